Background: an optimization exercise with open tools, aiming at small area and a short achievable clock period. Do not read the settings as production practice.
RTL that was checked went through simulation tests only; none was proved equivalent to the original.
Order is by start time. A run may have started before the one above it ended, and the first run may already hold edits.
The series may have gaps, and a smaller design here may also do less where the tests do not look.
Function not checked in runs 4 and 14: the RTL went through the layout flow alone.
In runs 13 to 17 the design's own scripts or RTL, not TritonCTS, make the clock network.
The clock input has no modelled driver; a real chip could not lean on it and would need a root buffer or a full tree.
No activity file was given, so power comes from the tool's default toggle rates.

## design/flow/run.sh

```bash
#!/bin/bash
# synth_recipe.tcl (not shown) runs the flow's synth.tcl, then flattens the netlist and writes it again
# the make line also repeats each setting of config.mk as NAME=value (left out here)
make -C /OpenROAD-flow-scripts/flow DESIGN_CONFIG=/design/flow/config.mk WORK_HOME=/design/flow/orfs CLKGATE_MAP_FILE= SYNTH_SCRIPT=/design/flow/synth_recipe.tcl finish
```

## design/flow/config.mk

```make
export PLATFORM = sky130hd
export DESIGN_NAME = Apb3UartCtrl
export DESIGN_NICKNAME = Apb3UartCtrl
export VERILOG_FILES = /design/flow/design.v
export SDC_FILE = /design/flow/constraint.sdc
export NUM_CORES = 4
export LEC_CHECK = 0
export CAP_MARGIN = 20
export CORE_MARGIN = 2
export CORE_UTILIZATION = 40
export SLEW_MARGIN = 20
```

## design/flow/constraint.sdc

```tcl
create_clock -name core_clock -period 10.0 [get_ports {io_axiClk}]
set_input_delay 2.0000 -clock core_clock [delete_from_list [all_inputs] [get_ports {io_axiClk}]]
set_output_delay 2.0000 -clock core_clock [all_outputs]
set_load 0.01 [all_outputs]
```

## design/flow/design.v

```verilog
module Apb3UartCtrl (
  input      [4:0]    io_apb_PADDR,
  input      [0:0]    io_apb_PSEL,
  input               io_apb_PENABLE,
  output              io_apb_PREADY,
  input               io_apb_PWRITE,
  input      [31:0]   io_apb_PWDATA,
  output     [31:0]   io_apb_PRDATA,
  output              io_uart_txd,
  input               io_uart_rxd,
  output              io_interrupt,
  input               io_axiClk,
  input               resetCtrl_axiReset
);
  wire clk = io_axiClk;
  wire rst = resetCtrl_axiReset;
  localparam [2:0] S_IDLE = 3'd0, S_START = 3'd1, S_DATA = 3'd2,
                   S_PARITY = 3'd3, S_STOP = 3'd4;
  reg s_w0, s_w4, s_w8, s_wc, s_w10, s_r0, s_r4, s_r10;
  always @(posedge clk) begin
    s_w0  <=  io_apb_PWRITE & (io_apb_PADDR == 5'h00);
    s_w4  <=  io_apb_PWRITE & (io_apb_PADDR == 5'h04);
    s_w8  <=  io_apb_PWRITE & (io_apb_PADDR == 5'h08);
    s_wc  <=  io_apb_PWRITE & (io_apb_PADDR == 5'h0c);
    s_w10 <=  io_apb_PWRITE & (io_apb_PADDR == 5'h10);
    s_r0  <= !io_apb_PWRITE & (io_apb_PADDR == 5'h00);
    s_r4  <= !io_apb_PWRITE & (io_apb_PADDR == 5'h04);
    s_r10 <= !io_apb_PWRITE & (io_apb_PADDR == 5'h10);
  end
  wire acc  = io_apb_PSEL[0] & io_apb_PENABLE;
  wire wr0  = acc & s_w0;
  wire wr4  = acc & s_w4;
  wire wr8  = acc & s_w8;
  wire wrc  = acc & s_wc;
  wire wr10 = acc & s_w10;
  wire rd0  = acc & s_r0;
  reg [19:0] divider;
  reg        tie, rie;
  reg        readError, overflowError, breakDetected, doBreak;
  reg [2:0]  dataLength;
  reg [1:0]  parity;
  reg        stop2;
  reg        brk_prev;
  wire       brk;           
  wire       rx_error;
  wire       rx_overflow;
  always @(posedge clk or posedge rst) begin
    if (rst) begin
      divider       <= 20'h0;
      tie           <= 1'b0;
      rie           <= 1'b0;
      readError     <= 1'b0;
      overflowError <= 1'b0;
      breakDetected <= 1'b0;
      doBreak       <= 1'b0;
    end else begin
      if (wr8) divider <= io_apb_PWDATA[19:0];
      if (wr4) begin
        tie <= io_apb_PWDATA[0];
        rie <= io_apb_PWDATA[1];
      end
      if (rx_error) readError <= 1'b1;
      else if (wr10 & io_apb_PWDATA[0]) readError <= 1'b0;
      if (rx_overflow) overflowError <= 1'b1;
      else if (wr10 & io_apb_PWDATA[1]) overflowError <= 1'b0;
      if (wr10 & io_apb_PWDATA[9]) breakDetected <= 1'b0;
      else if (brk & !brk_prev) breakDetected <= 1'b1;
      if (wr10 & io_apb_PWDATA[11]) doBreak <= 1'b0;
      else if (wr10 & io_apb_PWDATA[10]) doBreak <= 1'b1;
    end
  end
  always @(posedge clk) begin
    brk_prev <= brk;
    if (wrc) begin
      dataLength <= io_apb_PWDATA[2:0];
      parity     <= io_apb_PWDATA[9:8];
      stop2      <= io_apb_PWDATA[16];
    end
  end
  reg [19:0] bcnt;
  reg        tick;
  always @(posedge clk or posedge rst) begin
    if (rst) begin
      bcnt <= 20'h0;
      tick <= 1'b1;
    end else if (tick) begin
      bcnt <= divider;
      tick <= (divider == 20'h0);
    end else begin
      bcnt <= bcnt - 20'h1;
      tick <= (bcnt == 20'h1);
    end
  end
  reg b0, b1;
  reg s1, s2, s3, s4;
  reg sval, stick;
  reg [6:0] bkcnt;
  reg brk_q;
  reg [2:0] rstate;
  reg rvalid;
  reg [2:0] btimer;
  reg [2:0] bcount;
  reg rpar;
  reg [7:0] shifter;
  assign brk = brk_q;
  wire s0 = b1;
  wire maj = (s0 & s1 & (s2 | s3 | s4)) | (s2 & s3 & (s0 | s1 | s4)) |
             (s4 & ((s0 & (s2 | s3)) | (s1 & (s2 | s3))));
  wire btick = stick & (btimer == 3'd0);
  wire rx_go = stick & !sval & !brk_q;
  wire rdlast = (bcount == dataLength);
  assign rx_error = btick & (((rstate == S_PARITY) & (rpar != sval)) |
                             ((rstate == S_STOP) & !sval));
  always @(posedge clk or posedge rst) begin
    if (rst) begin
      b0 <= 1'b0;
      b1 <= 1'b0;
      s1 <= 1'b1;
      s2 <= 1'b1;
      s3 <= 1'b1;
      s4 <= 1'b1;
      sval <= 1'b1;
      stick <= 1'b0;
      bkcnt <= 7'h0;
      brk_q <= 1'b0;
      rstate <= S_IDLE;
      rvalid <= 1'b0;
    end else begin
      b0 <= io_uart_rxd;
      b1 <= b0;
      if (tick) begin
        s1 <= s0;
        s2 <= s1;
        s3 <= s2;
        s4 <= s3;
      end
      sval <= maj;
      stick <= tick;
      if (sval) begin
        bkcnt <= 7'h0;
        brk_q <= 1'b0;
      end else if (tick & !brk_q) begin
        bkcnt <= bkcnt + 7'h1;
        brk_q <= (bkcnt == 7'd103);
      end
      rvalid <= 1'b0;
      case (rstate)
        S_IDLE: if (rx_go) rstate <= S_START;
        S_START: if (btick) rstate <= sval ? S_IDLE : S_DATA;
        S_DATA: if (btick & rdlast) begin
          if (parity == 2'b00) begin
            rstate <= S_STOP;
            rvalid <= 1'b1;
          end else begin
            rstate <= S_PARITY;
          end
        end
        S_PARITY: if (btick) begin
          if (rpar == sval) begin
            rstate <= S_STOP;
            rvalid <= 1'b1;
          end else begin
            rstate <= S_IDLE;
          end
        end
        default: if (btick) begin
          if (!sval) rstate <= S_IDLE;
          else if (bcount == {2'b00, stop2}) rstate <= S_IDLE;
        end
      endcase
    end
  end
  always @(posedge clk) begin
    if (stick) btimer <= btimer - 3'd1;
    if (btick) begin
      bcount <= bcount + 3'd1;
      rpar <= rpar ^ sval;
    end
    case (rstate)
      S_IDLE: if (rx_go) btimer <= 3'd2;
      S_START: if (btick) begin
        bcount <= 3'd0;
        rpar <= (parity == 2'b10);
      end
      S_DATA: if (btick) begin
        shifter[bcount] <= sval;
        if (rdlast) bcount <= 3'd0;
      end
      S_PARITY: if (btick) bcount <= 3'd0;
      default: ;
    endcase
  end
  reg [7:0] rram [0:15];
  reg [3:0] rpush, rpop;
  reg [4:0] rocc;
  reg       rzz, rv;
  reg [7:0] rout;
  wire rfull  = rocc[4];
  wire rempty = (rocc == 5'd0);
  wire rone   = (rocc == 5'd1);
  wire r15    = (rocc == 5'd15);
  wire r_push = rvalid & !rfull;
  wire r_pop  = rv & (rd0 | brk_q);
  assign rx_overflow = rvalid & rfull;
  wire [3:0] rpop1 = rpop + 4'd1;
  wire req0 = (rpush == rpop);
  wire req1 = (rpush == rpop1);
  wire rempty_n0 = rempty & !r_push;
  wire rfull_n0  = rfull | (r15 & r_push);
  wire rzz_n0    = req0;
  wire rv_n0     = !rempty_n0 & !(rzz_n0 & !rfull_n0);
  wire rempty_n1 = rone & !r_push;
  wire rzz_n1    = req1;
  wire rv_n1     = !rempty_n1 & !rzz_n1;    
  always @(posedge clk or posedge rst) begin
    if (rst) begin
      rpush <= 4'd0;
      rpop  <= 4'd0;
      rocc  <= 5'd0;
      rzz   <= 1'b0;
      rv    <= 1'b0;
    end else begin
      if (r_push) rpush <= rpush + 4'd1;
      if (r_pop) rpop <= rpop1;
      if (r_push & !r_pop) rocc <= rocc + 5'd1;
      else if (!r_push & r_pop) rocc <= rocc - 5'd1;
      rzz <= r_pop ? rzz_n1 : rzz_n0;
      rv  <= r_pop ? rv_n1 : rv_n0;
    end
  end
  always @(posedge clk) begin
    if (r_push) rram[rpush] <= shifter;
    if (r_push & (r_pop ? req1 : req0)) rout <= shifter;
    else if (r_pop) rout <= rram[rpop1];
  end
  reg [7:0] tram [0:15];
  reg [3:0] tpush, tpop;
  reg [4:0] tavail;
  reg       tzz, tv;
  reg [7:0] tout;
  wire tempty = tavail[4];
  wire tfull  = (tavail == 5'd0);
  wire tone   = (tavail == 5'd15);
  wire t15    = (tavail == 5'd1);
  wire tx_ready;
  wire t_push = wr0 & !tfull;
  wire t_pop  = tv & (tx_ready | brk_q);
  wire [3:0] tpopn = tpop + {3'd0, t_pop};
  wire tempty_n = t_pop ? (tone & !t_push) : (tempty & !t_push);
  wire tfull_n  = !t_pop & (tfull | (t15 & t_push));
  wire tzz_n    = (tpopn == tpush);
  always @(posedge clk or posedge rst) begin
    if (rst) begin
      tpush  <= 4'd0;
      tpop   <= 4'd0;
      tavail <= 5'd16;
      tzz    <= 1'b0;
      tv     <= 1'b0;
    end else begin
      if (t_push) tpush <= tpush + 4'd1;
      tpop <= tpopn;
      if (t_push & !t_pop) tavail <= tavail - 5'd1;
      else if (!t_push & t_pop) tavail <= tavail + 5'd1;
      tzz <= tzz_n;
      tv  <= !tempty_n & !(tzz_n & !tfull_n);
    end
  end
  always @(posedge clk) begin
    if (t_push) tram[tpush] <= io_apb_PWDATA[7:0];
    tout <= tram[tpopn];
  end
  reg [2:0] tdiv;
  reg [2:0] tstate;
  reg [2:0] tcnt;
  reg       tpar;
  reg       txd_q;
  wire tovf = tick & (tdiv == 3'd7);
  wire tdlast = (tcnt == dataLength);
  wire tx_in_valid = tv & !brk_q;
  reg  stxd;
  always @(*) begin
    case (tstate)
      S_START:  stxd = 1'b0;
      S_DATA:   stxd = tout[tcnt];
      S_PARITY: stxd = tpar;
      default:  stxd = 1'b1;
    endcase
  end
  assign tx_ready = doBreak | ((tstate == S_DATA) & tovf & tdlast);
  always @(posedge clk or posedge rst) begin
    if (rst) begin
      tdiv   <= 3'd0;
      tstate <= S_IDLE;
      txd_q  <= 1'b1;
    end else begin
      tdiv <= tdiv + {2'd0, tick};
      case (tstate)
        S_IDLE: if (tx_in_valid & tovf) tstate <= S_START;
        S_START: if (tovf) tstate <= S_DATA;
        S_DATA: if (tovf & tdlast) tstate <= (parity == 2'b00) ? S_STOP : S_PARITY;
        S_PARITY: if (tovf) tstate <= S_STOP;
        default: if (tovf & (tcnt == {2'b00, stop2}))
          tstate <= tx_in_valid ? S_START : S_IDLE;
      endcase
      txd_q <= stxd & !doBreak;
    end
  end
  always @(posedge clk) begin
    if (tovf) begin
      tcnt <= tcnt + 3'd1;
      tpar <= tpar ^ stxd;
    end
    case (tstate)
      S_START: if (tovf) begin
        tpar <= (parity == 2'b10);
        tcnt <= 3'd0;
      end
      S_DATA: if (tovf & tdlast) tcnt <= 3'd0;
      S_PARITY: if (tovf) tcnt <= 3'd0;
      default: ;
    endcase
  end
  wire rx_avail = rv & !brk_q;
  wire tx_int = tie & !tv;
  wire rx_int = rie & rx_avail;
  assign io_apb_PREADY = 1'b1;
  assign io_uart_txd = txd_q;
  assign io_interrupt = tx_int | rx_int;
  assign io_apb_PRDATA[0]     = (s_r0 & rout[0]) | (s_r4 & tie) | (s_r10 & readError);
  assign io_apb_PRDATA[1]     = (s_r0 & rout[1]) | (s_r4 & rie) | (s_r10 & overflowError);
  assign io_apb_PRDATA[7:2]   = {6{s_r0}} & rout[7:2];
  assign io_apb_PRDATA[8]     = (s_r4 & tx_int) | (s_r10 & brk_q);
  assign io_apb_PRDATA[9]     = (s_r4 & rx_int) | (s_r10 & breakDetected);
  assign io_apb_PRDATA[14:10] = 5'd0;
  assign io_apb_PRDATA[15]    = s_r4 & tv;
  assign io_apb_PRDATA[16]    = (s_r0 & rx_avail) | (s_r4 & tavail[0]);
  assign io_apb_PRDATA[20:17] = {4{s_r4}} & tavail[4:1];
  assign io_apb_PRDATA[23:21] = 3'd0;
  assign io_apb_PRDATA[28:24] = {5{s_r4}} & rocc;
  assign io_apb_PRDATA[31:29] = 3'd0;
endmodule
```

==> key figures, run 1 <==
Yosys
  – Syn avg cell area: 15.3 um2
  – Adder-cell share of the synthesized area: 0.0271
  – Synth warnings: 1
  – Yosys top cell area share: 0.479
  – Most frequent cells after synthesis: 278 x edfxtp_1, 94 x dfrtp_1, 75 x nand2_1, 73 x mux4_2, 71 x nor2_1
  – Count leader, synth: edfxtp_1
  – Sequential area share after synthesis: 0.658
  – Main flop type after synthesis: edfxtp_1
  – Synth unique cells: 70
  – Post-synth EDFFs: 278
  – Cell taking the most area after synthesis: edfxtp_1
  – Xor/xnor share of the synthesized area: 0.0355
  – Post-Syn Area: 17400 um2
  – Simple-gate share of the synthesized area: 0.0822
  – Compound-cell area share of the yosys netlist: 0.0464
  – Largest family of logic cells by synthesized area: multiplexers
  – Mux contribution to synthesized area: 0.127
  – #FFs+latches synth: 408
  – Fraction of registers with async set/reset: 0.250
  – Area contributors post-synth: edfxtp_1 48%, dfrtp_1 13%, mux4_2 9.4%, dfxtp_1 3.2%, ha_1 2.7%
  – Mapped Cells: 1143

Floorplanning
  – Die X: 213 um
  – Total core area: 43100 um2
  – Initial Utilization: 0.405
  – Site Rows: 76
  – Die height: 213 um
  – Full die area: 45300 um2
  – I/O pin count: 78

Critical path
  – Reg2Reg Depth: 10
  – Reg-to-reg startpoint: tcnt[0]
  – Reg2reg end: tout[4]
  – Req. time, crit path: 8.00 ns
  – CP Buf/Inv Count: 1
  – Critical Path Stages: 3
  – Crit-path cells: nor2b_1 -> a32o_1 -> clkdlybuf4s50_1
  – Critical Path Sink Type: output port
  – Worst-path cell with the longest stage delay: clkdlybuf4s50_1
  – Crit Path Class: reg2out
  – Worst Path Max Fanout: 10
  – CP top delay family: buffers and inverters
  – CP Data Arrival Time: 2.28 ns
  – Crit-path max cell delay: 0.59 ns
  – Startpoint type of the worst setup path: flip-flop
  – Reg2reg setup slack: 6.10 ns

Clock network
  – Reg clk slew, reported paths: 0.06 ns
  – Postcts setup bufs: 0
  – CTS tree: yes
  – Htree depth: 2
  – Clock root cell: clkbuf_16
  – CTS max path bufs: 3
  – Clk latency of the worst-skew pair: 0.54 ns
  – Num CTS Buffers: 42
  – CTS Sinks: 408
  – Post-CTS Resized: 0
  – Cts hold-fix bufs: 0

Routing
  – Detail Route Antenna Nets: 0
  – Starting DRT DRC Count: 536
  – DR WL/cell: 19.5 um
  – First-pass DRT Iterations: 4
  – Drt drc: 0
  – Vias per cell: 5.19
  – DR vias: 9448
  – Total Routed Length: 35500 um

Place
  – DP Wirelength: 22700 um
  – RePlAce Congestion: 0.783
  – DP Cell Count: 1745
  – Port buffer count: 53
  – Dpl cell area: 18600 um2

STA
  – Slew Limit Fails: 0
  – Final min period: 4.28 ns
  – Least-Margin Pin Slew: 0.974 ns
  – Setup TNS: 0 ns
  – Max_slew headroom: 0.346
  – RSZ-0062 raised after global routing: false
  – FMAX: 234 MHz
  – Clock Skews: 0.0201 ns
  – Setup violations, final: 0
  – Final Hold Vio Count: 0
  – Tcrit/Tclk final: 0.428

Finish
  – Diode count: 0
  – Ratio of cells with drive above 1 in the final layout: 0.167
  – Fillers: 3755
  – Layout overhead on the synthesized area: 13.9%
  – Final Cell Area: 19900 um2
  – Register area: 11500 um2
  – Non-filler cells, final: 1822
  – Multi-input logic area: 5600 um2
  – Nets: 1284
  – Final Core Density: 0.461

Power
  – Peak VDD IR: 0.153 mV
  – Tot Pwr: 0.00366 W
  – Pwr dens: 184 nW/um2
  – Leakage: 6.84 nW

Min path
  – Worst Min Path Start: b0
  – Hold path cells: 0
  – Worst hold endpoint: b1
  – Worst min-delay path category: reg2reg

Global route
  – First-pass GRT wire length: 54300 um
  – Vias in the first global route: 9475
  – Total Routing Usage GR: 0.158
  – Pin count of the biggest net entering global routing: 64
  – Overflow after GRT: 0
  – Initial antenna violation count: 0

Job
  – Max-cap violations: 0

Run status
  – Outcome: no timing/DRC/antenna violations
==> per-layer routing <==
metal,vias up,share of wire,track usage
li1,4424,-,-
met2,194,0.50,0.271
met3,50,0.039,0.0229
met1,4780,0.44,0.210
met4,0,0.021,0.0444
met5,-,0,0
==> worst max-delay path by stage <==
stage                                  start          endpoint
after floorplan           resetCtrl_axiReset                b0
after global placement        io_apb_PSEL[0]       tram[11][6]
after detailed placement      io_apb_PSEL[0]        tram[7][1]
after CTS                              brk_q  io_apb_PRDATA[9]
after global routing          io_apb_PENABLE        tram[7][4]
final                                  brk_q  io_apb_PRDATA[9]
==> cell usage in the layout (no fill, tap or decap), types with 12 or more instances in the layout <==
cell | netlist | final
clkdlybuf4s50_1 | 0 | 53
nor3_1 | 24 | 24
edfxtp_1 | 278 | 278
clkbuf_16 | 0 | 43
ha_1 | 37 | 35
dfxtp_1 | 28 | 28
nand2_1 | 75 | 75
mux4_2 | 73 | 73
nor2b_1 | 15 | 15
a21oi_1 | 25 | 25
inv_1 | 31 | 30
buf_4 | 13 | 15
conb_1 | 2 | 12
xnor2_1 | 37 | 37
nor2_1 | 71 | 71
xor2_1 | 28 | 27
clkbuf_1 | 35 | 18
mux2i_1 | 14 | 14
o21ai_0 | 40 | 40
dfrtp_1 | 94 | 93
mux2_2 | 38 | 38
and2_1 | 17 | 17
==> kinds of logic after synthesis <==
family / count (synthesis)
DFF: 408
and+or+nand+nor: 285
adders and majority gates: 38
AOI/OAI and AO/OA: 125
other: 2
muxes: 125
xor gates and xnor gates: 67
buffers and inverters: 93
==> where the power goes <==
group	leakage [nW]	switching, W	total, W	internal [W]
sequential	3.92	0.0000332	0.00187	0.00184
clock	0.624	0.000627	0.00147	0.000845
combinational	2.29	0.000156	0.000322	0.000166
total	6.84	0.000816	0.00366	0.00285
==> stage by stage <==
step,setup WS (ns),hold WS (ns)
global placement,5.18,0.339
detailed placement,5.16,0.336
finish,5.72,0.348
floorplan,5.34,0.331
global route,5.48,0.382
CTS,5.68,0.348
==> state kept, by name (all words and copies together) (netlist names), 2 cells and up <==
| name | flops |
|---|---|
| btimer | 3 |
| rocc | 5 |
| rram | 128 |
| parity | 2 |
| bkcnt | 7 |
| rstate | 3 |
| bcnt | 20 |
| tcnt | 3 |
| tout | 8 |
| tstate | 3 |
| rpop | 4 |
| tpush | 4 |
| tavail | 5 |
| tpop | 4 |
| tdiv | 3 |
| divider | 20 |
| bcount | 3 |
| dataLength | 3 |
| rout | 8 |
| tram | 128 |
| rpush | 4 |
| shifter | 8 |
==> final cells by class <==
type | count | share of cell area
Clock buffer | 64 | 0.0597
Tap cell | 585 | 0.0369
Clock inverter | 13 | 0.00510
Multi-Input combinational cell | 652 | 0.282
Sequential cell | 408 | 0.578
Timing Repair Buffer | 68 | 0.0324
Inverter | 32 | 0.00617
==> run 2, diff against run 1 <==
==> design/flow/flow/run.sh (new file) <==
#!/bin/bash
# Standard ORFS layout (standard synthesis unchanged), with the I/O port
# buffers made from plain buffers and repair_timing asked for extra setup
# margin. Each step's full output is in orfs/logs; make's own output in make.log.
set -euo pipefail
bash standard.sh \
  "BUFFER_PORTS_ARGS=-buffer_cell sky130_fd_sc_hd__buf_2" \
  "SETUP_SLACK_MARGIN=7" \
  "TNS_END_PERCENT=100" \
  finish > make.log 2>&1
==> design/flow/standard.sh (new file) <==
#!/bin/bash
# synth_recipe.tcl (not shown) runs the flow's synth.tcl, then flattens the netlist and writes it again
# the make line also repeats each setting of config.mk as NAME=value (left out here)
make -C /OpenROAD-flow-scripts/flow DESIGN_CONFIG=/design/flow/config.mk WORK_HOME=/design/flow/orfs CLKGATE_MAP_FILE= SYNTH_SCRIPT=/design/flow/synth_recipe.tcl "${@:-finish}"
removed: design/flow/run.sh
==> key figures, run 2 <==
Run status
  – Outcome: no timing/DRC/antenna violations

Critical path
  – Startpoint type of the worst setup path: flip-flop
  – Crit Path Class: reg2out
  – Critical Path Sink Type: output port
  – Reg-to-reg startpoint: dataLength[1]
  – CP Data Arrival Time: 1.55 ns (-0.73 ns)
  – CP Launch Point: rie
  – Worst Path Max Fanout: 2 (-8)
  – Req. time, crit path: 8.00 ns (about the same)

Global route
  – Total Routing Usage GR: 0.159 (+0.00109)
  – Overflow after GRT: 0 (unchanged)
  – Initial antenna violation count: 0 (unchanged)
  – First-pass GRT wire length: 54900 um (+0.99%)
  – Vias in the first global route: 9542 (+0.71%)
  – Pin count of the biggest net entering global routing: 55 (-14%)

Finish
  – Commonest non-fill, non-tap cell in the layout: edfxtp_1
  – Final Core Density: 0.477 (+0.0164)
  – Layout overhead on the synthesized area: 17.9%
  – Diode count: 0 (unchanged)
  – Most frequent cells in the layout: 278 x edfxtp_1, 86 x dfrtp_1, 73 x mux4_2
  – Nets: 1312 (+2.2%)
  – Ratio of cells with drive above 1 in the final layout: 0.288 (+0.121)
  – Fillers: 3659 (-2.6%)
  – Largest regs: rram: 128 flops, tram: 128 flops

STA
  – Max_slew headroom: 0.427 (+0.0814)
  – FMAX: 282 MHz (+20%)
  – RSZ-0062 raised after global routing: true
  – Tcrit/Tclk final: 0.355 (-0.0724)
  – Slew Limit Fails: 0 (unchanged)
  – Final Hold Vio Count: 0 (unchanged)
  – Clock Skews: 0.0201 ns (+0.0000103 ns)
  – Setup violations, final: 0 (unchanged)
  – Least-Margin Pin Slew: 0.853 ns (-0.121 ns)
  – Final min period: 3.55 ns (-0.724 ns)
  – Setup TNS: 0 ns (unchanged)

Power
  – Leakage: 7.24 nW (+5.9%)
  – Pwr dens: 184 nW/um2 (about the same)
  – Clock power frac: 0.395 (-0.007)
  – Sw frac: 0.228 (+0.00507)
  – Pint: 0.00293 W (+2.9%)
  – P_sw: 0.000864 W (+5.9%)
  – Peak VDD IR: 0.148 mV (-3.1%)
  – Sequential share of power: 0.493 (-0.017)
  – Combinational power share: 0.112 (+0.024)

Clock network
  – Clock root cell: clkbuf_16
  – Reg clk slew, reported paths: 0.05 ns (about the same)
  – CTS max path bufs: 3 (unchanged)
  – Htree depth: 2 (unchanged)
  – CTS tree: yes
  – Num CTS Buffers: 43 (+2.4%)
  – Clk latency of the worst-skew pair: 0.56 ns (+0.02 ns)
  – CTS Sinks: 408 (unchanged)

Place
  – RePlAce Congestion: 0.834 (+6.6%)
  – DP Wirelength: 22200 um (-2.2%)
  – Port buffer count: 53 (unchanged)

Routing
  – Max layer used: met4
  – DR WL/cell: 19.0 um (-2.3%)
  – DR vias: 9494 (+0.49%)
  – WL met2: 16500 um (-6.7%)
  – Met1 wire length: 16700 um (+7.3%)
  – Total Routed Length: 35100 um (-0.96%)
  – Detail Route Antenna Nets: 0 (unchanged)
  – Starting DRT DRC Count: 703 (+31%)
  – First-pass DRT Iterations: 5 (+1)
  – Vias per cell: 5.14 (-0.87%)
  – Drt drc: 0 (unchanged)
  – Met3 routed WL: 1270 um (-9.4%)

Yosys
  – Cell taking the most area after synthesis: edfxtp_1
  – Mapped Cells: 1143 (unchanged)
  – Main flop type after synthesis: edfxtp_1
  – #FFs+latches synth: 408 (unchanged)
  – Fraction of registers with async set/reset: 0.250 (unchanged)
  – Post-synth EDFFs: 278 (unchanged)
  – Most frequent cells after synthesis: 278 x edfxtp_1, 94 x dfrtp_1, 75 x nand2_1, 73 x mux4_2, 71 x nor2_1
  – Area contributors post-synth: edfxtp_1 48%, dfrtp_1 13%, mux4_2 9.4%, dfxtp_1 3.2%, ha_1 2.7%
  – Sequential area share after synthesis: 0.658 (unchanged)
  – Synth warnings: 1 (unchanged)
  – Post-Syn Area: 17400 um2 (unchanged)
  – Count leader, synth: edfxtp_1
  – Synth unique cells: 70 (unchanged)
  – Yosys top cell area share: 0.479 (unchanged)
  – Syn avg cell area: 15.3 um2 (unchanged)

Floorplanning
  – Total core area: 43100 um2 (unchanged)
  – Full die area: 45300 um2 (unchanged)
  – Die height: 213 um (unchanged)
  – Site Rows: 76 (unchanged)
  – I/O pin count: 78 (unchanged)
  – Initial Utilization: 0.405 (unchanged)
  – Die X: 213 um (unchanged)

Min path
  – Worst Min Path Start: b0
  – Worst min-delay path category: reg2reg

Job
  – Max-cap violations: 0 (unchanged)
-- run 2: cell counts after synthesis --
No cell type changed its count.
-- run 2: path summary, 6_finish.rpt --
path | endpoint | slack (ns) | cells after the start
setup / recovery | io_apb_PRDATA[1] | 6.45 | 3
hold / removal | b1 | 0.35 | 0
setup reg to reg | tout[5] | 7.07 | 11
hold reg to reg | b1 | 0.35 | 0
max in group asynchronous | txd_q | 7.45 | 4
min in group asynchronous | bkcnt[0] | 1.64 | 3
-- run 2: cell families (layout without fill, tap and decap cells) --
| kind of cell | after synthesis | after routing | share of synthesized area |
|---|---|---|---|
| flops | 408 | 408 | 0.658 |
| simple gates | 285 | 285 | 0.0822 |
| compound gates | 125 | 125 | 0.0464 |
| mux | 125 | 125 | 0.127 |
| buf+inv | 93 | 202 | 0.0235 |
| xor+xnor | 67 | 67 | 0.0355 |
| fa+ha+maj | 38 | 38 | 0.0271 |
| other cells | 2 | 12 | 0.000431 |
-- run 2: repair_timing --
action	CTS	global route
cloned	2	2
endpoints found under the setup margin	143	115
hold buffers	0	0
buffers inserted	14	15
hold endpoints to repair	0	0
pin swaps	9	7
gates resized for setup	54	32
-- run 2: per-layer routing --
layer	up-vias	GRT usage
li1	4474	-
met1	4816	0.226
met2	163	0.253
met3	41	0.0257
met4	0	0.0490
met5	-	0
-- run 2: critical path, stage by stage (launching register included) --
cell and delay, ns:
dfrtp_1 0.39, a222oi_1 0.40, inv_1 0.07, buf_2 0.15
-- run 2: layout make-up --
cell class | count | area, um2 | share of cell area
Inverter | 32 | 126 | 0.00615
Sequential cell | 408 | 11500 | 0.559
Clock inverter | 19 | 176 | 0.00858
Multi-Input combinational cell | 652 | 6040 | 0.294
Timing Repair Buffer | 95 | 848 | 0.0413
Tap cell | 585 | 732 | 0.0356
Clock buffer | 56 | 1140 | 0.0557
-- run 2: power groups by stage --
stage / Sequential (W) / Clock [W] / Combinational, W
after floorplan: 0.00189 / 0 / 0.000265
after detailed placement: 0.00190 / 0 / 0.000335
after global routing: 0.00187 / 0.00161 / 0.000461
after CTS: 0.00187 / 0.00154 / 0.000378
after global placement: 0.00190 / 0 / 0.000331
final: 0.00187 / 0.00150 / 0.000425
-- run 2: stage by stage --
stage	power (W)	instances	cell area, um2	setup WS [ns]	hold WS [ns]
2_1_floorplan	0.00215	1153	17800	6.52	0.331
3_3_place_gp	0.00223	1739	18500	6.12	0.333
3_5_place_dp	0.00224	1739	18500	6.13	0.341
4_1_cts	0.00378	1830	20200	6.42	0.354
5_1_grt	0.00394	1847	20600	6.36	0.366
6_report	0.00379	1847	20600	6.45	0.349
==> run 3, diff against run 2 <==
--- a/design/flow/flow/run.sh
+++ b/design/flow/flow/run.sh
@@ -7,3 +7,3 @@
   "BUFFER_PORTS_ARGS=-buffer_cell sky130_fd_sc_hd__buf_2" \
-  "SETUP_SLACK_MARGIN=7" \
+  "SETUP_SLACK_MARGIN=6" \
   "TNS_END_PERCENT=100" \
==> key figures, run 3 <==
Run status
  – Outcome: no timing/DRC/antenna violations

Critical path
  – CP Data Arrival Time: 4.03 ns (+2.48 ns)
  – Crit Path Class: in2reg
  – Reg2Reg Depth: 10 (-1)
  – CP Launch Point: io_apb_PSEL[0]
  – Worst Path Max Fanout: 10 (+8)
  – Critical Path Sink Type: flip-flop
  – Reg-to-reg startpoint: tick
  – Req. time, crit path: 10.16 ns (+2.16 ns)
  – Startpoint type of the worst setup path: primary input

STA
  – FMAX: 258 MHz (-8.4%)
  – Slew Limit Fails: 0 (unchanged)
  – Final Hold Vio Count: 0 (unchanged)
  – Tcrit/Tclk final: 0.388 (+0.0325)
  – Setup TNS: 0 ns (unchanged)
  – Final min period: 3.88 ns (+0.325 ns)
  – Least-Margin Pin Slew: 1.02 ns (+0.167 ns)
  – Max_slew headroom: 0.318 (-0.109)
  – Clock Skews: 0.0167 ns (-0.00342 ns)
  – Setup violations, final: 0 (unchanged)
  – RSZ-0062 raised after global routing: true

Power
  – Tot Pwr: 0.00373 W (-1.5%)
  – Pwr dens: 190 nW/um2 (+2.9%)
  – Peak VDD IR: 0.104 mV (-30%)
  – Leakage: 6.91 nW (-4.6%)

Floorplanning
  – I/O pin count: 78 (unchanged)
  – Full die area: 45300 um2 (unchanged)
  – Die X: 213 um (unchanged)
  – Die height: 213 um (unchanged)
  – Site Rows: 76 (unchanged)
  – Total core area: 43100 um2 (unchanged)
  – Initial Utilization: 0.405 (unchanged)

Routing
  – Drt drc: 0 (unchanged)
  – Starting DRT DRC Count: 588 (-16%)
  – Detail Route Antenna Nets: 0 (unchanged)
  – DR vias: 9454 (-0.42%)
  – First-pass DRT Iterations: 5 (unchanged)
  – Total Routed Length: 34400 um (-2.0%)
  – DR WL/cell: 19.0 um (-0.33%)
  – Vias per cell: 5.21 (+1.3%)

Finish
  – Fillers: 3759 (+2.7%)
  – Layout overhead on the synthesized area: 12.9%
  – Commonest non-fill, non-tap cell in the layout: edfxtp_1
  – Ratio of cells with drive above 1 in the final layout: 0.215 (-0.0724)
  – Final Cell Area: 19700 um2 (-4.3%)
  – Largest regs: rram: 128 flops, tram: 128 flops
  – Nets: 1280 (-2.4%)
  – Register area: 11500 um2 (-0.14%)
  – Multi-input logic area: 5630 um2 (-6.8%)
  – Diode count: 0 (unchanged)
  – Most frequent cells in the layout: 278 x edfxtp_1, 93 x dfrtp_1, 75 x nand2_1
  – Non-filler cells, final: 1816 (-1.7%)
  – Final Core Density: 0.457 (-0.0206)

Clock network
  – CTS max path bufs: 3 (unchanged)
  – Cts hold-fix bufs: 0 (unchanged)
  – Clock root cell: clkbuf_16
  – Num CTS Buffers: 41 (-4.7%)
  – Reg clk slew, reported paths: 0.06 ns (about the same)
  – CTS Sinks: 408 (unchanged)
  – CTS tree: yes
  – Postcts setup bufs: 0 (-14)
  – Clk latency of the worst-skew pair: 0.53 ns (-0.03 ns)
  – Htree depth: 2 (unchanged)

Yosys
  – Cell taking the most area after synthesis: edfxtp_1
  – Post-Syn Area: 17400 um2 (unchanged)
  – Syn avg cell area: 15.3 um2 (unchanged)
  – #FFs+latches synth: 408 (unchanged)
  – Yosys top cell area share: 0.479 (unchanged)
  – Area contributors post-synth: edfxtp_1 48%, dfrtp_1 13%, mux4_2 9.4%, dfxtp_1 3.2%, ha_1 2.7%
  – Post-synth EDFFs: 278 (unchanged)
  – Sequential area share after synthesis: 0.658 (unchanged)
  – Most frequent cells after synthesis: 278 x edfxtp_1, 94 x dfrtp_1, 75 x nand2_1, 73 x mux4_2, 71 x nor2_1
  – Count leader, synth: edfxtp_1
  – Main flop type after synthesis: edfxtp_1
  – Fraction of registers with async set/reset: 0.250 (unchanged)
  – Synth unique cells: 70 (unchanged)
  – Mapped Cells: 1143 (unchanged)
  – Synth warnings: 1 (unchanged)

Place
  – DP Cell Count: 1742 (+0.17%)
  – DP Wirelength: 22100 um (-0.48%)
  – Port buffer count: 53 (unchanged)
  – RePlAce Congestion: 0.775 (-7.1%)
  – Dpl cell area: 18300 um2 (-1.3%)

Global route
  – Initial antenna violation count: 0 (unchanged)
  – Met2 usage: 0.259 (+0.00665)
  – Total Routing Usage GR: 0.156 (-0.00344)
  – Pin count of the biggest net entering global routing: 66 (+20%)
  – First-pass GRT wire length: 53900 um (-1.7%)
  – M1 GR Usage: 0.212 (-0.0144)
  – Vias in the first global route: 9521 (-0.22%)
  – GR Util met3: 0.0244 (-0.00132)
  – Overflow after GRT: 0 (unchanged)
  – GRT busiest layer: met2

Min path
  – Worst Min Path Start: b0
  – Worst min-delay path category: reg2reg
  – Hold path cells: 0 (unchanged)

Job
  – Max-cap violations: 0 (unchanged)
run 3: metal layers:
metal,routed length (um),part of all wire
met1,15500,0.45
met2,16600,0.48
met3,1470,0.043
met4,857,0.025
met5,0,0
run 3: path summary, 6_finish.rpt:
path	to	slack [ns]
hold reg to reg	b1	0.37
setup / recovery	tram[11][4]	6.12
min in group asynchronous	divider[14]	1.63
hold / removal	b1	0.37
setup reg to reg	tout[3]	6.46
max in group asynchronous	rpop[0]	6.98
run 3: per-stage QoR:
stage / worst slack [ns] / hold WS (ns)
after detailed placement: 5.64 / 0.358
after CTS: 6.05 / 0.372
after floorplan: 6.15 / 0.331
after global routing: 5.95 / 0.381
after global placement: 5.63 / 0.363
final: 6.12 / 0.369
run 3: power breakdown:
group	switching [W]	internal [W]	leakage, nW	total (W)
clock	0.000619	0.000933	0.660	0.00155
combinational	0.000156	0.000160	2.32	0.000316
sequential	0.0000327	0.00183	3.93	0.00187
total	0.000807	0.00293	6.91	0.00373
run 3: worst max-delay path, cell delays in order:
cell     delay [ns]
buf_2          0.10
and2_1         0.19
nand2_1        0.09
nor2_1         0.54
nand2_1        0.38
nor2_1         0.74
run 3: kinds of logic (layout without fill, tap and decap cells):
group | Yosys count | after routing | synth area share
XOR/XNOR | 67 | 67 | 0.0355
AO/OA/AOI/OAI | 125 | 125 | 0.0464
buffers and inverters | 93 | 171 | 0.0235
multiplexers | 125 | 125 | 0.127
AND/OR/NAND/NOR | 285 | 285 | 0.0822
flip-flops | 408 | 408 | 0.658
other | 2 | 12 | 0.000431
adder cells (fa/ha/maj) | 38 | 38 | 0.0271
run 3: cell type report:
| type | instances | area share |
|---|---|---|
| Sequential cell | 408 | 0.583 |
| Multi-Input combinational cell | 652 | 0.286 |
| Clock buffer | 55 | 0.0563 |
| Tap cell | 585 | 0.0372 |
| Timing Repair Buffer | 65 | 0.0182 |
| Clock inverter | 19 | 0.0124 |
| Inverter | 32 | 0.00630 |
run 3: what timing repair did:
| item | 4_1_cts | 5_1_grt |
|---|---|---|
| cloned | 0 | 0 |
| hold endpoints to repair | 0 | 0 |
| resized for setup | 1 | 6 |
| setup endpoints to repair | 2 | 49 |
| pin swaps | 0 | 0 |
==> run 4, diff against run 3 <==
--- a/design/flow/design.v
+++ b/design/flow/design.v
@@ -214,2 +214,3 @@
   wire rv_n1     = !rempty_n1 & !rzz_n1;    
+  wire rv_n      = r_pop ? rv_n1 : rv_n0;
   always @(posedge clk or posedge rst) begin
@@ -227,3 +228,3 @@
       rzz <= r_pop ? rzz_n1 : rzz_n0;
-      rv  <= r_pop ? rv_n1 : rv_n0;
+      rv  <= rv_n;
     end
@@ -251,2 +252,3 @@
   wire tzz_n    = (tpopn == tpush);
+  wire tv_n     = !tempty_n & !(tzz_n & !tfull_n);
   always @(posedge clk or posedge rst) begin
@@ -264,7 +266,10 @@
       tzz <= tzz_n;
-      tv  <= !tempty_n & !(tzz_n & !tfull_n);
+      tv  <= tv_n;
     end
   end
+  wire [15:0] tslot = (16'd1 << tpush) & {16{s_w0 & !tfull}};
+  integer k;
   always @(posedge clk) begin
-    if (t_push) tram[tpush] <= io_apb_PWDATA[7:0];
+    for (k = 0; k < 16; k = k + 1)
+      if (acc & tslot[k]) tram[k] <= io_apb_PWDATA[7:0];
     tout <= tram[tpopn];
@@ -276,2 +281,3 @@
   reg       txd_q;
+  reg       tdl;           
   wire tovf = tick & (tdiv == 3'd7);
@@ -288,3 +294,27 @@
   end
-  assign tx_ready = doBreak | ((tstate == S_DATA) & tovf & tdlast);
+  assign tx_ready = doBreak | (tdl & tovf);
+  reg [2:0] tstate_n;
+  reg [2:0] tcnt_n;
+  always @(*) begin
+    tstate_n = tstate;
+    tcnt_n = tovf ? tcnt + 3'd1 : tcnt;
+    case (tstate)
+      S_IDLE: if (tx_in_valid & tovf) tstate_n = S_START;
+      S_START: if (tovf) begin
+        tstate_n = S_DATA;
+        tcnt_n = 3'd0;
+      end
+      S_DATA: if (tovf & tdlast) begin
+        tstate_n = (parity == 2'b00) ? S_STOP : S_PARITY;
+        tcnt_n = 3'd0;
+      end
+      S_PARITY: if (tovf) begin
+        tstate_n = S_STOP;
+        tcnt_n = 3'd0;
+      end
+      default: if (tovf & (tcnt == {2'b00, stop2}))
+        tstate_n = tx_in_valid ? S_START : S_IDLE;
+    endcase
+  end
+  wire [2:0] dataLength_n = wrc ? io_apb_PWDATA[2:0] : dataLength;
   always @(posedge clk or posedge rst) begin
@@ -294,12 +324,7 @@
       txd_q  <= 1'b1;
+      tdl    <= 1'b0;
     end else begin
       tdiv <= tdiv + {2'd0, tick};
-      case (tstate)
-        S_IDLE: if (tx_in_valid & tovf) tstate <= S_START;
-        S_START: if (tovf) tstate <= S_DATA;
-        S_DATA: if (tovf & tdlast) tstate <= (parity == 2'b00) ? S_STOP : S_PARITY;
-        S_PARITY: if (tovf) tstate <= S_STOP;
-        default: if (tovf & (tcnt == {2'b00, stop2}))
-          tstate <= tx_in_valid ? S_START : S_IDLE;
-      endcase
+      tstate <= tstate_n;
+      tdl <= (tstate_n == S_DATA) & (tcnt_n == dataLength_n);
       txd_q <= stxd & !doBreak;
@@ -308,34 +333,46 @@
   always @(posedge clk) begin
-    if (tovf) begin
-      tcnt <= tcnt + 3'd1;
-      tpar <= tpar ^ stxd;
-    end
-    case (tstate)
-      S_START: if (tovf) begin
-        tpar <= (parity == 2'b10);
-        tcnt <= 3'd0;
-      end
-      S_DATA: if (tovf & tdlast) tcnt <= 3'd0;
-      S_PARITY: if (tovf) tcnt <= 3'd0;
-      default: ;
-    endcase
+    tcnt <= tcnt_n;
+    if (tovf) tpar <= tpar ^ stxd;
+    if ((tstate == S_START) & tovf) tpar <= (parity == 2'b10);
+  end
+  wire       r_pop_na   = rv & brk_q;
+  wire       rv_na      = r_pop_na ? rv_n1 : rv_n0;
+  wire [7:0] rout_na    = (r_push & (r_pop_na ? req1 : req0)) ? shifter :
+                          r_pop_na ? rram[rpop1] : rout;
+  wire [4:0] rocc_na    = (r_push & !r_pop_na) ? rocc + 5'd1 :
+                          (!r_push & r_pop_na) ? rocc - 5'd1 : rocc;
+  wire       tempty_na  = t_pop ? tone : tempty;
+  wire       tfull_na   = !t_pop & tfull;
+  wire       tv_na      = !tempty_na & !(tzz_n & !tfull_na);
+  wire [4:0] tavail_na  = tavail + {4'd0, t_pop};
+  wire       brk_na     = !sval & (brk_q | (tick & (bkcnt == 7'd103)));
+  wire       rerr_na    = readError | rx_error;
+  wire       rovf_na    = overflowError | rx_overflow;
+  wire       bdet_na    = breakDetected | (brk_q & !brk_prev);
+  wire a0  = (io_apb_PADDR == 5'h00);
+  wire a4  = (io_apb_PADDR == 5'h04);
+  wire a10 = (io_apb_PADDR == 5'h10);
+  reg [28:0] prdata;
+  always @(posedge clk) begin
+    prdata[0]     <= (a0 & rout_na[0]) | (a4 & tie) | (a10 & rerr_na);
+    prdata[1]     <= (a0 & rout_na[1]) | (a4 & rie) | (a10 & rovf_na);
+    prdata[7:2]   <= {6{a0}} & rout_na[7:2];
+    prdata[8]     <= (a4 & tie & !tv_na) | (a10 & brk_na);
+    prdata[9]     <= (a4 & rie & rv_na & !brk_na) | (a10 & bdet_na);
+    prdata[15]    <= a4 & tv_na;
+    prdata[16]    <= (a0 & rv_na & !brk_na) | (a4 & tavail_na[0]);
+    prdata[20:17] <= {4{a4}} & tavail_na[4:1];
+    prdata[28:24] <= {5{a4}} & rocc_na;
+  end
+  reg irq;
+  wire tie_n = wr4 ? io_apb_PWDATA[0] : tie;
+  wire rie_n = wr4 ? io_apb_PWDATA[1] : rie;
+  always @(posedge clk or posedge rst) begin
+    if (rst) irq <= 1'b0;
+    else irq <= (tie_n & !tv_n) | (rie_n & rv_n & !brk_na);
   end
-  wire rx_avail = rv & !brk_q;
-  wire tx_int = tie & !tv;
-  wire rx_int = rie & rx_avail;
   assign io_apb_PREADY = 1'b1;
   assign io_uart_txd = txd_q;
-  assign io_interrupt = tx_int | rx_int;
-  assign io_apb_PRDATA[0]     = (s_r0 & rout[0]) | (s_r4 & tie) | (s_r10 & readError);
-  assign io_apb_PRDATA[1]     = (s_r0 & rout[1]) | (s_r4 & rie) | (s_r10 & overflowError);
-  assign io_apb_PRDATA[7:2]   = {6{s_r0}} & rout[7:2];
-  assign io_apb_PRDATA[8]     = (s_r4 & tx_int) | (s_r10 & brk_q);
-  assign io_apb_PRDATA[9]     = (s_r4 & rx_int) | (s_r10 & breakDetected);
-  assign io_apb_PRDATA[14:10] = 5'd0;
-  assign io_apb_PRDATA[15]    = s_r4 & tv;
-  assign io_apb_PRDATA[16]    = (s_r0 & rx_avail) | (s_r4 & tavail[0]);
-  assign io_apb_PRDATA[20:17] = {4{s_r4}} & tavail[4:1];
-  assign io_apb_PRDATA[23:21] = 3'd0;
-  assign io_apb_PRDATA[28:24] = {5{s_r4}} & rocc;
-  assign io_apb_PRDATA[31:29] = 3'd0;
+  assign io_interrupt = irq;
+  assign io_apb_PRDATA = {3'd0, prdata[28:24], 3'd0, prdata[20:15], 5'd0, prdata[9:0]};
 endmodule
--- a/design/flow/flow/run.sh
+++ b/design/flow/flow/run.sh
@@ -7,3 +7,3 @@
   "BUFFER_PORTS_ARGS=-buffer_cell sky130_fd_sc_hd__buf_2" \
-  "SETUP_SLACK_MARGIN=6" \
+  "SETUP_SLACK_MARGIN=7" \
   "TNS_END_PERCENT=100" \
==> key figures, run 4 <==
Place
  – DP Wirelength: 31800 um (+44%)
  – RePlAce Congestion: 0.907 (+17%)
  – Dpl cell area: 20800 um2 (+14%)
  – Port buffer count: 53 (unchanged)

Finish
  – Fillers: 4261 (+13%)
  – Final Cell Area: 23300 um2 (+18%)
  – Nets: 1703 (+33%)
  – Ratio of cells with drive above 1 in the final layout: 0.241 (+0.0261)
  – Commonest non-fill, non-tap cell in the layout: edfxtp_1
  – Largest regs: rram: 128 flops, tram: 128 flops, prdata: 21 flops
  – Most frequent cells in the layout: 276 x edfxtp_1, 105 x nand2_1, 94 x dfrtp_1
  – Diode count: 0 (unchanged)
  – Layout overhead on the synthesized area: 18.0%

STA
  – RSZ-0062 raised after global routing: true
  – Slew Limit Fails: 0 (unchanged)
  – FMAX: 307 MHz (+19%)
  – Least-Margin Pin Slew: 1.15 ns (+0.134 ns)
  – Setup TNS: 0 ns (unchanged)
  – Setup violations, final: 0 (unchanged)
  – Tcrit/Tclk final: 0.326 (-0.0617)
  – Clock Skews: 0.0229 ns (+0.00623 ns)
  – Max_slew headroom: 0.230 (-0.0882)
  – Final min period: 3.26 ns (-0.617 ns)
  – Final Hold Vio Count: 0 (unchanged)
  – Hold WS: 0.349 ns (-0.0198 ns)

Global route
  – Pin count of the biggest net entering global routing: 61 (-7.6%)
  – Vias in the first global route: 12800 (+34%)
  – Initial antenna violation count: 0 (unchanged)
  – Overflow after GRT: 0 (unchanged)
  – Total Routing Usage GR: 0.202 (+0.0458)
  – First-pass GRT wire length: 77600 um (+44%)

Critical path
  – Reg2Reg Depth: 13 (+3)
  – Reg-to-reg startpoint: tdiv[1]
  – Critical Path Sink Type: flip-flop
  – Crit-path cells: nand4_1 -> clkinv_2 -> a211o_1 -> and2_4 -> ha_4 -> ha_4 -> buf_12 -> buf_12 -> mux2_4 -> a32o_1 -> or4_4 -> nor4_2 -> a21oi_1
  – Crit-path max cell delay: 0.51 ns (-0.23 ns)
  – Req. time, crit path: 10.46 ns (+0.30 ns)
  – Worst-path cell with the longest stage delay: or4_4
  – Reg2reg end: tout[7]
  – Reg2reg setup slack: 6.74 ns (+0.28 ns)
  – Worst Path Max Fanout: 6 (-4)
  – CP Data Arrival Time: 3.72 ns (-0.31 ns)
  – Crit Path Class: reg2reg
  – Startpoint type of the worst setup path: flip-flop

Clock network
  – Cts hold-fix bufs: 0 (unchanged)
  – Reg clk slew, reported paths: 0.06 ns (about the same)
  – Clk latency of the worst-skew pair: 0.58 ns (+0.05 ns)
  – CTS max path bufs: 3 (unchanged)
  – Clock root cell: clkbuf_16
  – Htree depth: 2 (unchanged)
  – CTS tree: yes
  – Num CTS Buffers: 47 (+15%)
  – CTS Sinks: 429 (+5.1%)

Yosys
  – Area contributors post-synth: edfxtp_1 42%, dfrtp_1 12%, dfxtp_1 5.0%, mux4_2 4.0%, mux2_2 3.0%
  – Sequential area share after synthesis: 0.603 (-0.0553)
  – Mapped Cells: 1534 (+34%)
  – Count leader, synth: edfxtp_1
  – Syn avg cell area: 12.9 um2 (-16%)
  – Post-synth EDFFs: 276 (-0.72%)
  – Fraction of registers with async set/reset: 0.242 (-0.00758)
  – #FFs+latches synth: 429 (+5.1%)
  – Main flop type after synthesis: edfxtp_1
  – Yosys top cell area share: 0.420 (-0.0584)
  – Cell taking the most area after synthesis: edfxtp_1
  – Synth warnings: 2 (+1)
  – Synth unique cells: 92 (+31%)
  – Most frequent cells after synthesis: 276 x edfxtp_1, 112 x nand2_1, 106 x nor2_1, 96 x dfrtp_1, 56 x a21oi_1
  – Post-Syn Area: 19700 um2 (+13%)

Power
  – Pint: 0.00318 W (+8.7%)
  – Sequential share of power: 0.463 (-0.037)
  – Combinational power share: 0.131 (+0.046)
  – Pwr dens: 183 nW/um2 (-3.5%)
  – Clock power frac: 0.406 (-0.009)
  – Leakage: 8.17 nW (+18%)
  – Peak VDD IR: 0.121 mV (+16%)
  – P_sw: 0.00108 W (+34%)
  – Sw frac: 0.254 (+0.0376)
  – Tot Pwr: 0.00426 W (+14%)

Min path
  – Hold path cells: 0 (unchanged)
  – Worst Min Path Start: b0
  – Worst min-delay path category: reg2reg
  – Worst hold endpoint: b1

Floorplanning
  – I/O pin count: 78 (unchanged)
  – Die height: 226 um (+6.2%)
  – Total core area: 48700 um2 (+13%)
  – Full die area: 51100 um2 (+13%)
  – Initial Utilization: 0.404 (about the same)
  – Die X: 226 um (+6.2%)
  – Site Rows: 81 (+6.6%)

Routing
  – Detail Route Antenna Nets: 0 (unchanged)
  – Vias per cell: 5.59 (+7.4%)
  – Total Routed Length: 51000 um (+48%)
  – First-pass DRT Iterations: 5 (unchanged)
  – DR WL/cell: 22.0 um (+16%)
  – DR vias: 13000 (+37%)
  – Drt drc: 0 (unchanged)
  – Starting DRT DRC Count: 1423 (+140%)

Job
  – Max-cap violations: 0 (unchanged)

Run status
  – Outcome: no timing/DRC/antenna violations
-- run 4: changes by cell type in the layout (fill, tap and decap cells not counted), moves of 13 or more --
cell	previous run	this run
buf_4	11	36
mux2_2	38	52
nor2_1	69	93
buf_12	0	16
mux4_2	73	35
nand2_1	75	105
dfxtp_1	28	44
nand4_1	10	25
a21oi_1	25	52
nand3_1	11	47
mux2i_1	14	42
buf_6	1	14
-- run 4: cell type report --
type | count | area [um2] | area share
Sequential cell | 429 | 11900 | 0.511
Clock inverter | 15 | 176 | 0.00758
Tap cell | 664 | 831 | 0.0357
Clock buffer | 72 | 1360 | 0.0586
Inverter | 44 | 176 | 0.00758
Timing Repair Buffer | 115 | 1030 | 0.0441
Multi-Input combinational cell | 982 | 7810 | 0.336
-- run 4: how the worst max path moves through the flow --
stage                     depth (start not counted)          end  slack [ns]           start
after floorplan                                   7      rocc[3]        6.66  io_apb_PSEL[0]
after global placement                           12      tout[2]        5.66            tick
after detailed placement                         10      tout[1]        5.58         tdiv[1]
after CTS                                         1  io_uart_txd        6.71           txd_q
after global routing                             14      tout[7]        6.65         tdiv[1]
final                                            13      tout[7]        6.74         tdiv[1]
-- run 4: metrics by stage --
step	cells	worst slack (ns)	util
floorplan	1544	6.66	-
global placement	2184	5.66	0.426
detailed placement	2184	5.58	0.426
CTS	2309	6.71	0.472
global route	2321	6.65	0.477
finish	2321	6.74	0.477
-- run 4: repair_timing --
item | CTS | global route
endpoints found under the setup margin | 173 | 75
pin swaps | 29 | 13
resized for setup | 62 | 22
setup buffers | 38 | 11
-- run 4: power groups by stage --
stage	logic (W)	clock network [W]	registers, W
4_1_cts	0.000543	0.00177	0.00197
3_5_place_dp	0.000431	0	0.00201
3_3_place_gp	0.000425	0	0.00200
6_report	0.000557	0.00173	0.00197
2_1_floorplan	0.000319	0	0.00198
5_1_grt	0.000589	0.00184	0.00198
-- run 4: per-layer routing --
| layer | part of all wire | up-vias | global-route usage |
|---|---|---|---|
| met5 | 0 | - | 0 |
| met4 | 0.021 | 0 | 0.0568 |
| met3 | 0.075 | 83 | 0.0389 |
| met2 | 0.44 | 513 | 0.301 |
| met1 | 0.46 | 6476 | 0.298 |
| li1 | - | 5900 | - |
-- run 4: cell families after synthesis --
kind of cell | count (synthesis) | share of synthesized area
other cells | 2 | 0.000381
flops | 429 | 0.603
fa+ha+maj | 42 | 0.0265
simple gates | 474 | 0.123
xor+xnor | 78 | 0.0365
compound gates | 243 | 0.0843
mux | 133 | 0.0942
buf+inv | 133 | 0.0326
-- run 4: worst max-delay path, delay by kind of cell (launching register included) --
kind | cells | cell delay, ns
AND/OR/NAND/NOR | 4 | 1.03
multiplexers | 1 | 0.29
flip-flops | 1 | 0.38
buffers and inverters | 3 | 0.37
AO/OA/AOI/OAI | 3 | 0.71
adder cells (fa/ha/maj) | 2 | 0.35
==> run 5, diff against run 4 <==
--- a/design/flow/design.v
+++ b/design/flow/design.v
@@ -80,3 +80,5 @@
   reg [19:0] bcnt;
-  reg        tick;
+  reg        tick_n;        
+  wire       tick = !tick_n;
+  wire       tick_nx = tick ? (divider == 20'h0) : (bcnt == 20'h1);
   always @(posedge clk or posedge rst) begin
@@ -84,9 +86,6 @@
       bcnt <= 20'h0;
-      tick <= 1'b1;
-    end else if (tick) begin
-      bcnt <= divider;
-      tick <= (divider == 20'h0);
+      tick_n <= 1'b0;
     end else begin
-      bcnt <= bcnt - 20'h1;
-      tick <= (bcnt == 20'h1);
+      bcnt <= tick ? divider : bcnt - 20'h1;
+      tick_n <= !tick_nx;
     end
@@ -105,2 +104,3 @@
   assign brk = brk_q;
+  wire   brk_na = !sval & (brk_q | (tick & (bkcnt == 7'd103)));    
   wire s0 = b1;
@@ -205,2 +205,3 @@
   wire [3:0] rpop1 = rpop + 4'd1;
+  wire [7:0] rhead1 = rram[rpop1];
   wire req0 = (rpush == rpop);
@@ -234,3 +235,3 @@
     if (r_push & (r_pop ? req1 : req0)) rout <= shifter;
-    else if (r_pop) rout <= rram[rpop1];
+    else if (r_pop) rout <= rhead1;
   end
@@ -245,6 +246,8 @@
   wire t15    = (tavail == 5'd1);
-  wire tx_ready;
-  wire t_push = wr0 & !tfull;
-  wire t_pop  = tv & (tx_ready | brk_q);
-  wire [3:0] tpopn = tpop + {3'd0, t_pop};
+  wire t_pre = s_w0 & !tfull;
+  wire t_push = acc & t_pre;
+  reg  tpr;                  
+  wire t_pop  = tv & tpr;
+  wire [3:0] tpop1 = tpop + 4'd1;
+  wire [3:0] tpopn = t_pop ? tpop1 : tpop;
   wire tempty_n = t_pop ? (tone & !t_push) : (tempty & !t_push);
@@ -269,7 +272,4 @@
   end
-  wire [15:0] tslot = (16'd1 << tpush) & {16{s_w0 & !tfull}};
-  integer k;
   always @(posedge clk) begin
-    for (k = 0; k < 16; k = k + 1)
-      if (acc & tslot[k]) tram[k] <= io_apb_PWDATA[7:0];
+    if (t_push) tram[tpush] <= io_apb_PWDATA[7:0];
     tout <= tram[tpopn];
@@ -280,5 +280,5 @@
   reg       tpar;
-  reg       txd_q;
+  reg       txd_n;         
   reg       tdl;           
-  wire tovf = tick & (tdiv == 3'd7);
+  reg  tovf;                
   wire tdlast = (tcnt == dataLength);
@@ -294,3 +294,2 @@
   end
-  assign tx_ready = doBreak | (tdl & tovf);
   reg [2:0] tstate_n;
@@ -319,2 +318,7 @@
   wire [2:0] dataLength_n = wrc ? io_apb_PWDATA[2:0] : dataLength;
+  wire [2:0] tdiv_n = tdiv + {2'd0, tick};
+  wire       tovf_n = tick_nx & (tdiv_n == 3'd7);
+  wire       tdl_n  = (tstate_n == S_DATA) & (tcnt_n == dataLength_n);
+  wire       doBreak_n = (wr10 & io_apb_PWDATA[11]) ? 1'b0 :
+                         (wr10 & io_apb_PWDATA[10]) ? 1'b1 : doBreak;
   always @(posedge clk or posedge rst) begin
@@ -323,9 +327,13 @@
       tstate <= S_IDLE;
-      txd_q  <= 1'b1;
+      txd_n  <= 1'b0;
       tdl    <= 1'b0;
+      tovf   <= 1'b0;
+      tpr    <= 1'b0;
     end else begin
-      tdiv <= tdiv + {2'd0, tick};
+      tdiv <= tdiv_n;
       tstate <= tstate_n;
-      tdl <= (tstate_n == S_DATA) & (tcnt_n == dataLength_n);
-      txd_q <= stxd & !doBreak;
+      tdl <= tdl_n;
+      tovf <= tovf_n;
+      tpr <= doBreak_n | brk_na | (tdl_n & tovf_n);
+      txd_n <= !(stxd & !doBreak);
     end
@@ -340,3 +348,3 @@
   wire [7:0] rout_na    = (r_push & (r_pop_na ? req1 : req0)) ? shifter :
-                          r_pop_na ? rram[rpop1] : rout;
+                          r_pop_na ? rhead1 : rout;
   wire [4:0] rocc_na    = (r_push & !r_pop_na) ? rocc + 5'd1 :
@@ -347,3 +355,2 @@
   wire [4:0] tavail_na  = tavail + {4'd0, t_pop};
-  wire       brk_na     = !sval & (brk_q | (tick & (bkcnt == 7'd103)));
   wire       rerr_na    = readError | rx_error;
@@ -374,3 +381,3 @@
   assign io_apb_PREADY = 1'b1;
-  assign io_uart_txd = txd_q;
+  assign io_uart_txd = !txd_n;
   assign io_interrupt = irq;
--- a/design/flow/flow/run.sh
+++ b/design/flow/flow/run.sh
@@ -7,3 +7,3 @@
   "BUFFER_PORTS_ARGS=-buffer_cell sky130_fd_sc_hd__buf_2" \
-  "SETUP_SLACK_MARGIN=7" \
+  "SETUP_SLACK_MARGIN=6.5" \
   "TNS_END_PERCENT=100" \
==> key figures, run 5 <==
Yosys
  – Mux contribution to synthesized area: 0.111 (+0.0171)
  – Cell taking the most area after synthesis: edfxtp_1
  – Syn avg cell area: 14.5 um2 (+13%)
  – Mapped Cells: 1274 (-17%)
  – Yosys top cell area share: 0.450 (+0.0295)
  – Post-synth EDFFs: 276 (unchanged)
  – Largest family of logic cells by synthesized area: multiplexers
  – Count leader, synth: edfxtp_1
  – #FFs+latches synth: 430 (+0.23%)
  – Compound-cell area share of the yosys netlist: 0.0566 (-0.0276)
  – Most frequent cells after synthesis: 276 x edfxtp_1, 102 x nand2_1, 99 x dfrtp_1, 79 x nor2_1, 66 x mux4_2
  – Simple-gate share of the synthesized area: 0.0943 (-0.0286)
  – Xor/xnor share of the synthesized area: 0.0386 (+0.00209)
  – Post-Syn Area: 18400 um2 (-6.6%)
  – Synth warnings: 1 (-1)
  – Area contributors post-synth: edfxtp_1 45%, dfrtp_1 13%, mux4_2 8.1%, dfxtp_1 5.3%, mux2_2 2.6%
  – Synth unique cells: 78 (-15%)
  – Main flop type after synthesis: edfxtp_1
  – Fraction of registers with async set/reset: 0.244 (+0.00176)
  – Sequential area share after synthesis: 0.646 (+0.0435)
  – Adder-cell share of the synthesized area: 0.0264 (-0.000176)

STA
  – Slew Limit Fails: 0 (unchanged)
  – Clock Skews: 0.0246 ns (+0.00169 ns)
  – Setup TNS: 0 ns (unchanged)
  – Final Hold Vio Count: 0 (unchanged)
  – Max_slew headroom: 0.311 (+0.0809)
  – FMAX: 299 MHz (-2.5%)
  – Final min period: 3.34 ns (+0.0822 ns)
  – Least-Margin Pin Slew: 1.03 ns (-0.123 ns)
  – Worst setup margin: 6.66 ns (-0.0822 ns)
  – RSZ-0062 raised after global routing: true
  – Setup violations, final: 0 (unchanged)
  – Tcrit/Tclk final: 0.334 (+0.00822)

Power
  – Tot Pwr: 0.00453 W (+6.3%)
  – P_sw: 0.00121 W (+12%)
  – Pint: 0.00333 W (+4.6%)
  – Combinational power share: 0.152 (+0.021)
  – Clock power frac: 0.365 (-0.041)
  – Pwr dens: 218 nW/um2 (+19%)
  – Peak VDD IR: 0.135 mV (+12%)
  – Sequential share of power: 0.483 (+0.020)
  – Sw frac: 0.266 (+0.0124)
  – Leakage: 7.73 nW (-5.4%)

Finish
  – Ratio of cells with drive above 1 in the final layout: 0.208 (-0.0330)
  – Register area: 11900 um2 (+0.12%)
  – Commonest non-fill, non-tap cell in the layout: edfxtp_1
  – Final Core Density: 0.458 (-0.0199)
  – Fillers: 4019 (-5.7%)
  – Most frequent cells in the layout: 276 x edfxtp_1, 102 x nand2_1, 99 x dfrtp_1
  – Largest regs: rram: 128 flops, tram: 128 flops, prdata: 21 flops
  – Nets: 1408 (-17%)
  – Multi-input logic area: 6160 um2 (-21%)
  – Layout overhead on the synthesized area: 12.7%

Routing
  – Drt drc: 0 (unchanged)
  – Total Routed Length: 38500 um (-24%)
  – Detail Route Antenna Nets: 0 (unchanged)
  – DR WL/cell: 19.6 um (-11%)
  – Vias per cell: 5.32 (-4.9%)
  – First-pass DRT Iterations: 5 (unchanged)
  – Starting DRT DRC Count: 884 (-38%)
  – DR vias: 10400 (-19%)

Floorplanning
  – Site Rows: 78 (-3.7%)
  – Die X: 219 um (-3.3%)
  – Full die area: 47800 um2 (-6.4%)
  – Total core area: 45400 um2 (-6.9%)
  – Initial Utilization: 0.406 (+0.00152)
  – Die height: 219 um (-3.3%)
  – I/O pin count: 78 (unchanged)

Clock network
  – Clk latency of the worst-skew pair: 0.59 ns (about the same)
  – Clock root cell: clkbuf_16
  – Htree depth: 2 (unchanged)
  – CTS tree: yes
  – Num CTS Buffers: 44 (-6.4%)
  – CTS Sinks: 430 (+0.23%)
  – Reg clk slew, reported paths: 0.06 ns (about the same)
  – Cts hold-fix bufs: 0 (unchanged)
  – CTS max path bufs: 3 (unchanged)

Min path
  – Worst min-delay path category: reg2reg

Global route
  – Initial antenna violation count: 0 (unchanged)
  – Vias in the first global route: 10300 (-19%)
  – Overflow after GRT: 0 (unchanged)
  – Pin count of the biggest net entering global routing: 67 (+9.8%)
  – Total Routing Usage GR: 0.163 (-0.0387)
  – First-pass GRT wire length: 59900 um (-23%)

Critical path
  – Reg2reg setup slack: 6.96 ns (+0.22 ns)
  – Critical Path Sink Type: flip-flop
  – Req. time, crit path: 10.25 ns (-0.21 ns)
  – Crit Path Class: in2reg
  – CP Data Arrival Time: 3.59 ns (-0.13 ns)
  – Worst Path Max Fanout: 11 (+5)
  – Startpoint type of the worst setup path: primary input

Job
  – Max-cap violations: 0 (unchanged)

Place
  – RePlAce Congestion: 0.792 (-13%)
  – DP Wirelength: 24900 um (-22%)
  – Post-Place Worst Slack: 5.44 ns (-0.140 ns)
  – Port buffer count: 53 (unchanged)

Run status
  – Outcome: no timing/DRC/antenna violations
## run 5: cell count changes after synthesis, sizes merged, moves of 23 or more
cell / change
and2: +23
buf: -25
mux2i: -35
mux4: +30
nand3: -31
nor2: -28
## run 5: metal layers
layer | part of all wire | vias to the layer above | track usage | wire length, um
met2 | 0.46 | 257 | 0.246 | 17600
met1 | 0.47 | 5283 | 0.241 | 18200
met5 | 0 | - | 0 | 0
li1 | - | 4844 | - | -
met3 | 0.049 | 59 | 0.0255 | 1890
met4 | 0.022 | 0 | 0.0515 | 850
## run 5: cells by family after synthesis
logic type,after synthesis
xor+xnor,76
fa+ha+maj,39
simple gates,344
flops,430
compound gates,161
other cells,2
buf+inv,105
mux,117
## run 5: layout make-up
| class | instances | share of cell area |
|---|---|---|
| clock inverters | 17 | 0.00922 |
| clock buffers | 65 | 0.0612 |
| inverters | 41 | 0.00759 |
| multi-input cells | 749 | 0.297 |
| repair buffers | 61 | 0.0157 |
| flip-flops and latches | 430 | 0.573 |
| diodes | 1 | 0.000121 |
| well taps | 600 | 0.0362 |
## run 5: what timing repair did
action                     4_1_cts  5_1_grt
setup buffers                    0        0
hold endpoints to repair         0        0
gates cloned                     0        0
gates resized for setup          5       15
setup endpoints to repair      136      124
## run 5: worst paths after layout
kind | start | endpoint | depth (start not counted)
hold / removal | b0 | b1 | 0
setup reg to reg | rpop[0] | rout[1] | 6
setup / recovery | io_apb_PSEL[0] | tram[1][4] | 6
min in group asynchronous | resetCtrl_axiReset | divider[17] | 2
hold reg to reg | b0 | b1 | 0
max in group asynchronous | resetCtrl_axiReset | tavail[0] | 3
## run 5: power by group through the flow
stage	registers, W	logic (W)	clock network, W
after floorplan	0.00215	0.000594	0
after global placement	0.00221	0.000685	0
after detailed placement	0.00222	0.000693	0
after CTS	0.00219	0.000699	0.00170
after global routing	0.00221	0.000774	0.00177
final	0.00219	0.000691	0.00165
## run 5: metrics by stage
| stage | instance area, um2 | hold WS [ns] | std cells |
|---|---|---|---|
| after floorplan | 18500 | 0.331 | 1284 |
| after global placement | 19200 | 0.339 | 1881 |
| after detailed placement | 19200 | 0.339 | 1881 |
| after CTS | 20700 | 0.354 | 1963 |
| after global routing | 20800 | 0.379 | 1963 |
| final | 20800 | 0.353 | 1964 |
## run 5: worst max-delay path, stage by stage
cell	delay [ns]
buf_2	0.12
and2_1	0.24
nand2_1	0.10
a21oi_2	0.38
nor3b_4	0.38
and2_2	0.37
==> run 6, diff against run 5 <==
--- a/design/flow/flow/run.sh
+++ b/design/flow/flow/run.sh
@@ -7,3 +7,3 @@
   "BUFFER_PORTS_ARGS=-buffer_cell sky130_fd_sc_hd__buf_2" \
-  "SETUP_SLACK_MARGIN=6.5" \
+  "SETUP_SLACK_MARGIN=7" \
   "TNS_END_PERCENT=100" \
==> key figures, run 6 <==
Finish
  – Layout overhead on the synthesized area: 14.9%
  – Ratio of cells with drive above 1 in the final layout: 0.240 (+0.0316)
  – Most frequent cells in the layout: 276 x edfxtp_1, 99 x dfrtp_1, 96 x nand2_1
  – Fillers: 3953 (-1.6%)
  – Commonest non-fill, non-tap cell in the layout: edfxtp_1
  – Largest regs: rram: 128 flops, tram: 128 flops, prdata: 21 flops
  – Non-filler cells, final: 1975 (+0.56%)
  – Diode count: 0 (-1)
  – Nets: 1422 (+0.99%)

Yosys
  – Count leader, synth: edfxtp_1
  – Main flop type after synthesis: edfxtp_1
  – Mapped Cells: 1274 (unchanged)
  – Area contributors post-synth: edfxtp_1 45%, dfrtp_1 13%, mux4_2 8.1%, dfxtp_1 5.3%, mux2_2 2.6%
  – #FFs+latches synth: 430 (unchanged)
  – Post-synth EDFFs: 276 (unchanged)
  – Cell taking the most area after synthesis: edfxtp_1
  – Sequential area share after synthesis: 0.646 (unchanged)
  – Synth warnings: 1 (unchanged)
  – Synth unique cells: 78 (unchanged)
  – Most frequent cells after synthesis: 276 x edfxtp_1, 102 x nand2_1, 99 x dfrtp_1, 79 x nor2_1, 66 x mux4_2
  – Post-Syn Area: 18400 um2 (unchanged)
  – Fraction of registers with async set/reset: 0.244 (unchanged)
  – Syn avg cell area: 14.5 um2 (unchanged)
  – Yosys top cell area share: 0.450 (unchanged)

STA
  – Clock Skews: 0.0207 ns (-0.00392 ns)
  – Setup TNS: 0 ns (unchanged)
  – Least-Margin Pin Slew: 0.729 ns (-0.302 ns)
  – Slew Limit Fails: 0 (unchanged)
  – Tcrit/Tclk final: 0.314 (-0.0206)
  – Max_slew headroom: 0.510 (+0.199)
  – RSZ-0062 raised after global routing: true
  – Setup violations, final: 0 (unchanged)
  – Final Hold Vio Count: 0 (unchanged)
  – FMAX: 319 MHz (+6.6%)
  – Final min period: 3.14 ns (-0.206 ns)

Routing
  – DR WL/cell: 19.4 um (-1.2%)
  – Vias per cell: 5.23 (-1.6%)
  – Starting DRT DRC Count: 723 (-18%)
  – First-pass DRT Iterations: 5 (unchanged)
  – Total Routed Length: 38300 um (-0.69%)
  – Drt drc: 0 (unchanged)
  – Detail Route Antenna Nets: 0 (unchanged)
  – DR vias: 10300 (-1.1%)

Min path
  – Worst min-delay path category: reg2reg
  – Worst Min Path Start: b0
  – Hold path cells: 0 (unchanged)
  – Worst hold endpoint: b1

Power
  – Pwr dens: 216 nW/um2 (-1.3%)
  – Peak VDD IR: 0.132 mV (-2.2%)
  – Leakage: 7.91 nW (+2.4%)

Clock network
  – Clock root cell: clkbuf_16
  – CTS max path bufs: 3 (unchanged)
  – Cts hold-fix bufs: 0 (unchanged)
  – Clk latency of the worst-skew pair: 0.56 ns (-0.03 ns)
  – CTS tree: yes
  – Num CTS Buffers: 43 (-2.3%)
  – Htree depth: 2 (unchanged)
  – CTS Sinks: 430 (unchanged)
  – Reg clk slew, reported paths: 0.06 ns (about the same)

Critical path
  – Reg2Reg Depth: 6 (unchanged)
  – Crit-path cells: inv_1 -> buf_2
  – Worst-path cell with the longest stage delay: dfrtp_1
  – Reg2reg end: rout[2]
  – Reg-to-reg startpoint: rpop[0]
  – Worst Path Max Fanout: 1 (-10)
  – Startpoint type of the worst setup path: flip-flop
  – Crit Path Class: reg2out
  – CP top delay family: flip-flops
  – CP Data Arrival Time: 1.14 ns (-2.45 ns)
  – Reg2reg setup slack: 7.16 ns (+0.20 ns)
  – Crit-path max cell delay: 0.40 ns (+0.02 ns)
  – Req. time, crit path: 8.00 ns (-2.25 ns)
  – Critical Path Sink Type: output port
  – CP Buf/Inv Count: 2 (+1)
  – Critical Path Stages: 2 (-4)

Global route
  – Overflow after GRT: 0 (unchanged)
  – GR Util met3: 0.0246 (-0.000835)
  – Pin count of the biggest net entering global routing: 74 (+10%)
  – M1 GR Usage: 0.227 (-0.0137)
  – Met2 usage: 0.268 (+0.0216)
  – GRT busiest layer: met2
  – Initial antenna violation count: 0 (unchanged)
  – Total Routing Usage GR: 0.163 (+0.000401)
  – Vias in the first global route: 10400 (+0.75%)
  – First-pass GRT wire length: 60100 um (+0.42%)

Place
  – Port buffer count: 53 (unchanged)
  – RePlAce Congestion: 0.799 (+0.86%)
  – DP Wirelength: 24500 um (-1.7%)
  – DP Cell Count: 1880 (-0.053%)

Floorplanning
  – Total core area: 45400 um2 (unchanged)
  – Site Rows: 78 (unchanged)
  – Die X: 219 um (unchanged)
  – Full die area: 47800 um2 (unchanged)
  – Die height: 219 um (unchanged)
  – I/O pin count: 78 (unchanged)
  – Initial Utilization: 0.406 (unchanged)

Run status
  – Outcome: no timing/DRC/antenna violations

Job
  – Max-cap violations: 0 (unchanged)
-- run 6: cell counts after synthesis --
Identical to the previous run, type by type.
-- run 6: worst max path at each step --
stage	start	slack, ns	endpoint
2_1_floorplan	io_apb_PENABLE	6.65	tpr
6_report	txd_n	6.86	io_uart_txd
3_5_place_dp	io_apb_PENABLE	6.13	tram[0][2]
3_3_place_gp	io_apb_PENABLE	6.17	tram[3][6]
4_1_cts	txd_n	6.84	io_uart_txd
5_1_grt	txd_n	6.80	io_uart_txd
-- run 6: final cells by class --
type / count / area, um2 / share of cell area
clock inverters: 21 / 302 / 0.0142
well taps: 600 / 751 / 0.0355
clock buffers: 58 / 1150 / 0.0544
multi-input cells: 749 / 6350 / 0.300
flip-flops and latches: 430 / 11900 / 0.563
repair buffers: 76 / 537 / 0.0254
inverters: 41 / 158 / 0.00745
-- run 6: repair_timing --
action	4_1_cts	5_1_grt
resized for setup	23	21
endpoints found under the hold margin	0	0
setup endpoints to repair	256	146
setup buffers	10	6
pin swaps	5	8
-- run 6: cells by family after synthesis --
logic type	count (synthesis)	synth area share
adders and majority gates	39	0.0264
AOI/OAI and AO/OA	161	0.0566
muxes	117	0.111
and+or+nand+nor	344	0.0943
buffers and inverters	105	0.0262
other	2	0.000408
xor gates and xnor gates	76	0.0386
DFF	430	0.646
-- run 6: stage by stage --
| step | setup WS [ns] | area (um2) | utilization | hold slack [ns] | power (W) |
|---|---|---|---|---|---|
| 6_report | 6.86 | 21200 | 0.466 | 0.366 | 0.00456 |
| 5_1_grt | 6.80 | 21200 | 0.466 | 0.372 | 0.00478 |
| 4_1_cts | 6.84 | 21000 | 0.464 | 0.368 | 0.00460 |
| 3_5_place_dp | 6.13 | 19400 | 0.428 | 0.355 | 0.00293 |
| 3_3_place_gp | 6.17 | 19400 | 0.428 | 0.339 | 0.00291 |
| 2_1_floorplan | 6.65 | 18700 | - | 0.331 | 0.00276 |
-- run 6: power by group --
group / leakage [nW] / total, W / switching, W / internal [W]
registers: 4.24 / 0.00219 / 0.000164 / 0.00202
clock network: 0.710 / 0.00166 / 0.000671 / 0.000994
logic: 2.97 / 0.000709 / 0.000362 / 0.000348
total: 7.91 / 0.00456 / 0.00120 / 0.00337
-- run 6: layer usage --
layer  share of wire  vias to the layer above
met5               0                        -
met4           0.018                        0
met3           0.035                       47
met2            0.49                      178
met1            0.46                     5235
li1                -                     4873
==> run 7, diff against run 6 <==
--- a/design/flow/flow/run.sh
+++ b/design/flow/flow/run.sh
@@ -9,2 +9,3 @@
   "TNS_END_PERCENT=100" \
+  "CTS_ARGS=-sink_clustering_enable -repair_clock_nets -dont_use_dummy_load -buf_list sky130_fd_sc_hd__clkbuf_8" \
   finish > make.log 2>&1
==> key figures, run 7 <==
Run status
  – Outcome: no timing/DRC/antenna violations

Yosys
  – Main flop type after synthesis: edfxtp_1
  – Mux contribution to synthesized area: 0.111 (unchanged)
  – Count leader, synth: edfxtp_1
  – Synth unique cells: 78 (unchanged)
  – Area contributors post-synth: edfxtp_1 45%, dfrtp_1 13%, mux4_2 8.1%, dfxtp_1 5.3%, mux2_2 2.6%
  – Xor/xnor share of the synthesized area: 0.0386 (unchanged)
  – Most frequent cells after synthesis: 276 x edfxtp_1, 102 x nand2_1, 99 x dfrtp_1, 79 x nor2_1, 66 x mux4_2
  – Cell taking the most area after synthesis: edfxtp_1
  – Fraction of registers with async set/reset: 0.244 (unchanged)
  – #FFs+latches synth: 430 (unchanged)
  – Adder-cell share of the synthesized area: 0.0264 (unchanged)
  – Synth warnings: 1 (unchanged)
  – Mapped Cells: 1274 (unchanged)
  – Yosys top cell area share: 0.450 (unchanged)
  – Largest family of logic cells by synthesized area: multiplexers
  – Sequential area share after synthesis: 0.646 (unchanged)
  – Simple-gate share of the synthesized area: 0.0943 (unchanged)
  – Compound-cell area share of the yosys netlist: 0.0566 (unchanged)
  – Syn avg cell area: 14.5 um2 (unchanged)
  – Post-synth EDFFs: 276 (unchanged)
  – Post-Syn Area: 18400 um2 (unchanged)

Clock network
  – CTS tree: yes
  – Reg clk slew, reported paths: 0.05 ns (about the same)
  – Clk latency of the worst-skew pair: 0.61 ns (+0.05 ns)
  – CTS max path bufs: 3 (unchanged)
  – Clock root cell: clkbuf_8
  – Htree depth: 3 (+1)
  – Num CTS Buffers: 70 (+63%)
  – CTS Sinks: 430 (unchanged)

STA
  – Hold WS: 0.354 ns (-0.0122 ns)
  – Final Hold Vio Count: 0 (unchanged)
  – Slew Limit Fails: 0 (unchanged)
  – Least-Margin Pin Slew: 0.729 ns (-0.000211 ns)
  – FMAX: 316 MHz (-1.0%)
  – Setup TNS: 0 ns (unchanged)
  – Setup violations, final: 0 (unchanged)
  – Tcrit/Tclk final: 0.317 (+0.00325)
  – Final min period: 3.17 ns (+0.0325 ns)
  – RSZ-0062 raised after global routing: true
  – Max_slew headroom: 0.510 (about the same)
  – Clock Skews: 0.0461 ns (+0.0254 ns)

Place
  – DP Cell Count: 1880 (unchanged)
  – DP Wirelength: 24500 um (unchanged)
  – RePlAce Congestion: 0.799 (unchanged)
  – Port buffer count: 53 (unchanged)

Routing
  – DR WL/cell: 19.4 um (about the same)
  – Starting DRT DRC Count: 704 (-2.6%)
  – Total Routed Length: 37900 um (-0.82%)
  – Vias per cell: 5.28 (+0.98%)
  – Detail Route Antenna Nets: 0 (unchanged)
  – First-pass DRT Iterations: 5 (unchanged)
  – Drt drc: 0 (unchanged)
  – DR vias: 10400 (+0.16%)

Power
  – Pwr dens: 200 nW/um2 (-7.4%)
  – Leakage: 7.64 nW (-3.5%)
  – Peak VDD IR: 0.117 mV (-12%)

Floorplanning
  – Full die area: 47800 um2 (unchanged)
  – Die X: 219 um (unchanged)
  – Site Rows: 78 (unchanged)
  – I/O pin count: 78 (unchanged)
  – Die height: 219 um (unchanged)
  – Total core area: 45400 um2 (unchanged)
  – Initial Utilization: 0.406 (unchanged)

Finish
  – Most frequent cells in the layout: 276 x edfxtp_1, 99 x dfrtp_1, 97 x nand2_1
  – Nets: 1442 (+1.4%)
  – Ratio of cells with drive above 1 in the final layout: 0.241 (+0.00135)
  – Diode count: 0 (unchanged)
  – Layout overhead on the synthesized area: 11.7%
  – Non-filler cells, final: 1959 (-0.81%)
  – Commonest non-fill, non-tap cell in the layout: edfxtp_1
  – Largest regs: rram: 128 flops, tram: 128 flops, prdata: 21 flops

Critical path
  – CP top delay family: flip-flops
  – Crit-path max cell delay: 0.40 ns (about the same)
  – CP Buf/Inv Count: 2 (unchanged)
  – Crit Path Class: reg2out
  – Crit-path cells: inv_1 -> buf_2
  – Reg2reg setup slack: 7.14 ns (-0.02 ns)
  – Worst-path cell with the longest stage delay: dfrtp_1
  – Req. time, crit path: 8.00 ns (about the same)
  – Critical Path Sink Type: output port
  – CP Data Arrival Time: 1.17 ns (+0.03 ns)
  – Startpoint type of the worst setup path: flip-flop
  – Worst Path Max Fanout: 1 (unchanged)

Job
  – Max-cap violations: 0 (unchanged)

Global route
  – Overflow after GRT: 0 (unchanged)
  – First-pass GRT wire length: 59900 um (-0.29%)
  – Initial antenna violation count: 0 (unchanged)
  – Pin count of the biggest net entering global routing: 74 (unchanged)
  – Vias in the first global route: 10600 (+1.8%)
  – Total Routing Usage GR: 0.164 (+0.000807)

Min path
  – Worst min-delay path category: reg2reg
==> run 7: cell types whose count changed in the layout (fill, tap and decap cells not counted), sizes merged <==
cell | previous run | this run
bufinv | 7 | 0
buf | 76 | 69
clkbuf | 58 | 70
clkinv | 15 | 1
==> run 7: report_power, final <==
part / switching (W) / leakage [nW] / total, W / internal, W
sequential: 0.000163 / 4.24 / 0.00219 / 0.00203
combinational: 0.000359 / 2.90 / 0.000705 / 0.000346
clock: 0.000597 / 0.503 / 0.00121 / 0.000617
==> run 7: layout make-up <==
class / instances / area, um2
Timing Repair Buffer: 69 / 457
Inverter: 41 / 158
Sequential cell: 430 / 11900
Fill cell: 4023 / 24800
Tap cell: 600 / 751
Clock buffer: 70 / 963
Multi-Input combinational cell: 749 / 6330
==> run 7: worst paths after layout <==
path	startpoint	end	cells after the start
max	txd_n	io_uart_txd	2
min	b0	b1	0
max reg2reg	rpop[0]	rout[0]	6
min reg2reg	b0	b1	0
max in group asynchronous	resetCtrl_axiReset	rocc[2]	3
min in group asynchronous	resetCtrl_axiReset	b0	2
==> run 7: through the flow <==
stage	setup WS [ns]	power [W]	cell area, um2	utilization
floorplan	6.65	0.00276	18700	-
CTS	6.78	0.00416	20500	0.452
detailed placement	6.13	0.00293	19400	0.428
global route	6.75	0.00433	20600	0.453
finish	6.83	0.00411	20600	0.453
global placement	6.17	0.00291	19400	0.428
==> run 7: logic make-up (layout without fill, tap and decap cells) <==
family	count (synthesis)	after routing
xor gates and xnor gates	76	76
buffers and inverters	105	180
adders and majority gates	39	39
other	2	12
AOI/OAI and AO/OA	161	161
DFF	430	430
muxes	117	117
and+or+nand+nor	344	344
==> run 7: repair_timing <==
action | CTS | global route
hold buffers | 0 | 0
gates resized for setup | 19 | 12
pin swaps | 0 | 3
gates cloned | 0 | 0
endpoints found under the setup margin | 219 | 52
buffers inserted | 6 | 3
==> run 7: per-layer routing <==
layer	vias up	wire length (um)	global-route usage
met5	-	0	0
met4	0	854	0.0576
met3	58	1440	0.0298
met2	206	18500	0.265
met1	5225	17200	0.223
li1	4861	-	-
==> run 7: worst reg2reg max path, cell delays in order, from the launching register on <==
cell     delay, ns
dfrtp_1       0.51
ha_2          0.41
buf_8         0.34
mux4_2        0.61
a22oi_1       0.34
nand2_1       0.13
mux2_2        0.28
==> run 8, diff against run 7 <==
--- a/design/flow/flow/run.sh
+++ b/design/flow/flow/run.sh
@@ -9,3 +9,3 @@
   "TNS_END_PERCENT=100" \
-  "CTS_ARGS=-sink_clustering_enable -repair_clock_nets -dont_use_dummy_load -buf_list sky130_fd_sc_hd__clkbuf_8" \
+  "CTS_ARGS=-sink_clustering_enable -repair_clock_nets -dont_use_dummy_load -buf_list sky130_fd_sc_hd__clkbuf_4" \
   finish > make.log 2>&1
==> key figures, run 8 <==
Clock network
  – Clk latency of the worst-skew pair: 0.79 ns (+0.18 ns)
  – CTS max path bufs: 3 (unchanged)
  – Cts hold-fix bufs: 0 (unchanged)
  – CTS tree: yes
  – Num CTS Buffers: 107 (+53%)
  – CTS Sinks: 430 (unchanged)
  – Clock root cell: clkbuf_4
  – Post-CTS Resized: 16 (-3)
  – Htree depth: 3 (unchanged)
  – Postcts setup bufs: 0 (-6)
  – Reg clk slew, reported paths: 0.06 ns (about the same)

STA
  – Final min period: 3.34 ns (+0.172 ns)
  – RSZ-0062 raised after global routing: true
  – Clock Skews: 0.0721 ns (+0.0260 ns)
  – Least-Margin Pin Slew: 0.940 ns (+0.211 ns)
  – FMAX: 299 MHz (-5.1%)
  – Slew Limit Fails: 0 (unchanged)
  – Tcrit/Tclk final: 0.334 (+0.0172)
  – Final Hold Vio Count: 0 (unchanged)
  – Max_slew headroom: 0.372 (-0.139)
  – Setup violations, final: 0 (unchanged)
  – Setup TNS: 0 ns (unchanged)

Global route
  – Met2 usage: 0.265 (about the same)
  – GRT busiest layer: met2
  – Pin count of the biggest net entering global routing: 74 (unchanged)
  – First-pass GRT wire length: 60200 um (+0.52%)
  – Total Routing Usage GR: 0.165 (+0.00105)
  – Vias in the first global route: 10800 (+1.8%)
  – Overflow after GRT: 0 (unchanged)
  – Initial antenna violation count: 1 (+1)
  – M1 GR Usage: 0.220 (-0.00216)
  – GR Util met3: 0.0359 (+0.00612)

Yosys
  – Adder-cell share of the synthesized area: 0.0264 (unchanged)
  – Sequential area share after synthesis: 0.646 (unchanged)
  – Area contributors post-synth: edfxtp_1 45%, dfrtp_1 13%, mux4_2 8.1%, dfxtp_1 5.3%, mux2_2 2.6%
  – Post-synth EDFFs: 276 (unchanged)
  – Largest family of logic cells by synthesized area: multiplexers
  – Syn avg cell area: 14.5 um2 (unchanged)
  – Count leader, synth: edfxtp_1
  – Most frequent cells after synthesis: 276 x edfxtp_1, 102 x nand2_1, 99 x dfrtp_1, 79 x nor2_1, 66 x mux4_2
  – Synth warnings: 1 (unchanged)
  – Post-Syn Area: 18400 um2 (unchanged)
  – #FFs+latches synth: 430 (unchanged)
  – Xor/xnor share of the synthesized area: 0.0386 (unchanged)
  – Mux contribution to synthesized area: 0.111 (unchanged)
  – Simple-gate share of the synthesized area: 0.0943 (unchanged)
  – Compound-cell area share of the yosys netlist: 0.0566 (unchanged)
  – Cell taking the most area after synthesis: edfxtp_1
  – Yosys top cell area share: 0.450 (unchanged)
  – Fraction of registers with async set/reset: 0.244 (unchanged)
  – Synth unique cells: 78 (unchanged)
  – Main flop type after synthesis: edfxtp_1
  – Mapped Cells: 1274 (unchanged)

Critical path
  – Reg2reg setup slack: 7.20 ns (+0.06 ns)
  – Worst Path Max Fanout: 1 (unchanged)
  – CP Data Arrival Time: 1.34 ns (+0.17 ns)
  – CP top delay family: flip-flops
  – Critical Path Sink Type: output port
  – Crit Path Class: reg2out
  – CP Buf/Inv Count: 1 (-1)
  – Req. time, crit path: 8.00 ns (about the same)
  – Reg2Reg Depth: 6 (unchanged)
  – Reg-to-reg startpoint: rpop[0]
  – Worst-path cell with the longest stage delay: dfrtp_1
  – Startpoint type of the worst setup path: flip-flop
  – Reg2reg end: rout[2]
  – Crit-path max cell delay: 0.40 ns (about the same)
  – Crit-path cells: buf_2

Job
  – Max-cap violations: 0 (unchanged)

Routing
  – Total Routed Length: 38100 um (+0.31%)
  – Starting DRT DRC Count: 648 (-8.0%)
  – Drt drc: 0 (unchanged)
  – Detail Route Antenna Nets: 0 (unchanged)
  – Vias per cell: 5.27 (-0.25%)
  – DR WL/cell: 19.1 um (-1.3%)
  – DR vias: 10500 (+1.3%)
  – First-pass DRT Iterations: 7 (+2)

Floorplanning
  – Total core area: 45400 um2 (unchanged)
  – Initial Utilization: 0.406 (unchanged)
  – Full die area: 47800 um2 (unchanged)
  – Die height: 219 um (unchanged)
  – Site Rows: 78 (unchanged)
  – Die X: 219 um (unchanged)
  – I/O pin count: 78 (unchanged)

Min path
  – Worst hold endpoint: b1
  – Worst min-delay path category: reg2reg
  – Worst Min Path Start: b0
  – Hold path cells: 0 (unchanged)

Place
  – DP Wirelength: 24500 um (unchanged)
  – Dpl cell area: 19400 um2 (unchanged)
  – DP Cell Count: 1880 (unchanged)
  – RePlAce Congestion: 0.799 (unchanged)
  – Port buffer count: 53 (unchanged)

Finish
  – Largest regs: rram: 128 flops, tram: 128 flops, prdata: 21 flops
  – Non-filler cells, final: 1990 (+1.6%)
  – Commonest non-fill, non-tap cell in the layout: edfxtp_1
  – Fillers: 4078 (+1.4%)
  – Nets: 1470 (+1.9%)
  – Ratio of cells with drive above 1 in the final layout: 0.255 (+0.0139)
  – Most frequent cells in the layout: 276 x edfxtp_1, 107 x clkbuf_4, 99 x dfrtp_1
  – Layout overhead on the synthesized area: 10.4%
  – Final Cell Area: 20300 um2 (-1.1%)

Run status
  – Outcome: no timing/DRC/antenna violations

Power
  – P_sw: 0.00112 W (-0.35%)
  – Clock power frac: 0.271 (-0.025)
  – Pint: 0.00285 W (-4.6%)
  – Tot Pwr: 0.00397 W (-3.4%)
  – Sw frac: 0.281 (+0.00865)
  – Peak VDD IR: 0.103 mV (-12%)
  – Sequential share of power: 0.552 (+0.019)
  – Leakage: 7.57 nW (-0.87%)
  – Combinational power share: 0.177 (+0.006)
  – Pwr dens: 195 nW/um2 (-2.3%)
-- run 8: cell families (layout without fill, tap and decap cells) --
group,count (synthesis),in the layout
xor+xnor,76,76
mux,117,117
other cells,2,15
compound gates,161,161
simple gates,344,344
buf+inv,105,208
flops,430,430
fa+ha+maj,39,39
-- run 8: layout make-up --
class	count	area, um2	area share
multi-input combinational	749	6320	0.310
tap	600	751	0.0369
sequential	430	11900	0.586
antenna	3	7.51	0.000369
timing repair buffer	60	394	0.0194
inverter	41	158	0.00775
clock buffer	107	803	0.0395
-- run 8: worst max-delay path by stage --
stage                        start      endpoint  slack (ns)  cells after the start
global route                 txd_n   io_uart_txd        6.54                      2
CTS                          txd_n   io_uart_txd        6.57                      2
detailed placement  io_apb_PENABLE    tram[0][2]        6.13                      6
global placement    io_apb_PENABLE    tram[3][6]        6.17                      6
floorplan           io_apb_PENABLE           tpr        6.65                      6
finish                         irq  io_interrupt        6.66                      1
-- run 8: power by group through the flow --
stage | logic, W | clock network [W] | registers [W]
after floorplan | 0.000609 | 0 | 0.00215
after global placement | 0.000691 | 0 | 0.00222
after detailed placement | 0.000704 | 0 | 0.00222
after CTS | 0.000712 | 0.00112 | 0.00219
after global routing | 0.000793 | 0.00121 | 0.00221
final | 0.000703 | 0.00108 | 0.00219
-- run 8: routing by layer --
metal,part of all wire,vias up
met5,0,-
met1,0.45,5238
met2,0.49,220
met4,0.023,0
met3,0.041,65
li1,-,4965
-- run 8: stage by stage --
stage	hold WS, ns	util	setup slack, ns
5_1_grt	0.377	0.448	6.54
2_1_floorplan	0.331	-	6.65
3_3_place_gp	0.339	0.428	6.17
4_1_cts	0.377	0.447	6.57
3_5_place_dp	0.355	0.428	6.13
6_report	0.367	0.448	6.66
==> run 9, diff against run 8 <==
--- a/design/flow/design.v
+++ b/design/flow/design.v
@@ -193,6 +193,6 @@
   reg [7:0] rram [0:15];
-  reg [3:0] rpush, rpop;
+  reg [3:0] rpop;
   reg [4:0] rocc;
   reg       rzz, rv;
-  reg [7:0] rout;
+  wire [3:0] rpush = rpop + rocc[3:0];
   wire rfull  = rocc[4];
@@ -205,5 +205,4 @@
   wire [3:0] rpop1 = rpop + 4'd1;
-  wire [7:0] rhead1 = rram[rpop1];
-  wire req0 = (rpush == rpop);
-  wire req1 = (rpush == rpop1);
+  wire req0 = (rocc[3:0] == 4'd0);
+  wire req1 = (rocc[3:0] == 4'd1);
   wire rempty_n0 = rempty & !r_push;
@@ -218,3 +217,2 @@
     if (rst) begin
-      rpush <= 4'd0;
       rpop  <= 4'd0;
@@ -224,3 +222,2 @@
     end else begin
-      if (r_push) rpush <= rpush + 4'd1;
       if (r_pop) rpop <= rpop1;
@@ -234,8 +231,7 @@
     if (r_push) rram[rpush] <= shifter;
-    if (r_push & (r_pop ? req1 : req0)) rout <= shifter;
-    else if (r_pop) rout <= rhead1;
   end
   reg [7:0] tram [0:15];
-  reg [3:0] tpush, tpop;
+  reg [3:0] tpop;
   reg [4:0] tavail;
+  wire [3:0] tpush = tpop - tavail[3:0];
   reg       tzz, tv;
@@ -254,3 +250,3 @@
   wire tfull_n  = !t_pop & (tfull | (t15 & t_push));
-  wire tzz_n    = (tpopn == tpush);
+  wire tzz_n    = t_pop ? (tavail[3:0] == 4'hf) : (tavail[3:0] == 4'h0);
   wire tv_n     = !tempty_n & !(tzz_n & !tfull_n);
@@ -258,3 +254,2 @@
     if (rst) begin
-      tpush  <= 4'd0;
       tpop   <= 4'd0;
@@ -264,3 +259,2 @@
     end else begin
-      if (t_push) tpush <= tpush + 4'd1;
       tpop <= tpopn;
@@ -347,4 +341,3 @@
   wire       rv_na      = r_pop_na ? rv_n1 : rv_n0;
-  wire [7:0] rout_na    = (r_push & (r_pop_na ? req1 : req0)) ? shifter :
-                          r_pop_na ? rhead1 : rout;
+  wire [7:0] rout_na    = rram[r_pop_na ? rpop1 : rpop];
   wire [4:0] rocc_na    = (r_push & !r_pop_na) ? rocc + 5'd1 :
--- a/design/flow/flow/run.sh
+++ b/design/flow/flow/run.sh
@@ -9,3 +9,3 @@
   "TNS_END_PERCENT=100" \
-  "CTS_ARGS=-sink_clustering_enable -repair_clock_nets -dont_use_dummy_load -buf_list sky130_fd_sc_hd__clkbuf_4" \
+  "CTS_ARGS=-sink_clustering_enable -repair_clock_nets -dont_use_dummy_load -buf_list sky130_fd_sc_hd__clkbuf_8" \
   finish > make.log 2>&1
==> key figures, run 9 <==
Floorplanning
  – Site Rows: 77 (-1.3%)
  – Full die area: 46200 um2 (-3.3%)
  – Die height: 215 um (-1.6%)
  – Initial Utilization: 0.404 (-0.00234)
  – I/O pin count: 78 (unchanged)
  – Total core area: 44100 um2 (-2.8%)
  – Die X: 215 um (-1.6%)

Power
  – Clock power frac: 0.284 (+0.013)
  – Tot Pwr: 0.00424 W (+6.9%)
  – Peak VDD IR: 0.133 mV (+30%)
  – Combinational power share: 0.212 (+0.035)
  – Leakage: 7.37 nW (-2.7%)
  – Sequential share of power: 0.504 (-0.048)
  – Pwr dens: 212 nW/um2 (+8.5%)
  – Pint: 0.00298 W (+4.4%)
  – P_sw: 0.00126 W (+13%)
  – Sw frac: 0.298 (+0.0170)

Routing
  – Total Routed Length: 38800 um (+2.0%)
  – Drt drc: 0 (unchanged)
  – Detail Route Antenna Nets: 0 (unchanged)
  – DR vias: 10500 (-0.095%)
  – First-pass DRT Iterations: 5 (-2)
  – Starting DRT DRC Count: 608 (-6.2%)
  – Vias per cell: 5.35 (+1.5%)
  – DR WL/cell: 19.8 um (+3.7%)

STA
  – Setup TNS: 0 ns (unchanged)
  – Slew Limit Fails: 0 (unchanged)
  – Max_slew headroom: 0.383 (+0.0115)
  – Clock Skews: 0.0700 ns (-0.00203 ns)
  – RSZ-0062 raised after global routing: true
  – Tcrit/Tclk final: 0.323 (-0.0112)
  – Final Hold Vio Count: 0 (unchanged)
  – Final min period: 3.23 ns (-0.112 ns)
  – FMAX: 310 MHz (+3.5%)
  – Least-Margin Pin Slew: 0.923 ns (-0.0172 ns)
  – Setup violations, final: 0 (unchanged)

Yosys
  – Synth warnings: 1 (unchanged)
  – #FFs+latches synth: 414 (-3.7%)
  – Cell taking the most area after synthesis: edfxtp_1
  – Sequential area share after synthesis: 0.644 (-0.00248)
  – Mapped Cells: 1285 (+0.86%)
  – Synth unique cells: 73 (-6.4%)
  – Main flop type after synthesis: edfxtp_1
  – Post-synth EDFFs: 268 (-2.9%)
  – Syn avg cell area: 13.9 um2 (-4.2%)
  – Count leader, synth: edfxtp_1
  – Most frequent cells after synthesis: 268 x edfxtp_1, 125 x nor2_1, 91 x dfrtp_1, 80 x nand2_1, 51 x mux4_2
  – Area contributors post-synth: edfxtp_1 45%, dfrtp_1 13%, mux4_2 6.4%, dfxtp_1 5.5%, nor2_1 2.6%
  – Fraction of registers with async set/reset: 0.234 (-0.00989)
  – Post-Syn Area: 17800 um2 (-3.3%)
  – Yosys top cell area share: 0.452 (+0.00200)

Global route
  – Total Routing Usage GR: 0.173 (+0.00782)
  – First-pass GRT wire length: 61600 um (+2.3%)
  – Vias in the first global route: 10900 (+1.6%)
  – Pin count of the biggest net entering global routing: 56 (-24%)
  – Initial antenna violation count: 1 (unchanged)
  – Overflow after GRT: 0 (unchanged)

Critical path
  – Crit Path Class: reg2out
  – Worst Path Max Fanout: 1 (unchanged)
  – CP Buf/Inv Count: 1 (unchanged)
  – Startpoint type of the worst setup path: flip-flop
  – Crit-path cells: buf_2
  – Critical Path Sink Type: output port
  – CP top delay family: flip-flops
  – CP Data Arrival Time: 1.23 ns (-0.11 ns)
  – Crit-path max cell delay: 0.42 ns (+0.02 ns)
  – Worst-path cell with the longest stage delay: dfrtp_1
  – Req. time, crit path: 8.00 ns (about the same)

Clock network
  – Htree depth: 3 (unchanged)
  – CTS tree: yes
  – Num CTS Buffers: 69 (-36%)
  – CTS max path bufs: 3 (unchanged)
  – Reg clk slew, reported paths: 0.05 ns (about the same)
  – Clock root cell: clkbuf_8
  – Cts hold-fix bufs: 0 (unchanged)
  – CTS Sinks: 414 (-3.7%)
  – Clk latency of the worst-skew pair: 0.65 ns (-0.14 ns)

Place
  – Port buffer count: 53 (unchanged)
  – DP Wirelength: 25300 um (+3.4%)
  – Dpl cell area: 18800 um2 (-3.3%)
  – RePlAce Congestion: 0.832 (+4.2%)

Finish
  – Final Cell Area: 20100 um2 (-1.4%)
  – Layout overhead on the synthesized area: 12.6%
  – Commonest non-fill, non-tap cell in the layout: edfxtp_1
  – Largest regs: rram: 128 flops, tram: 128 flops, prdata: 21 flops
  – Diode count: 0 (-3)
  – Register area: 11500 um2 (-3.6%)
  – Ratio of cells with drive above 1 in the final layout: 0.232 (-0.0232)
  – Nets: 1447 (-1.6%)
  – Most frequent cells in the layout: 268 x edfxtp_1, 93 x nor2_1, 88 x dfrtp_1
  – Fillers: 4050 (-0.69%)
  – Multi-input logic area: 6280 um2 (-0.61%)

Run status
  – Outcome: no timing/DRC/antenna violations

Job
  – Max-cap violations: 0 (unchanged)

Min path
  – Worst min-delay path category: reg2reg
==> run 9: path summary, 6_finish.rpt <==
path	from	endpoint	cells past startpoint	slack (ns)
worst max-delay path	irq	io_interrupt	1	6.77
worst min register to register	b0	b1	0	0.35
min in group asynchronous	resetCtrl_axiReset	tie	3	1.55
worst min-delay path	b0	b1	0	0.35
worst max register to register	brk_q	prdata[3]	6	7.11
max in group asynchronous	resetCtrl_axiReset	divider[6]	4	7.30
==> run 9: stage by stage <==
stage                     setup slack (ns)   util  hold slack [ns]  std cells
after floorplan                       6.53      -            0.331       1295
after global placement                5.95  0.426            0.335       1884
after detailed placement              5.90  0.426            0.337       1884
after CTS                             6.71  0.451            0.348       1954
after global routing                  6.72  0.454            0.364       1958
final                                 6.77  0.454            0.346       1958
==> run 9: metal layers <==
layer | vias up | GRT usage | wire, um
li1 | 4908 | - | -
met1 | 5260 | 0.224 | 17000
met2 | 229 | 0.284 | 18900
met3 | 79 | 0.0446 | 1910
met4 | 2 | 0.0595 | 1030
met5 | - | 0 | 16
==> run 9: logic make-up (layout without fill, tap and decap cells) <==
| logic type | Yosys count | in the layout | share of synthesized area |
|---|---|---|---|
| AOI/OAI and AO/OA | 189 | 189 | 0.0692 |
| buffers and inverters | 104 | 175 | 0.0258 |
| other | 2 | 12 | 0.000422 |
| DFF | 414 | 414 | 0.644 |
| and+or+nand+nor | 356 | 356 | 0.0975 |
| adders and majority gates | 37 | 37 | 0.0267 |
| xor gates and xnor gates | 70 | 70 | 0.0344 |
| muxes | 113 | 113 | 0.102 |
==> run 9: layout make-up <==
type | instances | share of cell area
tap | 592 | 0.0369
clock buffer | 69 | 0.0474
multi-input combinational | 777 | 0.313
sequential | 414 | 0.573
inverter | 41 | 0.00786
timing repair buffer | 65 | 0.0220
==> run 9: power by group through the flow <==
stage	Clock, W	Combinational [W]	Sequential [W]
CTS	0.00125	0.000908	0.00214
detailed placement	0	0.000894	0.00217
floorplan	0	0.000760	0.00209
finish	0.00120	0.000899	0.00214
global placement	0	0.000878	0.00217
global route	0.00131	0.00101	0.00216
==> run 9: what timing repair did <==
action                     CTS  global route
gates resized for setup     43            23
buffers inserted             1             4
pin swaps                    3             6
setup endpoints to repair  216           154
==> run 10, diff against run 9 <==
--- a/design/flow/flow/run.sh
+++ b/design/flow/flow/run.sh
@@ -7,3 +7,3 @@
   "BUFFER_PORTS_ARGS=-buffer_cell sky130_fd_sc_hd__buf_2" \
-  "SETUP_SLACK_MARGIN=7" \
+  "SETUP_SLACK_MARGIN=7.2" "MATCH_CELL_FOOTPRINT=0" \
   "TNS_END_PERCENT=100" \
==> key figures, run 10 <==
Run status
  – Outcome: no timing/DRC/antenna violations

Power
  – Tot Pwr: 0.00432 W (+1.9%)
  – P_sw: 0.00130 W (+2.9%)
  – Peak VDD IR: 0.124 mV (-6.7%)
  – Clock power frac: 0.288 (+0.004)
  – Leakage: 7.59 nW (+2.9%)
  – Sw frac: 0.301 (+0.00280)
  – Pwr dens: 211 nW/um2 (-0.31%)
  – Combinational power share: 0.218 (+0.006)
  – Pint: 0.00302 W (+1.5%)
  – Sequential share of power: 0.494 (-0.010)

STA
  – Tcrit/Tclk final: 0.313 (-0.00989)
  – RSZ-0062 raised after global routing: true
  – Setup violations, final: 0 (unchanged)
  – Slew Limit Fails: 0 (unchanged)
  – Hold WS: 0.339 ns (-0.00621 ns)
  – Setup TNS: 0 ns (unchanged)
  – Clock Skews: 0.0617 ns (-0.00831 ns)
  – FMAX: 320 MHz (+3.2%)
  – Final Hold Vio Count: 0 (unchanged)
  – Least-Margin Pin Slew: 0.786 ns (-0.137 ns)
  – Max_slew headroom: 0.472 (+0.0890)
  – Final min period: 3.13 ns (-0.0989 ns)

Place
  – Dpl cell area: 18800 um2 (+0.21%)
  – DP Cell Count: 1884 (unchanged)
  – Port buffer count: 53 (unchanged)
  – DP Wirelength: 25000 um (-1.2%)
  – RePlAce Congestion: 0.828 (-0.50%)

Yosys
  – Post-Syn Area: 17800 um2 (unchanged)
  – Fraction of registers with async set/reset: 0.234 (unchanged)
  – Cell taking the most area after synthesis: edfxtp_1
  – Syn avg cell area: 13.9 um2 (unchanged)
  – Post-synth EDFFs: 268 (unchanged)
  – Yosys top cell area share: 0.452 (unchanged)
  – Count leader, synth: edfxtp_1
  – Area contributors post-synth: edfxtp_1 45%, dfrtp_1 13%, mux4_2 6.4%, dfxtp_1 5.5%, nor2_1 2.6%
  – Sequential area share after synthesis: 0.644 (unchanged)
  – #FFs+latches synth: 414 (unchanged)
  – Mapped Cells: 1285 (unchanged)
  – Most frequent cells after synthesis: 268 x edfxtp_1, 125 x nor2_1, 91 x dfrtp_1, 80 x nand2_1, 51 x mux4_2
  – Synth warnings: 1 (unchanged)
  – Synth unique cells: 73 (unchanged)
  – Main flop type after synthesis: edfxtp_1

Critical path
  – CP Data Arrival Time: 1.13 ns (-0.10 ns)
  – Req. time, crit path: 8.00 ns (about the same)
  – Critical Path Sink Type: output port
  – Worst Path Max Fanout: 1 (unchanged)
  – Crit Path Class: reg2out
  – CP Buf/Inv Count: 2 (+1)
  – Startpoint type of the worst setup path: flip-flop
  – CP top delay family: flip-flops
  – Worst-path cell with the longest stage delay: dfrtp_1
  – Crit-path cells: inv_1 -> buf_2
  – Crit-path max cell delay: 0.36 ns (-0.06 ns)

Finish
  – Diode count: 0 (unchanged)
  – Ratio of cells with drive above 1 in the final layout: 0.252 (+0.0203)
  – Final Cell Area: 20500 um2 (+2.3%)
  – Most frequent cells in the layout: 268 x edfxtp_1, 91 x nor2_1, 87 x dfrtp_1
  – Nets: 1472 (+1.7%)
  – Commonest non-fill, non-tap cell in the layout: edfxtp_1
  – Largest regs: rram: 128 flops, tram: 128 flops, prdata: 21 flops
  – Layout overhead on the synthesized area: 15.1%
  – Fillers: 3987 (-1.6%)
  – Non-filler cells, final: 1983 (+1.3%)

Clock network
  – Htree depth: 3 (unchanged)
  – Clk latency of the worst-skew pair: 0.64 ns (about the same)
  – CTS Sinks: 414 (unchanged)
  – Clock root cell: clkbuf_8
  – CTS max path bufs: 3 (unchanged)
  – Reg clk slew, reported paths: 0.06 ns (about the same)
  – CTS tree: yes
  – Cts hold-fix bufs: 0 (unchanged)
  – Num CTS Buffers: 73 (+5.8%)

Global route
  – Initial antenna violation count: 0 (-1)
  – Pin count of the biggest net entering global routing: 78 (+39%)
  – First-pass GRT wire length: 61400 um (-0.31%)
  – Total Routing Usage GR: 0.172 (-0.000751)
  – Vias in the first global route: 10900 (-0.73%)
  – Overflow after GRT: 0 (unchanged)

Min path
  – Worst min-delay path category: reg2reg

Routing
  – Detail Route Antenna Nets: 0 (unchanged)
  – Total Routed Length: 39200 um (+0.92%)
  – Vias per cell: 5.35 (about the same)
  – First-pass DRT Iterations: 5 (unchanged)
  – DR WL/cell: 19.8 um (-0.35%)
  – Starting DRT DRC Count: 700 (+15%)
  – DR vias: 10600 (+1.3%)
  – Drt drc: 0 (unchanged)

Job
  – Max-cap violations: 0 (unchanged)

Floorplanning
  – I/O pin count: 78 (unchanged)
  – Die height: 215 um (unchanged)
  – Full die area: 46200 um2 (unchanged)
  – Site Rows: 77 (unchanged)
  – Initial Utilization: 0.404 (unchanged)
  – Total core area: 44100 um2 (unchanged)
  – Die X: 215 um (unchanged)
-- run 10: cell counts after synthesis --
Identical to the previous run, type by type.
-- run 10: timing repair --
item	4_1_cts	5_1_grt
resized for setup	66	26
pin swaps	19	14
endpoints found under the setup margin	337	232
setup buffers	18	8
-- run 10: per-layer routing --
layer	wire, um	track usage	vias up	share of wire
met5	0	0	-	0
met4	967	0.0577	0	0.025
met3	1710	0.0375	76	0.044
met2	19100	0.281	261	0.49
met1	17400	0.229	5315	0.44
li1	-	-	4966	-
-- run 10: per-stage QoR --
step,setup WS [ns],utilization
after floorplan,6.55,-
after global placement,5.97,0.427
after detailed placement,5.92,0.427
after CTS,6.80,0.461
after global routing,6.79,0.465
final,6.87,0.465
-- run 10: logic make-up after synthesis --
| logic type | Yosys count | synth area share |
|---|---|---|
| muxes | 113 | 0.102 |
| other | 2 | 0.000422 |
| xor gates and xnor gates | 70 | 0.0344 |
| adders and majority gates | 37 | 0.0267 |
| DFF | 414 | 0.644 |
| and+or+nand+nor | 356 | 0.0975 |
| buffers and inverters | 104 | 0.0258 |
| AOI/OAI and AO/OA | 189 | 0.0692 |
-- run 10: final timing paths --
kind / end / from / slack [ns] / depth (start not counted)
max: io_uart_txd / txd_n / 6.87 / 2
min: b1 / b0 / 0.34 / 0
max reg2reg: rram[4][5] / rpop[0] / 7.28 / 4
min reg2reg: b1 / b0 / 0.34 / 0
max in group asynchronous: rpop[0] / resetCtrl_axiReset / 7.46 / 3
min in group asynchronous: b1 / resetCtrl_axiReset / 1.41 / 2
-- run 10: worst register-to-register path, delay by kind of cell (launching register included) --
family	cells	cell delay, ns
simple gates	2	1.02
fa+ha+maj	2	0.76
flops	1	0.59
-- run 10: area by class of cell --
type / count / area, um2 / area share
flip-flops and latches: 414 / 11500 / 0.560
inverters: 41 / 158 / 0.00769
clock buffers: 73 / 1000 / 0.0490
multi-input cells: 777 / 6370 / 0.311
repair buffers: 86 / 748 / 0.0365
well taps: 592 / 741 / 0.0361
-- run 10: power groups by stage --
stage	sequential, W	clock [W]	combinational, W
after floorplan	0.00209	0	0.000763
after global placement	0.00216	0	0.000890
after detailed placement	0.00216	0	0.000906
after CTS	0.00213	0.00129	0.000945
after global routing	0.00216	0.00135	0.00105
final	0.00213	0.00125	0.000943
==> run 11, diff against run 10 <==
--- a/design/flow/design.v
+++ b/design/flow/design.v
@@ -18,20 +18,18 @@
                    S_PARITY = 3'd3, S_STOP = 3'd4;
-  reg s_w0, s_w4, s_w8, s_wc, s_w10, s_r0, s_r4, s_r10;
+  wire setup = io_apb_PSEL[0] & !io_apb_PENABLE;
+  reg s_w0, s_w4, s_w8, s_wc, s_w10, s_r0;
   always @(posedge clk) begin
-    s_w0  <=  io_apb_PWRITE & (io_apb_PADDR == 5'h00);
-    s_w4  <=  io_apb_PWRITE & (io_apb_PADDR == 5'h04);
-    s_w8  <=  io_apb_PWRITE & (io_apb_PADDR == 5'h08);
-    s_wc  <=  io_apb_PWRITE & (io_apb_PADDR == 5'h0c);
-    s_w10 <=  io_apb_PWRITE & (io_apb_PADDR == 5'h10);
-    s_r0  <= !io_apb_PWRITE & (io_apb_PADDR == 5'h00);
-    s_r4  <= !io_apb_PWRITE & (io_apb_PADDR == 5'h04);
-    s_r10 <= !io_apb_PWRITE & (io_apb_PADDR == 5'h10);
-  end
-  wire acc  = io_apb_PSEL[0] & io_apb_PENABLE;
-  wire wr0  = acc & s_w0;
-  wire wr4  = acc & s_w4;
-  wire wr8  = acc & s_w8;
-  wire wrc  = acc & s_wc;
-  wire wr10 = acc & s_w10;
-  wire rd0  = acc & s_r0;
+    s_w0  <= setup &  io_apb_PWRITE & (io_apb_PADDR == 5'h00);
+    s_w4  <= setup &  io_apb_PWRITE & (io_apb_PADDR == 5'h04);
+    s_w8  <= setup &  io_apb_PWRITE & (io_apb_PADDR == 5'h08);
+    s_wc  <= setup &  io_apb_PWRITE & (io_apb_PADDR == 5'h0c);
+    s_w10 <= setup &  io_apb_PWRITE & (io_apb_PADDR == 5'h10);
+    s_r0  <= setup & !io_apb_PWRITE & (io_apb_PADDR == 5'h00);
+  end
+  wire wr0  = s_w0;
+  wire wr4  = s_w4;
+  wire wr8  = s_w8;
+  wire wrc  = s_wc;
+  wire wr10 = s_w10;
+  wire rd0  = s_r0;
   reg [19:0] divider;
@@ -242,4 +240,3 @@
   wire t15    = (tavail == 5'd1);
-  wire t_pre = s_w0 & !tfull;
-  wire t_push = acc & t_pre;
+  wire t_push = wr0 & !tfull;
   reg  tpr;                  
==> design/flow/flow/run.sh (replaced) <==
#!/bin/bash
# Standard ORFS layout (standard synthesis unchanged) with:
#  - I/O port buffers made from plain buffers,
#  - a clock tree of clkbuf_16 with larger sink clusters and no dummy loads,
#  - repair_timing asked for extra setup margin, free to change footprints.
# Each step's full output is in orfs/logs; make's own output in make.log.
set -euo pipefail
bash standard.sh \
  "BUFFER_PORTS_ARGS=-buffer_cell sky130_fd_sc_hd__buf_2" \
  "SETUP_SLACK_MARGIN=7.2" \
  "MATCH_CELL_FOOTPRINT=0" \
  "TNS_END_PERCENT=100" \
  "CTS_ARGS=-sink_clustering_enable -repair_clock_nets -dont_use_dummy_load -buf_list sky130_fd_sc_hd__clkbuf_16 -sink_clustering_size 25 -sink_clustering_max_diameter 150" \
  finish > make.log 2>&1
==> key figures, run 11 <==
Global route
  – GR Util met3: 0.0203 (-0.0172)
  – Overflow after GRT: 0 (unchanged)
  – Initial antenna violation count: 0 (unchanged)
  – M1 GR Usage: 0.211 (-0.0182)
  – Pin count of the biggest net entering global routing: 55 (-29%)
  – Met2 usage: 0.257 (-0.0242)
  – GRT busiest layer: met2
  – Vias in the first global route: 9761 (-10%)
  – Total Routing Usage GR: 0.152 (-0.0198)
  – First-pass GRT wire length: 56000 um (-8.9%)

Routing
  – First-pass DRT Iterations: 5 (unchanged)
  – Total Routed Length: 35100 um (-10%)
  – Drt drc: 0 (unchanged)
  – Starting DRT DRC Count: 563 (-20%)
  – Vias per cell: 5.27 (-1.5%)
  – DR vias: 9683 (-8.8%)
  – Detail Route Antenna Nets: 0 (unchanged)
  – DR WL/cell: 19.1 um (-3.2%)

Yosys
  – Yosys top cell area share: 0.457 (+0.00462)
  – Main flop type after synthesis: edfxtp_1
  – Synth warnings: 1 (unchanged)
  – Mapped Cells: 1214 (-5.5%)
  – Most frequent cells after synthesis: 268 x edfxtp_1, 121 x nor2_1, 91 x dfrtp_1, 88 x nand2_1, 53 x a21oi_1
  – Cell taking the most area after synthesis: edfxtp_1
  – Area contributors post-synth: edfxtp_1 46%, dfrtp_1 13%, dfxtp_1 5.6%, mux4_2 5.2%, mux4_1 3.4%
  – Synth unique cells: 75 (+2.7%)
  – Sequential area share after synthesis: 0.650 (+0.00658)
  – Post-Syn Area: 17600 um2 (-1.0%)
  – Fraction of registers with async set/reset: 0.234 (unchanged)
  – Syn avg cell area: 14.5 um2 (+4.8%)
  – Post-synth EDFFs: 268 (unchanged)
  – Count leader, synth: edfxtp_1
  – #FFs+latches synth: 414 (unchanged)

STA
  – Final Hold Vio Count: 0 (unchanged)
  – FMAX: 321 MHz (+0.61%)
  – Slew Limit Fails: 0 (unchanged)
  – RSZ-0062 raised after global routing: true
  – Setup violations, final: 0 (unchanged)
  – Final min period: 3.11 ns (-0.0190 ns)
  – Worst setup margin: 6.89 ns (+0.0190 ns)
  – Least-Margin Pin Slew: 1.06 ns (+0.274 ns)
  – Tcrit/Tclk final: 0.311 (-0.00190)
  – Clock Skews: 0.0287 ns (-0.0330 ns)
  – Max_slew headroom: 0.292 (-0.180)
  – Setup TNS: 0 ns (unchanged)

Clock network
  – Clock root cell: clkbuf_16
  – CTS tree: yes
  – Reg clk slew, reported paths: 0.10 ns (+0.04 ns)
  – Num CTS Buffers: 20 (-73%)
  – CTS max path bufs: 3 (unchanged)
  – Htree depth: 1 (-2)
  – CTS Sinks: 414 (unchanged)
  – Clk latency of the worst-skew pair: 0.54 ns (-0.10 ns)

Finish
  – Commonest non-fill, non-tap cell in the layout: edfxtp_1
  – Ratio of cells with drive above 1 in the final layout: 0.195 (-0.0573)
  – Nets: 1332 (-9.5%)
  – Fillers: 3847 (-3.5%)
  – Largest regs: rram: 128 flops, tram: 128 flops, prdata: 21 flops
  – Register area: 11500 um2 (about the same)
  – Layout overhead on the synthesized area: 10.0%
  – Most frequent cells in the layout: 268 x edfxtp_1, 90 x dfrtp_1, 87 x nand2_1
  – Diode count: 0 (unchanged)
  – Multi-input logic area: 6100 um2 (-4.3%)

Critical path
  – Crit Path Class: reg2out
  – Critical Path Sink Type: output port
  – CP Data Arrival Time: 1.11 ns (-0.02 ns)
  – Req. time, crit path: 8.00 ns (about the same)
  – Startpoint type of the worst setup path: flip-flop
  – Worst Path Max Fanout: 1 (unchanged)

Run status
  – Outcome: no timing/DRC/antenna violations

Job
  – Max-cap violations: 0 (unchanged)

Power
  – Leakage: 7.00 nW (-7.8%)
  – Peak VDD IR: 0.124 mV (-0.15%)
  – Pwr dens: 180 nW/um2 (-15%)

Floorplanning
  – I/O pin count: 78 (unchanged)
  – Site Rows: 76 (-1.3%)
  – Die height: 214 um (-0.50%)
  – Die X: 214 um (-0.50%)
  – Full die area: 45800 um2 (-0.99%)
  – Initial Utilization: 0.407 (+0.00384)
  – Total core area: 43300 um2 (-1.9%)

Place
  – RePlAce Congestion: 0.807 (-2.5%)
  – Port buffer count: 53 (unchanged)
  – Post-Place Worst Slack: 6.42 ns (+0.499 ns)
  – DP Wirelength: 23300 um (-6.8%)

Min path
  – Worst min-delay path category: reg2reg
run 11: critical path, cell delays in order (launching register included):
cell and delay, ns:
dfrtp_1 0.39, inv_2 0.08, buf_6 0.10
run 11: routing by layer:
layer / wire (um) / vias up
met5: 0 / -
met4: 706 / 0
met3: 1340 / 40
met2: 17000 / 173
met1: 16100 / 4882
li1: - / 4588
run 11: through the flow:
stage	cell area, um2	hold slack, ns	total power, W	instances	util
3_3_place_gp	18500	0.333	0.00261	1812	0.428
6_report	19400	0.356	0.00348	1836	0.448
4_1_cts	19200	0.358	0.00349	1834	0.443
5_1_grt	19400	0.373	0.00366	1836	0.448
2_1_floorplan	17700	0.331	0.00248	1224	-
3_5_place_dp	18500	0.335	0.00262	1812	0.428
run 11: final timing paths:
path / startpoint / endpoint / slack (ns) / cells after the start
min in group asynchronous: resetCtrl_axiReset / bcnt[2] / 1.51 / 2
max reg2reg: tv / tout[0] / 7.32 / 8
max in group asynchronous: resetCtrl_axiReset / brk_q / 7.60 / 3
max: txd_n / io_uart_txd / 6.89 / 2
min reg2reg: b0 / b1 / 0.36 / 0
min: b0 / b1 / 0.36 / 0
run 11: report_power, final:
part | switching (W) | total, W | leakage [nW] | internal, W
Clock | 0.000507 | 0.000867 | 0.246 | 0.000360
Combinational | 0.000335 | 0.000614 | 2.71 | 0.000279
Sequential | 0.0000948 | 0.00200 | 4.04 | 0.00191
Total | 0.000936 | 0.00348 | 7.00 | 0.00255
run 11: repair_timing:
item	CTS	global route
cloned	1	1
gates resized for setup	39	60
buffers inserted	1	1
hold buffers	0	0
endpoints found under the setup margin	190	329
pin swaps	1	6
run 11: area by class of cell:
| type | instances | area share |
|---|---|---|
| multi-input combinational | 721 | 0.314 |
| sequential | 414 | 0.592 |
| timing repair inverter | 1 | 0.000258 |
| timing repair buffer | 60 | 0.0231 |
| inverter | 35 | 0.00697 |
| clock buffer | 20 | 0.0258 |
| tap | 585 | 0.0377 |
run 11: logic make-up (layout without fill, tap and decap cells):
group           Yosys count  after routing  share of synthesized area
other cells               2             12                   0.000426
xor+xnor                 70             71                     0.0363
buf+inv                  90            116                     0.0243
compound gates          159            159                     0.0578
simple gates            336            336                     0.0911
flops                   414            414                      0.650
fa+ha+maj                37             37                     0.0270
mux                     106            106                      0.113
==> run 12, diff against run 11 <==
--- a/design/flow/design.v
+++ b/design/flow/design.v
@@ -18,18 +18,20 @@
                    S_PARITY = 3'd3, S_STOP = 3'd4;
-  wire setup = io_apb_PSEL[0] & !io_apb_PENABLE;
-  reg s_w0, s_w4, s_w8, s_wc, s_w10, s_r0;
+  reg s_w0, s_w4, s_w8, s_wc, s_w10, s_r0, s_r4, s_r10;
   always @(posedge clk) begin
-    s_w0  <= setup &  io_apb_PWRITE & (io_apb_PADDR == 5'h00);
-    s_w4  <= setup &  io_apb_PWRITE & (io_apb_PADDR == 5'h04);
-    s_w8  <= setup &  io_apb_PWRITE & (io_apb_PADDR == 5'h08);
-    s_wc  <= setup &  io_apb_PWRITE & (io_apb_PADDR == 5'h0c);
-    s_w10 <= setup &  io_apb_PWRITE & (io_apb_PADDR == 5'h10);
-    s_r0  <= setup & !io_apb_PWRITE & (io_apb_PADDR == 5'h00);
-  end
-  wire wr0  = s_w0;
-  wire wr4  = s_w4;
-  wire wr8  = s_w8;
-  wire wrc  = s_wc;
-  wire wr10 = s_w10;
-  wire rd0  = s_r0;
+    s_w0  <=  io_apb_PWRITE & (io_apb_PADDR == 5'h00);
+    s_w4  <=  io_apb_PWRITE & (io_apb_PADDR == 5'h04);
+    s_w8  <=  io_apb_PWRITE & (io_apb_PADDR == 5'h08);
+    s_wc  <=  io_apb_PWRITE & (io_apb_PADDR == 5'h0c);
+    s_w10 <=  io_apb_PWRITE & (io_apb_PADDR == 5'h10);
+    s_r0  <= !io_apb_PWRITE & (io_apb_PADDR == 5'h00);
+    s_r4  <= !io_apb_PWRITE & (io_apb_PADDR == 5'h04);
+    s_r10 <= !io_apb_PWRITE & (io_apb_PADDR == 5'h10);
+  end
+  wire acc  = io_apb_PSEL[0] & io_apb_PENABLE;
+  wire wr0  = acc & s_w0;
+  wire wr4  = acc & s_w4;
+  wire wr8  = acc & s_w8;
+  wire wrc  = acc & s_wc;
+  wire wr10 = acc & s_w10;
+  wire rd0  = acc & s_r0;
   reg [19:0] divider;
@@ -240,3 +242,4 @@
   wire t15    = (tavail == 5'd1);
-  wire t_push = wr0 & !tfull;
+  wire t_pre = s_w0 & !tfull;
+  wire t_push = acc & t_pre;
   reg  tpr;                  
==> key figures, run 12 <==
Yosys
  – Sequential area share after synthesis: 0.644 (-0.00658)
  – Post-synth EDFFs: 268 (unchanged)
  – Area contributors post-synth: edfxtp_1 45%, dfrtp_1 13%, mux4_2 6.4%, dfxtp_1 5.5%, nor2_1 2.6%
  – Count leader, synth: edfxtp_1
  – Synth unique cells: 73 (-2.7%)
  – Yosys top cell area share: 0.452 (-0.00462)
  – Synth warnings: 1 (unchanged)
  – Most frequent cells after synthesis: 268 x edfxtp_1, 125 x nor2_1, 91 x dfrtp_1, 80 x nand2_1, 51 x mux4_2
  – #FFs+latches synth: 414 (unchanged)
  – Post-Syn Area: 17800 um2 (+1.0%)
  – Main flop type after synthesis: edfxtp_1
  – Cell taking the most area after synthesis: edfxtp_1
  – Fraction of registers with async set/reset: 0.234 (unchanged)
  – Syn avg cell area: 13.9 um2 (-4.6%)
  – Mapped Cells: 1285 (+5.8%)

Clock network
  – Cts hold-fix bufs: 0 (unchanged)
  – Htree depth: 1 (unchanged)
  – CTS max path bufs: 3 (unchanged)
  – Clk latency of the worst-skew pair: 0.56 ns (+0.02 ns)
  – Clock root cell: clkbuf_16
  – CTS Sinks: 414 (unchanged)
  – Num CTS Buffers: 20 (unchanged)
  – Reg clk slew, reported paths: 0.09 ns (about the same)
  – CTS tree: yes

Critical path
  – CP Data Arrival Time: 1.09 ns (-0.02 ns)
  – Startpoint type of the worst setup path: flip-flop
  – Worst Path Max Fanout: 1 (unchanged)
  – Reg-to-reg startpoint: rpop[0]
  – Crit Path Class: reg2out
  – Critical Path Sink Type: output port
  – CP Launch Point: txd_n
  – Req. time, crit path: 8.00 ns (about the same)

STA
  – Worst setup margin: 6.91 ns (+0.0207 ns)
  – Slew Limit Fails: 0 (unchanged)
  – Tcrit/Tclk final: 0.309 (-0.00207)
  – Final min period: 3.09 ns (-0.0207 ns)
  – Max_slew headroom: 0.503 (+0.210)
  – FMAX: 324 MHz (+0.67%)
  – Final Hold Vio Count: 0 (unchanged)
  – Least-Margin Pin Slew: 0.741 ns (-0.320 ns)
  – Setup TNS: 0 ns (unchanged)
  – Clock Skews: 0.0461 ns (+0.0174 ns)
  – Setup violations, final: 0 (unchanged)
  – RSZ-0062 raised after global routing: true

Job
  – Max-cap violations: 0 (unchanged)

Floorplanning
  – Full die area: 46200 um2 (+1.0%)
  – Die X: 215 um (+0.50%)
  – I/O pin count: 78 (unchanged)
  – Initial Utilization: 0.404 (-0.00384)
  – Site Rows: 77 (+1.3%)
  – Total core area: 44100 um2 (+2.0%)
  – Die height: 215 um (+0.50%)

Global route
  – Pin count of the biggest net entering global routing: 78 (+42%)
  – Overflow after GRT: 0 (unchanged)
  – First-pass GRT wire length: 60200 um (+7.6%)
  – Vias in the first global route: 10600 (+8.1%)
  – Total Routing Usage GR: 0.166 (+0.0131)
  – Initial antenna violation count: 0 (unchanged)

Run status
  – Outcome: no timing/DRC/antenna violations

Min path
  – Worst Min Path Start: b0
  – Worst min-delay path category: reg2reg

Finish
  – Non-filler cells, final: 1947 (+6.0%)
  – Layout overhead on the synthesized area: 13.3%
  – Most frequent cells in the layout: 268 x edfxtp_1, 91 x nor2_1, 87 x dfrtp_1
  – Nets: 1436 (+7.8%)
  – Ratio of cells with drive above 1 in the final layout: 0.232 (+0.0374)
  – Diode count: 0 (unchanged)
  – Final Core Density: 0.457 (+0.00903)
  – Largest regs: rram: 128 flops, tram: 128 flops, prdata: 21 flops
  – Commonest non-fill, non-tap cell in the layout: edfxtp_1

Place
  – RePlAce Congestion: 0.828 (+2.6%)
  – DP Wirelength: 25000 um (+7.3%)
  – DP Cell Count: 1884 (+4.0%)
  – Port buffer count: 53 (unchanged)
  – Post-Place Worst Slack: 5.92 ns (-0.499 ns)

Power
  – Sw frac: 0.305 (+0.0362)
  – Pint: 0.00275 W (+7.8%)
  – Leakage: 7.43 nW (+6.2%)
  – Pwr dens: 196 nW/um2 (+9.0%)
  – Combinational power share: 0.242 (+0.066)
  – P_sw: 0.00121 W (+29%)
  – Clock power frac: 0.219 (-0.030)
  – Peak VDD IR: 0.127 mV (+1.8%)
  – Sequential share of power: 0.539 (-0.036)

Routing
  – Starting DRT DRC Count: 854 (+52%)
  – DR vias: 10400 (+7.5%)
  – Total Routed Length: 38200 um (+8.8%)
  – DR WL/cell: 19.6 um (+2.6%)
  – Drt drc: 0 (unchanged)
  – Detail Route Antenna Nets: 0 (unchanged)
  – Vias per cell: 5.35 (+1.4%)
  – First-pass DRT Iterations: 5 (unchanged)
## run 12: logic make-up (layout without fill, tap and decap cells)
logic type	Yosys count	count (layout)	share of synthesized area
flip-flops	414	414	0.644
AND/OR/NAND/NOR	356	356	0.0975
AO/OA/AOI/OAI	189	189	0.0692
multiplexers	113	113	0.102
buffers and inverters	104	164	0.0258
XOR/XNOR	70	70	0.0344
adder cells (fa/ha/maj)	37	37	0.0267
other	2	12	0.000422
## run 12: power groups by stage
stage	Combinational (W)	Clock (W)	Sequential (W)
2_1_floorplan	0.000763	0	0.00209
3_3_place_gp	0.000890	0	0.00216
4_1_cts	0.000948	0.000898	0.00213
6_report	0.000954	0.000867	0.00213
3_5_place_dp	0.000906	0	0.00216
5_1_grt	0.00106	0.000947	0.00215
## run 12: cell type report
class	count	area [um2]
repair buffers	103	923
well taps	592	741
multi-input cells	777	6370
flip-flops and latches	414	11500
fillers	4008	23900
inverters	41	158
clock buffers	20	500
## run 12: metal layers
layer | track usage | up-vias | wire length (um)
met4 | 0.0324 | 0 | 740
met5 | 0 | - | 0
li1 | - | 4901 | -
met3 | 0.0214 | 45 | 1470
met2 | 0.282 | 195 | 18800
met1 | 0.230 | 5270 | 17200
## run 12: path summary, 6_finish.rpt
path / end / slack, ns / cells past startpoint
hold reg to reg: b1 / 0.35 / 0
setup reg to reg: rram[0][3] / 7.32 / 4
min in group asynchronous: divider[14] / 1.46 / 2
hold / removal: b1 / 0.35 / 0
setup / recovery: io_uart_txd / 6.91 / 2
max in group asynchronous: rpop[1] / 7.47 / 3
## run 12: worst max-delay path: stages (launching register included)
cell and delay (ns):
dfrtp_1 0.37, inv_1 0.05, buf_2 0.12
## run 12: repair_timing
| item | CTS | global route |
|---|---|---|
| setup endpoints to repair | 388 | 270 |
| buffers inserted | 31 | 12 |
| pin swaps | 29 | 20 |
| resized for setup | 70 | 27 |
## run 12: through the flow
| stage | hold WS, ns | area, um2 | power, W |
|---|---|---|---|
| floorplan | 0.331 | 18100 | 0.00285 |
| finish | 0.354 | 20200 | 0.00395 |
| CTS | 0.355 | 20000 | 0.00397 |
| detailed placement | 0.340 | 18800 | 0.00307 |
| global placement | 0.335 | 18800 | 0.00305 |
| global route | 0.369 | 20200 | 0.00416 |
==> run 13, diff against run 12 <==
--- a/design/flow/design.v
+++ b/design/flow/design.v
@@ -18,20 +18,18 @@
                    S_PARITY = 3'd3, S_STOP = 3'd4;
-  reg s_w0, s_w4, s_w8, s_wc, s_w10, s_r0, s_r4, s_r10;
+  wire setup = io_apb_PSEL[0] & !io_apb_PENABLE;
+  reg s_w0, s_w4, s_w8, s_wc, s_w10, s_r0;
   always @(posedge clk) begin
-    s_w0  <=  io_apb_PWRITE & (io_apb_PADDR == 5'h00);
-    s_w4  <=  io_apb_PWRITE & (io_apb_PADDR == 5'h04);
-    s_w8  <=  io_apb_PWRITE & (io_apb_PADDR == 5'h08);
-    s_wc  <=  io_apb_PWRITE & (io_apb_PADDR == 5'h0c);
-    s_w10 <=  io_apb_PWRITE & (io_apb_PADDR == 5'h10);
-    s_r0  <= !io_apb_PWRITE & (io_apb_PADDR == 5'h00);
-    s_r4  <= !io_apb_PWRITE & (io_apb_PADDR == 5'h04);
-    s_r10 <= !io_apb_PWRITE & (io_apb_PADDR == 5'h10);
-  end
-  wire acc  = io_apb_PSEL[0] & io_apb_PENABLE;
-  wire wr0  = acc & s_w0;
-  wire wr4  = acc & s_w4;
-  wire wr8  = acc & s_w8;
-  wire wrc  = acc & s_wc;
-  wire wr10 = acc & s_w10;
-  wire rd0  = acc & s_r0;
+    s_w0  <= setup &  io_apb_PWRITE & (io_apb_PADDR == 5'h00);
+    s_w4  <= setup &  io_apb_PWRITE & (io_apb_PADDR == 5'h04);
+    s_w8  <= setup &  io_apb_PWRITE & (io_apb_PADDR == 5'h08);
+    s_wc  <= setup &  io_apb_PWRITE & (io_apb_PADDR == 5'h0c);
+    s_w10 <= setup &  io_apb_PWRITE & (io_apb_PADDR == 5'h10);
+    s_r0  <= setup & !io_apb_PWRITE & (io_apb_PADDR == 5'h00);
+  end
+  wire wr0  = s_w0;
+  wire wr4  = s_w4;
+  wire wr8  = s_w8;
+  wire wrc  = s_wc;
+  wire wr10 = s_w10;
+  wire rd0  = s_r0;
   reg [19:0] divider;
@@ -242,4 +240,3 @@
   wire t15    = (tavail == 5'd1);
-  wire t_pre = s_w0 & !tfull;
-  wire t_push = acc & t_pre;
+  wire t_push = wr0 & !tfull;
   reg  tpr;                  
==> design/flow/flow/run.sh (replaced) <==
#!/bin/bash
# ORFS layout with the standard synthesis unchanged, except for the clock
# tree: ORFS runs up to placement, flow/cts_step.tcl builds a two-level
# clock tree (port -> 4 clkbuf_16 -> 16 clkbuf_16 -> registers) and repairs
# timing, then ORFS continues with routing and finishing.
# Logs: make_place.log, cts_step.log, make_finish.log (and orfs/logs).
set -euo pipefail
ARGS=(
  "BUFFER_PORTS_ARGS=-buffer_cell sky130_fd_sc_hd__buf_2"
  "SETUP_SLACK_MARGIN=7.2"
  "MATCH_CELL_FOOTPRINT=0"
  "TNS_END_PERCENT=100"
)
bash standard.sh "${ARGS[@]}" place > make_place.log 2>&1
MCTS_RESULTS=$PWD/orfs/results/sky130hd/Apb3UartCtrl/base \
MCTS_LEAVES=16 MCTS_MIDS=4 MCTS_SETUP_MARGIN=7.2 \
  openroad -no_init -exit flow/cts_step.tcl > cts_step.log 2>&1
bash standard.sh "${ARGS[@]}" finish > make_finish.log 2>&1
==> design/flow/flow/cts_step.tcl (new file) <==
# Clock tree step run in place of ORFS's CTS step: reads the placed design,
# builds a two-level clkbuf_16 tree (mcts.tcl), legalizes, repairs setup and
# hold as ORFS's CTS step does, and writes the files ORFS's later steps read.
set R $::env(MCTS_RESULTS)
set P $::env(FLOW_HOME)/platforms/sky130hd
read_lef $P/lef/sky130_fd_sc_hd.tlef
read_lef $P/lef/sky130_fd_sc_hd_merged.lef
read_liberty $P/lib/sky130_fd_sc_hd__tt_025C_1v80.lib
read_db $R/3_place.odb
read_sdc $R/3_place.sdc
source $P/setRC.tcl
set_dont_use [get_lib_cells {*probe* *lpflow*}]

source [file dirname [info script]]/mcts.tcl
mcts_build io_axiClk $::env(MCTS_LEAVES) $::env(MCTS_MIDS)

set_placement_padding -global -left 0 -right 0
detailed_placement
set_propagated_clock [all_clocks]
estimate_parasitics -placement
report_clock_latency
report_worst_slack -max
report_worst_slack -min

repair_timing -setup_margin $::env(MCTS_SETUP_MARGIN) -hold_margin 0 \
  -repair_tns 100 -verbose
detailed_placement
check_placement -verbose
estimate_parasitics -placement
report_worst_slack -max
report_worst_slack -min
report_clock_latency

write_db $R/4_1_cts.odb
write_sdc -no_timestamp $R/4_cts.sdc
==> design/flow/flow/mcts.tcl (new file) <==
# Manual two-level clock tree: the clock port drives NMID clkbuf_16 buffers
# (one per region), each drives a few leaf clkbuf_16 buffers placed at the
# centroids of k-means clusters of the register clock pins.
proc mcts_build {clk_port nleaf nmid} {
  set block [ord::get_db_block]
  set db [ord::get_db]
  set master [$db findMaster sky130_fd_sc_hd__clkbuf_16]
  set net [$block findNet $clk_port]
  set sinks {}
  foreach it [$net getITerms] {
    set inst [$it getInst]
    set bb [$inst getBBox]
    lappend sinks [list $it [expr {([$bb xMin] + [$bb xMax]) / 2.0}] [expr {([$bb yMin] + [$bb yMax]) / 2.0}]]
  }
  set n [llength $sinks]
  puts "MCTS sinks $n"
  # k-means, initialised on a grid ordering by x then y
  set sorted [lsort -real -index 1 $sinks]
  set cents {}
  for {set k 0} {$k < $nleaf} {incr k} {
    set s [lindex $sorted [expr {int(($k + 0.5) * $n / $nleaf)}]]
    lappend cents [list [lindex $s 1] [lindex $s 2]]
  }
  set cap [expr {int(ceil(1.15 * $n / $nleaf))}]
  for {set iter 0} {$iter < 40} {incr iter} {
    # capacity-limited assignment: sinks in order of their best distance
    set cand {}
    set i 0
    foreach s $sinks {
      set x [lindex $s 1]; set y [lindex $s 2]
      set k 0
      foreach c $cents {
        set d [expr {abs($x - [lindex $c 0]) + abs($y - [lindex $c 1])}]
        lappend cand [list $d $i $k]
        incr k
      }
      incr i
    }
    set cand [lsort -real -index 0 $cand]
    set asg [lrepeat $n -1]
    set cnt [lrepeat $nleaf 0]
    foreach c $cand {
      lassign $c d i k
      if {[lindex $asg $i] >= 0} continue
      if {[lindex $cnt $k] >= $cap} continue
      lset asg $i $k
      lset cnt $k [expr {[lindex $cnt $k] + 1}]
    }
    set sx [lrepeat $nleaf 0.0]; set sy [lrepeat $nleaf 0.0]
    set i 0
    foreach s $sinks {
      set k [lindex $asg $i]
      lset sx $k [expr {[lindex $sx $k] + [lindex $s 1]}]
      lset sy $k [expr {[lindex $sy $k] + [lindex $s 2]}]
      incr i
    }
    set cents {}
    for {set k 0} {$k < $nleaf} {incr k} {
      set m [lindex $cnt $k]
      if {$m == 0} { set m 1 }
      lappend cents [list [expr {[lindex $sx $k] / $m}] [expr {[lindex $sy $k] / $m}]]
    }
  }
  puts "MCTS cluster sizes $cnt"
  # mid-level groups: split leaves into nmid groups by k-means on centroids
  set lsorted {}
  for {set k 0} {$k < $nleaf} {incr k} { lappend lsorted [list $k {*}[lindex $cents $k]] }
  set mc {}
  set ls [lsort -real -index 1 $lsorted]
  for {set j 0} {$j < $nmid} {incr j} {
    set s [lindex $ls [expr {int(($j + 0.5) * $nleaf / $nmid)}]]
    lappend mc [list [lindex $s 1] [lindex $s 2]]
  }
  set mcap [expr {int(ceil(1.0 * $nleaf / $nmid))}]
  for {set iter 0} {$iter < 30} {incr iter} {
    set cand {}
    foreach l $lsorted {
      lassign $l k x y
      set j 0
      foreach c $mc {
        lappend cand [list [expr {abs($x - [lindex $c 0]) + abs($y - [lindex $c 1])}] $k $j]
        incr j
      }
    }
    set cand [lsort -real -index 0 $cand]
    set masg [lrepeat $nleaf -1]
    set mcnt [lrepeat $nmid 0]
    foreach c $cand {
      lassign $c d k j
      if {[lindex $masg $k] >= 0} continue
      if {[lindex $mcnt $j] >= $mcap} continue
      lset masg $k $j
      lset mcnt $j [expr {[lindex $mcnt $j] + 1}]
    }
    set mx [lrepeat $nmid 0.0]; set my [lrepeat $nmid 0.0]
    for {set k 0} {$k < $nleaf} {incr k} {
      set j [lindex $masg $k]
      lset mx $j [expr {[lindex $mx $j] + [lindex $cents $k 0]}]
      lset my $j [expr {[lindex $my $j] + [lindex $cents $k 1]}]
    }
    set mc {}
    for {set j 0} {$j < $nmid} {incr j} {
      set m [lindex $mcnt $j]; if {$m == 0} { set m 1 }
      lappend mc [list [expr {[lindex $mx $j] / $m}] [expr {[lindex $my $j] / $m}]]
    }
  }
  puts "MCTS mid sizes $mcnt"
  # build the netlist
  set mids {}
  for {set j 0} {$j < $nmid} {incr j} {
    set inst [odb::dbInst_create $block $master "mcts_mid_$j"]
    $inst setLocation [expr {int([lindex $mc $j 0])}] [expr {int([lindex $mc $j 1])}]
    $inst setPlacementStatus PLACED
    set mnet [odb::dbNet_create $block "mcts_mid_net_$j"]
    $mnet setSigType CLOCK
    [$inst findITerm A] connect $net
    [$inst findITerm X] connect $mnet
    lappend mids $mnet
  }
  set lnets {}
  for {set k 0} {$k < $nleaf} {incr k} {
    set inst [odb::dbInst_create $block $master "mcts_leaf_$k"]
    $inst setLocation [expr {int([lindex $cents $k 0])}] [expr {int([lindex $cents $k 1])}]
    $inst setPlacementStatus PLACED
    set lnet [odb::dbNet_create $block "mcts_leaf_net_$k"]
    $lnet setSigType CLOCK
    [$inst findITerm A] connect [lindex $mids [lindex $masg $k]]
    [$inst findITerm X] connect $lnet
    lappend lnets $lnet
  }
  set i 0
  foreach s $sinks {
    set it [lindex $s 0]
    $it disconnect
    $it connect [lindex $lnets [lindex $asg $i]]
    incr i
  }
}
==> key figures, run 13 <==
Power
  – P_sw: 0.000919 W (-24%)
  – Sw frac: 0.264 (-0.0406)
  – Combinational power share: 0.179 (-0.063)
  – Clock power frac: 0.245 (+0.026)
  – Leakage: 7.09 nW (-4.6%)
  – Peak VDD IR: 0.126 mV (-0.27%)
  – Pint: 0.00256 W (-6.9%)
  – Sequential share of power: 0.576 (+0.037)
  – Pwr dens: 177 nW/um2 (-9.3%)

STA
  – Clock Skews: 0.0435 ns (-0.00256 ns)
  – Tcrit/Tclk final: 0.292 (-0.0168)
  – Slew Limit Fails: 0 (unchanged)
  – Max_slew headroom: 0.288 (-0.214)
  – Least-Margin Pin Slew: 1.07 ns (+0.325 ns)
  – Final min period: 2.92 ns (-0.168 ns)
  – Final Hold Vio Count: 0 (unchanged)
  – Worst setup margin: 7.08 ns (+0.168 ns)
  – RSZ-0062 raised after global routing: true
  – FMAX: 342 MHz (+5.7%)
  – Setup violations, final: 0 (unchanged)
  – Setup TNS: 0 ns (unchanged)

Global route
  – Initial antenna violation count: 0 (unchanged)
  – First-pass GRT wire length: 56400 um (-6.4%)
  – Vias in the first global route: 9796 (-7.2%)
  – Overflow after GRT: 0 (unchanged)
  – Total Routing Usage GR: 0.152 (-0.0138)
  – Pin count of the biggest net entering global routing: 55 (-29%)

Routing
  – First-pass DRT Iterations: 5 (unchanged)
  – Drt drc: 0 (unchanged)
  – Vias per cell: 5.28 (-1.3%)
  – Total Routed Length: 35700 um (-6.7%)
  – DR WL/cell: 19.3 um (-1.6%)
  – DR vias: 9751 (-6.3%)
  – Detail Route Antenna Nets: 0 (unchanged)
  – Starting DRT DRC Count: 615 (-28%)

Yosys
  – Count leader, synth: edfxtp_1
  – #FFs+latches synth: 414 (unchanged)
  – Compound-cell area share of the yosys netlist: 0.0578 (-0.0114)
  – Main flop type after synthesis: edfxtp_1
  – Sequential area share after synthesis: 0.650 (+0.00658)
  – Largest family of logic cells by synthesized area: multiplexers
  – Xor/xnor share of the synthesized area: 0.0363 (+0.00184)
  – Cell taking the most area after synthesis: edfxtp_1
  – Most frequent cells after synthesis: 268 x edfxtp_1, 121 x nor2_1, 91 x dfrtp_1, 88 x nand2_1, 53 x a21oi_1
  – Simple-gate share of the synthesized area: 0.0911 (-0.00638)
  – Mapped Cells: 1214 (-5.5%)
  – Fraction of registers with async set/reset: 0.234 (unchanged)
  – Syn avg cell area: 14.5 um2 (+4.8%)
  – Area contributors post-synth: edfxtp_1 46%, dfrtp_1 13%, dfxtp_1 5.6%, mux4_2 5.2%, mux4_1 3.4%
  – Yosys top cell area share: 0.457 (+0.00462)
  – Post-synth EDFFs: 268 (unchanged)
  – Synth unique cells: 75 (+2.7%)
  – Mux contribution to synthesized area: 0.113 (+0.0105)
  – Adder-cell share of the synthesized area: 0.0270 (+0.000273)
  – Synth warnings: 1 (unchanged)
  – Post-Syn Area: 17600 um2 (-1.0%)

Place
  – Port buffer count: 53 (unchanged)
  – RePlAce Congestion: 0.807 (-2.5%)
  – DP Wirelength: 23300 um (-6.8%)
  – Post-Place Worst Slack: 6.42 ns (+0.499 ns)

Critical path
  – Startpoint type of the worst setup path: flip-flop
  – Critical Path Sink Type: output port
  – CP top delay family: flip-flops
  – Worst Path Max Fanout: 1 (unchanged)
  – CP Data Arrival Time: 0.92 ns (-0.17 ns)
  – Req. time, crit path: 8.00 ns (about the same)
  – Crit-path cells: buf_2
  – Crit-path max cell delay: 0.42 ns (+0.05 ns)
  – CP Buf/Inv Count: 1 (-1)
  – Worst-path cell with the longest stage delay: dfrtp_1
  – Crit Path Class: reg2out

Finish
  – Layout overhead on the synthesized area: 11.1%
  – Diode count: 0 (unchanged)
  – Fillers: 3835 (-4.3%)
  – Most frequent cells in the layout: 268 x edfxtp_1, 90 x dfrtp_1, 86 x nand2_1
  – Ratio of cells with drive above 1 in the final layout: 0.205 (-0.0272)
  – Largest regs: rram: 128 flops, tram: 128 flops, prdata: 21 flops
  – Commonest non-fill, non-tap cell in the layout: edfxtp_1
  – Nets: 1343 (-6.5%)

Min path
  – Worst min-delay path category: reg2reg

Run status
  – Outcome: no timing/DRC/antenna violations

Floorplanning
  – Site Rows: 76 (-1.3%)
  – I/O pin count: 78 (unchanged)
  – Full die area: 45800 um2 (-0.99%)
  – Die height: 214 um (-0.50%)
  – Die X: 214 um (-0.50%)
  – Initial Utilization: 0.407 (+0.00384)
  – Total core area: 43300 um2 (-1.9%)

Clock network
  – Clk latency of the worst-skew pair: 0.36 ns (-0.20 ns)
  – Reg clk slew, reported paths: 0.10 ns (about the same)

Job
  – Max-cap violations: 0 (unchanged)
run 13: cell types whose count changed after synthesis, moves of 9 or more:
| cell | delta |
|---|---|
| mux4_1 | +23 |
| a211oi_1 | -20 |
| and3_1 | -20 |
| clkbuf_1 | -11 |
| mux2_2 | -10 |
| mux2i_1 | -10 |
| mux4_2 | -10 |
| o22ai_1 | -9 |
run 13: worst paths after layout:
check,slack (ns),start,to,cells after the start
worst max-delay path,7.08,irq,io_interrupt,1
worst min-delay path,0.36,b0,b1,0
worst max register to register,7.21,rpop[0],prdata[4],5
worst min register to register,0.36,b0,b1,0
max in group asynchronous,7.41,resetCtrl_axiReset,brk_q,3
min in group asynchronous,1.72,resetCtrl_axiReset,bcnt[2],2
run 13: final cells by class:
| type | count | area (um2) | area share |
|---|---|---|---|
| plain buffers | 20 | 500 | 0.0256 |
| inverters | 35 | 135 | 0.00690 |
| multi-input cells | 721 | 6120 | 0.313 |
| flip-flops and latches | 414 | 11500 | 0.586 |
| well taps | 585 | 732 | 0.0374 |
| repair buffers | 71 | 604 | 0.0309 |
| repair inverters | 1 | 5.00 | 0.000256 |
run 13: stage by stage:
step	total power (W)	std cells	util	cell area (um2)	hold WS, ns
3_5_place_dp	0.00262	1812	0.428	18500	0.335
6_report	0.00347	1847	0.453	19600	0.358
2_1_floorplan	0.00248	1224	-	17700	0.331
5_1_grt	0.00364	1847	0.453	19600	0.374
3_3_place_gp	0.00261	1812	0.428	18500	0.333
run 13: cell families after synthesis:
logic type                 after synthesis
other                                    2
adders and majority gates               37
DFF                                    414
and+or+nand+nor                        336
AOI/OAI and AO/OA                      159
buffers and inverters                   90
muxes                                  106
xor gates and xnor gates                70
run 13: worst register-to-register path, stage by stage, from the launching register on:
cell     delay, ns
dfrtp_1       0.61
ha_1          0.24
nand3_1       0.34
xnor2_2       0.76
mux4_2        0.42
a221o_1       0.30
run 13: power by group through the flow:
stage / clock network, W / registers (W) / logic (W)
after floorplan: 0 / 0.00200 / 0.000473
after global routing: 0.000926 / 0.00202 / 0.000697
final: 0.000851 / 0.00200 / 0.000621
after detailed placement: 0 / 0.00204 / 0.000579
after global placement: 0 / 0.00204 / 0.000568
run 13: metal layers:
layer	global-route usage	wire length (um)	vias up
li1	-	-	4621
met1	0.212	16100	4915
met2	0.261	17400	166
met3	0.0118	1300	49
met4	0.0319	850	0
met5	0	0	-
==> run 14, diff against run 13 <==
--- a/design/flow/design.v
+++ b/design/flow/design.v
@@ -312,2 +312,8 @@
   wire       tdl_n  = (tstate_n == S_DATA) & (tcnt_n == dataLength_n);
+  wire       tx_at_data = tovf_n & (tstate_n == S_DATA);
+  wire       tpr_base = brk_na | (!wrc & tx_at_data & (tcnt_n == dataLength)) |
+                        (!wr10 & doBreak);
+  wire       tpr_n = tpr_base |
+                     (wr10 & !io_apb_PWDATA[11] & (io_apb_PWDATA[10] | doBreak)) |
+                     (wrc & tx_at_data & (tcnt_n == io_apb_PWDATA[2:0]));
   wire       doBreak_n = (wr10 & io_apb_PWDATA[11]) ? 1'b0 :
@@ -327,3 +333,3 @@
       tovf <= tovf_n;
-      tpr <= doBreak_n | brk_na | (tdl_n & tovf_n);
+      tpr <= tpr_n;
       txd_n <= !(stxd & !doBreak);
@@ -348,16 +354,16 @@
   wire       bdet_na    = breakDetected | (brk_q & !brk_prev);
-  wire a0  = (io_apb_PADDR == 5'h00);
-  wire a4  = (io_apb_PADDR == 5'h04);
-  wire a10 = (io_apb_PADDR == 5'h10);
+  wire [28:0] f0, f4, f10;
+  assign f0  = {12'd0, rv_na & !brk_na, 8'd0, rout_na};
+  assign f4  = {rocc_na, 3'd0, tavail_na, tv_na, 5'd0, rie & rv_na & !brk_na,
+                tie & !tv_na, 6'd0, rie, tie};
+  assign f10 = {19'd0, bdet_na, brk_na, 6'd0, rovf_na, rerr_na};
+  wire        a_ok = !(io_apb_PADDR[3] | io_apb_PADDR[1] | io_apb_PADDR[0]);
+  wire [28:0] f_lo = io_apb_PADDR[2] ? f4 : f0;
+  wire [28:0] f_hi = io_apb_PADDR[2] ? 29'd0 : f10;
+  wire [28:0] prdata_n = {29{a_ok}} & (io_apb_PADDR[4] ? f_hi : f_lo);
   reg [28:0] prdata;
   always @(posedge clk) begin
-    prdata[0]     <= (a0 & rout_na[0]) | (a4 & tie) | (a10 & rerr_na);
-    prdata[1]     <= (a0 & rout_na[1]) | (a4 & rie) | (a10 & rovf_na);
-    prdata[7:2]   <= {6{a0}} & rout_na[7:2];
-    prdata[8]     <= (a4 & tie & !tv_na) | (a10 & brk_na);
-    prdata[9]     <= (a4 & rie & rv_na & !brk_na) | (a10 & bdet_na);
-    prdata[15]    <= a4 & tv_na;
-    prdata[16]    <= (a0 & rv_na & !brk_na) | (a4 & tavail_na[0]);
-    prdata[20:17] <= {4{a4}} & tavail_na[4:1];
-    prdata[28:24] <= {5{a4}} & rocc_na;
+    prdata[9:0]   <= prdata_n[9:0];
+    prdata[20:15] <= prdata_n[20:15];
+    prdata[28:24] <= prdata_n[28:24];
   end
==> key figures, run 14 <==
Yosys
  – #FFs+latches synth: 414 (unchanged)
  – Post-Syn Area: 17900 um2 (+1.5%)
  – Main flop type after synthesis: edfxtp_1
  – Cell taking the most area after synthesis: edfxtp_1
  – Yosys top cell area share: 0.455 (-0.00176)
  – Most frequent cells after synthesis: 271 x edfxtp_1, 122 x nand2_1, 122 x nor2_1, 91 x dfrtp_1, 53 x mux4_2
  – Synth unique cells: 76 (+1.3%)
  – Syn avg cell area: 13.6 um2 (-6.0%)
  – Sequential area share after synthesis: 0.642 (-0.00801)
  – Count leader, synth: edfxtp_1
  – Synth warnings: 1 (unchanged)
  – Area contributors post-synth: edfxtp_1 45%, dfrtp_1 13%, mux4_2 6.7%, dfxtp_1 5.1%, nand2_1 2.6%
  – Fraction of registers with async set/reset: 0.234 (unchanged)
  – Mapped Cells: 1311 (+8.0%)
  – Post-synth EDFFs: 271 (+1.1%)

Critical path
  – Req. time, crit path: 10.27 ns (+2.27 ns)
  – Worst-path cell with the longest stage delay: or4b_1
  – Reg-to-reg startpoint: rpop[0]
  – Reg2reg setup slack: 7.28 ns (+0.07 ns)
  – CP Data Arrival Time: 3.27 ns (+2.35 ns)
  – Worst Path Max Fanout: 2 (+1)
  – CP Launch Point: io_apb_PWDATA[0]
  – Critical Path Sink Type: flip-flop
  – Reg2Reg Depth: 4 (-1)
  – CP endpoint: tpr
  – Reg2reg end: rram[4][0]
  – Startpoint type of the worst setup path: primary input
  – Crit-path cells: buf_16 -> or4b_1 -> mux2_4 -> a31oi_4 -> nand4b_1 -> a21oi_2
  – Crit Path Class: in2reg
  – Crit-path max cell delay: 0.51 ns (+0.09 ns)

Global route
  – GRT busiest layer: met2
  – GR Util met3: 0.0137 (+0.00189)
  – Vias in the first global route: 10200 (+3.9%)
  – Overflow after GRT: 0 (unchanged)
  – Total Routing Usage GR: 0.157 (+0.00550)
  – Initial antenna violation count: 0 (unchanged)
  – First-pass GRT wire length: 58400 um (+3.6%)
  – Pin count of the biggest net entering global routing: 66 (+20%)
  – Met2 usage: 0.255 (-0.00609)
  – M1 GR Usage: 0.238 (+0.0262)

STA
  – Setup TNS: 0 ns (unchanged)
  – Final min period: 3.00 ns (+0.0764 ns)
  – Setup violations, final: 0 (unchanged)
  – Final Hold Vio Count: 0 (unchanged)
  – Tcrit/Tclk final: 0.300 (+0.00764)
  – FMAX: 333 MHz (-2.5%)
  – RSZ-0062 raised after global routing: true
  – Slew Limit Fails: 0 (unchanged)
  – Max_slew headroom: 0.292 (+0.00395)
  – Least-Margin Pin Slew: 1.06 ns (-0.00591 ns)
  – Clock Skews: 0.0272 ns (-0.0163 ns)

Floorplanning
  – Full die area: 46400 um2 (+1.5%)
  – Site Rows: 77 (+1.3%)
  – I/O pin count: 78 (unchanged)
  – Die X: 216 um (+0.74%)
  – Die height: 216 um (+0.74%)
  – Total core area: 44200 um2 (+2.2%)
  – Initial Utilization: 0.405 (-0.00277)

Min path
  – Worst min-delay path category: reg2reg

Power
  – Peak VDD IR: 0.0977 mV (-23%)
  – Leakage: 7.19 nW (+1.4%)
  – Pwr dens: 184 nW/um2 (+3.9%)

Place
  – DP Wirelength: 24600 um (+5.4%)
  – Port buffer count: 53 (unchanged)
  – RePlAce Congestion: 0.827 (+2.4%)
  – DP Cell Count: 1908 (+5.3%)

Run status
  – Outcome: no timing/DRC/antenna violations

Routing
  – DR WL/cell: 19.2 um (-0.61%)
  – DR vias: 10400 (+6.9%)
  – Drt drc: 0 (unchanged)
  – Detail Route Antenna Nets: 0 (unchanged)
  – First-pass DRT Iterations: 5 (unchanged)
  – Total Routed Length: 37300 um (+4.5%)
  – Starting DRT DRC Count: 862 (+40%)
  – Vias per cell: 5.37 (+1.7%)

Finish
  – Largest regs: rram: 128 flops, tram: 128 flops, prdata: 21 flops
  – Non-filler cells, final: 1942 (+5.1%)
  – Ratio of cells with drive above 1 in the final layout: 0.199 (-0.00671)
  – Nets: 1430 (+6.5%)
  – Commonest non-fill, non-tap cell in the layout: edfxtp_1
  – Layout overhead on the synthesized area: 10.1%
  – Most frequent cells in the layout: 271 x edfxtp_1, 119 x nand2_1, 89 x nor2_1
  – Diode count: 0 (unchanged)
  – Fillers: 3934 (+2.6%)

Clock network
  – Clk latency of the worst-skew pair: 0.34 ns (-0.02 ns)
  – Reg clk slew, reported paths: 0.10 ns (about the same)

Job
  – Max-cap violations: 0 (unchanged)
run 14: cell count changes after synthesis, sizes merged, moves of 4 or more:
cell,change
a21o,-4
nand3,+29
mux4,-11
nand4,+10
a221o,-5
nor4b,-6
mux2i,+19
inv,+4
nand2,+34
clkbuf,+4
o22ai,+5
xor2,+4
buf,+6
a31oi,+4
run 14: worst min path at each step:
stage / from / endpoint / slack, ns / cells past startpoint
3_3_place_gp: b0 / b1 / 0.34 / 0
3_5_place_dp: b0 / b1 / 0.34 / 0
2_1_floorplan: b0 / b1 / 0.33 / 0
5_1_grt: b0 / b1 / 0.37 / 0
6_report: b0 / b1 / 0.36 / 0
run 14: worst max-delay path, delay by kind of cell:
family,cells,cell delay [ns]
and+or+nand+nor,2,0.63
muxes,1,0.29
AOI/OAI and AO/OA,2,0.25
buffers and inverters,1,0.11
run 14: report_power, final:
group | internal [W] | leakage, nW | switching, W
registers | 0.00194 | 4.04 | 0.000145
clock network | 0.000363 | 0.246 | 0.000478
logic | 0.000327 | 2.90 | 0.000376
run 14: logic make-up after synthesis:
kind of cell    share of synthesized area
buf+inv                            0.0265
other cells                      0.000420
flops                               0.642
fa+ha+maj                          0.0259
simple gates                        0.109
xor+xnor                           0.0382
compound gates                     0.0547
mux                                 0.103
run 14: through the flow:
step	instance area [um2]	setup slack (ns)	utilization	power (W)	hold WS [ns]
6_report	19700	7.00	0.445	0.00363	0.359
5_1_grt	19700	6.96	0.445	0.00381	0.366
3_5_place_dp	18800	6.39	0.424	0.00280	0.342
3_3_place_gp	18800	6.41	0.424	0.00278	0.339
2_1_floorplan	18000	6.73	-	0.00263	0.331
run 14: cell type report:
type                    count  area (um2)  area share
multi-input cells         805        6270       0.318
plain buffers              20         500      0.0254
repair inverters            1        5.00    0.000254
inverters                  38         146     0.00743
flip-flops and latches    414       11500       0.584
well taps                 592         741      0.0376
repair buffers             72         527      0.0267
run 14: metal layers:
metal  vias up  part of all wire
met1      5289              0.47
met2       228              0.47
li1       4880                 -
met3        29             0.047
met5         -                 0
met4         0             0.014
==> run 15, diff against run 14 <==
--- a/design/flow/design.v
+++ b/design/flow/design.v
@@ -312,8 +312,2 @@
   wire       tdl_n  = (tstate_n == S_DATA) & (tcnt_n == dataLength_n);
-  wire       tx_at_data = tovf_n & (tstate_n == S_DATA);
-  wire       tpr_base = brk_na | (!wrc & tx_at_data & (tcnt_n == dataLength)) |
-                        (!wr10 & doBreak);
-  wire       tpr_n = tpr_base |
-                     (wr10 & !io_apb_PWDATA[11] & (io_apb_PWDATA[10] | doBreak)) |
-                     (wrc & tx_at_data & (tcnt_n == io_apb_PWDATA[2:0]));
   wire       doBreak_n = (wr10 & io_apb_PWDATA[11]) ? 1'b0 :
@@ -333,3 +327,3 @@
       tovf <= tovf_n;
-      tpr <= tpr_n;
+      tpr <= doBreak_n | brk_na | (tdl_n & tovf_n);
       txd_n <= !(stxd & !doBreak);
@@ -354,16 +348,16 @@
   wire       bdet_na    = breakDetected | (brk_q & !brk_prev);
-  wire [28:0] f0, f4, f10;
-  assign f0  = {12'd0, rv_na & !brk_na, 8'd0, rout_na};
-  assign f4  = {rocc_na, 3'd0, tavail_na, tv_na, 5'd0, rie & rv_na & !brk_na,
-                tie & !tv_na, 6'd0, rie, tie};
-  assign f10 = {19'd0, bdet_na, brk_na, 6'd0, rovf_na, rerr_na};
-  wire        a_ok = !(io_apb_PADDR[3] | io_apb_PADDR[1] | io_apb_PADDR[0]);
-  wire [28:0] f_lo = io_apb_PADDR[2] ? f4 : f0;
-  wire [28:0] f_hi = io_apb_PADDR[2] ? 29'd0 : f10;
-  wire [28:0] prdata_n = {29{a_ok}} & (io_apb_PADDR[4] ? f_hi : f_lo);
+  wire a0  = (io_apb_PADDR == 5'h00);
+  wire a4  = (io_apb_PADDR == 5'h04);
+  wire a10 = (io_apb_PADDR == 5'h10);
   reg [28:0] prdata;
   always @(posedge clk) begin
-    prdata[9:0]   <= prdata_n[9:0];
-    prdata[20:15] <= prdata_n[20:15];
-    prdata[28:24] <= prdata_n[28:24];
+    prdata[0]     <= (a0 & rout_na[0]) | (a4 & tie) | (a10 & rerr_na);
+    prdata[1]     <= (a0 & rout_na[1]) | (a4 & rie) | (a10 & rovf_na);
+    prdata[7:2]   <= {6{a0}} & rout_na[7:2];
+    prdata[8]     <= (a4 & tie & !tv_na) | (a10 & brk_na);
+    prdata[9]     <= (a4 & rie & rv_na & !brk_na) | (a10 & bdet_na);
+    prdata[15]    <= a4 & tv_na;
+    prdata[16]    <= (a0 & rv_na & !brk_na) | (a4 & tavail_na[0]);
+    prdata[20:17] <= {4{a4}} & tavail_na[4:1];
+    prdata[28:24] <= {5{a4}} & rocc_na;
   end
--- a/design/flow/flow/run.sh
+++ b/design/flow/flow/run.sh
@@ -12,2 +12,3 @@
   "TNS_END_PERCENT=100"
+  "CORE_UTILIZATION=60"
 )
==> key figures, run 15 <==
Run status
  – Outcome: no timing/DRC/antenna violations

Routing
  – Vias per cell: 5.90 (+10%)
  – Starting DRT DRC Count: 673 (-22%)
  – DR WL/cell: 20.9 um (+8.9%)
  – First-pass DRT Iterations: 4 (-1)
  – Drt drc: 0 (unchanged)
  – Detail Route Antenna Nets: 0 (unchanged)
  – DR vias: 9694 (-7.0%)
  – Total Routed Length: 34300 um (-7.9%)

Critical path
  – Req. time, crit path: 10.24 ns (-0.03 ns)
  – Crit-path cells: buf_6 -> mux2_4 -> nor2_1 -> nand2_1 -> a211oi_2 -> nor3b_2 -> o31ai_2
  – CP Data Arrival Time: 3.18 ns (-0.09 ns)
  – Worst Path Max Fanout: 20 (+18)
  – Worst-path cell with the longest stage delay: mux2_4
  – CP top delay family: compound AO/OA/AOI/OAI gates
  – Crit Path Class: in2reg
  – Startpoint type of the worst setup path: primary input
  – CP Buf/Inv Count: 1 (unchanged)
  – Crit-path max cell delay: 0.30 ns (-0.21 ns)
  – Critical Path Sink Type: flip-flop

Job
  – Max-cap violations: 0 (unchanged)

Power
  – P_sw: 0.000893 W (-11%)
  – Peak VDD IR: 0.151 mV (+55%)
  – Pwr dens: 179 nW/um2 (-2.6%)
  – Leakage: 7.05 nW (-1.9%)
  – Sw frac: 0.259 (-0.0160)
  – Pint: 0.00255 W (-3.0%)
  – Sequential share of power: 0.582 (+0.007)
  – Clock power frac: 0.240 (+0.009)
  – Combinational power share: 0.178 (-0.016)

Yosys
  – Cell taking the most area after synthesis: edfxtp_1
  – Yosys top cell area share: 0.457 (+0.00176)
  – Synth warnings: 1 (unchanged)
  – Synth unique cells: 75 (-1.3%)
  – Post-synth EDFFs: 268 (-1.1%)
  – Syn avg cell area: 14.5 um2 (+6.4%)
  – Area contributors post-synth: edfxtp_1 46%, dfrtp_1 13%, dfxtp_1 5.6%, mux4_2 5.2%, mux4_1 3.4%
  – #FFs+latches synth: 414 (unchanged)
  – Fraction of registers with async set/reset: 0.234 (unchanged)
  – Post-Syn Area: 17600 um2 (-1.5%)
  – Sequential area share after synthesis: 0.650 (+0.00801)
  – Mapped Cells: 1214 (-7.4%)
  – Count leader, synth: edfxtp_1
  – Main flop type after synthesis: edfxtp_1
  – Most frequent cells after synthesis: 268 x edfxtp_1, 121 x nor2_1, 91 x dfrtp_1, 88 x nand2_1, 53 x a21oi_1

Place
  – DP Wirelength: 23100 um (-6.0%)
  – Port buffer count: 53 (unchanged)
  – RePlAce Congestion: 0.837 (+1.2%)
  – Dpl cell area: 18300 um2 (-2.7%)

Finish
  – Final Cell Area: 19200 um2 (-2.5%)
  – Layout overhead on the synthesized area: 8.92%
  – Commonest non-fill, non-tap cell in the layout: edfxtp_1
  – Ratio of cells with drive above 1 in the final layout: 0.192 (-0.00615)
  – Diode count: 0 (unchanged)
  – Multi-input logic area: 6060 um2 (-3.3%)
  – Most frequent cells in the layout: 268 x edfxtp_1, 90 x dfrtp_1, 88 x nor2_1
  – Register area: 11500 um2 (-0.30%)
  – Nets: 1339 (-6.4%)
  – Fillers: 2077 (-47%)
  – Largest regs: rram: 128 flops, tram: 128 flops, prdata: 21 flops

STA
  – RSZ-0062 raised after global routing: true
  – Tcrit/Tclk final: 0.295 (-0.00522)
  – Max_slew headroom: 0.302 (+0.00971)
  – Final min period: 2.95 ns (-0.0522 ns)
  – Hold WS: 0.404 ns (+0.0450 ns)
  – Slew Limit Fails: 0 (unchanged)
  – Final Hold Vio Count: 0 (unchanged)
  – Setup TNS: 0 ns (unchanged)
  – Setup violations, final: 0 (unchanged)
  – Least-Margin Pin Slew: 1.05 ns (-0.0145 ns)
  – Clock Skews: 0.0365 ns (+0.00924 ns)
  – FMAX: 339 MHz (+1.8%)

Global route
  – Total Routing Usage GR: 0.226 (+0.0687)
  – Initial antenna violation count: 0 (unchanged)
  – Pin count of the biggest net entering global routing: 77 (+17%)
  – First-pass GRT wire length: 54300 um (-7.1%)
  – Vias in the first global route: 9713 (-4.6%)
  – Overflow after GRT: 0 (unchanged)

Floorplanning
  – Site Rows: 62 (-19%)
  – Total core area: 28800 um2 (-35%)
  – Initial Utilization: 0.613 (+0.208)
  – Full die area: 30800 um2 (-34%)
  – I/O pin count: 78 (unchanged)
  – Die X: 175 um (-19%)
  – Die height: 175 um (-19%)

Clock network
  – Clk latency of the worst-skew pair: 0.34 ns (about the same)
  – Reg clk slew, reported paths: 0.10 ns (about the same)

Min path
  – Worst min-delay path category: reg2reg
[run 15: changes by cell type in the layout (fill, tap and decap cells not counted), sizes merged, moves of 6 or more]
cell	before	now
nand3	47	18
mux2i	30	11
nand2	124	89
nand4	19	9
mux4	53	64
nor4b	0	6
[run 15: cells by family (layout without fill, tap and decap cells)]
group,count (synthesis),count (layout),synth area share
other cells,2,12,0.000426
flops,414,414,0.650
mux,106,106,0.113
fa+ha+maj,37,37,0.0270
xor+xnor,70,70,0.0363
compound gates,159,159,0.0578
buf+inv,90,124,0.0243
simple gates,336,336,0.0911
[run 15: cell type report]
class                      instances  area share
buffer                            20      0.0261
sequential                       414       0.598
multi-input combinational        720       0.316
timing repair buffer              69      0.0285
inverter                          35     0.00704
tap                              384      0.0250
[run 15: power groups by stage]
stage | clock (W) | combinational, W | sequential (W)
floorplan | 0 | 0.000473 | 0.00200
global placement | 0 | 0.000565 | 0.00204
detailed placement | 0 | 0.000576 | 0.00204
global route | 0.000908 | 0.000681 | 0.00202
finish | 0.000828 | 0.000613 | 0.00200
[run 15: per-layer routing]
| layer | wire length (um) | vias up | track usage |
|---|---|---|---|
| li1 | - | 4607 | - |
| met1 | 14600 | 4870 | 0.303 |
| met2 | 17800 | 167 | 0.408 |
| met3 | 1090 | 50 | 0.0186 |
| met4 | 840 | 0 | 0.0472 |
| met5 | 0 | - | 0 |
[run 15: path summary, 6_finish.rpt]
path / from / to / slack, ns / cells past startpoint
min: b0 / b1 / 0.40 / 0
max reg2reg: rpop[0] / rram[4][0] / 7.09 / 4
max: io_apb_PWDATA[1] / tpr / 7.05 / 7
min in group asynchronous: resetCtrl_axiReset / bcnt[16] / 1.71 / 2
max in group asynchronous: resetCtrl_axiReset / rocc[2] / 7.51 / 3
min reg2reg: b0 / b1 / 0.40 / 0
[run 15: stage by stage]
| step | instances | worst slack [ns] | util | total power, W |
|---|---|---|---|---|
| after floorplan | 1224 | 6.86 | - | 0.00248 |
| after global placement | 1612 | 6.51 | 0.635 | 0.00260 |
| after detailed placement | 1612 | 6.48 | 0.635 | 0.00262 |
| after global routing | 1642 | 6.98 | 0.667 | 0.00361 |
| final | 1642 | 7.05 | 0.667 | 0.00345 |
==> run 16, diff against run 15 <==
--- a/design/flow/flow/run.sh
+++ b/design/flow/flow/run.sh
@@ -9,6 +9,5 @@
   "BUFFER_PORTS_ARGS=-buffer_cell sky130_fd_sc_hd__buf_2"
-  "SETUP_SLACK_MARGIN=7.2"
+  "SETUP_SLACK_MARGIN=7.05"
   "MATCH_CELL_FOOTPRINT=0"
   "TNS_END_PERCENT=100"
-  "CORE_UTILIZATION=60"
 )
@@ -16,3 +15,3 @@
 MCTS_RESULTS=$PWD/orfs/results/sky130hd/Apb3UartCtrl/base \
-MCTS_LEAVES=16 MCTS_MIDS=4 MCTS_SETUP_MARGIN=7.2 \
+MCTS_LEAVES=16 MCTS_MIDS=4 MCTS_SETUP_MARGIN=7.05 \
   openroad -no_init -exit flow/cts_step.tcl > cts_step.log 2>&1
==> key figures, run 16 <==
Yosys
  – Mapped Cells: 1214 (unchanged)
  – Most frequent cells after synthesis: 268 x edfxtp_1, 121 x nor2_1, 91 x dfrtp_1, 88 x nand2_1, 53 x a21oi_1
  – Cell taking the most area after synthesis: edfxtp_1
  – Sequential area share after synthesis: 0.650 (unchanged)
  – #FFs+latches synth: 414 (unchanged)
  – Main flop type after synthesis: edfxtp_1
  – Area contributors post-synth: edfxtp_1 46%, dfrtp_1 13%, dfxtp_1 5.6%, mux4_2 5.2%, mux4_1 3.4%
  – Post-Syn Area: 17600 um2 (unchanged)
  – Syn avg cell area: 14.5 um2 (unchanged)
  – Yosys top cell area share: 0.457 (unchanged)
  – Synth warnings: 1 (unchanged)
  – Fraction of registers with async set/reset: 0.234 (unchanged)
  – Count leader, synth: edfxtp_1
  – Post-synth EDFFs: 268 (unchanged)
  – Synth unique cells: 75 (unchanged)

Finish
  – Most frequent cells in the layout: 268 x edfxtp_1, 101 x nor2_1, 90 x dfrtp_1
  – Fillers: 3878 (+87%)
  – Largest regs: rram: 128 flops, tram: 128 flops, prdata: 21 flops
  – Layout overhead on the synthesized area: 9.23%
  – Ratio of cells with drive above 1 in the final layout: 0.176 (-0.0163)
  – Diode count: 0 (unchanged)
  – Final Cell Area: 19300 um2 (+0.28%)
  – Nets: 1336 (-0.22%)
  – Commonest non-fill, non-tap cell in the layout: edfxtp_1

Global route
  – Overflow after GRT: 0 (unchanged)
  – Vias in the first global route: 9773 (+0.62%)
  – Initial antenna violation count: 0 (unchanged)
  – First-pass GRT wire length: 55500 um (+2.2%)
  – Pin count of the biggest net entering global routing: 50 (-35%)
  – Total Routing Usage GR: 0.151 (-0.0753)

Critical path
  – Reg-to-reg startpoint: brk_q
  – CP endpoint: tpr
  – Worst Path Max Fanout: 6 (-70%)
  – Reg2Reg Depth: 7 (+3)
  – Startpoint type of the worst setup path: primary input
  – Crit Path Class: in2reg
  – Critical Path Sink Type: flip-flop
  – Req. time, crit path: 10.26 ns (+0.02 ns)
  – CP Launch Point: io_apb_PWDATA[0]
  – Reg2reg setup slack: 7.18 ns (+0.09 ns)
  – Reg2reg end: prdata[0]
  – CP Data Arrival Time: 3.23 ns (+0.05 ns)

STA
  – Final min period: 2.97 ns (+0.0285 ns)
  – Setup TNS: 0 ns (unchanged)
  – Final Hold Vio Count: 0 (unchanged)
  – Clock Skews: 0.0534 ns (+0.0169 ns)
  – Slew Limit Fails: 0 (unchanged)
  – Setup violations, final: 0 (unchanged)
  – Max_slew headroom: 0.291 (-0.0107)
  – Tcrit/Tclk final: 0.297 (+0.00285)
  – Hold WS: 0.362 ns (-0.0422 ns)
  – RSZ-0062 raised after global routing: true
  – FMAX: 336 MHz (-0.96%)
  – Worst setup margin: 7.03 ns (-0.0285 ns)
  – Least-Margin Pin Slew: 1.06 ns (+0.0161 ns)

Routing
  – First-pass DRT Iterations: 6 (+2)
  – Vias per cell: 5.33 (-9.7%)
  – Drt drc: 0 (unchanged)
  – DR vias: 9805 (+1.1%)
  – Detail Route Antenna Nets: 0 (unchanged)
  – Total Routed Length: 35600 um (+3.7%)
  – DR WL/cell: 19.3 um (-7.4%)
  – Starting DRT DRC Count: 872 (+30%)

Run status
  – Outcome: no timing/DRC/antenna violations

Power
  – P_sw: 0.000894 W (about the same)
  – Sequential share of power: 0.583 (about the same)
  – Sw frac: 0.260 (+0.000671)
  – Pwr dens: 179 nW/um2 (-0.45%)
  – Peak VDD IR: 0.126 mV (-17%)
  – Clock power frac: 0.246 (+0.006)
  – Combinational power share: 0.172 (-0.006)
  – Leakage: 7.02 nW (-0.54%)
  – Pint: 0.00255 W (-0.26%)

Floorplanning
  – Die X: 214 um (+22%)
  – Total core area: 43300 um2 (+50%)
  – Die height: 214 um (+22%)
  – Full die area: 45800 um2 (+49%)
  – Initial Utilization: 0.407 (-0.205)
  – I/O pin count: 78 (unchanged)
  – Site Rows: 76 (+23%)

Min path
  – Worst Min Path Start: b0
  – Worst min-delay path category: reg2reg

Place
  – Port buffer count: 53 (unchanged)
  – DP Wirelength: 23500 um (+1.6%)
  – RePlAce Congestion: 0.815 (-2.6%)
  – Post-Place Worst Slack: 6.39 ns (-0.0903 ns)
  – Dpl cell area: 18500 um2 (+1.1%)

Clock network
  – Clk latency of the worst-skew pair: 0.35 ns (about the same)
  – Reg clk slew, reported paths: 0.11 ns (about the same)

Job
  – Max-cap violations: 0 (unchanged)
run 16: metrics by stage:
stage	total power [W]	util	instances
finish	0.00344	0.445	1840
global route	0.00361	0.445	1840
detailed placement	0.00262	0.427	1813
global placement	0.00260	0.427	1813
floorplan	0.00248	-	1224
run 16: worst min-delay path by stage:
stage	endpoint	slack [ns]	depth (start not counted)
5_1_grt	b1	0.38	0
3_5_place_dp	b1	0.34	0
6_report	b1	0.36	0
3_3_place_gp	b1	0.34	0
2_1_floorplan	b1	0.33	0
run 16: layout make-up:
cell class                 count  area [um2]  share of cell area
sequential                   414       11500               0.595
multi-input combinational    720        5970               0.310
tap                          585         732              0.0380
buffer                        20         500              0.0260
timing repair buffer          65         447              0.0232
inverter                      35         135             0.00702
timing repair inverter         1        7.51            0.000390
run 16: layer usage:
| metal | global-route usage | share of wire |
|---|---|---|
| met2 | 0.254 | 0.49 |
| met1 | 0.215 | 0.45 |
| met5 | 0 | 0 |
| met4 | 0.0294 | 0.024 |
| met3 | 0.0125 | 0.035 |
run 16: critical path, stage by stage:
cell and delay (ns):
buf_16 0.12, mux2_4 0.29, xnor2_2 0.14, a31oi_1 0.18, nand4b_1 0.17, o31ai_2 0.33
run 16: logic make-up after synthesis:
family | Yosys count | synth area share
flip-flops | 414 | 0.650
AND/OR/NAND/NOR | 336 | 0.0911
AO/OA/AOI/OAI | 159 | 0.0578
multiplexers | 106 | 0.113
buffers and inverters | 90 | 0.0243
XOR/XNOR | 70 | 0.0363
adder cells (fa/ha/maj) | 37 | 0.0270
other | 2 | 0.000426
run 16: power groups by stage:
stage / clock (W) / sequential, W / combinational, W
finish: 0.000846 / 0.00200 / 0.000590
global route: 0.000931 / 0.00202 / 0.000659
detailed placement: 0 / 0.00204 / 0.000574
global placement: 0 / 0.00204 / 0.000565
floorplan: 0 / 0.00200 / 0.000472
==> run 17, diff against run 16 <==
--- a/design/flow/flow/run.sh
+++ b/design/flow/flow/run.sh
@@ -9,3 +9,3 @@
   "BUFFER_PORTS_ARGS=-buffer_cell sky130_fd_sc_hd__buf_2"
-  "SETUP_SLACK_MARGIN=7.05"
+  "SETUP_SLACK_MARGIN=7.4"
   "MATCH_CELL_FOOTPRINT=0"
@@ -15,3 +15,3 @@
 MCTS_RESULTS=$PWD/orfs/results/sky130hd/Apb3UartCtrl/base \
-MCTS_LEAVES=16 MCTS_MIDS=4 MCTS_SETUP_MARGIN=7.05 \
+MCTS_LEAVES=16 MCTS_MIDS=4 MCTS_SETUP_MARGIN=7.4 \
   openroad -no_init -exit flow/cts_step.tcl > cts_step.log 2>&1
==> key figures, run 17 <==
Routing
  – DR vias: 9870 (+0.66%)
  – DR WL/cell: 19.2 um (-0.76%)
  – WL met2: 18200 um (+5.2%)
  – Met3 routed WL: 1080 um (-13%)
  – Detail Route Antenna Nets: 0 (unchanged)
  – Max layer used: met4
  – Starting DRT DRC Count: 546 (-37%)
  – Vias per cell: 5.28 (-1.0%)
  – First-pass DRT Iterations: 4 (-2)
  – Total Routed Length: 35900 um (+0.91%)
  – Met1 wire length: 15800 um (-2.1%)
  – Drt drc: 0 (unchanged)

Floorplanning
  – Die height: 214 um (unchanged)
  – Total core area: 43300 um2 (unchanged)
  – Initial Utilization: 0.407 (unchanged)
  – Full die area: 45800 um2 (unchanged)
  – Die X: 214 um (unchanged)
  – Site Rows: 76 (unchanged)
  – I/O pin count: 78 (unchanged)

Critical path
  – Req. time, crit path: 10.21 ns (-0.05 ns)
  – Crit-path max cell delay: 0.29 ns (-0.04 ns)
  – Worst-path cell with the longest stage delay: o31ai_2
  – Startpoint type of the worst setup path: primary input
  – CP Data Arrival Time: 3.21 ns (-0.02 ns)
  – Crit-path cells: buf_6 -> mux2i_4 -> inv_1 -> nor2_2 -> and2_1 -> a31oi_1 -> nor3b_2 -> o31ai_2
  – Worst Path Max Fanout: 18 (+12)
  – CP top delay family: simple AND/OR/NAND/NOR gates
  – CP Launch Point: io_apb_PWDATA[2]
  – Critical Path Sink Type: flip-flop
  – Crit Path Class: in2reg
  – CP Buf/Inv Count: 2 (+1)
  – Reg-to-reg startpoint: rpop[0]
  – Reg2reg setup slack: 7.39 ns (+0.21 ns)

Global route
  – Initial antenna violation count: 1 (+1)
  – Total Routing Usage GR: 0.149 (-0.00144)
  – First-pass GRT wire length: 55500 um (about the same)
  – Overflow after GRT: 0 (unchanged)
  – Pin count of the biggest net entering global routing: 61 (+22%)
  – Vias in the first global route: 9782 (+0.092%)

Yosys
  – #FFs+latches synth: 414 (unchanged)
  – Post-synth EDFFs: 268 (unchanged)
  – Sequential area share after synthesis: 0.650 (unchanged)
  – Yosys top cell area share: 0.457 (unchanged)
  – Area contributors post-synth: edfxtp_1 46%, dfrtp_1 13%, dfxtp_1 5.6%, mux4_2 5.2%, mux4_1 3.4%
  – Mapped Cells: 1214 (unchanged)
  – Synth unique cells: 75 (unchanged)
  – Main flop type after synthesis: edfxtp_1
  – Post-Syn Area: 17600 um2 (unchanged)
  – Cell taking the most area after synthesis: edfxtp_1
  – Most frequent cells after synthesis: 268 x edfxtp_1, 121 x nor2_1, 91 x dfrtp_1, 88 x nand2_1, 53 x a21oi_1
  – Fraction of registers with async set/reset: 0.234 (unchanged)
  – Count leader, synth: edfxtp_1
  – Syn avg cell area: 14.5 um2 (unchanged)
  – Synth warnings: 1 (unchanged)

Finish
  – Diode count: 0 (unchanged)
  – Largest regs: rram: 128 flops, tram: 128 flops, prdata: 21 flops
  – Layout overhead on the synthesized area: 15.0%
  – Commonest non-fill, non-tap cell in the layout: edfxtp_1
  – Most frequent cells in the layout: 268 x edfxtp_1, 88 x dfrtp_1, 84 x nand2_1, 84 x nor2_1, 46 x a21oi_1
  – Final Cell Area: 20300 um2 (+5.3%)
  – Nets: 1367 (+2.3%)
  – Ratio of cells with drive above 1 in the final layout: 0.231 (+0.0549)
  – Final Core Density: 0.468 (+0.0235)

Place
  – Port buffer count: 53 (unchanged)
  – Dpl cell area: 18500 um2 (+0.37%)
  – RePlAce Congestion: 0.797 (-2.3%)
  – DP Wirelength: 23200 um (-1.2%)

Power
  – Sequential share of power: 0.570 (-0.013)
  – Combinational power share: 0.190 (+0.018)
  – Sw frac: 0.268 (+0.00829)
  – Leakage: 7.31 nW (+4.2%)
  – Peak VDD IR: 0.138 mV (+9.5%)
  – Pwr dens: 173 nW/um2 (-3.0%)
  – Tot Pwr: 0.00351 W (+2.1%)
  – Clock power frac: 0.240 (-0.006)
  – P_sw: 0.000942 W (+5.4%)
  – Pint: 0.00257 W (+0.95%)

STA
  – Least-Margin Pin Slew: 0.920 ns (-0.141 ns)
  – Max_slew headroom: 0.381 (+0.0896)
  – Tcrit/Tclk final: 0.300 (+0.00211)
  – FMAX: 334 MHz (-0.70%)
  – Hold WS: 0.367 ns (+0.00549 ns)
  – Setup TNS: 0 ns (unchanged)
  – Clock Skews: 0.0463 ns (-0.00709 ns)
  – Final Hold Vio Count: 0 (unchanged)
  – Final min period: 3.00 ns (+0.0211 ns)
  – Slew Limit Fails: 0 (unchanged)
  – RSZ-0062 raised after global routing: true
  – Setup violations, final: 0 (unchanged)

Min path
  – Worst Min Path Start: b0
  – Worst min-delay path category: reg2reg

Clock network
  – Clk latency of the worst-skew pair: 0.35 ns (about the same)
  – Reg clk slew, reported paths: 0.09 ns (-0.02 ns)

Job
  – Max-cap violations: 0 (unchanged)

Run status
  – Outcome: no timing/DRC/antenna violations
run 17: changes by cell type in the layout (fill, tap and decap cells not counted), moves of 3 or more:
cell | before | now
nor2_2 | 18 | 1
nor2_1 | 101 | 84
buf_8 | 0 | 3
dfxtp_1 | 49 | 35
buf_2 | 47 | 31
buf_4 | 8 | 13
buf_12 | 1 | 19
nor2_4 | 2 | 36
dfxtp_2 | 0 | 14
buf_6 | 7 | 23
run 17: worst paths after layout:
kind,end,cells past startpoint
setup / recovery,tpr,8
hold / removal,b1,0
setup reg to reg,prdata[0],7
hold reg to reg,b1,0
max in group asynchronous,tavail[4],3
min in group asynchronous,bcnt[15],2
run 17: routing by layer:
layer	vias up	track usage
met1	5003	0.203
met5	-	0
li1	4673	-
met3	44	0.0111
met2	150	0.265
met4	0	0.0275
run 17: logic make-up (layout without fill, tap and decap cells):
kind of cell             after synthesis  after routing  synth area share
adder cells (fa/ha/maj)               37             37            0.0270
other                                  2             12          0.000426
AND/OR/NAND/NOR                      336            336            0.0911
multiplexers                         106            106             0.113
buffers and inverters                 90            151            0.0243
flip-flops                           414            414             0.650
XOR/XNOR                              70             71            0.0363
AO/OA/AOI/OAI                        159            159            0.0578
run 17: power groups by stage:
stage          Combinational [W]  Sequential, W  Clock (W)
2_1_floorplan           0.000473        0.00200          0
3_3_place_gp            0.000568        0.00203          0
3_5_place_dp            0.000577        0.00204          0
5_1_grt                 0.000733        0.00202   0.000928
6_report                0.000667        0.00200   0.000843
run 17: cell type report:
class / instances / area [um2]
sequential: 414 / 11500
buffer: 20 / 500
fill: 3713 / 23000
tap: 585 / 732
timing repair buffer: 95 / 1080
timing repair inverter: 1 / 5.00
multi-input combinational: 721 / 6330
inverter: 35 / 139
run 17: worst register-to-register path: stages, from the launching register on:
cell	delay, ns
dfrtp_1	0.53
ha_1	0.38
and3_1	0.18
a21o_2	0.44
mux4_1	0.42
nand2_1	0.11
a21oi_2	0.06
or3_1	0.37
run 17: per-stage QoR:
| step | setup WS (ns) | std cells |
|---|---|---|
| floorplan | 6.86 | 1224 |
| global placement | 6.43 | 1813 |
| detailed placement | 6.43 | 1813 |
| global route | 6.97 | 1871 |
| finish | 7.00 | 1871 |

afterwards: timing with drivers on the ports:
How much do the figures lean on ideal ports? The routed layouts below were timed once more, with nothing changed but the port constraints. Step 1, drivers: a clkbuf_16 drives io_axiClk and a buf_2 each remaining input, both assumed. Step 2 moves the port delays by t, midway between the first and last clock arrival at a register: inputs arrive t later, outputs are due t later. That takes back most of the time a late clock gives input paths. Slacks: ideal ports / drivers / drivers and shift; pairs: ideal ports / drivers.
run	shift t [ns]	slack for setup (ns)	worst hold slack (ns)	pins driven straight from the clock port
run 1	0.585	5.724 / 5.673 / 5.171	0.348 / 0.348 / 0.348	1
run 2	0.609	6.448 / 6.394 / 6.432	0.349 / 0.349 / 0.349	1
run 3	0.579	6.123 / 6.074 / 5.573	0.369 / 0.369 / 0.369	1
run 4	0.630	6.739 / 6.694 / 6.449	0.349 / 0.349 / 0.349	1
run 5	0.633	6.657 / 6.686 / 6.053	0.353 / 0.353 / 0.353	1
run 6	0.601	6.864 / 6.812 / 6.399	0.366 / 0.366 / 0.366	1
run 7	0.627	6.831 / 6.782 / 6.394	0.354 / 0.354 / 0.354	1
run 8	0.807	6.659 / 6.611 / 6.277	0.367 / 0.367 / 0.367	1
run 9	0.669	6.771 / 6.720 / 6.215	0.346 / 0.346 / 0.346	1
run 10	0.658	6.870 / 6.818 / 6.378	0.339 / 0.339 / 0.339	1
run 11	0.578	6.889 / 6.837 / 6.679	0.356 / 0.356 / 0.356	1
run 12	0.589	6.910 / 6.858 / 6.404	0.354 / 0.354 / 0.354	1
run 13	0.442	7.078 / 6.970 / 6.681	0.358 / 0.358 / 0.358	4
run 14	0.434	7.001 / 6.952 / 6.570	0.359 / 0.359 / 0.359	4
run 15	0.436	7.054 / 7.029 / 6.675	0.404 / 0.404 / 0.404	4
run 16	0.445	7.025 / 6.954 / 6.585	0.362 / 0.362 / 0.362	4
run 17	0.421	7.004 / 7.008 / 6.587	0.367 / 0.367 / 0.367	4
After both steps every run listed still meets setup and hold. For run 5, which loses most, drivers alone change the setup slack by +0.029 ns; drivers and shift together by -0.604 ns.
